What follows belongs to an exercise in optimizing a design on an open flow for small area and a short achievable clock period; a production flow would make more cautious choices.
RTL that was checked went through simulation tests only; none was proved equivalent to the original.
The runs stand in the order in which they began. Some may have run side by side, so a run need not build on the results above it, and the first need not be the original design.
Not every run is shown, and edits may drop behaviour that the tests do not exercise.
No functional check of the RTL was part of run 2.

$ cat flow/run.sh
#!/bin/bash
# synth_recipe.tcl (not shown) runs the flow's synth.tcl, then flattens the netlist and writes it again
# the make line also repeats each setting of config.mk as NAME=value (left out here)
make -C /OpenROAD-flow-scripts/flow DESIGN_CONFIG=/design/flow/config.mk WORK_HOME=/design/flow/orfs CLKGATE_MAP_FILE= SYNTH_SCRIPT=/design/flow/synth_recipe.tcl finish
$ cat flow/config.mk
export PLATFORM = sky130hd
export DESIGN_NAME = srpt_grant_pkts
export DESIGN_NICKNAME = srpt_grant_pkts
export VERILOG_FILES = /design/flow/design.v
export SDC_FILE = /design/flow/constraint.sdc
export NUM_CORES = 8
export LEC_CHECK = 0
export CAP_MARGIN = 20
export CORE_MARGIN = 2
export CORE_UTILIZATION = 45
export SLEW_MARGIN = 20
export SYNTH_MEMORY_MAX_BITS = 8192
$ cat flow/constraint.sdc
create_clock -name core_clock -period 15.0 [get_ports {ap_clk}]
set_input_delay 3.0000 -clock core_clock [delete_from_list [all_inputs] [get_ports {ap_clk}]]
set_output_delay 3.0000 -clock core_clock [all_outputs]
set_load 0.01 [all_outputs]
$ cat flow/design.v
`timescale 1ns / 1ps
module srpt_grant_pkts #(parameter MAX_OVERCOMMIT = 8,
			 parameter MAX_OVERCOMMIT_LOG2 = 3,
			 parameter MAX_SRPT = 64)
   (input ap_clk, ap_rst, ap_ce, ap_start, ap_continue,
    input			 header_in_empty_i,
    output reg			 header_in_read_en_o,
    input [64-1:0]	 header_in_data_i,
    input			 grant_pkt_full_i,
    output reg			 grant_pkt_write_en_o,
    output reg [97-1:0] grant_pkt_data_o, 
    output			 ap_idle, ap_done, ap_ready);
   (* mem2reg *) reg [97-1:0]	 srpt_queue[MAX_SRPT-1:0];
   wire [97-1:0]	 srpt_active[MAX_OVERCOMMIT-1:0];
   reg [97-1:0]	 srpt_odd[MAX_SRPT-1:0]; 
   reg [97-1:0]	 srpt_even[MAX_SRPT-1:0]; 
   reg				 swap_type;
   reg [MAX_OVERCOMMIT_LOG2-1:0] peer_match; 
   reg [MAX_OVERCOMMIT_LOG2-1:0] rpc_match;   
   reg [MAX_OVERCOMMIT_LOG2-1:0] ready_match;  
   reg				 peer_match_en;
   reg				 rpc_match_en;
   reg				 ready_match_en;
   reg [31:0]			 avail_pkts;
   reg [1:0]			 state;
   reg				 new_header;
   reg				 new_grant;
   reg				 new_active;
   assign ap_ready = 1;
   assign ap_idle = 0;
   assign ap_done = 1;
   task prioritize;
      output [97-1:0] low_o, high_o;
      input [97-1:0]  low_i, high_i;
      begin
	 if ((low_i[96:94] != high_i[96:94]) 
	     ? (low_i[96:94] < high_i[96:94]) 
	     : (low_i[93:62] > high_i[93:62])) begin
	    high_o = low_i;
	    low_o  = high_i;
	    if (low_i[13:0] == high_i[13:0]) begin
	       if (low_i[96:94] == 3'b001) begin
		  low_o[96:94]  = 3'b101;
	       end else if (low_i[96:94] == 3'b011) begin
		  low_o[96:94]  = 3'b110;
	       end else if (low_i[29:14] == high_i[29:14]
			    && low_i[96:94] == 3'b000) begin
		  low_o[93:62] = low_i[93:62] - 32'h56a;
		  low_o[61:30]      = low_i[61:30] + 32'h56a;
	       end 
	    end
	 end else begin 
	    high_o = high_i;
	    low_o  = low_i;
	 end 
      end
   endtask 
   integer entry;
   always @* begin
      grant_pkt_data_o     = 0;
      grant_pkt_write_en_o = 0;
      header_in_read_en_o  = 0;
      peer_match     = {MAX_OVERCOMMIT_LOG2{1'b1}};
      rpc_match      = {MAX_OVERCOMMIT_LOG2{1'b1}};
      ready_match    = {MAX_OVERCOMMIT_LOG2{1'b1}};
      peer_match_en  = 1'b0;
      rpc_match_en   = 1'b0;
      ready_match_en = 1'b0;
      new_header = header_in_empty_i;
      new_active = ((srpt_queue[MAX_OVERCOMMIT-1][96:94] != srpt_queue[MAX_OVERCOMMIT][96:94]) ?
		    (srpt_queue[MAX_OVERCOMMIT-1][96:94] < srpt_queue[MAX_OVERCOMMIT][96:94]) :
		    (srpt_queue[MAX_OVERCOMMIT-1][93:62] > srpt_queue[MAX_OVERCOMMIT][93:62])) && 
		   (srpt_queue[MAX_OVERCOMMIT][96:94] == 3'b110);
      for (entry = 0; entry < MAX_OVERCOMMIT; entry=entry+1) begin
	 if (header_in_data_i[13:0] == srpt_queue[entry][13:0] && peer_match_en == 1'b0) begin
	    peer_match = entry[MAX_OVERCOMMIT_LOG2-1:0];
	    peer_match_en = 1'b1;
	 end else begin
	    peer_match = peer_match;
	 end 
	 if (header_in_data_i[29:14] == srpt_queue[entry][29:14] && rpc_match_en == 1'b0) begin
	    rpc_match = entry[MAX_OVERCOMMIT_LOG2-1:0];
	    rpc_match_en = 1'b1;
	 end else begin
	    rpc_match = rpc_match;
	 end
	 if (srpt_queue[entry][96:94] == 3'b110 
	     && srpt_queue[entry][61:30] != 0 
	     && ready_match_en == 1'b0) begin
	    ready_match = entry[MAX_OVERCOMMIT_LOG2-1:0];
	    ready_match_en = 1'b1;
	 end else begin
	    ready_match = ready_match;
	 end
      end  
      new_grant = grant_pkt_full_i && ready_match_en && avail_pkts != 0;
      /*verilator lint_off WIDTH*/
      if (new_header) begin
	 header_in_read_en_o  = 1;
	 grant_pkt_write_en_o = 0;
      end else if (new_grant) begin  
	 grant_pkt_data_o[13:0]    = srpt_queue[ready_match][13:0];
	 grant_pkt_data_o[29:14]     = srpt_queue[ready_match][29:14];
	 grant_pkt_data_o[61:30] = 32'b0;
	 if (srpt_queue[ready_match][61:30] > avail_pkts) begin
	    grant_pkt_data_o[93:62] = srpt_queue[ready_match][93:62] - avail_pkts;
	 end else begin 
	    grant_pkt_data_o[93:62] = srpt_queue[ready_match][93:62] - srpt_queue[ready_match][61:30];
	 end 
	 header_in_read_en_o = 0;
	 grant_pkt_write_en_o = 1;
      end  
      /*verilator lint_on WIDTH*/
      srpt_odd[0] = srpt_queue[0];
      srpt_odd[MAX_SRPT-1] = srpt_queue[MAX_SRPT-1];
      for (entry = 2; entry < MAX_SRPT-1; entry=entry+2) begin
	 prioritize(srpt_odd[entry-1], srpt_odd[entry], srpt_queue[entry-1], srpt_queue[entry]);
      end
      for (entry = 1; entry < MAX_SRPT; entry=entry+2) begin
	 prioritize(srpt_even[entry-1], srpt_even[entry], srpt_queue[entry-1], srpt_queue[entry]);
      end
   end
   integer rst_entry;
   always @(posedge ap_clk) begin
      if (ap_rst) begin
	 swap_type <= 0;
	 avail_pkts <= 480000;
	 for (rst_entry = 0; rst_entry < MAX_SRPT; rst_entry=rst_entry+1) begin
	    srpt_queue[rst_entry][13:0]         <= 0;
	    srpt_queue[rst_entry][29:14]          <= 0;
	    srpt_queue[rst_entry][61:30]      <= 0;
	    srpt_queue[rst_entry][93:62] <= 0;
	    srpt_queue[rst_entry][96:94]        <= 3'b100;
	 end
      end else if (ap_ce && ap_start) begin
	 if (new_header) begin
	    for (entry = MAX_OVERCOMMIT+1; entry < MAX_SRPT-1; entry=entry+1) begin
	       srpt_queue[entry] <= srpt_queue[entry-1];
	    end
	    if (header_in_data_i[63:62] == 2'b00) begin
	       /*verilator lint_on WIDTH*/
	       srpt_queue[MAX_OVERCOMMIT][13:0]         <= header_in_data_i[13:0];
	       srpt_queue[MAX_OVERCOMMIT][29:14]          <= header_in_data_i[29:14];
	       srpt_queue[MAX_OVERCOMMIT][61:30]      <= 32'h56a;
	       srpt_queue[MAX_OVERCOMMIT][93:62] <= header_in_data_i[61:30] - 32'h56a;
	       if (peer_match_en) begin
		  /*verilator lint_off WIDTH*/
		  if ((header_in_data_i[61:30] -32'h56a) < srpt_queue[peer_match][93:62]) begin
		     srpt_queue[peer_match][96:94]     <= 3'b101;
		     srpt_queue[MAX_OVERCOMMIT][96:94] <= 3'b110;
		  end else begin
		     srpt_queue[MAX_OVERCOMMIT][96:94] <= 3'b101;
		  end
		  /*verilator lint_on WIDTH*/
	       end else begin 
		  avail_pkts <= avail_pkts + 32'h56a;
		  srpt_queue[MAX_OVERCOMMIT][96:94] <= 3'b110;
	       end
	    end else begin  
	       /*verilator lint_off WIDTH*/
	       if (rpc_match_en) begin
		  srpt_queue[rpc_match][61:30]      <= srpt_queue[rpc_match][61:30] + 32'h56a;
		  srpt_queue[rpc_match][93:62] <= srpt_queue[rpc_match][93:62] - 32'h56a;
	       end else begin
		  srpt_queue[MAX_OVERCOMMIT][13:0]         <= header_in_data_i[13:0];
		  srpt_queue[MAX_OVERCOMMIT][29:14]          <= header_in_data_i[29:14];
		  srpt_queue[MAX_OVERCOMMIT][61:30]      <= 0;
		  srpt_queue[MAX_OVERCOMMIT][93:62] <= 0;
		  srpt_queue[MAX_OVERCOMMIT][96:94]        <= 3'b000;
	       end
	       /*verilator lint_on WIDTH*/
	    end
	 end else if (new_grant) begin  
	    /*verilator lint_off WIDTH*/
	    if (srpt_queue[ready_match][61:30] > avail_pkts) begin
	       srpt_queue[ready_match][61:30]      <= srpt_queue[ready_match][61:30] - avail_pkts;
	       srpt_queue[ready_match][93:62] <= srpt_queue[ready_match][93:62] - avail_pkts;
	       avail_pkts <= 0;  
	    end else begin 
	       if ((srpt_queue[ready_match][93:62] - srpt_queue[ready_match][61:30]) == 0) begin
		  srpt_queue[ready_match][96:94] <= 3'b100;
	       end
	       srpt_queue[ready_match][61:30]      <= 0;
	       srpt_queue[ready_match][93:62] <= srpt_queue[ready_match][93:62] - srpt_queue[ready_match][61:30];
	       avail_pkts <= avail_pkts - srpt_queue[ready_match][61:30];
	    end  
	    /*verilator lint_on WIDTH*/
	 end else if (new_active) begin  
	    for (entry = MAX_OVERCOMMIT+2; entry < MAX_SRPT-1; entry=entry+1) begin
	       srpt_queue[entry] <= srpt_queue[entry-1];
	    end
	    srpt_queue[MAX_OVERCOMMIT][13:0]         <= srpt_queue[MAX_OVERCOMMIT][13:0];
	    srpt_queue[MAX_OVERCOMMIT][29:14]          <= srpt_queue[MAX_OVERCOMMIT][29:14];
	    srpt_queue[MAX_OVERCOMMIT][61:30]      <= 32'b0;
	    srpt_queue[MAX_OVERCOMMIT][93:62] <= 32'b0;
	    srpt_queue[MAX_OVERCOMMIT][96:94]        <= 3'b001;
	    srpt_queue[MAX_OVERCOMMIT-1] <= srpt_queue[MAX_OVERCOMMIT];
	    srpt_queue[MAX_OVERCOMMIT+1] <= srpt_queue[MAX_OVERCOMMIT-1];
	 end else begin
	    if (swap_type == 1'b0) begin
	       for (entry = 0; entry < MAX_SRPT; entry=entry+1) begin
		  srpt_queue[entry] <= srpt_even[entry];
	       end
	       swap_type <= 1'b1;
	    end else begin
	       for (entry = 0; entry < MAX_OVERCOMMIT-1; entry=entry+1) begin
		  srpt_queue[entry] <= srpt_odd[entry];
	       end
	       for (entry = MAX_OVERCOMMIT+1; entry < MAX_SRPT; entry=entry+1) begin
		  srpt_queue[entry] <= srpt_odd[entry];
	       end
	       swap_type <= 1'b0;
	    end
	 end
      end
   end 
endmodule  
==> results of run 1 <==
==> layer usage <==
layer,share of wire (%),vias to the layer above
met5,0.026,-
met1,46,209000
met3,6.6,3188
met4,6.0,54
li1,-,221000
met2,42,14000
==> cell families after synthesis <==
kind of cell    count (synthesis)
compound gates              17700
xor+xnor                     5406
fa+ha+maj                    2493
buf+inv                      8015
flops                        6241
mux                          2379
other cells                     2
simple gates                21900
==> sequential cells by signal, summed over array words and instances, names as in the netlist <==
signal      count
srpt_queue   6208
swap_type       1
avail_pkts     32
==> worst max-delay path, delay by kind of cell (launching register included) <==
kind            cells  cell delay, ns
simple gates       12            5.58
compound gates      5            2.10
buf+inv             3            1.35
fa+ha+maj           1            0.59
flops               1            0.48
mux                 1            0.24
==> worst paths after layout <==
check / slack (ns) / cells past startpoint / end
setup / recovery: 0.43 / 22 / grant_pkt_data_o[67]
hold reg to reg: 0.49 / 2 / srpt_queue[63][36]
setup reg to reg: 3.94 / 27 / srpt_queue[2][96]
hold / removal: 0.49 / 2 / srpt_queue[63][36]
==> cell type report <==
class | instances | area [sq um] | area share [%]
Multi-Input combinational cell | 49900 | 317000 | 62.8
Clock inverter | 244 | 3220 | 0.639
Inverter | 2506 | 9420 | 1.87
Antenna cell | 31 | 77.6 | 0.0154
Clock buffer | 1179 | 23300 | 4.62
Sequential cell | 6241 | 125000 | 24.8
Tap cell | 13900 | 17500 | 3.46
Timing Repair Buffer | 990 | 8830 | 1.75
==> metrics by stage <==
stage	hold slack, ns	util, %	setup WS, ns
after floorplan	0.451	-	6.11
after global placement	0.465	45.7	1.92
after detailed placement	0.475	45.7	2.02
after CTS	0.491	48.3	0.715
after global routing	0.517	48.3	0.451
final	0.486	48.3	0.434
==> cells in the mapped netlist, drive strengths merged, types with 413 or more instances <==
| cell | number |
|---|---|
| nor2 | 9785 |
| nand2 | 6648 |
| dfxtp | 6241 |
| a211oi | 4838 |
| clkbuf | 4758 |
| a21oi | 4462 |
| xnor2 | 3588 |
| o21ai | 3048 |
| inv | 2500 |
| ha | 2489 |
| mux2i | 2290 |
| a311oi | 1954 |
| xor2 | 1818 |
| nand4 | 1185 |
| nand3 | 894 |
| a21o | 776 |
| buf | 751 |
| nor4 | 727 |
| nor3 | 651 |
| o211ai | 458 |
| nor2b | 440 |
| or3 | 413 |
==> reports/results.ini, run 1 <==
[route]
drtAntennaViolNets = 0
drc = 0
wirelength_microns = 1710000
vias = 447000
drtIter0Drc = 43300
vias_per_cell = 5.96
dr.pass1.iters = 9
wl_per_cell_microns = 22.8

[placed_design]
place_congestion = 0.995
dpl.cell_count = 73500
dp_hpwl_microns = 1250000
numPortBuffers = 133
dpl_cell_area_sq_mm = 0.477

[sta]
fin_crit_ns = 14.57
tns_ns = 0
worstMarginPinSlew_ns = 1.30
setup_violations = 0
clock_skew_ns = 0.0783
finalHoldViolations = 0
relSlewSlack_pct = 13.1
rsz0062_at_grt = false
drv_slew = 0
min_period_over_period_pct = 97.1
fmax_mhz = 68.7

[synthesis]
netlist.area_leader.share_pct = 26.5
synth_xor_area_share_pct = 10.1
synth-simple-area-share_pct = 20.1
async_flop_share_pct = 0
syn_inst = 64100
synth_mux_area_share_pct = 5.08
ys_types = 122
synthFlopType = dfxtp_1
synth_top_cell_by_area = dfxtp_1
synth_top_family_by_area = compound AO/OA/AOI/OAI gates
ys_ff_latch = 6241
seq_area_frac_synth_pct = 26.5
syn-cell-area_sq_mm = 0.471
synth-edff-count = 0
yosys_warnings = 3
synth-adder-area-share_pct = 6.63
synth_compound_area_share_pct = 25.0
syn_avg_cell_area_sq_um = 7.35
ys_top_cells_by_area = dfxtp_1 (27%), nor2_1 (7.8%), a211oi_1 (7.7%)

[grt]
grt_use_met3_pct = 4.70
track_usage_pct = 30.9
antenna_found_initial = 80
gr-total-overflow = 0
met2_usage_pct = 46.3
gr-max-usage-layer = met2
grt_pass1_vias = 408000
grt_first_pass_wirelength_microns = 2610000
grt_max_degree = 208
grt.met1_usage_pct = 43.1

[cells_and_area]
area.growth.synth_to_final_pct = 6.99
drive_gt1_share_pct = 4.31
final_common_cell = nor2_1
final_area_sq_mm = 0.504
fillCellCount = 104000
final_cell_mix = nor2_1 (9738), nand2_1 (6638), dfxtp_1 (6240)
fin_nets = 62900
finalNonFillerCells = 75000

[setup_path]
critical_path.reg2reg.startpoint = srpt_queue[5][44]
slowest_delay_ns = 0.91
endpoint_kind = primary output
cp_data_required_time_ns = 12.00
crit_start = srpt_queue[5][44]
crit_chain = nor4_1, nand4_1, o2111a_2, buf_4, or2_2, or2_2, nor2_1, nor2_4, mux2i_1, nor2_1, o32a_1, ha_1, nand4_1, nor4_1, nor2b_1, o211ai_1, o211ai_1, and2_2, buf_4, nand2_1, a21oi_1, clkdlybuf4s50_1
cp_slowest_cell = nor2_1
criticalPathCategory = reg2out
crit_path_start_kind = flop
cp_max_fo = 28
worst-endpoint-arrival_ns = 11.57

[worst_hold_path]
hp-class = reg2reg
hp-start = srpt_queue[63][36]

[clock_network]
cts_buffer_depth = 5
post_cts.repair.setup_buffers = 0
cts-htree-levels = 6
cts-resized-gates = 0
cts_sinks = 6241
clkSlewWorstSetupHoldPaths_ns = 0.06
tritoncts = built
root_buffer = clkbuf_16
insertion_delay_ns = 1.20
ctsHoldBuffers = 0
cts_inserted_buffers = 779

[die]
rows = 375
die_y_microns = 1030
ioPinCount = 173
die-width_microns = 1030
die_area_sq_mm = 1.05
floorplan.core_area_sq_mm = 1.04
start_util_pct = 45.1

[run_status]
status = finished clean

[flow_run]
maxCapViolations = 0

Power of run 1 is not shown: the default activity estimate is doubtful for this run.
==> inputs of run 2 (changes only) <==
==> flow/design.v (replaced) <==
`timescale 1ns / 1ps
module srpt_grant_pkts #(parameter MAX_OVERCOMMIT = 8,
			 parameter MAX_OVERCOMMIT_LOG2 = 3,
			 parameter MAX_SRPT = 64)
   (input ap_clk, ap_rst, ap_ce, ap_start, ap_continue,
    input			 header_in_empty_i,
    output reg			 header_in_read_en_o,
    input [63:0]		 header_in_data_i,
    input			 grant_pkt_full_i,
    output reg			 grant_pkt_write_en_o,
    output reg [96:0]		 grant_pkt_data_o,
    output			 ap_idle, ap_done, ap_ready);
   localparam N = 64;   
   localparam A = 8;    
   assign ap_ready = 1;
   assign ap_idle = 0;
   assign ap_done = 1;
   reg [N*14-1:0] pe_q;       
   reg [N*16-1:0] rp_q;       
   reg [N*32-1:0] rv_q;       
   reg [N*32-1:0] gbn_q;      
   reg [N*3-1:0]  prn_q;      
   wire [N*32-1:0] gb_q = ~gbn_q;
   wire [N*3-1:0]  pr_q = ~prn_q;
   reg [31:0]	  avail;      
   reg		  swap_type;  
   reg [A-1:0]	  rdy_q;      
   reg [A-1:0]	  gf_q;       
   reg		  rdany_q;    
   reg [31:0]	  rsel_q;     
   reg [31:0]	  gsel_q;     
   reg		  anz_q;      
   wire [N*14-1:0] pe_d;
   wire [N*16-1:0] rp_d;
   wire [N*32-1:0] rv_d;
   wire [N*32-1:0] gb_d;
   wire [N*3-1:0]  pr_d;
   wire [A-1:0]	   rdy_d;
   reg [31:0]	   avail_d;
   wire        hdr   = header_in_empty_i;
   wire [13:0] hpeer = header_in_data_i[13:0];
   wire [15:0] hrpc  = header_in_data_i[29:14];
   wire [31:0] hlen  = header_in_data_i[61:30];
   wire        hinit = header_in_data_i[63:62] == 2'b00;
   wire [31:0] hgb   = hlen - 32'h56a;
   wire [N-2:0] sw;     
   wire [N-2:0] mblk;   
   wire [N-2:0] mupd;   
   genvar k, j;
   integer jj;
   generate
      for (k = 1; k < N-1; k = k + 2) begin : csh
	 if (k != A-1) begin : c
	    wire [34:0] ca = {pr_q[(k)*3 +: 3], ~gb_q[(k)*32 +: 32]};
	    wire [34:0] cb = ~(swap_type ? {pr_q[(k+1)*3 +: 3], ~gb_q[(k+1)*32 +: 32]} : {pr_q[(k-1)*3 +: 3], ~gb_q[(k-1)*32 +: 32]});
	    wire [35:0] cc;
	    assign cc[0] = swap_type;
	    for (j = 0; j < 35; j = j + 1) begin : rip
	       assign cc[j+1] = (ca[j] & cb[j]) | (ca[j] & cc[j]) | (cb[j] & cc[j]);
	    end
	    assign sw[k-1] = cc[35] ^ swap_type;
	    assign sw[k]   = cc[35] ^ swap_type;
	 end
      end
      for (k = A-2; k < N-1; k = k + 1) begin : cown
	 if (k == A-2 || k == A-1 || k == N-2) begin : c
	    wire [34:0] ca = {pr_q[(k+1)*3 +: 3], ~gb_q[(k+1)*32 +: 32]};
	    wire [34:0] cb = ~{pr_q[(k)*3 +: 3], ~gb_q[(k)*32 +: 32]};
	    wire [35:0] cc;
	    assign cc[0] = 1'b0;
	    for (j = 0; j < 35; j = j + 1) begin : rip
	       assign cc[j+1] = (ca[j] & cb[j]) | (ca[j] & cc[j]) | (cb[j] & cc[j]);
	    end
	    assign sw[k] = cc[35];
	 end
      end
      for (k = 0; k < N-1; k = k + 1) begin : pair
	 if (k < A) begin : act
	    assign mblk[k] = 1'b0;
	    assign mupd[k] = 1'b0;
	 end else begin : que
	    wire peq = pe_q[(k)*14 +: 14] == pe_q[(k+1)*14 +: 14];
	    wire req = rp_q[(k)*16 +: 16] == rp_q[(k+1)*16 +: 16];
	    assign mblk[k] = peq && pr_q[(k)*3 +: 3] == 3'b001;
	    assign mupd[k] = peq && req && pr_q[(k)*3 +: 3] == 3'b000;
	 end
      end
   endgenerate
   wire [A-1:0] pm, rm;
   generate
      for (k = 0; k < A; k = k + 1) begin : am
	 assign pm[k] = hpeer == pe_q[(k)*14 +: 14];
	 assign rm[k] = hrpc == rp_q[(k)*16 +: 16];
      end
   endgenerate
   wire [A-1:0] pf = pm & ~(pm - 1'b1);
   wire [A-1:0] rf = rm & ~(rm - 1'b1);
   wire pm_any = |pm;
   wire rm_any = |rm;
   reg [31:0] gpf;
   always @* begin
      gpf = 0;
      for (jj = 0; jj < A; jj = jj + 1)
	gpf = gpf | ({32{pf[jj]}} & gb_q[(jj)*32 +: 32]);
   end
   wire [32:0] lc;
   assign lc[0] = 1'b0;
   generate
      for (j = 0; j < 32; j = j + 1) begin : ltr
	 assign lc[j+1] = (gpf[j] & ~hgb[j]) | (gpf[j] & lc[j]) | (~hgb[j] & lc[j]);
      end
   endgenerate
   wire shorter = lc[32];
   reg [13:0] pesel;
   reg [15:0] rpsel;
   always @* begin
      pesel = 0; rpsel = 0;
      for (jj = 0; jj < A; jj = jj + 1) begin
	 pesel = pesel | ({14{gf_q[jj]}} & pe_q[(jj)*14 +: 14]);
	 rpsel = rpsel | ({16{gf_q[jj]}} & rp_q[(jj)*16 +: 16]);
      end
   end
   wire [31:0] ks_x [0:2];
   wire [31:0] ks_y [0:2];
   wire [31:0] ks_d [0:2];
   wire [2:0]  ks_c;
   assign ks_x[0] = gsel_q; assign ks_y[0] = avail;
   assign ks_x[1] = gsel_q; assign ks_y[1] = rsel_q;
   assign ks_x[2] = rsel_q; assign ks_y[2] = avail;
   genvar ka, kl, kb;
   generate
      for (ka = 0; ka < 3; ka = ka + 1) begin : ks
	 wire [31:0] g0 = ks_x[ka] & ~ks_y[ka];
	 wire [31:0] t0 = ks_x[ka] | ~ks_y[ka];
	 wire [31:0] pg [0:5];
	 wire [31:0] pt [0:5];
	 if (ka < 2) begin : ci1
	    assign pg[0] = {g0[31:1], t0[0]};
	 end else begin : ci0
	    assign pg[0] = g0;
	 end
	 assign pt[0] = {t0[31:1], ka < 2 ? 1'b0 : t0[0]};
	 for (kl = 0; kl < 5; kl = kl + 1) begin : lv
	    for (kb = 0; kb < 32; kb = kb + 1) begin : b
	       if (kb >= (1 << kl)) begin : c
		  assign pg[kl+1][kb] = pg[kl][kb] | (pt[kl][kb] & pg[kl][kb - (1 << kl)]);
		  assign pt[kl+1][kb] = pt[kl][kb] & pt[kl][kb - (1 << kl)];
	       end else begin : n
		  assign pg[kl+1][kb] = pg[kl][kb];
		  assign pt[kl+1][kb] = pt[kl][kb];
	       end
	    end
	 end
	 assign ks_d[ka] = ~(ks_x[ka] ^ ks_y[ka]) ^ {pg[5][30:0], ka < 2 ? 1'b1 : 1'b0};
	 assign ks_c[ka] = pg[5][31];
      end
   endgenerate
   wire        r_gt_a = ks_c[2];
   wire [31:0] g_m_a  = ks_d[0];
   wire [31:0] g_m_r  = ks_d[1];
   wire [31:0] r_m_a  = rsel_q - avail;
   wire [31:0] a_m_r  = avail - rsel_q;
   wire [31:0] gout   = r_gt_a ? g_m_a : g_m_r;
   wire [31:0] rnew   = r_gt_a ? r_m_a : 32'd0;
   wire        gempty = !r_gt_a && gsel_q == rsel_q;
   wire new_grant  = grant_pkt_full_i && rdany_q && anz_q;
   wire new_active = sw[A-1] && pr_q[(A)*3 +: 3] == 3'b110;
   always @* begin
      header_in_read_en_o  = hdr;
      grant_pkt_write_en_o = !hdr && new_grant;
      grant_pkt_data_o     = {3'b000, gout, 32'd0, rpsel, pesel};
   end
   wire run  = !ap_rst && ap_ce && ap_start;
   wire op_h = run && hdr;
   wire op_g = run && !hdr && new_grant;
   wire op_a = run && !hdr && !new_grant && new_active;
   wire op_s = run && !hdr && !new_grant && !new_active;
   wire op_e = op_s && !swap_type;    
   wire op_o = op_s && swap_type;     
   wire keep = !ap_rst && !run;       
   wire [A-1:0] w_hr = {A{op_h && !hinit}} & rf;      
   wire [A-1:0] w_hb = {A{op_h && hinit && shorter}} & pf;  
   wire [A-1:0] w_g  = {A{op_g}} & gf_q;              
   wire [A-1:0] w_rg = w_hr | w_g;
   genvar i;
   generate
      for (i = 0; i < N; i = i + 1) begin : ent
	 wire lo_act, hi_act;    
	 if (i == N-1 || i == A-1) begin : lnone
	    assign lo_act = 1'b0;
	 end else begin : lx
	    assign lo_act = (i % 2 == 0) ? op_e : op_o;
	 end
	 if (i == 0 || i == A) begin : hnone
	    assign hi_act = 1'b0;
	 end else begin : hx
	    assign hi_act = (i % 2 == 1) ? op_e : op_o;
	 end
	 wire sw_lo = sw[i < N-1 ? i : 0];
	 wire sw_hi = sw[i > 0 ? i-1 : 0];
	 wire take_n = lo_act && sw_lo;    
	 wire take_p = hi_act && sw_hi;    
	 wire stay_s = (lo_act && !sw_lo) || (hi_act && !sw_hi);
	 if (i < A) begin : act
	    wire tn = take_n || (i == A-1 && op_a);    
	    wire hold = keep || op_h || op_g || stay_s || (op_o && (i == 0 || i == A-1))
			|| (op_a && i != A-1);
	    wire hold_rg = hold && !w_rg[i];
	    wire hold_p  = hold && !w_hb[i] && !(w_g[i] && gempty);
	    wire [13:0] pe_p = pe_q[(i > 0 ? i-1 : 0)*14 +: 14];
	    wire [15:0] rp_p = rp_q[(i > 0 ? i-1 : 0)*16 +: 16];
	    wire [31:0] rv_p = rv_q[(i > 0 ? i-1 : 0)*32 +: 32];
	    wire [31:0] gb_p = gb_q[(i > 0 ? i-1 : 0)*32 +: 32];
	    wire [2:0]  pr_p = pr_q[(i > 0 ? i-1 : 0)*3 +: 3];
	    assign pe_d[i*14 +: 14] = ({14{take_p}} & pe_p) | ({14{hold}} & pe_q[(i)*14 +: 14]) | ({14{tn}} & pe_q[(i+1)*14 +: 14]);
	    assign rp_d[i*16 +: 16] = ({16{take_p}} & rp_p) | ({16{hold}} & rp_q[(i)*16 +: 16]) | ({16{tn}} & rp_q[(i+1)*16 +: 16]);
	    wire [31:0] rv_h = rv_q[(i)*32 +: 32] + 32'h56a;
	    wire [31:0] gb_h = gb_q[(i)*32 +: 32] - 32'h56a;
	    assign rv_d[i*32 +: 32] = ({32{take_p}} & rv_p) | ({32{hold_rg}} & rv_q[(i)*32 +: 32]) | ({32{tn}} & rv_q[(i+1)*32 +: 32])
				      | ({32{w_hr[i]}} & rv_h) | ({32{w_g[i]}} & rnew);
	    assign gb_d[i*32 +: 32] = ({32{take_p}} & gb_p) | ({32{hold_rg}} & gb_q[(i)*32 +: 32]) | ({32{tn}} & gb_q[(i+1)*32 +: 32])
				      | ({32{w_hr[i]}} & gb_h) | ({32{w_g[i]}} & gout);
	    assign pr_d[i*3 +: 3]   = ({3{take_p}} & pr_p) | ({3{hold_p}} & pr_q[(i)*3 +: 3]) | ({3{tn}} & pr_q[(i+1)*3 +: 3])
				      | ({3{w_hb[i]}} & 3'b101) | ({3{w_g[i] && gempty}} & 3'b100)
				      | ({3{ap_rst}} & 3'b100);
	    wire rdy_p = rdy_q[i > 0 ? i-1 : 0];
	    wire rdy_n = (i == A-1) ? (rv_q[(A)*32 +: 32] != 0) : rdy_q[i < A-1 ? i+1 : 0];
	    assign rdy_d[i] = (take_p & rdy_p) | (hold_rg & !w_hb[i] & rdy_q[i]) | (tn & rdy_n)
			      | (w_hr[i] & pr_q[(i)*3 +: 3] == 3'b110 & rv_q[(i)*32 +: 32] != (32'd0 - 32'h56a))
			      | (w_g[i] & r_gt_a);
	 end else if (i == A) begin : e8
	    wire h_new = op_h && (hinit || !rm_any);
	    wire hold  = keep || op_g || op_o || (op_h && !hinit && rm_any) || stay_s;
	    wire mvu   = take_n && mupd[i];
	    wire mvb   = take_n && mblk[i];
	    wire [2:0] h_pr = hinit ? ((!pm_any || shorter) ? 3'b110 : 3'b101) : 3'b000;
	    wire [31:0] h_gb = hinit ? hgb : (32'd0 - 32'h56a);
	    assign pe_d[i*14 +: 14] = ({14{hold || op_a}} & pe_q[(i)*14 +: 14]) | ({14{take_n}} & pe_q[(i+1)*14 +: 14]) | ({14{h_new}} & hpeer);
	    assign rp_d[i*16 +: 16] = ({16{hold || op_a}} & rp_q[(i)*16 +: 16]) | ({16{take_n}} & rp_q[(i+1)*16 +: 16]) | ({16{h_new}} & hrpc);
	    assign rv_d[i*32 +: 32] = ({32{hold || mvu}} & rv_q[(i)*32 +: 32]) | ({32{take_n && !mupd[i]}} & rv_q[(i+1)*32 +: 32])
				      | ({32{h_new}} & 32'h56a);
	    assign gb_d[i*32 +: 32] = ({32{hold || mvu}} & gb_q[(i)*32 +: 32]) | ({32{take_n && !mupd[i]}} & gb_q[(i+1)*32 +: 32])
				      | ({32{h_new}} & h_gb);
	    assign pr_d[i*3 +: 3]   = ({3{hold}} & pr_q[(i)*3 +: 3]) | ({3{take_n && !mblk[i]}} & pr_q[(i+1)*3 +: 3])
				      | ({3{mvb}} & 3'b101) | ({3{h_new}} & h_pr)
				      | ({3{op_a}} & 3'b001) | ({3{ap_rst}} & 3'b100);
	 end else begin : que
	    wire from_7 = (i == A+1) && op_a;                      
	    wire shift  = (i < N-1) && (op_h || (op_a && i != A+1));
	    wire tp     = take_p || shift;
	    wire hold   = keep || op_g || stay_s || (i == N-1 && (op_h || op_a || op_o));
	    wire mu     = mupd[i < N-1 ? i : 0];
	    wire mb     = mblk[i < N-1 ? i : 0];
	    wire hold_rg = hold || (take_n && mu);
	    wire tn_rg   = take_n && !mu;
	    wire tn_p    = take_n && !mb;
	    wire mvb     = take_n && mb;
	    wire [13:0] pe_n = pe_q[(i < N-1 ? i+1 : i)*14 +: 14];
	    wire [15:0] rp_n = rp_q[(i < N-1 ? i+1 : i)*16 +: 16];
	    wire [31:0] rv_n = rv_q[(i < N-1 ? i+1 : i)*32 +: 32];
	    wire [31:0] gb_n = gb_q[(i < N-1 ? i+1 : i)*32 +: 32];
	    wire [2:0]  pr_n = pr_q[(i < N-1 ? i+1 : i)*3 +: 3];
	    assign pe_d[i*14 +: 14] = ({14{tp}} & pe_q[(i-1)*14 +: 14]) | ({14{hold}} & pe_q[(i)*14 +: 14]) | ({14{take_n}} & pe_n)
				      | ({14{from_7}} & pe_q[(A-1)*14 +: 14]);
	    assign rp_d[i*16 +: 16] = ({16{tp}} & rp_q[(i-1)*16 +: 16]) | ({16{hold}} & rp_q[(i)*16 +: 16]) | ({16{take_n}} & rp_n)
				      | ({16{from_7}} & rp_q[(A-1)*16 +: 16]);
	    assign rv_d[i*32 +: 32] = ({32{tp}} & rv_q[(i-1)*32 +: 32]) | ({32{hold_rg}} & rv_q[(i)*32 +: 32]) | ({32{tn_rg}} & rv_n)
				      | ({32{from_7}} & rv_q[(A-1)*32 +: 32]);
	    assign gb_d[i*32 +: 32] = ({32{tp}} & gb_q[(i-1)*32 +: 32]) | ({32{hold_rg}} & gb_q[(i)*32 +: 32]) | ({32{tn_rg}} & gb_n)
				      | ({32{from_7}} & gb_q[(A-1)*32 +: 32]);
	    assign pr_d[i*3 +: 3]   = ({3{tp}} & pr_q[(i-1)*3 +: 3]) | ({3{hold}} & pr_q[(i)*3 +: 3]) | ({3{tn_p}} & pr_n)
				      | ({3{mvb}} & 3'b101) | ({3{from_7}} & pr_q[(A-1)*3 +: 3])
				      | ({3{ap_rst}} & 3'b100);
	 end
      end
   endgenerate
   always @* begin
      if (ap_rst)
	avail_d = 32'd480000;
      else if (op_h && hinit && !pm_any)
	avail_d = avail + 32'h56a;
      else if (op_g)
	avail_d = r_gt_a ? 32'd0 : a_m_r;
      else
	avail_d = avail;
   end
   wire [A-1:0] gf_d = rdy_d & ~(rdy_d - 1'b1);
   reg [31:0]	rsel_d, gsel_d;
   always @* begin
      rsel_d = 0; gsel_d = 0;
      for (jj = 0; jj < A; jj = jj + 1) begin
	 rsel_d = rsel_d | ({32{gf_d[jj]}} & rv_d[jj*32 +: 32]);
	 gsel_d = gsel_d | ({32{gf_d[jj]}} & gb_d[jj*32 +: 32]);
      end
   end
   always @(posedge ap_clk) begin
      pe_q    <= pe_d;
      rp_q    <= rp_d;
      rv_q    <= rv_d;
      gbn_q   <= ~gb_d;
      prn_q   <= ~pr_d;
      avail   <= avail_d;
      anz_q   <= avail_d != 0;
      rdy_q   <= rdy_d;
      gf_q    <= gf_d;
      rdany_q <= |rdy_d;
      rsel_q  <= rsel_d;
      gsel_q  <= gsel_d;
      if (ap_rst)
	swap_type <= 1'b0;
      else if (op_s)
	swap_type <= !swap_type;
   end
endmodule
==> flow/flow/run.sh (new file) <==
#!/bin/bash
# The standard layout (standard.sh), with two changes to how it is made:
#  - timing repair aims at a setup margin below the clock period, so the
#    resizer keeps working on paths that already meet the 15 ns clock;
#  - clock tree synthesis without dummy loads and with larger sink clusters.
# Synthesis, floorplan, placement, routing and the constraints are the standard flow's own.
set -euo pipefail
bash standard.sh SETUP_SLACK_MARGIN=8.7 \
  "CTS_ARGS=-sink_clustering_enable -repair_clock_nets -sink_clustering_size 20 -sink_clustering_max_diameter 80 -dont_use_dummy_load" \
  finish > standard_finish.log 2>&1
==> flow/standard.sh (new file) <==
#!/bin/bash
# synth_recipe.tcl (not shown) runs the flow's synth.tcl, then flattens the netlist and writes it again
# the make line also repeats each setting of config.mk as NAME=value (left out here)
make -C /OpenROAD-flow-scripts/flow DESIGN_CONFIG=/design/flow/config.mk WORK_HOME=/design/flow/orfs CLKGATE_MAP_FILE= SYNTH_SCRIPT=/design/flow/synth_recipe.tcl "${@:-finish}"
--- a/flow/config.mk
+++ b/flow/config.mk
@@ -8,5 +8,6 @@
 export CAP_MARGIN = 20
 export CORE_MARGIN = 2
-export CORE_UTILIZATION = 45
+export CORE_UTILIZATION = 35
+export MIN_ROUTING_LAYER = met2
 export SLEW_MARGIN = 20
 export SYNTH_MEMORY_MAX_BITS = 8192
removed: flow/run.sh
==> run 2 against run 1 <==
- the flow now stops in global routing
- synthesized cell count is 43% lower
- synthesized area is 33% lower
==> reports/results.ini, run 2 <==
[synthesis]
seq_area_frac_synth_pct = 39.8  ; +13 points
ys_ff_latch = 6322  ; +1.3%
syn_inst = 36200  ; -43%
syn-cell-area_sq_mm = 0.318  ; -33%
async_flop_share_pct = 0  ; unchanged
synth_commonest_cells = dfxtp_1 (6322), inv_1 (3761), a222oi_1 (2275)
ys_top_cells_by_area = dfxtp_1 (40%), a222oi_1 (7.2%), xor2_1 (4.5%)
netlist.area_leader.share_pct = 39.8  ; +13 points
synthFlopType = dfxtp_1
ys_types = 128  ; +4.9%
yosys_warnings = 1  ; -2
syn_avg_cell_area_sq_um = 8.76  ; +19%
synth-edff-count = 0  ; unchanged
synth_top_cell_by_area = dfxtp_1
yosysMostFrequentCell = dfxtp_1

[run_status]
error = [ERROR GRT-0232] Routing congestion too high. Check the congestion heatmap in the GUI.
stop_stage = global routing
status = stopped before the end

[die]
start_util_pct = 35.1  ; -10 points
ioPinCount = 173  ; unchanged
die_y_microns = 957  ; -6.8%
rows = 349  ; -6.9%
die-width_microns = 957  ; -6.8%

[placed_design]
dp_hpwl_microns = 1070000  ; -14%
dpl.cell_count = 46300  ; -37%
numPortBuffers = 133  ; unchanged
place_congestion = 1.17  ; +18%

[grt]
track_usage_pct = 54.7
gr-total-overflow = 1
grt_max_degree = 100

[clock_network]
cts_inserted_buffers = 443  ; -43%
cts_buffer_depth = 4  ; -1
cts-htree-levels = 5  ; -1
root_buffer = clkbuf_16
cts_sinks = 6322  ; +1.3%

## run 2: cells by family after synthesis
logic type / Yosys count / synth area share (%)
adder cells (fa/ha/maj): 384 / 1.39
XOR/XNOR: 2428 / 6.70
AO/OA/AOI/OAI: 12600 / 30.1
AND/OR/NAND/NOR: 6967 / 10.4
multiplexers: 980 / 3.10
flip-flops: 6322 / 39.8
other: 2 / 0.00236
buffers and inverters: 6597 / 8.42
## run 2: worst max path at each step
| stage | endpoint | from | cells after the start |
|---|---|---|---|
| floorplan | gsel_q[13] | header_in_data_i[5] | 26 |
| global placement | rsel_q[19] | header_in_data_i[13] | 27 |
| detailed placement | rsel_q[19] | header_in_data_i[5] | 27 |
| CTS | grant_pkt_data_o[64] | rsel_q[0] | 19 |
## run 2: what timing repair did
item                       4_1_cts
pin swaps                      239
hold buffers                     0
cloned                         152
buffers inserted               372
hold endpoints to repair         0
resized for setup             1487
setup endpoints to repair     6295
## run 2: through the flow
stage / setup WS [ns] / hold WS, ns / area [sq um] / utilization, %
4_1_cts: 6.68 / 0.407 / 352000 / 39.0
3_5_place_dp: 3.11 / 0.444 / 330000 / 36.5
3_3_place_gp: 3.05 / 0.436 / 330000 / 36.5
2_1_floorplan: 7.36 / 0.426 / 319000 / -
## run 2: layer usage
metal  GRT overflow  global-route usage [%]
met4              0                    34.7
met3              0                    63.9
met5              1                    40.7
met1              -                       -
met2              0                    58.6
==> inputs of run 3 (changes only) <==
--- a/flow/design.v
+++ b/flow/design.v
@@ -48,32 +48,14 @@
    wire [N-2:0] mupd;   
    genvar k, j;
-   integer jj;
    generate
-      for (k = 1; k < N-1; k = k + 2) begin : csh
-	 if (k != A-1) begin : c
-	    wire [34:0] ca = {pr_q[(k)*3 +: 3], ~gb_q[(k)*32 +: 32]};
-	    wire [34:0] cb = ~(swap_type ? {pr_q[(k+1)*3 +: 3], ~gb_q[(k+1)*32 +: 32]} : {pr_q[(k-1)*3 +: 3], ~gb_q[(k-1)*32 +: 32]});
-	    wire [35:0] cc;
-	    assign cc[0] = swap_type;
-	    for (j = 0; j < 35; j = j + 1) begin : rip
-	       assign cc[j+1] = (ca[j] & cb[j]) | (ca[j] & cc[j]) | (cb[j] & cc[j]);
-	    end
-	    assign sw[k-1] = cc[35] ^ swap_type;
-	    assign sw[k]   = cc[35] ^ swap_type;
-	 end
-      end
-      for (k = A-2; k < N-1; k = k + 1) begin : cown
-	 if (k == A-2 || k == A-1 || k == N-2) begin : c
-	    wire [34:0] ca = {pr_q[(k+1)*3 +: 3], ~gb_q[(k+1)*32 +: 32]};
-	    wire [34:0] cb = ~{pr_q[(k)*3 +: 3], ~gb_q[(k)*32 +: 32]};
-	    wire [35:0] cc;
-	    assign cc[0] = 1'b0;
-	    for (j = 0; j < 35; j = j + 1) begin : rip
-	       assign cc[j+1] = (ca[j] & cb[j]) | (ca[j] & cc[j]) | (cb[j] & cc[j]);
-	    end
-	    assign sw[k] = cc[35];
-	 end
-      end
       for (k = 0; k < N-1; k = k + 1) begin : pair
+	 wire [34:0] ca = {pr_q[(k+1)*3 +: 3], gb_q[(k)*32 +: 32]};
+	 wire [34:0] cb = ~{pr_q[(k)*3 +: 3], gb_q[(k+1)*32 +: 32]};
+	 wire [35:0] cc;
+	 assign cc[0] = 1'b0;
+	 for (j = 0; j < 35; j = j + 1) begin : rip
+	    assign cc[j+1] = (ca[j] & cb[j]) | (ca[j] & cc[j]) | (cb[j] & cc[j]);
+	 end
+	 assign sw[k] = cc[35];
 	 if (k < A) begin : act
 	    assign mblk[k] = 1'b0;
@@ -87,9 +69,17 @@
       end
    endgenerate
-   wire [A-1:0] pm, rm;
+   wire [A-1:0] pm, rm, lt;
    generate
       for (k = 0; k < A; k = k + 1) begin : am
 	 assign pm[k] = hpeer == pe_q[(k)*14 +: 14];
 	 assign rm[k] = hrpc == rp_q[(k)*16 +: 16];
+	 wire [31:0] la = gb_q[(k)*32 +: 32];
+	 wire [31:0] lb = ~hgb;
+	 wire [32:0] lc;
+	 assign lc[0] = 1'b0;
+	 for (j = 0; j < 32; j = j + 1) begin : rip
+	    assign lc[j+1] = (la[j] & lb[j]) | (la[j] & lc[j]) | (lb[j] & lc[j]);
+	 end
+	 assign lt[k] = lc[32];
       end
    endgenerate
@@ -98,65 +88,23 @@
    wire pm_any = |pm;
    wire rm_any = |rm;
-   reg [31:0] gpf;
-   always @* begin
-      gpf = 0;
-      for (jj = 0; jj < A; jj = jj + 1)
-	gpf = gpf | ({32{pf[jj]}} & gb_q[(jj)*32 +: 32]);
-   end
-   wire [32:0] lc;
-   assign lc[0] = 1'b0;
-   generate
-      for (j = 0; j < 32; j = j + 1) begin : ltr
-	 assign lc[j+1] = (gpf[j] & ~hgb[j]) | (gpf[j] & lc[j]) | (~hgb[j] & lc[j]);
-      end
-   endgenerate
-   wire shorter = lc[32];
+   wire shorter = |(pf & lt);
+   reg [31:0] hrsel, hgsel;
    reg [13:0] pesel;
    reg [15:0] rpsel;
-   always @* begin
-      pesel = 0; rpsel = 0;
+   integer    jj;
+   always @* begin
+      hrsel = 0; hgsel = 0; pesel = 0; rpsel = 0;
       for (jj = 0; jj < A; jj = jj + 1) begin
+	 hrsel = hrsel | ({32{rf[jj]}} & rv_q[(jj)*32 +: 32]);
+	 hgsel = hgsel | ({32{rf[jj]}} & gb_q[(jj)*32 +: 32]);
 	 pesel = pesel | ({14{gf_q[jj]}} & pe_q[(jj)*14 +: 14]);
 	 rpsel = rpsel | ({16{gf_q[jj]}} & rp_q[(jj)*16 +: 16]);
       end
    end
-   wire [31:0] ks_x [0:2];
-   wire [31:0] ks_y [0:2];
-   wire [31:0] ks_d [0:2];
-   wire [2:0]  ks_c;
-   assign ks_x[0] = gsel_q; assign ks_y[0] = avail;
-   assign ks_x[1] = gsel_q; assign ks_y[1] = rsel_q;
-   assign ks_x[2] = rsel_q; assign ks_y[2] = avail;
-   genvar ka, kl, kb;
-   generate
-      for (ka = 0; ka < 3; ka = ka + 1) begin : ks
-	 wire [31:0] g0 = ks_x[ka] & ~ks_y[ka];
-	 wire [31:0] t0 = ks_x[ka] | ~ks_y[ka];
-	 wire [31:0] pg [0:5];
-	 wire [31:0] pt [0:5];
-	 if (ka < 2) begin : ci1
-	    assign pg[0] = {g0[31:1], t0[0]};
-	 end else begin : ci0
-	    assign pg[0] = g0;
-	 end
-	 assign pt[0] = {t0[31:1], ka < 2 ? 1'b0 : t0[0]};
-	 for (kl = 0; kl < 5; kl = kl + 1) begin : lv
-	    for (kb = 0; kb < 32; kb = kb + 1) begin : b
-	       if (kb >= (1 << kl)) begin : c
-		  assign pg[kl+1][kb] = pg[kl][kb] | (pt[kl][kb] & pg[kl][kb - (1 << kl)]);
-		  assign pt[kl+1][kb] = pt[kl][kb] & pt[kl][kb - (1 << kl)];
-	       end else begin : n
-		  assign pg[kl+1][kb] = pg[kl][kb];
-		  assign pt[kl+1][kb] = pt[kl][kb];
-	       end
-	    end
-	 end
-	 assign ks_d[ka] = ~(ks_x[ka] ^ ks_y[ka]) ^ {pg[5][30:0], ka < 2 ? 1'b1 : 1'b0};
-	 assign ks_c[ka] = pg[5][31];
-      end
-   endgenerate
-   wire        r_gt_a = ks_c[2];
-   wire [31:0] g_m_a  = ks_d[0];
-   wire [31:0] g_m_r  = ks_d[1];
+   wire [31:0] hrnew = hrsel + 32'h56a;
+   wire [31:0] hgnew = hgsel - 32'h56a;
+   wire        r_gt_a = rsel_q > avail;
+   wire [31:0] g_m_a  = gsel_q - avail;
+   wire [31:0] g_m_r  = gsel_q - rsel_q;
    wire [31:0] r_m_a  = rsel_q - avail;
    wire [31:0] a_m_r  = avail - rsel_q;
@@ -180,7 +128,9 @@
    wire keep = !ap_rst && !run;       
    wire [A-1:0] w_hr = {A{op_h && !hinit}} & rf;      
-   wire [A-1:0] w_hb = {A{op_h && hinit && shorter}} & pf;  
+   wire [A-1:0] w_hb = {A{op_h && hinit}} & pf & lt;  
    wire [A-1:0] w_g  = {A{op_g}} & gf_q;              
    wire [A-1:0] w_rg = w_hr | w_g;
+   wire [31:0]	wr_r = hdr ? hrnew : rnew;
+   wire [31:0]	wr_g = hdr ? hgnew : gout;
    genvar i;
    generate
@@ -215,10 +165,8 @@
 	    assign pe_d[i*14 +: 14] = ({14{take_p}} & pe_p) | ({14{hold}} & pe_q[(i)*14 +: 14]) | ({14{tn}} & pe_q[(i+1)*14 +: 14]);
 	    assign rp_d[i*16 +: 16] = ({16{take_p}} & rp_p) | ({16{hold}} & rp_q[(i)*16 +: 16]) | ({16{tn}} & rp_q[(i+1)*16 +: 16]);
-	    wire [31:0] rv_h = rv_q[(i)*32 +: 32] + 32'h56a;
-	    wire [31:0] gb_h = gb_q[(i)*32 +: 32] - 32'h56a;
 	    assign rv_d[i*32 +: 32] = ({32{take_p}} & rv_p) | ({32{hold_rg}} & rv_q[(i)*32 +: 32]) | ({32{tn}} & rv_q[(i+1)*32 +: 32])
-				      | ({32{w_hr[i]}} & rv_h) | ({32{w_g[i]}} & rnew);
+				      | ({32{w_rg[i]}} & wr_r);
 	    assign gb_d[i*32 +: 32] = ({32{take_p}} & gb_p) | ({32{hold_rg}} & gb_q[(i)*32 +: 32]) | ({32{tn}} & gb_q[(i+1)*32 +: 32])
-				      | ({32{w_hr[i]}} & gb_h) | ({32{w_g[i]}} & gout);
+				      | ({32{w_rg[i]}} & wr_g);
 	    assign pr_d[i*3 +: 3]   = ({3{take_p}} & pr_p) | ({3{hold_p}} & pr_q[(i)*3 +: 3]) | ({3{tn}} & pr_q[(i+1)*3 +: 3])
 				      | ({3{w_hb[i]}} & 3'b101) | ({3{w_g[i] && gempty}} & 3'b100)
==> flow/flow/run.sh (replaced) <==
#!/bin/bash
set -euo pipefail
bash standard.sh SETUP_SLACK_MARGIN=8.5 finish > standard_finish.log 2>&1
--- a/flow/config.mk
+++ b/flow/config.mk
@@ -6,8 +6,8 @@
 export NUM_CORES = 8
 export LEC_CHECK = 0
+export ABC_CLOCK_PERIOD_IN_PS = 5000
 export CAP_MARGIN = 20
 export CORE_MARGIN = 2
-export CORE_UTILIZATION = 35
-export MIN_ROUTING_LAYER = met2
+export CORE_UTILIZATION = 45
 export SLEW_MARGIN = 20
 export SYNTH_MEMORY_MAX_BITS = 8192
==> run 3 against run 2 <==
- now clean on timing, DRC and antenna
- synthesized cell count up 1.4%
- synthesized area down 1.3%
==> reports/results.ini, run 3 <==
[flow_run]
maxCapViolations = 0

[setup_path]
reg2reg_to = gsel_q[17]
cp_max_fo = 6
criticalPathCategory = reg2out
endpoint_kind = primary output
regToRegSetupSlack_ns = 7.39
cp_data_required_time_ns = 12.00
critical_path.reg2reg.startpoint = gbn_q[90]
r2r_cells = 26
worst-endpoint-arrival_ns = 5.04
crit_path_start_kind = flop

[cells_and_area]
area.growth.synth_to_final_pct = 16.8
final_cell_mix = dfxtp_1 (6267), inv_1 (4421), a222oi_1 (3159)
drive_gt1_share_pct = 11.6
final_common_cell = dfxtp_1
top_regs = gbn_q: 2048 flops, rv_q: 2048 flops, rp_q: 1024 flops
fin_nets = 36700

[sta]
hold_ws_ns = 0.457
min_period_over_period_pct = 53.6
worstMarginPinSlew_ns = 1.37
tns_ns = 0
fin_crit_ns = 8.04
relSlewSlack_pct = 8.53
rsz0062_at_grt = true
drv_slew = 0
setup_violations = 0
fmax_mhz = 124
finalHoldViolations = 0
clock_skew_ns = 0.121

[synthesis]
syn_inst = 36800  ; +1.4%
ys_ff_latch = 6322  ; unchanged
syn_avg_cell_area_sq_um = 8.53  ; -2.7%
seq_area_frac_synth_pct = 40.4  ; +0.51 points
yosys_warnings = 1  ; unchanged
ys_top_cells_by_area = dfxtp_1 (40%), a222oi_1 (10%), inv_1 (5.4%)
synthFlopType = dfxtp_1
synth-edff-count = 0  ; unchanged
synth_top_cell_by_area = dfxtp_1
yosysMostFrequentCell = dfxtp_1
synth_commonest_cells = dfxtp_1 (6322), inv_1 (4491), nand2_1 (3161)
netlist.area_leader.share_pct = 40.4  ; +0.51 points
ys_types = 118  ; -7.8%
syn-cell-area_sq_mm = 0.314  ; -1.3%
async_flop_share_pct = 0  ; unchanged

[clock_network]
tritoncts = built
insertion_delay_ns = 1.25
clkSlewWorstSetupHoldPaths_ns = 0.06
root_buffer = clkbuf_16
cts-htree-levels = 6  ; +1
cts_inserted_buffers = 704  ; +59%
cts_buffer_depth = 4  ; unchanged
cts_sinks = 6322  ; unchanged

[grt]
grt_first_pass_wirelength_microns = 2190000
gr-total-overflow = 0
track_usage_pct = 41.5
grt_pass1_vias = 299000
antenna_found_initial = 159
grt_max_degree = 135

[route]
drtIter0Drc = 60400
drtAntennaViolNets = 0
wirelength_microns = 1560000
vias = 326000
vias_per_cell = 7.02
wl_per_cell_microns = 33.6
drc = 0
dr.pass1.iters = 22

[die]
die-width_microns = 839  ; -12%
die_y_microns = 839  ; -12%
start_util_pct = 45.1  ; +10 points
ioPinCount = 173  ; unchanged
rows = 306  ; -12%
die_area_sq_mm = 0.704
floorplan.core_area_sq_mm = 0.695

[placed_design]
dp_hpwl_microns = 1050000  ; -2.3%
place_congestion = 1.08  ; -7.7%
numPortBuffers = 133  ; unchanged

[run_status]
status = finished clean

[worst_hold_path]
hp-class = reg2reg
whs_path_depth = 2
hold_end = rv_q[1206]
hp-start = rv_q[1206]

[run 3: worst max-delay path by stage]
stage,startpoint,end,slack (ns)
6_report,gsel_q[23],grant_pkt_data_o[93],6.96
5_1_grt,avail[2],grant_pkt_data_o[93],6.88
4_1_cts,avail[22],grant_pkt_data_o[93],7.07
3_5_place_dp,header_in_data_i[34],rsel_q[29],2.88
3_3_place_gp,header_in_data_i[34],rsel_q[27],2.93
2_1_floorplan,header_in_data_i[28],gsel_q[31],7.56
[run 3: routing by layer]
layer / wire length [microns] / global-route usage, % / vias up / part of all wire [%]
met2: 653000 / 61.1 / 21800 / 42
met4: 107000 / 23.0 / 100 / 6.9
met5: 3340 / 2.41 / - / 0.21
met3: 205000 / 15.6 / 5159 / 13
li1: - / - / 139000 / -
met1: 592000 / 52.2 / 161000 / 38
[run 3: area by class of cell]
cell class / instances / area [sq um]
Clock buffer: 1059 / 20800
Fill cell: 64700 / 328000
Multi-Input combinational cell: 23400 / 169000
Timing Repair inverter: 4 / 61.3
Antenna cell: 122 / 305
Clock inverter: 218 / 3010
Inverter: 4504 / 17300
Timing Repair Buffer: 1643 / 17400
Tap cell: 9240 / 11600
Sequential cell: 6322 / 127000
[run 3: critical path: stages (launching register included)]
cell	delay, ns
dfxtp_1	1.20
ha_1	0.50
or2_2	0.31
a21oi_1	0.21
a21oi_2	0.11
o41ai_4	0.29
buf_4	0.21
o21a_4	0.15
nor2_1	0.06
mux2i_1	0.13
nor4_2	0.19
xor2_1	0.20
buf_6	0.14
buf_6	0.10
[run 3: metrics by stage]
| step | cell area [sq um] | worst slack [ns] | cells | utilization, % |
|---|---|---|---|---|
| floorplan | 316000 | 7.56 | 36800 | - |
| global placement | 324000 | 2.93 | 44100 | 46.6 |
| detailed placement | 324000 | 2.88 | 44100 | 46.7 |
| CTS | 359000 | 7.07 | 46000 | 51.7 |
| global route | 366000 | 6.88 | 46400 | 52.7 |
| finish | 366000 | 6.96 | 46500 | 52.7 |
[run 3: kinds of logic (layout without fill, tap and decap cells)]
logic type	after synthesis	after routing	synth area share, %
AO/OA/AOI/OAI	12500	12600	30.5
AND/OR/NAND/NOR	7713	7758	11.5
buffers and inverters	7194	7428	8.78
flip-flops	6322	6322	40.4
XOR/XNOR	2055	2055	5.74
adder cells (fa/ha/maj)	911	911	3.02
multiplexers	28	28	0.0970
other	2	160	0.00239
[run 3: repair_timing]
item,in CTS,in global routing
cloned,101,22
setup buffers,511,293
pin swaps,270,283
gates resized for setup,1661,715
hold buffers,0,0
setup endpoints to repair,6054,5022
Power of run 3 is not shown: the default activity estimate is doubtful for this run.
==> inputs of run 4 (changes only) <==
--- a/flow/design.v
+++ b/flow/design.v
@@ -25,10 +25,10 @@
    reg [31:0]	  avail;      
    reg		  swap_type;  
+   reg [7:0]	  swc;        
    reg [A-1:0]	  rdy_q;      
    reg [A-1:0]	  gf_q;       
-   reg		  rdany_q;    
+   reg		  gok_q;      
    reg [31:0]	  rsel_q;     
    reg [31:0]	  gsel_q;     
-   reg		  anz_q;      
    wire [N*14-1:0] pe_d;
    wire [N*16-1:0] rp_d;
@@ -36,4 +36,6 @@
    wire [N*32-1:0] gb_d;
    wire [N*3-1:0]  pr_d;
+   wire [N*32-1:0] gbn_d;     
+   wire [N*3-1:0]  prn_d;     
    wire [A-1:0]	   rdy_d;
    reg [31:0]	   avail_d;
@@ -48,14 +50,33 @@
    wire [N-2:0] mupd;   
    genvar k, j;
+   integer jj;
    generate
-      for (k = 0; k < N-1; k = k + 1) begin : pair
-	 wire [34:0] ca = {pr_q[(k+1)*3 +: 3], gb_q[(k)*32 +: 32]};
-	 wire [34:0] cb = ~{pr_q[(k)*3 +: 3], gb_q[(k+1)*32 +: 32]};
-	 wire [35:0] cc;
-	 assign cc[0] = 1'b0;
-	 for (j = 0; j < 35; j = j + 1) begin : rip
-	    assign cc[j+1] = (ca[j] & cb[j]) | (ca[j] & cc[j]) | (cb[j] & cc[j]);
+      for (k = 1; k < N-1; k = k + 2) begin : csh
+	 if (k != A-1) begin : c
+	    wire [34:0] ca = {pr_q[(k)*3 +: 3], ~gb_q[(k)*32 +: 32]};
+	    wire st = swc[k >> 3];
+	    wire [34:0] cb = ~(st ? {pr_q[(k+1)*3 +: 3], ~gb_q[(k+1)*32 +: 32]} : {pr_q[(k-1)*3 +: 3], ~gb_q[(k-1)*32 +: 32]});
+	    wire [35:0] cc;
+	    assign cc[0] = st;
+	    for (j = 0; j < 35; j = j + 1) begin : rip
+	       assign cc[j+1] = (ca[j] & cb[j]) | (ca[j] & cc[j]) | (cb[j] & cc[j]);
+	    end
+	    assign sw[k-1] = cc[35] ^ st;
+	    assign sw[k]   = cc[35] ^ st;
+	 end
+      end
+      for (k = A-2; k < N-1; k = k + 1) begin : cown
+	 if (k == A-2 || k == A-1 || k == N-2) begin : c
+	    wire [34:0] ca = {pr_q[(k+1)*3 +: 3], ~gb_q[(k+1)*32 +: 32]};
+	    wire [34:0] cb = ~{pr_q[(k)*3 +: 3], ~gb_q[(k)*32 +: 32]};
+	    wire [35:0] cc;
+	    assign cc[0] = 1'b0;
+	    for (j = 0; j < 35; j = j + 1) begin : rip
+	       assign cc[j+1] = (ca[j] & cb[j]) | (ca[j] & cc[j]) | (cb[j] & cc[j]);
+	    end
+	    assign sw[k] = cc[35];
 	 end
-	 assign sw[k] = cc[35];
+      end
+      for (k = 0; k < N-1; k = k + 1) begin : pair
 	 if (k < A) begin : act
 	    assign mblk[k] = 1'b0;
@@ -69,17 +90,9 @@
       end
    endgenerate
-   wire [A-1:0] pm, rm, lt;
+   wire [A-1:0] pm, rm;
    generate
       for (k = 0; k < A; k = k + 1) begin : am
 	 assign pm[k] = hpeer == pe_q[(k)*14 +: 14];
 	 assign rm[k] = hrpc == rp_q[(k)*16 +: 16];
-	 wire [31:0] la = gb_q[(k)*32 +: 32];
-	 wire [31:0] lb = ~hgb;
-	 wire [32:0] lc;
-	 assign lc[0] = 1'b0;
-	 for (j = 0; j < 32; j = j + 1) begin : rip
-	    assign lc[j+1] = (la[j] & lb[j]) | (la[j] & lc[j]) | (lb[j] & lc[j]);
-	 end
-	 assign lt[k] = lc[32];
       end
    endgenerate
@@ -88,34 +101,40 @@
    wire pm_any = |pm;
    wire rm_any = |rm;
-   wire shorter = |(pf & lt);
-   reg [31:0] hrsel, hgsel;
+   reg [31:0] gpf;
+   always @* begin
+      gpf = 0;
+      for (jj = 0; jj < A; jj = jj + 1)
+	gpf = gpf | ({32{pf[jj]}} & gb_q[(jj)*32 +: 32]);
+   end
+   wire [32:0] lc;
+   assign lc[0] = 1'b0;
+   generate
+      for (j = 0; j < 32; j = j + 1) begin : ltr
+	 assign lc[j+1] = (gpf[j] & ~hgb[j]) | (gpf[j] & lc[j]) | (~hgb[j] & lc[j]);
+      end
+   endgenerate
+   wire shorter = lc[32];
    reg [13:0] pesel;
    reg [15:0] rpsel;
-   integer    jj;
    always @* begin
-      hrsel = 0; hgsel = 0; pesel = 0; rpsel = 0;
+      pesel = 0; rpsel = 0;
       for (jj = 0; jj < A; jj = jj + 1) begin
-	 hrsel = hrsel | ({32{rf[jj]}} & rv_q[(jj)*32 +: 32]);
-	 hgsel = hgsel | ({32{rf[jj]}} & gb_q[(jj)*32 +: 32]);
 	 pesel = pesel | ({14{gf_q[jj]}} & pe_q[(jj)*14 +: 14]);
 	 rpsel = rpsel | ({16{gf_q[jj]}} & rp_q[(jj)*16 +: 16]);
       end
    end
-   wire [31:0] hrnew = hrsel + 32'h56a;
-   wire [31:0] hgnew = hgsel - 32'h56a;
    wire        r_gt_a = rsel_q > avail;
-   wire [31:0] g_m_a  = gsel_q - avail;
-   wire [31:0] g_m_r  = gsel_q - rsel_q;
-   wire [31:0] r_m_a  = rsel_q - avail;
+   wire [31:0] gout   = r_gt_a ? gsel_q - avail : gsel_q - rsel_q;
+   wire [31:0] rnew   = r_gt_a ? rsel_q - avail : 32'd0;
    wire [31:0] a_m_r  = avail - rsel_q;
-   wire [31:0] gout   = r_gt_a ? g_m_a : g_m_r;
-   wire [31:0] rnew   = r_gt_a ? r_m_a : 32'd0;
    wire        gempty = !r_gt_a && gsel_q == rsel_q;
-   wire new_grant  = grant_pkt_full_i && rdany_q && anz_q;
+   wire [31:0] gout_o;
+   srpt_grant_arith arith (.g(gsel_q), .r(rsel_q), .a(avail), .gout(gout_o));
+   wire new_grant  = grant_pkt_full_i && gok_q;
    wire new_active = sw[A-1] && pr_q[(A)*3 +: 3] == 3'b110;
    always @* begin
       header_in_read_en_o  = hdr;
       grant_pkt_write_en_o = !hdr && new_grant;
-      grant_pkt_data_o     = {3'b000, gout, 32'd0, rpsel, pesel};
+      grant_pkt_data_o     = {3'b000, gout_o, 32'd0, rpsel, pesel};
    end
    wire run  = !ap_rst && ap_ce && ap_start;
@@ -128,9 +147,17 @@
    wire keep = !ap_rst && !run;       
    wire [A-1:0] w_hr = {A{op_h && !hinit}} & rf;      
-   wire [A-1:0] w_hb = {A{op_h && hinit}} & pf & lt;  
+   wire [A-1:0] w_hb = {A{op_h && hinit && shorter}} & pf;  
    wire [A-1:0] w_g  = {A{op_g}} & gf_q;              
    wire [A-1:0] w_rg = w_hr | w_g;
-   wire [31:0]	wr_r = hdr ? hrnew : rnew;
-   wire [31:0]	wr_g = hdr ? hgnew : gout;
+   reg [31:0] hrsel, hgsel;
+   always @* begin
+      hrsel = 0; hgsel = 0;
+      for (jj = 0; jj < A; jj = jj + 1) begin
+	 hrsel = hrsel | ({32{rf[jj]}} & rv_q[(jj)*32 +: 32]);
+	 hgsel = hgsel | ({32{rf[jj]}} & gb_q[(jj)*32 +: 32]);
+      end
+   end
+   wire [31:0]	wr_r = hdr ? hrsel + 32'h56a : rnew;
+   wire [31:0]	wr_g = hdr ? hgsel - 32'h56a : gout;
    genvar i;
    generate
@@ -177,5 +204,9 @@
 			      | (w_hr[i] & pr_q[(i)*3 +: 3] == 3'b110 & rv_q[(i)*32 +: 32] != (32'd0 - 32'h56a))
 			      | (w_g[i] & r_gt_a);
+	    assign gbn_d[i*32 +: 32] = ~gb_d[i*32 +: 32];
+	    assign prn_d[i*3 +: 3] = ~pr_d[i*3 +: 3];
 	 end else if (i == A) begin : e8
+	    assign gbn_d[i*32 +: 32] = ~gb_d[i*32 +: 32];
+	    assign prn_d[i*3 +: 3] = ~pr_d[i*3 +: 3];
 	    wire h_new = op_h && (hinit || !rm_any);
 	    wire hold  = keep || op_g || op_o || (op_h && !hinit && rm_any) || stay_s;
@@ -209,4 +240,17 @@
 	    wire [31:0] gb_n = gb_q[(i < N-1 ? i+1 : i)*32 +: 32];
 	    wire [2:0]  pr_n = pr_q[(i < N-1 ? i+1 : i)*3 +: 3];
+	    if (i > A+1 && i < N-1) begin : m
+	       srpt_qmux qm (.tp(tp), .hold(hold), .take_n(take_n), .hold_rg(hold_rg), .tn_rg(tn_rg),
+			     .tn_p(tn_p), .mvb(mvb), .rst(ap_rst),
+			     .p_pe(pe_q[(i-1)*14 +: 14]), .s_pe(pe_q[(i)*14 +: 14]), .n_pe(pe_n),
+			     .p_rp(rp_q[(i-1)*16 +: 16]), .s_rp(rp_q[(i)*16 +: 16]), .n_rp(rp_n),
+			     .p_rv(rv_q[(i-1)*32 +: 32]), .s_rv(rv_q[(i)*32 +: 32]), .n_rv(rv_n),
+			     .p_gb(gb_q[(i-1)*32 +: 32]), .s_gb(gb_q[(i)*32 +: 32]), .n_gb(gb_n),
+			     .p_pr(pr_q[(i-1)*3 +: 3]), .s_pr(pr_q[(i)*3 +: 3]), .n_pr(pr_n),
+			     .pe_d(pe_d[i*14 +: 14]), .rp_d(rp_d[i*16 +: 16]), .rv_d(rv_d[i*32 +: 32]),
+			     .gbn_d(gbn_d[i*32 +: 32]), .prn_d(prn_d[i*3 +: 3]));
+	    end else begin : f
+	    assign gbn_d[i*32 +: 32] = ~gb_d[i*32 +: 32];
+	    assign prn_d[i*3 +: 3] = ~pr_d[i*3 +: 3];
 	    assign pe_d[i*14 +: 14] = ({14{tp}} & pe_q[(i-1)*14 +: 14]) | ({14{hold}} & pe_q[(i)*14 +: 14]) | ({14{take_n}} & pe_n)
 				      | ({14{from_7}} & pe_q[(A-1)*14 +: 14]);
@@ -220,4 +264,5 @@
 				      | ({3{mvb}} & 3'b101) | ({3{from_7}} & pr_q[(A-1)*3 +: 3])
 				      | ({3{ap_rst}} & 3'b100);
+	    end
 	 end
       end
@@ -246,11 +291,10 @@
       rp_q    <= rp_d;
       rv_q    <= rv_d;
-      gbn_q   <= ~gb_d;
-      prn_q   <= ~pr_d;
+      gbn_q   <= gbn_d;
+      prn_q   <= prn_d;
       avail   <= avail_d;
-      anz_q   <= avail_d != 0;
       rdy_q   <= rdy_d;
       gf_q    <= gf_d;
-      rdany_q <= |rdy_d;
+      gok_q   <= |rdy_d && avail_d != 0;
       rsel_q  <= rsel_d;
       gsel_q  <= gsel_d;
@@ -259,4 +303,57 @@
       else if (op_s)
 	swap_type <= !swap_type;
+      for (jj = 0; jj < 8; jj = jj + 1)
+	if (ap_rst)
+	  swc[jj] <= 1'b0;
+	else if (op_s)
+	  swc[jj] <= !swc[jj];
    end
 endmodule
+module srpt_grant_arith (input [31:0] g, r, a, output [31:0] gout);
+   wire [31:0] px_x [0:2];
+   wire [31:0] px_y [0:2];
+   wire [31:0] px_g [0:2];
+   wire [31:0] px_t [0:2];
+   assign px_x[0] = r; assign px_y[0] = a;
+   assign px_x[1] = g; assign px_y[1] = a;
+   assign px_x[2] = g; assign px_y[2] = r;
+   genvar ka, kl, kb;
+   generate
+      for (ka = 0; ka < 3; ka = ka + 1) begin : px
+	 wire [31:0] pg [0:5];
+	 wire [31:0] pt [0:5];
+	 assign pg[0] = px_x[ka] & ~px_y[ka];
+	 assign pt[0] = px_x[ka] | ~px_y[ka];
+	 for (kl = 0; kl < 5; kl = kl + 1) begin : lv
+	    for (kb = 0; kb < 32; kb = kb + 1) begin : b
+	       if ((kb >> kl) & 1) begin : c
+		  assign pg[kl+1][kb] = pg[kl][kb] | (pt[kl][kb] & pg[kl][((kb >> kl) << kl) - 1]);
+		  assign pt[kl+1][kb] = pg[kl][kb] | (pt[kl][kb] & pt[kl][((kb >> kl) << kl) - 1]);
+	       end else begin : n
+		  assign pg[kl+1][kb] = pg[kl][kb];
+		  assign pt[kl+1][kb] = pt[kl][kb];
+	       end
+	    end
+	 end
+	 assign px_g[ka] = pg[5];
+	 assign px_t[ka] = pt[5];
+      end
+   endgenerate
+   wire        r_gt_a = px_g[0][31];
+   wire [31:0] g_m_a  = ~(g ^ a) ^ {px_t[1][30:0], 1'b1};
+   wire [31:0] g_m_r  = ~(g ^ r) ^ {px_t[2][30:0], 1'b1};
+   assign gout = r_gt_a ? g_m_a : g_m_r;
+endmodule
+module srpt_qmux (input tp, hold, take_n, hold_rg, tn_rg, tn_p, mvb, rst,
+		  input [13:0] p_pe, s_pe, n_pe, input [15:0] p_rp, s_rp, n_rp,
+		  input [31:0] p_rv, s_rv, n_rv, input [31:0] p_gb, s_gb, n_gb,
+		  input [2:0] p_pr, s_pr, n_pr,
+		  output [13:0] pe_d, output [15:0] rp_d, output [31:0] rv_d,
+		  output [31:0] gbn_d, output [2:0] prn_d);
+   assign pe_d  = ({14{tp}} & p_pe) | ({14{hold}} & s_pe) | ({14{take_n}} & n_pe);
+   assign rp_d  = ({16{tp}} & p_rp) | ({16{hold}} & s_rp) | ({16{take_n}} & n_rp);
+   assign rv_d  = ({32{tp}} & p_rv) | ({32{hold_rg}} & s_rv) | ({32{tn_rg}} & n_rv);
+   assign gbn_d = ~(({32{tp}} & p_gb) | ({32{hold_rg}} & s_gb) | ({32{tn_rg}} & n_gb));
+   assign prn_d = ~(({3{tp}} & p_pr) | ({3{hold}} & s_pr) | ({3{tn_p}} & n_pr)
+		    | ({3{mvb}} & 3'b101) | ({3{rst}} & 3'b100));
+endmodule
==> flow/flow/run.sh (replaced) <==
#!/bin/bash
# The standard layout (standard.sh), with changes to how it is made:
#  - timing repair aims at a setup margin below the clock period, so the
#    resizer keeps working on paths that already meet the 15 ns clock;
#  - timing repair does not clone gates (a clone adds load to the gate that
#    drives it, which nothing repairs after routing);
#  - clock tree synthesis without dummy loads and with larger sink clusters.
# Synthesis, floorplan, placement, routing and the constraints are the standard flow's own.
set -euo pipefail
bash standard.sh SETUP_SLACK_MARGIN=7.5 SKIP_GATE_CLONING=1 \
  "CTS_ARGS=-sink_clustering_enable -repair_clock_nets -sink_clustering_size 20 -sink_clustering_max_diameter 80 -dont_use_dummy_load" \
  finish > standard_finish.log 2>&1
--- a/flow/config.mk
+++ b/flow/config.mk
@@ -6,8 +6,9 @@
 export NUM_CORES = 8
 export LEC_CHECK = 0
-export ABC_CLOCK_PERIOD_IN_PS = 5000
 export CAP_MARGIN = 20
 export CORE_MARGIN = 2
-export CORE_UTILIZATION = 45
+export CORE_UTILIZATION = 40
 export SLEW_MARGIN = 20
+export SYNTH_HIERARCHICAL = 1
 export SYNTH_MEMORY_MAX_BITS = 8192
+export SYNTH_MINIMUM_KEEP_SIZE = 0
==> run 4 against run 3 <==
- non-clock buffer count decreased by 672
- wire length decreased by 19%
- cell area decreased by 8.4%
- largest cell class unchanged
- synthesized area decreased by 0.90%
- via count decreased by 11%
- critical path depth increased by 17
- clock-buffer cell count decreased by 647
- worst hold slack got worse by 0.042 ns
- cell count decreased by 7.0%
- die area increased by 11%
- still clean
- critical path type is now in2reg
==> reports/results.ini, run 4 <==
[route]
drtAntennaViolNets = 0  ; unchanged
wl_per_cell_microns = 29.1  ; -13%
wirelength_microns = 1260000  ; -19%
dr.pass1.iters = 15  ; -32%
vias = 289000  ; -11%
drc = 0  ; unchanged
drtIter0Drc = 52500  ; -13%
vias_per_cell = 6.69  ; -4.8%

[die]
die_area_sq_mm = 0.784  ; +11%
ioPinCount = 173  ; unchanged
floorplan.core_area_sq_mm = 0.774  ; +11%
start_util_pct = 40.2  ; -5.0 points
rows = 323  ; +5.6%
die_y_microns = 885  ; +5.6%
die-width_microns = 885  ; +5.6%

[synthesis]
synth-edff-count = 0  ; unchanged
ys_top_cells_by_area = dfxtp_1 (41%), a222oi_1 (18%), inv_1 (7.1%)
ys_types = 113  ; -4.2%
synth_commonest_cells = dfxtp_1 (6329), inv_1 (5851), a222oi_1 (5517)
yosys_warnings = 8  ; +7
syn_avg_cell_area_sq_um = 9.08  ; +6.4%
yosysMostFrequentCell = dfxtp_1
seq_area_frac_synth_pct = 40.8  ; +0.41 points
ys_ff_latch = 6329  ; +0.11%
syn_inst = 34200  ; -6.9%
syn-cell-area_sq_mm = 0.311  ; -0.90%
async_flop_share_pct = 0  ; unchanged
synthFlopType = dfxtp_1
synth_top_cell_by_area = dfxtp_1
netlist.area_leader.share_pct = 40.8  ; +0.41 points

[sta]
worstMarginPinSlew_ns = 1.37  ; +0.00170 ns
drv_slew = 0  ; unchanged
finalHoldViolations = 0  ; unchanged
min_period_over_period_pct = 57.3  ; +3.7 points
setup_violations = 0  ; unchanged
clock_skew_ns = 0.146  ; +0.0249 ns
rsz0062_at_grt = true
fmax_mhz = 116  ; -6.4%
hold_ws_ns = 0.415  ; -0.0419 ns
relSlewSlack_pct = 7.57  ; -0.96 points
fin_crit_ns = 8.60  ; +0.554 ns
tns_ns = 0  ; unchanged

[setup_path]
cp_data_required_time_ns = 15.99  ; +3.99 ns
worst-endpoint-arrival_ns = 9.58  ; +4.54 ns
r2r_cells = 22  ; -15%
crit_end = rsel_q[0]
endpoint_kind = flop
crit_path_start_kind = input pin
cp_slowest_cell = or4_4
crit_start = header_in_data_i[6]
reg2reg_to = gsel_q[16]
criticalPathCategory = in2reg
regToRegSetupSlack_ns = 6.46  ; -0.93 ns
cp_max_fo = 8  ; +2
slowest_delay_ns = 0.56  ; -0.64 ns
cpMostUsedCell = buf_12
critical_path.reg2reg.startpoint = swc[0]

[placed_design]
numPortBuffers = 133  ; unchanged
dpl.cell_count = 42500  ; -3.8%
place_congestion = 1.01  ; -6.7%
dpl_cell_area_sq_mm = 0.318  ; -1.8%
dp_hpwl_microns = 865000  ; -18%

[clock_network]
ctsHoldBuffers = 0  ; unchanged
cts_inserted_buffers = 412  ; -41%
clkSlewWorstSetupHoldPaths_ns = 0.08  ; +0.02 ns
tritoncts = built
cts_sinks = 6329  ; +0.11%
insertion_delay_ns = 1.13  ; -0.12 ns
cts_buffer_depth = 4  ; unchanged
root_buffer = clkbuf_16
cts-htree-levels = 5  ; -1

[cells_and_area]
final_area_sq_mm = 0.335  ; -8.4%
drive_gt1_share_pct = 7.03  ; -4.6 points
finalNonFillerCells = 43200  ; -7.0%
fillCellCount = 74700  ; +15%
fin_nets = 33300  ; -9.4%
final_cell_mix = dfxtp_1 (6279), inv_1 (5840), a222oi_1 (5517)
top_regs = gbn_q: 2048 flops, rv_q: 2048 flops, rp_q: 1024 flops
area.growth.synth_to_final_pct = 7.95
final_common_cell = dfxtp_1

[grt]
antenna_found_initial = 63  ; -60%
grt_first_pass_wirelength_microns = 1840000  ; -16%
grt_pass1_vias = 274000  ; -8.3%
track_usage_pct = 29.9  ; -12 points
grt_max_degree = 128  ; -5.2%
gr-total-overflow = 0  ; unchanged

[worst_hold_path]
hp-start = rv_q[1992]
hp-class = reg2reg

[run_status]
status = finished clean

[flow_run]
maxCapViolations = 0  ; unchanged

## run 4: changes by cell type in the layout (fill, tap and decap cells not counted), sizes merged, moves of 172 or more
cell    delta
a222oi  +2358
nand2   -1592
inv     +1385
o22ai   -1237
a21oi   -1108
a22oi    -890
mux2i    +875
buf      -683
clkbuf   -666
maj3     -532
a21o     -307
nor2b    -264
a22o     -224
nor2     -172
## run 4: area by class of cell
| cell class | count | area [sq um] | area share, % |
|---|---|---|---|
| clock buffers | 412 | 10300 | 3.07 |
| flip-flops and latches | 6329 | 127000 | 37.8 |
| inverters | 5861 | 22100 | 6.58 |
| diodes | 53 | 133 | 0.0395 |
| multi-input cells | 19400 | 154000 | 45.8 |
| well taps | 10200 | 12800 | 3.82 |
| repair buffers | 971 | 9710 | 2.89 |
## run 4: critical path, delay by kind of cell
| kind | cells | cell delay (ns) |
|---|---|---|
| AOI/OAI and AO/OA | 8 | 2.16 |
| and+or+nand+nor | 10 | 2.65 |
| buffers and inverters | 11 | 1.55 |
| xor gates and xnor gates | 1 | 0.13 |
## run 4: timing repair
action	CTS	global route
hold endpoints to repair	0	0
pin swaps	121	97
setup buffers	190	105
endpoints found under the setup margin	3792	4291
resized for setup	747	337
## run 4: cell families (layout without fill, tap and decap cells)
family	Yosys count	count (layout)	synth area share (%)
other	2	91	0.00242
adder cells (fa/ha/maj)	507	507	1.88
AO/OA/AOI/OAI	10500	10500	29.0
XOR/XNOR	2142	2142	6.04
buffers and inverters	8567	7244	11.3
AND/OR/NAND/NOR	5291	5291	8.05
multiplexers	901	901	2.91
flip-flops	6329	6329	40.8
## run 4: metal layers
metal	routed length, microns	GRT usage, %	part of all wire, %	vias to the layer above
met5	282	0	0.022	-
met2	561000	48.0	45	15100
met3	111000	5.35	8.8	3598
met1	490000	37.1	39	142000
li1	-	-	-	128000
met4	95300	19.2	7.6	42
## run 4: how the worst min path moves through the flow
stage | to | cells past startpoint
after floorplan | rv_q[1984] | 2
final | rv_q[1960] | 2
after global placement | rv_q[2005] | 2
after CTS | rv_q[615] | 2
after global routing | rv_q[391] | 2
after detailed placement | rv_q[293] | 2
## run 4: Yosys stat by module, one instance, submodules excluded
module / cells / flops+latches
srpt_grant_arith: 603 / 0
srpt_grant_pkts: 23400 / 6329
srpt_qmux: 193 / 0
## run 4: metrics by stage
step                utilization [%]  setup WS, ns
CTS                            43.0          6.51
finish                         43.3          6.40
global route                   43.3          6.39
floorplan                         -          6.47
detailed placement             41.1          2.19
global placement               41.1          2.25
Power of run 4 is not shown: the default activity estimate is doubtful for this run.
==> inputs of run 5 (changes only) <==
--- a/flow/design.v
+++ b/flow/design.v
@@ -39,4 +39,5 @@
    wire [N*3-1:0]  prn_d;     
    wire [A-1:0]	   rdy_d;
+   wire [A-1:0]	   rdy_d0;    
    reg [31:0]	   avail_d;
    wire        hdr   = header_in_empty_i;
@@ -97,6 +98,11 @@
       end
    endgenerate
-   wire [A-1:0] pf = pm & ~(pm - 1'b1);
-   wire [A-1:0] rf = rm & ~(rm - 1'b1);
+   reg [A-1:0] pf, rf;
+   always @* begin
+      for (jj = 0; jj < A; jj = jj + 1) begin
+	 pf[jj] = pm[jj] && !(|(pm & ((8'd1 << jj) - 8'd1)));
+	 rf[jj] = rm[jj] && !(|(rm & ((8'd1 << jj) - 8'd1)));
+      end
+   end
    wire pm_any = |pm;
    wire rm_any = |rm;
@@ -150,14 +156,8 @@
    wire [A-1:0] w_g  = {A{op_g}} & gf_q;              
    wire [A-1:0] w_rg = w_hr | w_g;
-   reg [31:0] hrsel, hgsel;
-   always @* begin
-      hrsel = 0; hgsel = 0;
-      for (jj = 0; jj < A; jj = jj + 1) begin
-	 hrsel = hrsel | ({32{rf[jj]}} & rv_q[(jj)*32 +: 32]);
-	 hgsel = hgsel | ({32{rf[jj]}} & gb_q[(jj)*32 +: 32]);
-      end
-   end
-   wire [31:0]	wr_r = hdr ? hrsel + 32'h56a : rnew;
-   wire [31:0]	wr_g = hdr ? hgsel - 32'h56a : gout;
+   wire [31:0] hrnew, hgnew;
+   srpt_hupd hu (.rf(rf), .rv(rv_q[A*32-1:0]), .gbn(gbn_q[A*32-1:0]), .rv_u(hrnew), .gb_u(hgnew));
+   wire [31:0]	wr_r = hdr ? hrnew : rnew;
+   wire [31:0]	wr_g = hdr ? hgnew : gout;
    genvar i;
    generate
@@ -201,5 +201,6 @@
 	    wire rdy_p = rdy_q[i > 0 ? i-1 : 0];
 	    wire rdy_n = (i == A-1) ? (rv_q[(A)*32 +: 32] != 0) : rdy_q[i < A-1 ? i+1 : 0];
-	    assign rdy_d[i] = (take_p & rdy_p) | (hold_rg & !w_hb[i] & rdy_q[i]) | (tn & rdy_n)
+	    assign rdy_d[i] = rdy_d0[i] & !w_hb[i];
+	    assign rdy_d0[i] = (take_p & rdy_p) | (hold_rg & rdy_q[i]) | (tn & rdy_n)
 			      | (w_hr[i] & pr_q[(i)*3 +: 3] == 3'b110 & rv_q[(i)*32 +: 32] != (32'd0 - 32'h56a))
 			      | (w_g[i] & r_gt_a);
@@ -278,11 +279,23 @@
 	avail_d = avail;
    end
-   wire [A-1:0] gf_d = rdy_d & ~(rdy_d - 1'b1);
-   reg [31:0]	rsel_d, gsel_d;
+   wire [A-1:0] rdy_d1 = rdy_d0 & ~({A{op_h && hinit}} & pf);
+   reg [A-1:0]	gf_d0, gf_d1;
    always @* begin
-      rsel_d = 0; gsel_d = 0;
       for (jj = 0; jj < A; jj = jj + 1) begin
-	 rsel_d = rsel_d | ({32{gf_d[jj]}} & rv_d[jj*32 +: 32]);
-	 gsel_d = gsel_d | ({32{gf_d[jj]}} & gb_d[jj*32 +: 32]);
+	 gf_d0[jj] = rdy_d0[jj] && !(|(rdy_d0 & ((8'd1 << jj) - 8'd1)));
+	 gf_d1[jj] = rdy_d1[jj] && !(|(rdy_d1 & ((8'd1 << jj) - 8'd1)));
+      end
+   end
+   wire [A-1:0] gf_d = shorter ? gf_d1 : gf_d0;
+   reg [31:0]	rsel_d0, gsel_d0, rsel_d1, gsel_d1;
+   wire [31:0]	rsel_d = shorter ? rsel_d1 : rsel_d0;
+   wire [31:0]	gsel_d = shorter ? gsel_d1 : gsel_d0;
+   always @* begin
+      rsel_d0 = 0; gsel_d0 = 0; rsel_d1 = 0; gsel_d1 = 0;
+      for (jj = 0; jj < A; jj = jj + 1) begin
+	 rsel_d0 = rsel_d0 | ({32{gf_d0[jj]}} & rv_d[jj*32 +: 32]);
+	 gsel_d0 = gsel_d0 | ({32{gf_d0[jj]}} & gb_d[jj*32 +: 32]);
+	 rsel_d1 = rsel_d1 | ({32{gf_d1[jj]}} & rv_d[jj*32 +: 32]);
+	 gsel_d1 = gsel_d1 | ({32{gf_d1[jj]}} & gb_d[jj*32 +: 32]);
       end
    end
@@ -296,5 +309,5 @@
       rdy_q   <= rdy_d;
       gf_q    <= gf_d;
-      gok_q   <= |rdy_d && avail_d != 0;
+      gok_q   <= (shorter ? |rdy_d1 : |rdy_d0) && avail_d != 0;
       rsel_q  <= rsel_d;
       gsel_q  <= gsel_d;
@@ -345,4 +358,18 @@
    assign gout = r_gt_a ? g_m_a : g_m_r;
 endmodule
+module srpt_hupd (input [7:0] rf, input [8*32-1:0] rv, gbn,
+		  output [31:0] rv_u, gb_u);
+   reg [31:0] r, g;
+   integer jj;
+   always @* begin
+      r = 0; g = 0;
+      for (jj = 0; jj < 8; jj = jj + 1) begin
+	 r = r | ({32{rf[jj]}} & rv[jj*32 +: 32]);
+	 g = g | ({32{rf[jj]}} & ~gbn[jj*32 +: 32]);
+      end
+   end
+   assign rv_u = r + 32'h56a;
+   assign gb_u = g - 32'h56a;
+endmodule
 module srpt_qmux (input tp, hold, take_n, hold_rg, tn_rg, tn_p, mvb, rst,
 		  input [13:0] p_pe, s_pe, n_pe, input [15:0] p_rp, s_rp, n_rp,
==> run 5 against run 4 <==
- non-clock buffer count is 216 higher
- clock-buffer cell count is the same
- die area up 0.32%
- synthesized area grew 0.32%
- clock skew decreased by 0.036 ns
- utilization grew 0.49 points
- via count increased by 2.1%
- wire length rose by 4.4%
- global-route usage up 1.1 points
- register-to-register slack gained 0.68 ns
- critical endpoint is now gsel_q[2]
- largest cell class unchanged
==> reports/results.ini, run 5 <==
[setup_path]
critical_path.reg2reg.startpoint = gbn_q[224]
regToRegSetupSlack_ns = 7.14  ; +0.68 ns
reg2reg_to = gsel_q[26]
cp_max_fo = 17  ; +9
worst-endpoint-arrival_ns = 8.94  ; -0.64 ns
criticalPathCategory = in2reg
crit_path_start_kind = input pin
endpoint_kind = flop
cp_data_required_time_ns = 15.94  ; -0.05 ns
r2r_cells = 22  ; unchanged

[synthesis]
netlist.area_leader.share_pct = 40.6  ; -0.12 points
ys_types = 130  ; +15%
synth_top_family_by_area = compound AO/OA/AOI/OAI gates
synth-adder-area-share_pct = 1.89  ; +0.0080 points
synth_commonest_cells = dfxtp_1 (6330), inv_1 (5944), a222oi_1 (5497)
async_flop_share_pct = 0  ; unchanged
synth-edff-count = 0  ; unchanged
synth_xor_area_share_pct = 5.99  ; -0.045 points
synth_mux_area_share_pct = 2.99  ; +0.086 points
ys_ff_latch = 6330  ; +0.016%
synth_compound_area_share_pct = 29.2  ; +0.18 points
syn_avg_cell_area_sq_um = 9.09  ; +0.15%
synth_top_cell_by_area = dfxtp_1
yosysMostFrequentCell = dfxtp_1
yosys_warnings = 9  ; +1
synth-simple-area-share_pct = 7.80  ; -0.25 points
syn_inst = 34300  ; +0.17%
syn-cell-area_sq_mm = 0.312  ; +0.32%
ys_top_cells_by_area = dfxtp_1 (41%), a222oi_1 (18%), inv_1 (7.2%)
synthFlopType = dfxtp_1
seq_area_frac_synth_pct = 40.6  ; -0.12 points

[die]
floorplan.core_area_sq_mm = 0.778  ; +0.47%
die-width_microns = 887  ; +0.16%
die_y_microns = 887  ; +0.16%
ioPinCount = 173  ; unchanged
start_util_pct = 40.1  ; -0.057 points
rows = 324  ; +0.31%
die_area_sq_mm = 0.786  ; +0.32%

[sta]
fmax_mhz = 125  ; +7.4%
rsz0062_at_grt = true
drv_slew = 0  ; unchanged
setup_violations = 0  ; unchanged
clock_skew_ns = 0.110  ; -0.0357 ns
tns_ns = 0  ; unchanged
fin_crit_ns = 8.01  ; -0.591 ns
worstMarginPinSlew_ns = 1.46  ; +0.0817 ns
relSlewSlack_pct = 2.64  ; -4.9 points
min_period_over_period_pct = 53.4  ; -3.9 points
finalHoldViolations = 0  ; unchanged

[clock_network]
cts_sinks = 6330  ; +0.016%
tritoncts = built
insertion_delay_ns = 1.09  ; -0.04 ns
cts_buffer_depth = 4  ; unchanged
ctsHoldBuffers = 0  ; unchanged
cts-htree-levels = 5  ; unchanged
cts_inserted_buffers = 412  ; unchanged
clkSlewWorstSetupHoldPaths_ns = 0.08  ; about the same
root_buffer = clkbuf_16

[route]
vias_per_cell = 6.78  ; +1.3%
dr.pass1.iters = 17  ; +2
drtIter0Drc = 61500  ; +17%
drtAntennaViolNets = 0  ; unchanged
drc = 0  ; unchanged
wl_per_cell_microns = 30.1  ; +3.6%
wirelength_microns = 1310000  ; +4.4%
vias = 295000  ; +2.1%

[worst_hold_path]
hp-class = reg2reg
hold_end = rv_q[1315]
hp-start = rv_q[1347]
whs_path_depth = 2  ; unchanged

[cells_and_area]
final_cell_mix = dfxtp_1 (6283), inv_1 (5929), a222oi_1 (5497)
area.growth.synth_to_final_pct = 9.34
drive_gt1_share_pct = 8.35  ; +1.3 points
final_common_cell = dfxtp_1
top_regs = gbn_q: 2048 flops, rv_q: 2048 flops, rp_q: 1024 flops
fin_nets = 33600  ; +0.94%

[run_status]
status = finished clean

[flow_run]
maxCapViolations = 0  ; unchanged

[placed_design]
numPortBuffers = 133  ; unchanged
dp_hpwl_microns = 883000  ; +2.1%
place_congestion = 1.01  ; -0.12%

[grt]
grt_max_degree = 128  ; unchanged
gr-total-overflow = 0  ; unchanged
track_usage_pct = 31.1  ; +1.1 points
grt_first_pass_wirelength_microns = 1890000  ; +2.9%
grt_pass1_vias = 272000  ; -0.65%
antenna_found_initial = 57  ; -9.5%

[run 5: worst max-delay path, cell delays in order]
cell       delay, ns
buf_2           0.15
o21ai_4         0.20
a21oi_2         0.08
o21a_1          0.20
o21a_1          0.19
or4b_4          0.55
buf_1           0.20
nor4_1          0.30
xor2_1          1.15
a22o_1          0.28
a22o_1          0.18
a211oi_4        0.06
o31ai_2         0.30
maj3_2          0.26
maj3_4          0.28
buf_6           0.13
buf_12          0.13
buf_6           0.12
buf_16          0.14
buf_6           0.21
buf_16          0.22
o2111ai_1       0.16
a2bb2oi_2       0.26
o221ai_2        0.12
[run 5: worst max path at each step]
stage	end	slack, ns	cells after the start	from
4_1_cts	grant_pkt_data_o[93]	7.23	14	gsel_q[0]
5_1_grt	gsel_q[7]	7.01	24	header_in_data_i[32]
6_report	gsel_q[2]	6.99	24	header_in_data_i[32]
3_3_place_gp	rsel_q[19]	3.28	24	header_in_data_i[6]
3_5_place_dp	gsel_q[27]	3.30	26	header_in_data_i[25]
2_1_floorplan	gsel_q[31]	6.90	27	header_in_data_i[16]
[run 5: layout make-up]
| type | instances | area (sq um) |
|---|---|---|
| fill | 75500 | 437000 |
| multi-input combinational | 19400 | 156000 |
| sequential | 6330 | 127000 |
| inverter | 5962 | 22500 |
| tap | 10300 | 12800 |
| timing repair buffer | 1187 | 12500 |
| clock buffer | 412 | 10300 |
| antenna | 42 | 105 |
[run 5: repair_timing]
action | in CTS | in global routing
pin swaps | 229 | 199
resized for setup | 1000 | 516
setup endpoints to repair | 5253 | 4738
setup buffers | 365 | 181
[run 5: routing by layer]
layer	share of wire (%)	vias to the layer above	track usage (%)
met5	0.013	-	0
met4	7.2	26	18.7
met2	43	17400	47.7
met3	10	3631	5.90
met1	40	145000	40.6
li1	-	129000	-
[run 5: per-module statistics from Yosys, one instance, submodules excluded]
module	cell area, sq um	flip-flops and latches	cells	copies in the design
srpt_qmux	1390	0	193	53
srpt_hupd	4220	0	595	1
srpt_grant_arith	4500	0	603	1
srpt_grant_pkts	229000	6330	22900	1
[run 5: stage by stage]
| step | setup WS, ns | utilization (%) | hold slack [ns] | instances | instance area [sq um] |
|---|---|---|---|---|---|
| final | 6.99 | 43.8 | 0.450 | 43600 | 341000 |
| after global routing | 7.01 | 43.8 | 0.458 | 43500 | 341000 |
| after CTS | 7.23 | 43.3 | 0.427 | 43300 | 336000 |
| after detailed placement | 3.30 | 41.1 | 0.451 | 42600 | 319000 |
| after global placement | 3.28 | 41.1 | 0.444 | 42600 | 319000 |
| after floorplan | 6.90 | - | 0.434 | 34300 | 313000 |
[run 5: kinds of logic after synthesis]
group | count (synthesis)
xor+xnor | 2133
mux | 930
flops | 6330
simple gates | 5108
compound gates | 10600
buf+inv | 8629
other cells | 2
fa+ha+maj | 510
Power of run 5 is not shown: the default activity estimate is doubtful for this run.
==> inputs of run 6 (changes only) <==
--- a/flow/config.mk
+++ b/flow/config.mk
@@ -8,5 +8,5 @@
 export CAP_MARGIN = 20
 export CORE_MARGIN = 2
-export CORE_UTILIZATION = 40
+export CORE_UTILIZATION = 45
 export SLEW_MARGIN = 20
 export SYNTH_HIERARCHICAL = 1
==> run 6 against run 5 <==
- highest routed layer unchanged
- synthesized cell count did not move
- clock skew up 0.026 ns
- via count fell by 1.3%
- sequential share of layout area increased by 0.18 points
- still clean on timing, DRC and antenna
- non-clock buffer count shrank 69
- clock-buffer cell count did not move
==> reports/results.ini, run 6 <==
[run_status]
status = finished clean

[cells_and_area]
final_common_cell = dfxtp_1
fin_nets = 33500  ; -0.21%
drive_gt1_share_pct = 8.05  ; -0.30 points
final_area_sq_mm = 0.339  ; -0.50%
area.growth.synth_to_final_pct = 8.79
fillCellCount = 65000  ; -14%
final_cell_mix = dfxtp_1 (6283), inv_1 (5929), a222oi_1 (5497)
fin_util_pct = 49.2  ; +5.3 points
top_regs = gbn_q: 2048 flops, rv_q: 2048 flops, rp_q: 1024 flops

[sta]
relSlewSlack_pct = 9.70  ; +7.1 points
rsz0062_at_grt = true
min_period_over_period_pct = 52.7  ; -0.62 points
finalHoldViolations = 0  ; unchanged
tns_ns = 0  ; unchanged
worst_slack_ns = 7.09  ; +0.0932 ns
worstMarginPinSlew_ns = 1.35  ; -0.105 ns
fmax_mhz = 126  ; +1.2%
setup_violations = 0  ; unchanged
clock_skew_ns = 0.136  ; +0.0259 ns
drv_slew = 0  ; unchanged
fin_crit_ns = 7.91  ; -0.0932 ns

[synthesis]
yosysMostFrequentCell = dfxtp_1
synth_top_cell_by_area = dfxtp_1
seq_area_frac_synth_pct = 40.6  ; unchanged
netlist.area_leader.share_pct = 40.6  ; unchanged
ys_top_cells_by_area = dfxtp_1 (41%), a222oi_1 (18%), inv_1 (7.2%)
ys_ff_latch = 6330  ; unchanged
yosys_warnings = 9  ; unchanged
syn_inst = 34300  ; unchanged
synthFlopType = dfxtp_1
syn-cell-area_sq_mm = 0.312  ; unchanged
syn_avg_cell_area_sq_um = 9.09  ; unchanged
synth_commonest_cells = dfxtp_1 (6330), inv_1 (5944), a222oi_1 (5497)
ys_types = 130  ; unchanged
async_flop_share_pct = 0  ; unchanged
synth-edff-count = 0  ; unchanged

[route]
m1WireLength_microns = 500000  ; -3.7%
wl_per_cell_microns = 30.4  ; +0.75%
vias = 292000  ; -1.3%
vias_per_cell = 6.87  ; +1.4%
wl_met3_microns = 121000  ; -9.4%
drtIter0Drc = 55300  ; -10%
wl_met2_microns = 564000  ; -0.26%
wirelength_microns = 1290000  ; -1.9%
drc = 0  ; unchanged
drtAntennaViolNets = 0  ; unchanged
top_layer_used = met5
dr.pass1.iters = 13  ; -4

[worst_hold_path]
whs_path_depth = 2  ; unchanged
hp-class = reg2reg
hp-start = rv_q[2046]
hold_end = rv_q[2014]

[grt]
antenna_found_initial = 55  ; -3.5%
grt_pass1_vias = 273000  ; +0.19%
track_usage_pct = 34.2  ; +3.1 points
grt_first_pass_wirelength_microns = 1860000  ; -1.9%
grt_max_degree = 111  ; -13%
gr-total-overflow = 0  ; unchanged

[die]
start_util_pct = 45.2  ; +5.1 points
ioPinCount = 173  ; unchanged
die_y_microns = 836  ; -5.7%
die_area_sq_mm = 0.699  ; -11%
rows = 305  ; -5.9%
floorplan.core_area_sq_mm = 0.690  ; -11%
die-width_microns = 836  ; -5.7%

[setup_path]
endpoint_kind = flop
criticalPathCategory = reg2reg
cp_data_required_time_ns = 16.01  ; +0.07 ns
critical_path.reg2reg.startpoint = gbn_q[193]
cp_max_fo = 21  ; +4
regToRegSetupSlack_ns = 7.09  ; -0.05 ns
reg2reg_to = gsel_q[31]
worst-endpoint-arrival_ns = 8.93  ; about the same
crit_path_start_kind = flop
crit_start = gbn_q[193]
r2r_cells = 25  ; +14%

[clock_network]
clkSlewWorstSetupHoldPaths_ns = 0.09  ; about the same
root_buffer = clkbuf_16
insertion_delay_ns = 1.14  ; +0.05 ns
cts-htree-levels = 5  ; unchanged
tritoncts = built
cts_inserted_buffers = 412  ; unchanged
ctsHoldBuffers = 0  ; unchanged
cts_buffer_depth = 4  ; unchanged
cts_sinks = 6330  ; unchanged

[placed_design]
dpl_cell_area_sq_mm = 0.318  ; -0.39%
place_ws_ns = 2.71  ; -0.592 ns
dp_hpwl_microns = 867000  ; -1.8%
numPortBuffers = 133  ; unchanged
place_congestion = 1.01  ; -0.24%

[flow_run]
maxCapViolations = 0  ; unchanged

## run 6: changes by cell type in the layout (fill, tap and decap cells not counted), moves of 10 or more
| cell | change |
|---|---|
| buf_4 | -98 |
| buf_8 | +18 |
| nor2_1 | +17 |
| nor2_4 | -11 |
| nand2_1 | -10 |
| nand2_8 | +10 |
| or4_1 | +10 |
| or4_4 | -10 |
## run 6: per-layer routing
layer  up-vias  global-route usage [%]
li1     129000                       -
met1    143000                    43.0
met5         -                       0
met4        34                    23.0
met3      3577                    6.23
met2     15700                    53.5
## run 6: Yosys stat by module, one instance, submodules excluded
| module | cells | area (sq um) |
|---|---|---|
| srpt_hupd | 595 | 4220 |
| srpt_qmux | 193 | 1390 |
| srpt_grant_arith | 603 | 4500 |
| srpt_grant_pkts | 22900 | 229000 |
## run 6: final cells by class
class / instances / area [sq um] / share of cell area [%]
multi-input combinational: 19400 / 156000 / 45.9
sequential: 6330 / 127000 / 37.4
timing repair buffer: 1118 / 12300 / 3.63
antenna: 38 / 95.1 / 0.0280
tap: 9210 / 11500 / 3.40
clock buffer: 412 / 10300 / 3.04
inverter: 5962 / 22500 / 6.63
## run 6: timing repair
item	4_1_cts	5_1_grt
pin swaps	176	134
endpoints found under the hold margin	0	0
endpoints found under the setup margin	5376	4581
resized for setup	1089	450
buffers inserted	327	144
cloned	0	0
## run 6: cell families after synthesis
| family | Yosys count | synth area share, % |
|---|---|---|
| flops | 6330 | 40.6 |
| compound gates | 10600 | 29.2 |
| mux | 930 | 2.99 |
| other cells | 2 | 0.00241 |
| xor+xnor | 2133 | 5.99 |
| fa+ha+maj | 510 | 1.89 |
| simple gates | 5108 | 7.80 |
| buf+inv | 8629 | 11.5 |
## run 6: metrics by stage
| step | std cells | hold WS (ns) |
|---|---|---|
| 3_5_place_dp | 41500 | 0.450 |
| 2_1_floorplan | 34300 | 0.434 |
| 4_1_cts | 42200 | 0.424 |
| 3_3_place_gp | 41500 | 0.443 |
| 6_report | 42400 | 0.418 |
| 5_1_grt | 42400 | 0.447 |
## run 6: worst max-delay path by stage
stage | to | slack [ns] | depth (start not counted)
after global routing | gsel_q[21] | 7.06 | 29
after floorplan | gsel_q[31] | 6.90 | 27
after CTS | grant_pkt_data_o[93] | 7.20 | 15
after detailed placement | rsel_q[19] | 2.71 | 23
final | gsel_q[31] | 7.09 | 25
after global placement | rsel_q[22] | 2.67 | 25
## run 6: worst max-delay path: stages (launching register included)
cell	delay [ns]
dfxtp_1	0.53
inv_1	0.15
maj3_1	0.47
a221oi_2	0.51
o311ai_1	0.19
a32o_1	0.31
maj3_1	0.46
a21oi_1	0.34
o22ai_1	0.13
a221oi_1	0.28
a311oi_1	0.16
o2111ai_1	0.42
o2111ai_1	0.51
nand3_1	0.27
nand4_1	0.11
a21oi_1	0.58
o21ai_0	0.22
nand3_2	0.12
and2_2	0.40
a21o_2	0.19
buf_4	0.58
nand2_8	0.15
buf_6	0.17
buf_16	0.16
buf_12	0.16
o2111ai_2	0.15
Power of run 6 is not shown: the default activity estimate is doubtful for this run.
==> inputs of run 7 (changes only) <==
--- a/flow/design.v
+++ b/flow/design.v
@@ -36,8 +36,5 @@
    wire [N*32-1:0] gb_d;
    wire [N*3-1:0]  pr_d;
-   wire [N*32-1:0] gbn_d;     
-   wire [N*3-1:0]  prn_d;     
    wire [A-1:0]	   rdy_d;
-   wire [A-1:0]	   rdy_d0;    
    reg [31:0]	   avail_d;
    wire        hdr   = header_in_empty_i;
@@ -98,11 +95,6 @@
       end
    endgenerate
-   reg [A-1:0] pf, rf;
-   always @* begin
-      for (jj = 0; jj < A; jj = jj + 1) begin
-	 pf[jj] = pm[jj] && !(|(pm & ((8'd1 << jj) - 8'd1)));
-	 rf[jj] = rm[jj] && !(|(rm & ((8'd1 << jj) - 8'd1)));
-      end
-   end
+   wire [A-1:0] pf = pm & ~(pm - 1'b1);
+   wire [A-1:0] rf = rm & ~(rm - 1'b1);
    wire pm_any = |pm;
    wire rm_any = |rm;
@@ -130,11 +122,9 @@
       end
    end
-   wire        r_gt_a = rsel_q > avail;
-   wire [31:0] gout   = r_gt_a ? gsel_q - avail : gsel_q - rsel_q;
-   wire [31:0] rnew   = r_gt_a ? rsel_q - avail : 32'd0;
-   wire [31:0] a_m_r  = avail - rsel_q;
-   wire        gempty = !r_gt_a && gsel_q == rsel_q;
-   wire [31:0] gout_o;
-   srpt_grant_arith arith (.g(gsel_q), .r(rsel_q), .a(avail), .gout(gout_o));
+   wire        r_gt_a;
+   wire [31:0] gout, rnew, a_m_r;
+   wire        gempty;
+   srpt_grant_arith arith (.g(gsel_q), .r(rsel_q), .a(avail), .r_gt_a(r_gt_a),
+			   .gout(gout), .rnew(rnew), .a_m_r(a_m_r), .gempty(gempty));
    wire new_grant  = grant_pkt_full_i && gok_q;
    wire new_active = sw[A-1] && pr_q[(A)*3 +: 3] == 3'b110;
@@ -142,5 +132,5 @@
       header_in_read_en_o  = hdr;
       grant_pkt_write_en_o = !hdr && new_grant;
-      grant_pkt_data_o     = {3'b000, gout_o, 32'd0, rpsel, pesel};
+      grant_pkt_data_o     = {3'b000, gout, 32'd0, rpsel, pesel};
    end
    wire run  = !ap_rst && ap_ce && ap_start;
@@ -156,8 +146,14 @@
    wire [A-1:0] w_g  = {A{op_g}} & gf_q;              
    wire [A-1:0] w_rg = w_hr | w_g;
-   wire [31:0] hrnew, hgnew;
-   srpt_hupd hu (.rf(rf), .rv(rv_q[A*32-1:0]), .gbn(gbn_q[A*32-1:0]), .rv_u(hrnew), .gb_u(hgnew));
-   wire [31:0]	wr_r = hdr ? hrnew : rnew;
-   wire [31:0]	wr_g = hdr ? hgnew : gout;
+   reg [31:0] hrsel, hgsel;
+   always @* begin
+      hrsel = 0; hgsel = 0;
+      for (jj = 0; jj < A; jj = jj + 1) begin
+	 hrsel = hrsel | ({32{rf[jj]}} & rv_q[(jj)*32 +: 32]);
+	 hgsel = hgsel | ({32{rf[jj]}} & gb_q[(jj)*32 +: 32]);
+      end
+   end
+   wire [31:0]	wr_r = hdr ? hrsel + 32'h56a : rnew;
+   wire [31:0]	wr_g = hdr ? hgsel - 32'h56a : gout;
    genvar i;
    generate
@@ -201,13 +197,8 @@
 	    wire rdy_p = rdy_q[i > 0 ? i-1 : 0];
 	    wire rdy_n = (i == A-1) ? (rv_q[(A)*32 +: 32] != 0) : rdy_q[i < A-1 ? i+1 : 0];
-	    assign rdy_d[i] = rdy_d0[i] & !w_hb[i];
-	    assign rdy_d0[i] = (take_p & rdy_p) | (hold_rg & rdy_q[i]) | (tn & rdy_n)
+	    assign rdy_d[i] = (take_p & rdy_p) | (hold_rg & !w_hb[i] & rdy_q[i]) | (tn & rdy_n)
 			      | (w_hr[i] & pr_q[(i)*3 +: 3] == 3'b110 & rv_q[(i)*32 +: 32] != (32'd0 - 32'h56a))
 			      | (w_g[i] & r_gt_a);
-	    assign gbn_d[i*32 +: 32] = ~gb_d[i*32 +: 32];
-	    assign prn_d[i*3 +: 3] = ~pr_d[i*3 +: 3];
 	 end else if (i == A) begin : e8
-	    assign gbn_d[i*32 +: 32] = ~gb_d[i*32 +: 32];
-	    assign prn_d[i*3 +: 3] = ~pr_d[i*3 +: 3];
 	    wire h_new = op_h && (hinit || !rm_any);
 	    wire hold  = keep || op_g || op_o || (op_h && !hinit && rm_any) || stay_s;
@@ -241,17 +232,4 @@
 	    wire [31:0] gb_n = gb_q[(i < N-1 ? i+1 : i)*32 +: 32];
 	    wire [2:0]  pr_n = pr_q[(i < N-1 ? i+1 : i)*3 +: 3];
-	    if (i > A+1 && i < N-1) begin : m
-	       srpt_qmux qm (.tp(tp), .hold(hold), .take_n(take_n), .hold_rg(hold_rg), .tn_rg(tn_rg),
-			     .tn_p(tn_p), .mvb(mvb), .rst(ap_rst),
-			     .p_pe(pe_q[(i-1)*14 +: 14]), .s_pe(pe_q[(i)*14 +: 14]), .n_pe(pe_n),
-			     .p_rp(rp_q[(i-1)*16 +: 16]), .s_rp(rp_q[(i)*16 +: 16]), .n_rp(rp_n),
-			     .p_rv(rv_q[(i-1)*32 +: 32]), .s_rv(rv_q[(i)*32 +: 32]), .n_rv(rv_n),
-			     .p_gb(gb_q[(i-1)*32 +: 32]), .s_gb(gb_q[(i)*32 +: 32]), .n_gb(gb_n),
-			     .p_pr(pr_q[(i-1)*3 +: 3]), .s_pr(pr_q[(i)*3 +: 3]), .n_pr(pr_n),
-			     .pe_d(pe_d[i*14 +: 14]), .rp_d(rp_d[i*16 +: 16]), .rv_d(rv_d[i*32 +: 32]),
-			     .gbn_d(gbn_d[i*32 +: 32]), .prn_d(prn_d[i*3 +: 3]));
-	    end else begin : f
-	    assign gbn_d[i*32 +: 32] = ~gb_d[i*32 +: 32];
-	    assign prn_d[i*3 +: 3] = ~pr_d[i*3 +: 3];
 	    assign pe_d[i*14 +: 14] = ({14{tp}} & pe_q[(i-1)*14 +: 14]) | ({14{hold}} & pe_q[(i)*14 +: 14]) | ({14{take_n}} & pe_n)
 				      | ({14{from_7}} & pe_q[(A-1)*14 +: 14]);
@@ -265,5 +243,4 @@
 				      | ({3{mvb}} & 3'b101) | ({3{from_7}} & pr_q[(A-1)*3 +: 3])
 				      | ({3{ap_rst}} & 3'b100);
-	    end
 	 end
       end
@@ -279,23 +256,11 @@
 	avail_d = avail;
    end
-   wire [A-1:0] rdy_d1 = rdy_d0 & ~({A{op_h && hinit}} & pf);
-   reg [A-1:0]	gf_d0, gf_d1;
+   wire [A-1:0] gf_d = rdy_d & ~(rdy_d - 1'b1);
+   reg [31:0]	rsel_d, gsel_d;
    always @* begin
+      rsel_d = 0; gsel_d = 0;
       for (jj = 0; jj < A; jj = jj + 1) begin
-	 gf_d0[jj] = rdy_d0[jj] && !(|(rdy_d0 & ((8'd1 << jj) - 8'd1)));
-	 gf_d1[jj] = rdy_d1[jj] && !(|(rdy_d1 & ((8'd1 << jj) - 8'd1)));
-      end
-   end
-   wire [A-1:0] gf_d = shorter ? gf_d1 : gf_d0;
-   reg [31:0]	rsel_d0, gsel_d0, rsel_d1, gsel_d1;
-   wire [31:0]	rsel_d = shorter ? rsel_d1 : rsel_d0;
-   wire [31:0]	gsel_d = shorter ? gsel_d1 : gsel_d0;
-   always @* begin
-      rsel_d0 = 0; gsel_d0 = 0; rsel_d1 = 0; gsel_d1 = 0;
-      for (jj = 0; jj < A; jj = jj + 1) begin
-	 rsel_d0 = rsel_d0 | ({32{gf_d0[jj]}} & rv_d[jj*32 +: 32]);
-	 gsel_d0 = gsel_d0 | ({32{gf_d0[jj]}} & gb_d[jj*32 +: 32]);
-	 rsel_d1 = rsel_d1 | ({32{gf_d1[jj]}} & rv_d[jj*32 +: 32]);
-	 gsel_d1 = gsel_d1 | ({32{gf_d1[jj]}} & gb_d[jj*32 +: 32]);
+	 rsel_d = rsel_d | ({32{gf_d[jj]}} & rv_d[jj*32 +: 32]);
+	 gsel_d = gsel_d | ({32{gf_d[jj]}} & gb_d[jj*32 +: 32]);
       end
    end
@@ -304,10 +269,10 @@
       rp_q    <= rp_d;
       rv_q    <= rv_d;
-      gbn_q   <= gbn_d;
-      prn_q   <= prn_d;
+      gbn_q   <= ~gb_d;
+      prn_q   <= ~pr_d;
       avail   <= avail_d;
       rdy_q   <= rdy_d;
       gf_q    <= gf_d;
-      gok_q   <= (shorter ? |rdy_d1 : |rdy_d0) && avail_d != 0;
+      gok_q   <= |rdy_d && avail_d != 0;
       rsel_q  <= rsel_d;
       gsel_q  <= gsel_d;
@@ -323,9 +288,12 @@
    end
 endmodule
-module srpt_grant_arith (input [31:0] g, r, a, output [31:0] gout);
+module srpt_grant_arith (input [31:0] g, r, a,
+			 output r_gt_a, output [31:0] gout, rnew, a_m_r,
+			 output gempty);
    wire [31:0] px_x [0:2];
    wire [31:0] px_y [0:2];
    wire [31:0] px_g [0:2];
    wire [31:0] px_t [0:2];
+   wire [31:0] px_p [0:2];
    assign px_x[0] = r; assign px_y[0] = a;
    assign px_x[1] = g; assign px_y[1] = a;
@@ -338,4 +306,5 @@
 	 assign pg[0] = px_x[ka] & ~px_y[ka];
 	 assign pt[0] = px_x[ka] | ~px_y[ka];
+	 assign px_p[ka] = ~(px_x[ka] ^ px_y[ka]);
 	 for (kl = 0; kl < 5; kl = kl + 1) begin : lv
 	    for (kb = 0; kb < 32; kb = kb + 1) begin : b
@@ -353,34 +322,11 @@
       end
    endgenerate
-   wire        r_gt_a = px_g[0][31];
-   wire [31:0] g_m_a  = ~(g ^ a) ^ {px_t[1][30:0], 1'b1};
-   wire [31:0] g_m_r  = ~(g ^ r) ^ {px_t[2][30:0], 1'b1};
-   assign gout = r_gt_a ? g_m_a : g_m_r;
-endmodule
-module srpt_hupd (input [7:0] rf, input [8*32-1:0] rv, gbn,
-		  output [31:0] rv_u, gb_u);
-   reg [31:0] r, g;
-   integer jj;
-   always @* begin
-      r = 0; g = 0;
-      for (jj = 0; jj < 8; jj = jj + 1) begin
-	 r = r | ({32{rf[jj]}} & rv[jj*32 +: 32]);
-	 g = g | ({32{rf[jj]}} & ~gbn[jj*32 +: 32]);
-      end
-   end
-   assign rv_u = r + 32'h56a;
-   assign gb_u = g - 32'h56a;
-endmodule
-module srpt_qmux (input tp, hold, take_n, hold_rg, tn_rg, tn_p, mvb, rst,
-		  input [13:0] p_pe, s_pe, n_pe, input [15:0] p_rp, s_rp, n_rp,
-		  input [31:0] p_rv, s_rv, n_rv, input [31:0] p_gb, s_gb, n_gb,
-		  input [2:0] p_pr, s_pr, n_pr,
-		  output [13:0] pe_d, output [15:0] rp_d, output [31:0] rv_d,
-		  output [31:0] gbn_d, output [2:0] prn_d);
-   assign pe_d  = ({14{tp}} & p_pe) | ({14{hold}} & s_pe) | ({14{take_n}} & n_pe);
-   assign rp_d  = ({16{tp}} & p_rp) | ({16{hold}} & s_rp) | ({16{take_n}} & n_rp);
-   assign rv_d  = ({32{tp}} & p_rv) | ({32{hold_rg}} & s_rv) | ({32{tn_rg}} & n_rv);
-   assign gbn_d = ~(({32{tp}} & p_gb) | ({32{hold_rg}} & s_gb) | ({32{tn_rg}} & n_gb));
-   assign prn_d = ~(({3{tp}} & p_pr) | ({3{hold}} & s_pr) | ({3{tn_p}} & n_pr)
-		    | ({3{mvb}} & 3'b101) | ({3{rst}} & 3'b100));
+   assign r_gt_a = px_g[0][31];
+   wire [31:0] r_m_a = px_p[0] ^ {px_t[0][30:0], 1'b1};
+   assign a_m_r = ~(px_p[0] ^ {px_g[0][30:0], 1'b0});
+   wire [31:0] g_m_a = px_p[1] ^ {px_t[1][30:0], 1'b1};
+   wire [31:0] g_m_r = px_p[2] ^ {px_t[2][30:0], 1'b1};
+   assign gout   = r_gt_a ? g_m_a : g_m_r;
+   assign rnew   = r_gt_a ? r_m_a : 32'd0;
+   assign gempty = !r_gt_a && g == r;
 endmodule
--- a/flow/config.mk
+++ b/flow/config.mk
@@ -8,5 +8,5 @@
 export CAP_MARGIN = 20
 export CORE_MARGIN = 2
-export CORE_UTILIZATION = 45
+export CORE_UTILIZATION = 40
 export SLEW_MARGIN = 20
 export SYNTH_HIERARCHICAL = 1
==> run 7 against run 6 <==
- still clean on timing, DRC and antenna
- non-clock buffer count up 92
- die area grew 13%
- synthesized area grew 0.23%
- clock skew rose by 0.069 ns
- register-to-register slack got worse by 0.098 ns
- global-route usage is 1.4 points lower
- critical path depth increased by 6
- flip-flop and latch count is 1 lower
- first-iteration DRC count shrank 14%
- clock-buffer cell count up 11
- critical endpoint is now gsel_q[25]
==> reports/results.ini, run 7 <==
[cells_and_area]
area.growth.synth_to_final_pct = 9.68
top_regs = gbn_q: 2048 flops, rv_q: 2048 flops, rp_q: 1024 flops
drive_gt1_share_pct = 8.44  ; +0.39 points
fin_nets = 35100  ; +4.8%
final_common_cell = dfxtp_1
regArea_sq_mm = 0.127  ; about the same
final_cell_mix = dfxtp_1 (6270), inv_1 (3810), a222oi_1 (2666)
multiInputGateArea_sq_mm = 0.166  ; +6.4%
fillCellCount = 75700  ; +17%

[sta]
relSlewSlack_pct = 14.2  ; +4.5 points
hold_ws_ns = 0.461  ; +0.0426 ns
rsz0062_at_grt = true
drv_slew = 0  ; unchanged
fin_crit_ns = 8.31  ; +0.399 ns
clock_skew_ns = 0.205  ; +0.0688 ns
finalHoldViolations = 0  ; unchanged
min_period_over_period_pct = 55.4  ; +2.7 points
setup_violations = 0  ; unchanged
tns_ns = 0  ; unchanged
worstMarginPinSlew_ns = 1.28  ; -0.0749 ns
fmax_mhz = 120  ; -4.8%

[setup_path]
crit_start = header_in_data_i[11]
cp_slowest_cell = nor4_4
reg2reg_to = gsel_q[30]
cp_max_fo = 7  ; -67%
regToRegSetupSlack_ns = 6.99  ; -0.10 ns
slowest_delay_ns = 0.74  ; +0.16 ns
criticalPathCategory = in2reg
cp_data_required_time_ns = 15.97  ; -0.04 ns
endpoint_kind = flop
critical_path.reg2reg.startpoint = swc[0]
worst-endpoint-arrival_ns = 9.28  ; +0.35 ns
crit_path_start_kind = input pin
r2r_cells = 26  ; +4.0%

[grt]
antenna_found_initial = 62  ; +13%
grt_pass1_vias = 284000  ; +4.1%
track_usage_pct = 32.8  ; -1.4 points
gr-total-overflow = 0  ; unchanged
grt_max_degree = 155  ; +40%
grt_first_pass_wirelength_microns = 1980000  ; +6.8%

[synthesis]
syn-cell-area_sq_mm = 0.312  ; +0.23%
synth_commonest_cells = dfxtp_1 (6329), inv_1 (3830), a222oi_1 (2666)
syn_inst = 35800  ; +4.4%
yosysMostFrequentCell = dfxtp_1
seq_area_frac_synth_pct = 40.5  ; -0.099 points
synth-simple-area-share_pct = 11.2  ; +3.4 points
ys_types = 136  ; +4.6%
synthFlopType = dfxtp_1
synth-adder-area-share_pct = 1.60  ; -0.29 points
synth_xor_area_share_pct = 5.78  ; -0.22 points
ys_top_cells_by_area = dfxtp_1 (41%), a222oi_1 (8.5%), inv_1 (4.6%)
synth_top_family_by_area = compound AO/OA/AOI/OAI gates
synth-edff-count = 0  ; unchanged
syn_avg_cell_area_sq_um = 8.73  ; -4.0%
synth_mux_area_share_pct = 3.07  ; +0.077 points
async_flop_share_pct = 0  ; unchanged
synth_top_cell_by_area = dfxtp_1
yosys_warnings = 8  ; -1
ys_ff_latch = 6329  ; -0.016%
synth_compound_area_share_pct = 29.6  ; +0.41 points
netlist.area_leader.share_pct = 40.5  ; -0.099 points

[die]
ioPinCount = 173  ; unchanged
start_util_pct = 40.1  ; -5.0 points
rows = 324  ; +6.2%
floorplan.core_area_sq_mm = 0.778  ; +13%
die-width_microns = 888  ; +6.2%
die_area_sq_mm = 0.788  ; +13%
die_y_microns = 888  ; +6.2%

[worst_hold_path]
hp-class = reg2reg
whs_path_depth = 2  ; unchanged
hold_end = rv_q[1915]
hp-start = rv_q[1915]

[clock_network]
insertion_delay_ns = 1.14  ; about the same
cts_sinks = 6329  ; -0.016%
clkSlewWorstSetupHoldPaths_ns = 0.08  ; about the same
root_buffer = clkbuf_16
cts-htree-levels = 5  ; unchanged
cts_buffer_depth = 4  ; unchanged
cts_inserted_buffers = 423  ; +2.7%
tritoncts = built

[placed_design]
place_congestion = 0.996  ; -1.0%
numPortBuffers = 133  ; unchanged
dp_hpwl_microns = 951000  ; +9.7%

[route]
vias = 302000  ; +3.7%
drtIter0Drc = 47600  ; -14%
dr.pass1.iters = 15  ; +2
drc = 0  ; unchanged
vias_per_cell = 6.70  ; -2.5%
wl_per_cell_microns = 30.6  ; +0.74%
drtAntennaViolNets = 0  ; unchanged
wirelength_microns = 1380000  ; +7.2%

[run_status]
status = finished clean

[flow_run]
maxCapViolations = 0  ; unchanged

-- run 7: logic make-up (layout without fill, tap and decap cells) --
logic type                 count (synthesis)  count (layout)
AOI/OAI and AO/OA                      12000           12000
other                                      2              81
xor gates and xnor gates                2061            2061
buffers and inverters                   6463            5471
muxes                                    952             952
and+or+nand+nor                         7578            7578
DFF                                     6329            6329
adders and majority gates                432             432
-- run 7: repair_timing --
item | in CTS | in global routing
hold endpoints to repair | 0 | 0
pin swaps | 143 | 105
setup buffers | 296 | 103
endpoints found under the setup margin | 2297 | 2009
hold buffers | 0 | 0
gates cloned | 0 | 0
resized for setup | 830 | 389
-- run 7: worst max-delay path by stage --
| stage | to | depth (start not counted) |
|---|---|---|
| floorplan | gsel_q[23] | 21 |
| global placement | rsel_q[16] | 24 |
| detailed placement | rsel_q[16] | 24 |
| CTS | rsel_q[18] | 30 |
| global route | gsel_q[23] | 23 |
| finish | gsel_q[25] | 31 |
-- run 7: area by class of cell --
cell class | count | share of cell area, %
multi-input cells | 23000 | 48.3
flip-flops and latches | 6329 | 37.0
inverters | 3838 | 4.23
well taps | 10300 | 3.75
repair buffers | 1210 | 3.60
clock buffers | 423 | 3.09
diodes | 43 | 0.0314
-- run 7: layer usage --
metal,global-route usage (%),part of all wire (%)
met1,40.4,38
met5,0,0.027
met4,21.1,7.9
met2,51.7,44
met3,7.27,9.9
-- run 7: modules after synthesis (local to each module, per instance) --
| module | flip-flops and latches | times used | cells inside | cell area [sq um] |
|---|---|---|---|---|
| srpt_grant_pkts | 6329 | 1 | 34900 | 306000 |
| srpt_grant_arith | 0 | 1 | 898 | 6640 |
-- run 7: critical path: cells and delay by family --
family | cells | cell delay [ns]
AOI/OAI and AO/OA | 5 | 0.73
xor gates and xnor gates | 1 | 0.12
buffers and inverters | 14 | 2.22
and+or+nand+nor | 11 | 3.13
-- run 7: stage by stage --
stage / utilization (%) / setup slack (ns) / instances / instance area (sq um)
after global placement: 41.5 / 2.80 / 44300 / 323000
after detailed placement: 41.6 / 2.86 / 44300 / 324000
after global routing: 44.0 / 6.71 / 45100 / 343000
after CTS: 43.7 / 7.05 / 45000 / 340000
final: 44.0 / 6.69 / 45200 / 343000
after floorplan: - / 7.39 / 35800 / 313000
Power of run 7 is not shown: the default activity estimate is doubtful for this run.
==> inputs of run 8 (changes only) <==
==> flow/design.v: back to that of run 5 <==
==> flow/flow/run.sh (replaced) <==
#!/bin/bash
# The standard layout (standard.sh), with changes to how it is made:
#  - timing repair does not clone gates (a clone adds load to the gate that
#    drives it, which nothing repairs after routing);
#  - clock tree synthesis without dummy loads and with larger sink clusters.
# Synthesis, floorplan, placement, routing and the constraints are the standard flow's own.
set -euo pipefail
cts="CTS_ARGS=-sink_clustering_enable -repair_clock_nets -sink_clustering_size 20 -sink_clustering_max_diameter 80 -dont_use_dummy_load"
bash standard.sh SETUP_SLACK_MARGIN=7.5 SKIP_GATE_CLONING=1 "$cts" cts > standard_cts.log 2>&1
bash standard.sh SETUP_SLACK_MARGIN=8.0 SKIP_GATE_CLONING=1 "$cts" finish > standard_finish.log 2>&1
--- a/flow/config.mk
+++ b/flow/config.mk
@@ -8,5 +8,5 @@
 export CAP_MARGIN = 20
 export CORE_MARGIN = 2
-export CORE_UTILIZATION = 40
+export CORE_UTILIZATION = 45
 export SLEW_MARGIN = 20
 export SYNTH_HIERARCHICAL = 1
==> run 8 against run 7 <==
- cell count shrank 5.3%
- setup slack gained 0.40 ns
- die area shrank 11%
- critical endpoint is now gsel_q[31]
- still clean
- largest cell class unchanged
==> reports/results.ini, run 8 <==
[sta]
min_period_over_period_pct = 52.7  ; -2.7 points
fin_crit_ns = 7.91  ; -0.401 ns
fmax_mhz = 126  ; +5.1%
rsz0062_at_grt = true
setup_violations = 0  ; unchanged
drv_slew = 0  ; unchanged
relSlewSlack_pct = 7.78  ; -6.4 points
worstMarginPinSlew_ns = 1.38  ; +0.108 ns
finalHoldViolations = 0  ; unchanged
clock_skew_ns = 0.140  ; -0.0649 ns
tns_ns = 0  ; unchanged

[setup_path]
worst-endpoint-arrival_ns = 8.92  ; -0.36 ns
slowest_delay_ns = 0.43  ; -0.31 ns
cp_data_required_time_ns = 16.01  ; +0.04 ns
cp_slowest_cell = or3_4
criticalPathCategory = in2reg
cpMostUsedCell = buf_6
crit_path_start_kind = input pin
cp_max_fo = 9  ; +2
endpoint_kind = flop

[grt]
gr-total-overflow = 0  ; unchanged
grt_max_degree = 111  ; -28%
grt_pass1_vias = 273000  ; -3.9%
antenna_found_initial = 63  ; +1.6%
grt_first_pass_wirelength_microns = 1860000  ; -6.4%
track_usage_pct = 34.2  ; +1.4 points

[route]
vias_per_cell = 6.90  ; +2.9%
wirelength_microns = 1330000  ; -3.8%
drc = 0  ; unchanged
dr.pass1.iters = 15  ; unchanged
wl_per_cell_microns = 31.1  ; +1.6%
vias = 295000  ; -2.5%
drtIter0Drc = 57500  ; +21%
drtAntennaViolNets = 0  ; unchanged

[clock_network]
cts-htree-levels = 5  ; unchanged
cts_sinks = 6330  ; +0.016%
cts_buffer_depth = 4  ; unchanged
tritoncts = built
root_buffer = clkbuf_16
cts_inserted_buffers = 412  ; -2.6%
clkSlewWorstSetupHoldPaths_ns = 0.08  ; about the same
insertion_delay_ns = 1.15  ; about the same

[die]
floorplan.core_area_sq_mm = 0.690  ; -11%
die_y_microns = 836  ; -5.8%
die-width_microns = 836  ; -5.8%
rows = 305  ; -5.9%
start_util_pct = 45.2  ; +5.0 points
die_area_sq_mm = 0.699  ; -11%
ioPinCount = 173  ; unchanged

[synthesis]
synthFlopType = dfxtp_1
synth_top_cell_by_area = dfxtp_1
seq_area_frac_synth_pct = 40.6  ; +0.099 points
synth-edff-count = 0  ; unchanged
yosys_warnings = 9  ; +1
netlist.area_leader.share_pct = 40.6  ; +0.099 points
ys_top_cells_by_area = dfxtp_1 (41%), a222oi_1 (18%), inv_1 (7.2%)
ys_ff_latch = 6330  ; +0.016%
syn-cell-area_sq_mm = 0.312  ; -0.23%
yosysMostFrequentCell = dfxtp_1
ys_types = 130  ; -4.4%
synth_commonest_cells = dfxtp_1 (6330), inv_1 (5944), a222oi_1 (5497)
syn_inst = 34300  ; -4.2%
syn_avg_cell_area_sq_um = 9.09  ; +4.2%
async_flop_share_pct = 0  ; unchanged

[cells_and_area]
fin_nets = 33800  ; -3.7%
drive_gt1_share_pct = 9.58  ; +1.1 points
area.growth.synth_to_final_pct = 10.9
top_regs = gbn_q: 2048 flops, rv_q: 2048 flops, rp_q: 1024 flops
final_cell_mix = dfxtp_1 (6278), inv_1 (5920), a222oi_1 (5497)
final_common_cell = dfxtp_1
fin_util_pct = 50.1  ; +6.1 points

[placed_design]
dp_hpwl_microns = 867000  ; -8.9%
place_congestion = 1.01  ; +1.1%
numPortBuffers = 133  ; unchanged

[run_status]
status = finished clean

[worst_hold_path]
hp-class = reg2reg

[flow_run]
maxCapViolations = 0  ; unchanged

[run 8: kinds of logic (layout without fill, tap and decap cells)]
family          after synthesis  after routing  synth area share, %
buf+inv                    8629           7804                 11.5
simple gates               5108           5108                 7.80
xor+xnor                   2133           2133                 5.99
flops                      6330           6330                 40.6
mux                         930            930                 2.99
compound gates            10600          10600                 29.2
other cells                   2             70              0.00241
fa+ha+maj                   510            510                 1.89
[run 8: worst max-delay path, delay by kind of cell]
| family | cells | cell delay [ns] |
|---|---|---|
| AO/OA/AOI/OAI | 11 | 2.07 |
| AND/OR/NAND/NOR | 6 | 1.44 |
| buffers and inverters | 9 | 1.42 |
| adder cells (fa/ha/maj) | 2 | 0.72 |
| XOR/XNOR | 1 | 0.18 |
[run 8: routing by layer]
metal / vias up / global-route usage, % / part of all wire (%)
li1: 130000 / - / -
met1: 145000 / 43.0 / 38
met2: 16700 / 53.5 / 43
met3: 3793 / 6.23 / 9.8
met4: 36 / 23.0 / 8.4
met5: - / 0 / 0.017
[run 8: modules after synthesis, one instance, submodules excluded]
module	cell area, sq um	flip-flops and latches	cells inside
srpt_grant_pkts	229000	6330	22900
srpt_grant_arith	4500	0	603
srpt_hupd	4220	0	595
srpt_qmux	1390	0	193
[run 8: layout make-up]
type | count | area, sq um
antenna | 32 | 80.1
clock buffer | 412 | 10300
fill | 64200 | 344000
inverter | 5962 | 22500
multi-input combinational | 19400 | 157000
sequential | 6330 | 127000
tap | 9210 | 11500
timing repair buffer | 1430 | 17300
[run 8: worst paths after layout]
check,startpoint,end,slack (ns),cells after the start
worst max register to register,gbn_q[277],gsel_q[31],7.12,28
worst min-delay path,rv_q[2046],rv_q[2014],0.42,2
worst max-delay path,header_in_data_i[0],gsel_q[31],7.09,29
worst min register to register,rv_q[2046],rv_q[2014],0.42,2
[run 8: per-stage QoR]
step                      cells  worst slack [ns]  hold WS (ns)  cell area [sq um]
after floorplan           34300              6.90         0.434             313000
after global placement    41500              2.67         0.443             318000
after detailed placement  41500              2.71         0.450             318000
after CTS                 42200              7.20         0.424             335000
after global routing      42700              7.04         0.447             346000
final                     42700              7.09         0.421             346000
[run 8: timing repair]
| action | in CTS | in global routing |
|---|---|---|
| buffers inserted | 327 | 456 |
| resized for setup | 1089 | 1148 |
| pin swaps | 176 | 353 |
| hold buffers | 0 | 0 |
| endpoints found under the setup margin | 5376 | 5770 |
| endpoints found under the hold margin | 0 | 0 |
Power of run 8 is not shown: the default activity estimate is doubtful for this run.
==> inputs of run 9 (changes only) <==
==> flow/flow/run.sh (replaced) <==
#!/bin/bash
# The standard layout (standard.sh), with changes to how it is made:
#  - timing repair aims at a setup margin below the clock period, so the
#    resizer keeps working on paths that already meet the 15 ns clock;
#  - timing repair does not clone gates (a clone adds load to the gate that
#    drives it, which nothing repairs after routing);
#  - clock tree synthesis without dummy loads and with larger sink clusters.
# Synthesis, floorplan, placement, routing and the constraints are the standard flow's own.
set -euo pipefail
bash standard.sh SETUP_SLACK_MARGIN=7.5 SKIP_GATE_CLONING=1 \
  "CTS_ARGS=-sink_clustering_enable -repair_clock_nets -sink_clustering_size 20 -sink_clustering_max_diameter 80 -dont_use_dummy_load" \
  finish > standard_finish.log 2>&1
--- a/flow/config.mk
+++ b/flow/config.mk
@@ -8,5 +8,5 @@
 export CAP_MARGIN = 20
 export CORE_MARGIN = 2
-export CORE_UTILIZATION = 45
+export CORE_UTILIZATION = 50
 export SLEW_MARGIN = 20
 export SYNTH_HIERARCHICAL = 1
==> run 9 against run 8 <==
- still clean on timing, DRC and antenna
- clock skew barely moved
- flip-flop and latch count did not move
- utilization rose by 4.2 points
- via count rose by 0.76%
- wire length rose by 0.87%
- cell area fell by 2.2%
- non-clock buffer count fell by 306
- critical path depth fell by 6
- die area fell by 10%
- global-route usage rose by 5.6 points
- setup slack got worse by 0.27 ns
- highest routed layer unchanged
==> reports/results.ini, run 9 <==
[die]
die_area_sq_mm = 0.630  ; -10%
die_y_microns = 794  ; -5.1%
floorplan.core_area_sq_mm = 0.622  ; -9.8%
start_util_pct = 50.1  ; +4.9 points
ioPinCount = 173  ; unchanged
die-width_microns = 794  ; -5.1%
rows = 290  ; -4.9%

[synthesis]
synth_commonest_cells = dfxtp_1 (6330), inv_1 (5944), a222oi_1 (5497)
syn-cell-area_sq_mm = 0.312  ; unchanged
synth-edff-count = 0  ; unchanged
async_flop_share_pct = 0  ; unchanged
ys_types = 130  ; unchanged
yosys_warnings = 9  ; unchanged
synthFlopType = dfxtp_1
ys_ff_latch = 6330  ; unchanged
seq_area_frac_synth_pct = 40.6  ; unchanged
syn_avg_cell_area_sq_um = 9.09  ; unchanged
ys_top_cells_by_area = dfxtp_1 (41%), a222oi_1 (18%), inv_1 (7.2%)
yosysMostFrequentCell = dfxtp_1
syn_inst = 34300  ; unchanged
netlist.area_leader.share_pct = 40.6  ; unchanged
synth_top_cell_by_area = dfxtp_1

[setup_path]
criticalPathCategory = reg2reg
worst-endpoint-arrival_ns = 9.22  ; +0.30 ns
cp_max_fo = 31  ; +22
endpoint_kind = flop
cp_data_required_time_ns = 16.03  ; +0.02 ns
crit_path_start_kind = flop

[cells_and_area]
drive_gt1_share_pct = 8.19  ; -1.4 points
final_common_cell = dfxtp_1
fin_nets = 33500  ; -0.90%
top_regs = gbn_q: 2048 flops, rv_q: 2048 flops, rp_q: 1024 flops
area.growth.synth_to_final_pct = 8.47
final_cell_mix = dfxtp_1 (6276), inv_1 (5921), a222oi_1 (5497)

[route]
wirelength_microns = 1340000  ; +0.87%
vias_per_cell = 7.14  ; +3.6%
drc = 0  ; unchanged
drtAntennaViolNets = 0  ; unchanged
vias = 297000  ; +0.76%
dr.pass1.iters = 22  ; +7
wl_per_cell_microns = 32.2  ; +3.7%
drtIter0Drc = 62900  ; +9.3%

[grt]
grt_max_degree = 98  ; -12%
grt_first_pass_wirelength_microns = 1930000  ; +3.7%
grt_pass1_vias = 272000  ; -0.27%
track_usage_pct = 39.8  ; +5.6 points
gr-total-overflow = 0  ; unchanged
antenna_found_initial = 90  ; +43%

[sta]
min_period_over_period_pct = 54.6  ; +1.8 points
drv_slew = 0  ; unchanged
rsz0062_at_grt = true
tns_ns = 0  ; unchanged
fmax_mhz = 122  ; -3.4%
setup_violations = 0  ; unchanged
clock_skew_ns = 0.140  ; -0.0000480 ns
fin_crit_ns = 8.19  ; +0.275 ns
finalHoldViolations = 0  ; unchanged
relSlewSlack_pct = 9.15  ; +1.4 points
worstMarginPinSlew_ns = 1.35  ; -0.0330 ns

[clock_network]
root_buffer = clkbuf_16
cts-htree-levels = 5  ; unchanged
cts_inserted_buffers = 415  ; +0.73%
ctsHoldBuffers = 0  ; unchanged
cts_buffer_depth = 4  ; unchanged
clkSlewWorstSetupHoldPaths_ns = 0.09  ; about the same
insertion_delay_ns = 1.15  ; about the same
tritoncts = built
cts_sinks = 6330  ; unchanged

[placed_design]
dp_hpwl_microns = 905000  ; +4.4%
place_congestion = 1.04  ; +2.9%
numPortBuffers = 133  ; unchanged

[worst_hold_path]
hp-class = reg2reg

[run_status]
status = finished clean

[flow_run]
maxCapViolations = 0  ; unchanged

run 9: path summary, 6_finish.rpt:
check,start,endpoint,slack (ns),cells after the start
worst min register to register,rv_q[1323],rv_q[1291],0.45,2
worst max-delay path,swc[0],rsel_q[31],6.81,23
worst max register to register,swc[0],rsel_q[31],6.81,23
worst min-delay path,rv_q[1323],rv_q[1291],0.45,2
run 9: cells by family after synthesis:
| kind of cell | count (synthesis) | synth area share, % |
|---|---|---|
| AND/OR/NAND/NOR | 5108 | 7.80 |
| flip-flops | 6330 | 40.6 |
| buffers and inverters | 8629 | 11.5 |
| AO/OA/AOI/OAI | 10600 | 29.2 |
| multiplexers | 930 | 2.99 |
| other | 2 | 0.00241 |
| XOR/XNOR | 2133 | 5.99 |
| adder cells (fa/ha/maj) | 510 | 1.89 |
run 9: area by class of cell:
type | instances | area (sq um)
multi-input cells | 19400 | 156000
clock buffers | 415 | 10400
repair buffers | 1124 | 12000
inverters | 5962 | 22500
well taps | 8322 | 10400
flip-flops and latches | 6330 | 127000
diodes | 53 | 133
fillers | 57000 | 284000
run 9: worst max-delay path: stages (launching register included):
cell and delay (ns):
dfxtp_4 0.54, clkinv_1 0.91, o22ai_1 0.45, o21ai_0 0.14, o2bb2ai_1 0.34, maj3_1 0.59
a21oi_1 0.31, a211oi_1 0.16, o221ai_1 0.23, nand3_1 0.47, a22oi_1 0.36, a2111oi_0 0.10
nand3b_1 0.26, buf_4 0.21, o21a_1 0.20, buf_4 0.22, nor2_4 0.79, buf_4 0.71
a222oi_1 0.19, nand2_1 0.19, a32oi_1 0.12, o2111ai_1 0.15, a222oi_1 0.13, a21bo_2 0.21
run 9: what timing repair did:
action | in CTS | in global routing
endpoints found under the setup margin | 4824 | 4469
pin swaps | 192 | 179
cloned | 0 | 0
resized for setup | 975 | 500
buffers inserted | 295 | 161
run 9: Yosys stat by module (local to each module, per instance):
| module | cells | copies in the design | flops+latches |
|---|---|---|---|
| srpt_grant_arith | 603 | 1 | 0 |
| srpt_grant_pkts | 22900 | 1 | 6330 |
| srpt_hupd | 595 | 1 | 0 |
| srpt_qmux | 193 | 53 | 0 |
run 9: per-layer routing:
layer  part of all wire (%)  vias to the layer above  track usage, %
li1                       -                   129000               -
met2                     42                    18400            58.7
met3                     11                     4159            9.84
met4                    8.0                       40            26.3
met5                  0.018                        -           0.257
met1                     39                   145000            51.5
run 9: through the flow:
stage	setup slack, ns	util, %	area [sq um]	hold WS (ns)	std cells
after floorplan	6.90	-	313000	0.434	34300
after global placement	3.04	51.0	317000	0.443	40600
after detailed placement	3.02	51.0	317000	0.450	40600
after CTS	7.18	53.7	334000	0.438	41300
after global routing	7.04	54.3	338000	0.486	41500
final	6.81	54.3	338000	0.446	41600
Power of run 9 is not shown: the default activity estimate is doubtful for this run.
==> inputs of run 10 (changes only) <==
--- a/flow/flow/run.sh
+++ b/flow/flow/run.sh
@@ -9,4 +9,4 @@
 set -euo pipefail
 bash standard.sh SETUP_SLACK_MARGIN=7.5 SKIP_GATE_CLONING=1 \
-  "CTS_ARGS=-sink_clustering_enable -repair_clock_nets -sink_clustering_size 20 -sink_clustering_max_diameter 80 -dont_use_dummy_load" \
+  "CTS_ARGS=-sink_clustering_enable -repair_clock_nets -sink_clustering_size 25 -sink_clustering_max_diameter 90 -dont_use_dummy_load" \
   finish > standard_finish.log 2>&1
--- a/flow/config.mk
+++ b/flow/config.mk
@@ -8,5 +8,5 @@
 export CAP_MARGIN = 20
 export CORE_MARGIN = 2
-export CORE_UTILIZATION = 50
+export CORE_UTILIZATION = 45
 export SLEW_MARGIN = 20
 export SYNTH_HIERARCHICAL = 1
==> run 10 against run 9 <==
- still clean on timing, DRC and antenna
- register-to-register slack improved by 0.17 ns
- non-clock buffer count increased by 19
- clock skew fell by 0.026 ns
- wire length fell by 4.0%
- die area is 11% higher
- highest routed layer unchanged
==> reports/results.ini, run 10 <==
[run_status]
status = finished clean

[clock_network]
cts-htree-levels = 5  ; unchanged
cts_inserted_buffers = 334  ; -20%
root_buffer = clkbuf_16
cts_buffer_depth = 4  ; unchanged
cts_sinks = 6330  ; unchanged
ctsHoldBuffers = 0  ; unchanged
tritoncts = built
clkSlewWorstSetupHoldPaths_ns = 0.11  ; +0.02 ns
insertion_delay_ns = 1.10  ; -0.05 ns

[worst_hold_path]
hp-class = reg2reg
hp-start = rv_q[2014]

[sta]
tns_ns = 0  ; unchanged
setup_violations = 0  ; unchanged
min_period_over_period_pct = 53.8  ; -0.73 points
rsz0062_at_grt = true
drv_slew = 0  ; unchanged
clock_skew_ns = 0.114  ; -0.0262 ns
fmax_mhz = 124  ; +1.3%
worstMarginPinSlew_ns = 1.44  ; +0.0918 ns
fin_crit_ns = 8.08  ; -0.109 ns
finalHoldViolations = 0  ; unchanged
relSlewSlack_pct = 3.17  ; -6.0 points

[placed_design]
numPortBuffers = 133  ; unchanged
dp_hpwl_microns = 867000  ; -4.2%
place_congestion = 1.01  ; -2.8%

[setup_path]
cp_data_required_time_ns = 15.94  ; -0.09 ns
crit_start = header_in_data_i[12]
cpMostUsedCell = buf_12
crit_path_start_kind = input pin
critPathBufInv = 12  ; +8
criticalPathCategory = in2reg
critical_path.reg2reg.startpoint = gbn_q[277]
cp_max_fo = 22  ; -29%
slowest_delay_ns = 0.62  ; -0.29 ns
cp_slowest_cell = a2111oi_1
worst-endpoint-arrival_ns = 9.02  ; -0.20 ns
critPathTopFamily = compound AO/OA/AOI/OAI gates
endpoint_kind = flop

[cells_and_area]
multiInputGateArea_sq_mm = 0.155  ; -0.30%
fin_nets = 33500  ; -0.18%
fillCellCount = 65100  ; +14%
regArea_sq_mm = 0.127  ; about the same
area.growth.synth_to_final_pct = 8.17
final_cell_mix = dfxtp_1 (6289), inv_1 (5926), a222oi_1 (5497)
drive_gt1_share_pct = 7.83  ; -0.36 points
top_regs = gbn_q: 2048 flops, rv_q: 2048 flops, rp_q: 1024 flops
final_common_cell = dfxtp_1

[flow_run]
maxCapViolations = 0  ; unchanged

[synthesis]
yosysMostFrequentCell = dfxtp_1
ys_top_cells_by_area = dfxtp_1 (41%), a222oi_1 (18%), inv_1 (7.2%)
yosys_warnings = 9  ; unchanged
synth_commonest_cells = dfxtp_1 (6330), inv_1 (5944), a222oi_1 (5497)
ys_types = 130  ; unchanged
netlist.area_leader.share_pct = 40.6  ; unchanged
syn_avg_cell_area_sq_um = 9.09  ; unchanged
syn-cell-area_sq_mm = 0.312  ; unchanged
async_flop_share_pct = 0  ; unchanged
seq_area_frac_synth_pct = 40.6  ; unchanged
synth-edff-count = 0  ; unchanged
syn_inst = 34300  ; unchanged
ys_ff_latch = 6330  ; unchanged
synthFlopType = dfxtp_1
synth_top_cell_by_area = dfxtp_1

[grt]
track_usage_pct = 34.1  ; -5.7 points
gr-total-overflow = 0  ; unchanged
antenna_found_initial = 56  ; -38%
grt_pass1_vias = 272000  ; -0.16%
grt_max_degree = 111  ; +13%
grt_first_pass_wirelength_microns = 1850000  ; -3.8%

[route]
drtAntennaViolNets = 0  ; unchanged
drc = 0  ; unchanged
vias = 291000  ; -2.0%
wirelength_microns = 1290000  ; -4.0%
dr.pass1.iters = 14  ; -36%
drtIter0Drc = 54900  ; -13%
wl_per_cell_microns = 30.3  ; -5.9%
vias_per_cell = 6.86  ; -3.9%

[die]
die-width_microns = 836  ; +5.4%
floorplan.core_area_sq_mm = 0.690  ; +11%
ioPinCount = 173  ; unchanged
die_area_sq_mm = 0.699  ; +11%
die_y_microns = 836  ; +5.4%
rows = 305  ; +5.2%
start_util_pct = 45.2  ; -4.9 points

## run 10: cell counts after synthesis
No cell type changed its count.
## run 10: worst register-to-register path, delay by kind of cell, from the launching register on
kind	cells	cell delay, ns
AND/OR/NAND/NOR	4	0.64
buffers and inverters	10	2.57
AO/OA/AOI/OAI	14	3.88
flip-flops	1	0.78
## run 10: modules after synthesis (local to each module, per instance)
module	cells	flops+latches
srpt_qmux	193	0
srpt_grant_pkts	22900	6330
srpt_grant_arith	603	0
srpt_hupd	595	0
## run 10: worst paths after layout
kind	slack [ns]	to	cells after the start
worst max-delay path	6.92	rsel_q[27]	30
worst min-delay path	0.45	rv_q[1982]	2
worst max register to register	6.98	gsel_q[25]	28
worst min register to register	0.45	rv_q[1982]	2
## run 10: cell type report
| cell class | instances | area share (%) |
|---|---|---|
| multi-input combinational | 19400 | 46.1 |
| sequential | 6330 | 37.6 |
| inverter | 5962 | 6.67 |
| timing repair buffer | 1143 | 3.73 |
| tap | 9210 | 3.42 |
| clock buffer | 334 | 2.48 |
| antenna | 44 | 0.0326 |
## run 10: repair_timing
action                      CTS  global route
setup buffers               317           179
pin swaps                   166           160
gates resized for setup     973           476
setup endpoints to repair  5433          4581
## run 10: cell families (layout without fill, tap and decap cells)
kind of cell	count (synthesis)	after routing	share of synthesized area [%]
adders and majority gates	510	510	1.89
AOI/OAI and AO/OA	10600	10600	29.2
xor gates and xnor gates	2133	2133	5.99
muxes	930	930	2.99
other	2	82	0.00241
DFF	6330	6330	40.6
and+or+nand+nor	5108	5108	7.80
buffers and inverters	8629	7439	11.5
## run 10: routing by layer
metal	global-route usage (%)	share of wire (%)
met1	43.1	39
met2	53.3	44
met3	5.94	9.3
met4	22.9	8.0
met5	0	0.015
## run 10: through the flow
step,instance area (sq um),worst slack [ns],instances,util [%],hold WS (ns)
CTS,333000,7.11,42200,48.3,0.442
global route,337000,6.97,42400,48.9,0.464
detailed placement,318000,2.71,41500,46.1,0.450
global placement,318000,2.67,41500,46.1,0.443
finish,337000,6.92,42400,48.9,0.448
floorplan,313000,6.90,34300,-,0.434
Power of run 10 is not shown: the default activity estimate is doubtful for this run.

[port drivers added, routing unchanged]
The results above use ideal ports. As a check the final layouts listed here were re-extracted and re-timed, cells and wires unchanged. Step 1, drivers: a clkbuf_16 drives ap_clk and a buf_2 each remaining input, both assumed. Step 2, shift: input delay + t, output delay - t, t = (earliest + latest rising clock arrival at the registers) / 2. This alone moves slack from input paths to output paths. Slacks: ideal ports / drivers / drivers and shift; pairs: ideal ports / drivers.
| run | t (ns) | slack for setup (ns) | latest minus earliest clock arrival (ns) | worst register clock-pin slew, ns | cell pins on the clock port's net |
|---|---|---|---|---|---|
| run 1 | 1.329 | 0.434 / 0.264 / 1.593 | 0.086 / 0.086 | 0.07 / 0.07 | 1 |
| run 3 | 1.330 | 6.958 / 6.809 / 5.903 | 0.143 / 0.143 | 0.07 / 0.07 | 1 |
| run 4 | 1.220 | 6.404 / 6.463 / 5.269 | 0.151 / 0.151 | 0.09 / 0.09 | 1 |
| run 5 | 1.210 | 6.995 / 7.117 / 5.908 | 0.150 / 0.149 | 0.09 / 0.09 | 1 |
| run 6 | 1.223 | 7.088 / 7.088 / 5.978 | 0.142 / 0.143 | 0.10 / 0.10 | 1 |
| run 7 | 1.186 | 6.688 / 6.791 / 5.605 | 0.206 / 0.206 | 0.09 / 0.09 | 1 |
| run 8 | 1.222 | 7.089 / 7.120 / 5.973 | 0.146 / 0.146 | 0.10 / 0.10 | 1 |
| run 9 | 1.229 | 6.814 / 6.814 / 5.861 | 0.153 / 0.152 | 0.10 / 0.10 | 1 |
| run 10 | 1.197 | 6.923 / 6.979 / 5.826 | 0.119 / 0.120 | 0.12 / 0.12 | 1 |
After both steps setup and hold are still met in every run listed. For run 4, which loses most, drivers alone change the setup slack by +0.059 ns; drivers and shift together by -1.135 ns.
